Context: an optimization exercise on an open-source flow, tuned for small area and a short achievable clock period. The choices shown serve that exercise and are no tape-out recipe.
The RTL was checked by simulation tests, not by an equivalence proof against the original design.
Runs are listed by start time; runs that overlapped did not see each other's results, and the first one shown may already differ from the original design.
The series may have gaps, and a smaller design here may also do less where the tests do not look.

**flow/config.mk**
```make
export PLATFORM = sky130hd
export DESIGN_NAME = SM3_top
export DESIGN_NICKNAME = SM3_top
export VERILOG_FILES = /design/flow/design.v
export SDC_FILE = /design/flow/constraint.sdc
export NUM_CORES = 4
export LEC_CHECK = 0
export CAP_MARGIN = 20
export CORE_MARGIN = 2
export CORE_UTILIZATION = 40
export SLEW_MARGIN = 20
```
**flow/constraint.sdc**
```tcl
create_clock -name core_clock -period 9.5 [get_ports {clk_in}]
set_input_delay 1.9000 -clock core_clock [delete_from_list [all_inputs] [get_ports {clk_in}]]
set_output_delay 1.9000 -clock core_clock [all_outputs]
set_load 0.01 [all_outputs]
```
**flow/design.v**
```verilog
module barrel_shifter
	(
		data_in,
		shift_number_in,
		data_after_shift_out
	);
input	[31 : 0]			data_in;
input	[4 : 0]				shift_number_in;
output	reg	[31 : 0]		data_after_shift_out;
always@(*)
	case(shift_number_in)
		5'b0_0000:	data_after_shift_out	<=	 data_in;
		5'b0_0001:	data_after_shift_out	<=	{data_in[31 - 1  : 0], data_in[31 : 31  - 1  + 1]};
		5'b0_0010:	data_after_shift_out	<=	{data_in[31 - 2  : 0], data_in[31 : 31  - 2  + 1]};
		5'b0_0011:	data_after_shift_out	<=	{data_in[31 - 3  : 0], data_in[31 : 31  - 3  + 1]};
		5'b0_0100:	data_after_shift_out	<=	{data_in[31 - 4  : 0], data_in[31 : 31  - 4  + 1]};
		5'b0_0101:	data_after_shift_out	<=	{data_in[31 - 5  : 0], data_in[31 : 31  - 5  + 1]};
		5'b0_0110:	data_after_shift_out	<=	{data_in[31 - 6  : 0], data_in[31 : 31  - 6  + 1]};
		5'b0_0111:	data_after_shift_out	<=	{data_in[31 - 7  : 0], data_in[31 : 31  - 7  + 1]};
		5'b0_1000:	data_after_shift_out	<=	{data_in[31 - 8  : 0], data_in[31 : 31  - 8  + 1]};
		5'b0_1001:	data_after_shift_out	<=	{data_in[31 - 9  : 0], data_in[31 : 31  - 9  + 1]};
		5'b0_1010:	data_after_shift_out	<=	{data_in[31 - 10 : 0], data_in[31 : 31  - 10 + 1]};
		5'b0_1011:	data_after_shift_out	<=	{data_in[31 - 11 : 0], data_in[31 : 31  - 11 + 1]};
		5'b0_1100:	data_after_shift_out	<=	{data_in[31 - 12 : 0], data_in[31 : 31  - 12 + 1]};
		5'b0_1101:	data_after_shift_out	<=	{data_in[31 - 13 : 0], data_in[31 : 31  - 13 + 1]};
		5'b0_1110:	data_after_shift_out	<=	{data_in[31 - 14 : 0], data_in[31 : 31  - 14 + 1]};
		5'b0_1111:	data_after_shift_out	<=	{data_in[31 - 15 : 0], data_in[31 : 31  - 15 + 1]};
		5'b1_0000:	data_after_shift_out	<=	{data_in[31 - 16 : 0], data_in[31 : 31  - 16 + 1]};
		5'b1_0001:	data_after_shift_out	<=	{data_in[31 - 17 : 0], data_in[31 : 31  - 17 + 1]};
		5'b1_0010:	data_after_shift_out	<=	{data_in[31 - 18 : 0], data_in[31 : 31  - 18 + 1]};
		5'b1_0011:	data_after_shift_out	<=	{data_in[31 - 19 : 0], data_in[31 : 31  - 19 + 1]};
		5'b1_0100:	data_after_shift_out	<=	{data_in[31 - 20 : 0], data_in[31 : 31  - 20 + 1]};
		5'b1_0101:	data_after_shift_out	<=	{data_in[31 - 21 : 0], data_in[31 : 31  - 21 + 1]};
		5'b1_0110:	data_after_shift_out	<=	{data_in[31 - 22 : 0], data_in[31 : 31  - 22 + 1]};
		5'b1_0111:	data_after_shift_out	<=	{data_in[31 - 23 : 0], data_in[31 : 31  - 23 + 1]};
		5'b1_1000:	data_after_shift_out	<=	{data_in[31 - 24 : 0], data_in[31 : 31  - 24 + 1]};
		5'b1_1001:	data_after_shift_out	<=	{data_in[31 - 25 : 0], data_in[31 : 31  - 25 + 1]};
		5'b1_1010:	data_after_shift_out	<=	{data_in[31 - 26 : 0], data_in[31 : 31  - 26 + 1]};
		5'b1_1011:	data_after_shift_out	<=	{data_in[31 - 27 : 0], data_in[31 : 31  - 27 + 1]};
		5'b1_1100:	data_after_shift_out	<=	{data_in[31 - 28 : 0], data_in[31 : 31  - 28 + 1]};
		5'b1_1101:	data_after_shift_out	<=	{data_in[31 - 29 : 0], data_in[31 : 31  - 29 + 1]};
		5'b1_1110:	data_after_shift_out	<=	{data_in[31 - 30 : 0], data_in[31 : 31  - 30 + 1]};
		5'b1_1111:	data_after_shift_out	<=	{data_in[31 - 31 : 0], data_in[31 : 31  - 31 + 1]}; 
	endcase
endmodule	
module msg_padding
#(
	parameter	WIDTH = 32
)
	(
		clk_in,
		reset_n_in,
		SM3_en_in,
		padding_en_in,
		msg_in,
		msg_valid_in,
		is_last_word_in,
		last_word_byte_in,
		is_1st_msg_block_out,
		msg_padded_out,
		padding_1_block_finished_out,
		padding_all_finished_out
	);
input					clk_in,
						reset_n_in,
						SM3_en_in,
						padding_en_in;
input	[WIDTH - 1 : 0]	msg_in;
input					msg_valid_in;
input					is_last_word_in;
input	[1:0]			last_word_byte_in;	 
output	reg	[511:0]		msg_padded_out;
output	reg				padding_1_block_finished_out;
output	reg				padding_all_finished_out;
output					is_1st_msg_block_out;
reg		[511:0]			buffer;			 
reg		[3:0]			count;
reg		[54:0]			block_count;
reg		[8:0]			bit_count;
reg						first_block;
reg						data_done;		 
reg						final_block;	 
reg						extra_pending;	 
reg						extra_80;		 
wire					accept;
wire	[31:0]			word_in;
wire	[9:0]			last_bits;
wire	[63:0]			msg_length;
assign	is_1st_msg_block_out = first_block;
assign	accept		=	padding_en_in && msg_valid_in && !data_done && !padding_1_block_finished_out;
assign	word_in		=	!is_last_word_in			? msg_in :
						last_word_byte_in == 2'b00	? {msg_in[31:24], 8'h80, 16'h0} :
						last_word_byte_in == 2'b01	? {msg_in[31:16], 8'h80, 8'h0} :
						last_word_byte_in == 2'b10	? {msg_in[31:8],  8'h80} :
													  msg_in;
assign	last_bits	=	{1'b0, count, 5'd0} + {6'd0, last_word_byte_in, 3'd0} + 10'd8;
assign	msg_length	=	{block_count, bit_count};
always@(*)
	if(extra_80)
		msg_padded_out	=	{32'h8000_0000, 416'd0, msg_length};
	else if(final_block)
		msg_padded_out	=	{buffer[511:64], msg_length};
	else
		msg_padded_out	=	buffer;
always@(posedge clk_in)
	if(!reset_n_in || !SM3_en_in)
		begin
			buffer							<=	512'd0;
			count							<=	4'd0;
			block_count						<=	55'd0;
			bit_count						<=	9'd0;
			first_block						<=	1'b1;
			data_done						<=	1'b0;
			final_block						<=	1'b0;
			extra_pending					<=	1'b0;
			extra_80						<=	1'b0;
			padding_1_block_finished_out	<=	1'b0;
			padding_all_finished_out		<=	1'b0;
		end
	else if(padding_1_block_finished_out)
		begin
			buffer							<=	512'd0;
			count							<=	4'd0;
			first_block						<=	1'b0;
			final_block						<=	1'b0;
			extra_80						<=	1'b0;
			padding_1_block_finished_out	<=	1'b0;
		end
	else if(accept)
		begin
			buffer[511 - 32 * count -: 32]	<=	word_in;
			count							<=	count + 1'b1;
			if(is_last_word_in)
				begin
					data_done		<=	1'b1;
					bit_count		<=	last_bits[8:0];
					if(last_bits[9])
						block_count	<=	block_count + 1'b1;
					if(last_word_byte_in == 2'b11 && count != 4'd15)
						buffer[511 - 32 * (count + 1'b1) -: 32]	<=	32'h8000_0000;
					if(count < 4'd13 || (count == 4'd13 && last_word_byte_in != 2'b11))
						begin
							final_block					<=	1'b1;
							padding_all_finished_out	<=	1'b1;
						end
					else
						begin
							extra_pending	<=	1'b1;
							extra_80		<=	1'b0;
						end
					padding_1_block_finished_out	<=	1'b1;
				end
			else if(count == 4'd15)
				begin
					block_count						<=	block_count + 1'b1;
					padding_1_block_finished_out	<=	1'b1;
				end
		end
	else if(extra_pending && padding_en_in)
		begin
			buffer							<=	512'd0;
			extra_pending					<=	1'b0;
			extra_80						<=	(bit_count == 9'd0);
			final_block						<=	1'b1;
			padding_1_block_finished_out	<=	1'b1;
			padding_all_finished_out		<=	1'b1;
		end
endmodule
module msg_expansion
	(
		clk_in,
		reset_n_in,
		message_in,
		start_in,
		index_j_in,
		word_p_out,
		word_out,
		msg_exp_finished_out
	);
input				clk_in;
input				reset_n_in;	
input	[511 : 0]	message_in;			
input				start_in;		
input	[5:0]		index_j_in;		
output	reg[31 : 0]	word_p_out;			
output	reg[31 : 0]	word_out;			
output				msg_exp_finished_out;
reg					working_en;
reg					msg_exp_finished_out;
reg		[1:0]		current_state,
					next_state;
reg		[31 : 0]	w0;
reg		[31 : 0]	w1;
reg		[31 : 0]	w2;
reg		[31 : 0]	w3;
reg		[31 : 0]	w4;
reg		[31 : 0]	w5;
reg		[31 : 0]	w6;
reg		[31 : 0]	w7;
reg		[31 : 0]	w8;
reg		[31 : 0]	w9;
reg		[31 : 0]	w10;
reg		[31 : 0]	w11;
reg		[31 : 0]	w12;
reg		[31 : 0]	w13;
reg		[31 : 0]	w14;
reg		[31 : 0]	w15;
wire	[31 : 0]	tmp_shift_15;	
wire	[31 : 0]	tmp_shift_7;	
wire	[31 : 0]	data_for_p1;
wire	[31 : 0]	data_after_p1;
wire	[31 : 0]	word_update;
assign	tmp_shift_15	=	{w13[31-15:0], w13[31:31-15+1]};
assign	tmp_shift_7		=	{w3[31-7:0],   w3[31:31-7+1]};
assign	data_for_p1		=	w0 ^ w7 ^ tmp_shift_15;
assign	data_after_p1	=	data_for_p1 ^ {data_for_p1[31-15:0], data_for_p1[31:31-15+1]} ^ {data_for_p1[31-23:0], data_for_p1[31:31-23+1]};
assign	word_update		=	data_after_p1 ^ tmp_shift_7 ^ w10;
always@(posedge clk_in)
	if(!reset_n_in)
		{w0, w1,  w2, w3, w4, w5, w6, w7, w8, w9, w10, w11, w12, w13, w14, w15}	<=	512'd0;
	else if(start_in)
		{w0, w1,  w2, w3, w4, w5, w6, w7, w8, w9, w10, w11, w12, w13, w14, w15}	<=	message_in;
	else if(working_en)
		{w0, w1,  w2, w3, w4, w5, w6, w7, w8, w9, w10, w11, w12, w13, w14, w15}	<=	{w1,  w2, w3, w4, w5, w6, w7, w8, w9, w10, w11, w12, w13, w14, w15, word_update};
	else
		{w0, w1,  w2, w3, w4, w5, w6, w7, w8, w9, w10, w11, w12, w13, w14, w15}	<=	{w0, w1,  w2, w3, w4, w5, w6, w7, w8, w9, w10, w11, w12, w13, w14, w15};	
always@(posedge clk_in)
	if(!reset_n_in)
		begin
			word_p_out	<=	32'd0;
			word_out	<=	32'd0;
		end
	else if(working_en)
		begin
			word_p_out	<=	w0 ^ w4;
			word_out	<=	w0;
		end
	else
		begin
			word_p_out	<=	word_p_out;
			word_out	<=	word_out;
		end
always@(posedge clk_in)					
	if(!reset_n_in)
		current_state	<=	2'b00;
	else
		current_state	<=	next_state;
always@(*)
	begin	
		next_state	=	2'b00;
		case(current_state)
			2'b00:
					if(start_in)
						next_state = 2'b01;
					else
						next_state = 2'b00;
			2'b01:
					if(index_j_in == 'd63)
						next_state = 2'b00;
					else
						next_state = 2'b01;
			default:
					next_state = 2'b00;
		endcase
	end
always@(posedge clk_in)
	if(!reset_n_in)
		begin
			working_en				<=	1'b0;
			msg_exp_finished_out	<=	1'b0;
		end
	else 
		begin
			if(next_state == 2'b01)
				working_en <= 1'b1;
			else
				working_en	<=	1'b0;	
			if(current_state == 2'b01 && next_state == 2'b00)
				msg_exp_finished_out	<=	'd1;
			else
				msg_exp_finished_out	<=	'd0;
		end
endmodule
module compression_function
	(
		clk_in,
		reset_n_in,
		start_in,
		index_j_in,
		is_1st_msg_block_in,
		word_expanded_p_in,
		word_expanded_in,		
		data_after_cf_out
	);
input					clk_in;
input					reset_n_in;
input					start_in;
input	[5  : 0]		index_j_in;
input	[31 : 0]		word_expanded_p_in;
input	[31 : 0]		word_expanded_in;
input					is_1st_msg_block_in;
output	reg[255: 0]		data_after_cf_out;
reg						msg_cf_finished;
reg		[31 : 0]	reg_a;
reg		[31 : 0]	reg_b;
reg		[31 : 0]	reg_c;
reg		[31 : 0]	reg_d;
reg		[31 : 0]	reg_e;
reg		[31 : 0]	reg_f;
reg		[31 : 0]	reg_g;
reg		[31 : 0]	reg_h;
wire	[31 : 0]	tmp_for_ss1_0;
wire	[31 : 0]	TJ;
wire	[5  : 0]	J_mod;
wire	[31 : 0]	tmp_for_ss1_1;
wire	[31 : 0]	tmp_for_ss1_2;
wire	[31 : 0]	ss1;
wire	[31 : 0]	ss2;
wire	[31 : 0]	tmp_for_tt1_0;
wire	[31 : 0]	tmp_for_tt1_1;
wire	[31 : 0]	tt1;
wire	[31 : 0]	tmp_for_tt2_0;
wire	[31 : 0]	tmp_for_tt2_1;
wire	[31 : 0]	tt2;
wire	[31 : 0]	tt2_after_p0;
wire	[255:0]		data;
reg		[1:0]		current_state,
					next_state;
reg					working_en;	
reg					load_en;		
wire	[31:0]		tmp_a,
					tmp_b,
					tmp_c,
					tmp_d,
					tmp_e,
					tmp_f,
					tmp_g,
					tmp_h;
reg					reg_is_1st_msg_block2;
reg					reg_is_1st_msg_block;
always@(posedge clk_in)					
	if(!reset_n_in)
		reg_is_1st_msg_block2	<= 1'b0;
	else
		reg_is_1st_msg_block2	<=	is_1st_msg_block_in;
always@(posedge clk_in)					
	if(!reset_n_in)
		reg_is_1st_msg_block	<= 1'b0;
	else
		reg_is_1st_msg_block	<=	reg_is_1st_msg_block2;
assign	tmp_for_ss1_0	=	{reg_a[31-12:0], reg_a[31:31-12+1]} + reg_e;
assign	TJ				=	index_j_in < 16 ? 32'h79cc4519  : 32'h7a879d8a;
assign	J_mod			=	index_j_in < 6'd32 ? index_j_in	:  index_j_in - 6'd32;
assign	tmp_for_ss1_2	=	tmp_for_ss1_0 + tmp_for_ss1_1;
assign	ss1				=	{tmp_for_ss1_2[31 - 7 : 0], tmp_for_ss1_2[31 : 31 - 7 + 1]};
assign	ss2				=	ss1 ^ {reg_a[31 - 12 : 0], reg_a[31 : 31 - 12 + 1]};
assign	tmp_for_tt1_0	=	index_j_in < 16 ? reg_a ^ reg_b ^ reg_c : (reg_a & reg_b | reg_a & reg_c | reg_b & reg_c);
assign	tmp_for_tt1_1	=	reg_d + ss2 + word_expanded_p_in;
assign	tt1				=	tmp_for_tt1_0 + tmp_for_tt1_1;
assign	tmp_for_tt2_0	=	index_j_in < 16 ? reg_e ^ reg_f ^ reg_g : (reg_e & reg_f | ~reg_e & reg_g);
assign	tmp_for_tt2_1	=	reg_h + ss1 + word_expanded_in;
assign	tt2				=	tmp_for_tt2_0 + tmp_for_tt2_1;
assign	tt2_after_p0	=	tt2 ^ {tt2[31-9:0], tt2[31:31-9+1]} ^ {tt2[31-17:0], tt2[31:31-17+1]};
assign	is_1st_data_block	=	load_en == 1'b1 && index_j_in == 'd0;
assign	data	=	is_1st_data_block 
					? data_after_cf_out 
					: {reg_a,reg_b,reg_c,reg_d,reg_e,reg_f,reg_g,reg_h};
assign	{tmp_a, tmp_b, tmp_c, tmp_d, tmp_e, tmp_f, tmp_g, tmp_h} = data;
always@(posedge clk_in)
	if(!reset_n_in)
		begin
			reg_a	<=	'd0;
			reg_b	<=	'd0;
			reg_c	<=	'd0;
			reg_d	<=	'd0;
			reg_e	<=	'd0;
			reg_f	<=	'd0;
			reg_g	<=	'd0;
			reg_h	<=	'd0;
		end
	else if(load_en && reg_is_1st_msg_block)
		begin
			reg_a	<=	32'h7380166f;
			reg_b	<=	32'h4914b2b9;
			reg_c	<=	32'h172442d7;
			reg_d	<=	32'hda8a0600;
			reg_e	<=	32'ha96f30bc;
			reg_f	<=	32'h163138aa;
			reg_g	<=	32'he38dee4d;
			reg_h	<=	32'hb0fb0e4e;		
		end
	else if(load_en &&!reg_is_1st_msg_block)
		begin
			reg_a	<=	tmp_a;
			reg_b	<=	tmp_b;
			reg_c	<=	tmp_c;
			reg_d	<=	tmp_d;
			reg_e	<=	tmp_e;
			reg_f	<=	tmp_f;
			reg_g	<=	tmp_g;
			reg_h	<=	tmp_h;
		end	
	else if(working_en)
		begin
			reg_d	<=	reg_c;
			reg_c	<=	{reg_b[31 - 9 : 0], reg_b[31 : 31 - 9 + 1]};
			reg_b 	<=	reg_a;
			reg_a	<=	tt1;
			reg_h	<=	reg_g;
			reg_g	<=	{reg_f[31 - 19 : 0], reg_f[31 : 31 - 19 + 1]};
			reg_f	<=	reg_e;
			reg_e	<=	tt2_after_p0;
		end
	else
		begin
			reg_a	<=	reg_a;
			reg_b	<=	reg_b;
			reg_c	<=	reg_c;
			reg_d	<=	reg_d;
			reg_e	<=	reg_e;
			reg_f	<=	reg_f;
			reg_g	<=	reg_g;
			reg_h	<=	reg_h;
		end			
always@(posedge clk_in)
	if(!reset_n_in)
		data_after_cf_out	<=	'd0;
	else if(is_1st_data_block && reg_is_1st_msg_block)
		data_after_cf_out	<=	{32'h7380166f, 32'h4914b2b9, 32'h172442d7, 32'hda8a0600, 32'ha96f30bc, 32'h163138aa, 32'he38dee4d, 32'hb0fb0e4e};
	else if(msg_cf_finished == 1'b1)
		data_after_cf_out	<=	{reg_a,reg_b,reg_c,reg_d,reg_e,reg_f,reg_g,reg_h} ^ data_after_cf_out;
	else
		data_after_cf_out	<=	data_after_cf_out;
barrel_shifter u_barrel_shifter
	(
		.data_in(TJ),
		.shift_number_in(J_mod[4:0]),
		.data_after_shift_out(tmp_for_ss1_1)
	);
always@(posedge clk_in)					
	if(!reset_n_in)
		current_state	<=	2'b00;
	else
		current_state	<=	next_state;
always@(*)
	begin	
		next_state	=	2'b00;
		case(current_state)
			2'b00:
					if(start_in)
						next_state = 2'b01;
					else
						next_state = 2'b00;
			2'b01:
					next_state = 2'b10;
			2'b10:
					if(index_j_in == 'd63)
						next_state = 2'b00;
					else
						next_state = 2'b10;
			default:
					next_state = 2'b00;
		endcase
	end
always@(posedge clk_in)
	if(!reset_n_in)
		begin
			working_en				<=	1'b0;
			msg_cf_finished	<=	1'b0;
		end
	else 
		begin
			if(current_state == 2'b00 && next_state == 2'b01)
				load_en	<=	1'b1;
			else
				load_en	<=	1'b0;
			if(next_state == 2'b10)
				working_en <= 1'b1;
			else
				working_en	<=	1'b0;	
			if(current_state == 2'b10 && next_state == 2'b00)
				msg_cf_finished	<=	'd1;
			else
				msg_cf_finished	<=	'd0;
		end
endmodule
module SM3_top
	(
		clk_in,
		reset_n_in,
		SM3_en_in,
		msg_in,
		msg_valid_in,
		is_last_word_in,
		last_word_byte_in,
		sm3_result_out,
		sm3_finished_out
	);
localparam	WIDTH = 32;	
input					clk_in,
						reset_n_in,
						SM3_en_in;
input	[WIDTH - 1 : 0]	msg_in;	
input					msg_valid_in;
input					is_last_word_in;	
input	[1:0]			last_word_byte_in;	
output	[255 : 0]		sm3_result_out;		
output					sm3_finished_out;	
reg						padding_en,
						iteration_en;
reg						sm3_finished_out;
reg		[1:0]			current_state,
						next_state;		
reg		[5:0]			index_j;
wire					padding_1_block_finished;
wire	[511:0]			msg_padded;
wire					padding_all_finished;
wire	[31:0]			word_expanded_p;
wire	[31:0]			word_expanded;
wire					msg_exp_finished;
reg						is_last_block;
wire					is_1st_msg_block;
always@(posedge clk_in)
	if(!reset_n_in)
		is_last_block 	<=	1'b0;
	else if(padding_all_finished)	
		is_last_block	<=	1'b1;
	else if(SM3_en_in == 1'b0)
		is_last_block	<=	1'b0;
	else
		is_last_block	<=	is_last_block;
always@(posedge clk_in)					
	if(!reset_n_in)
		current_state	<=	2'b00;
	else
		current_state	<=	next_state;
always@(*)
	begin	
		next_state	=	2'b00;
		case(current_state)
			2'b00:
				if(SM3_en_in == 1'b1 && is_last_block != 1'b1)	
					next_state = 2'b01;
				else
					next_state = 2'b00;
			2'b01:
				if(padding_1_block_finished)
					next_state = 2'b10;
				else
					next_state = 2'b01;
			2'b10:
				if(msg_exp_finished)
					next_state = 2'b00;
				else
					next_state = 2'b10;
			default:
					next_state = 2'b00;
		endcase
	end
always@(posedge clk_in)
	if(!reset_n_in)
		begin
			padding_en			<=	1'b0;
			iteration_en		<=	1'b0;
			sm3_finished_out	<=	1'b0;
		end
	else
		begin
			if(next_state == 2'b01)
				padding_en		<=	1'b1;
			else
				padding_en		<=	1'b0;
			if(current_state == 2'b10)
				iteration_en	<=	1'b1;
			else
				iteration_en	<=	1'b0;
			if(current_state == 2'b10 && next_state == 2'b00 && is_last_block ==  1'b1)
				sm3_finished_out	<=	1'b1;
			else
				sm3_finished_out	<=	1'b0;								
		end
always@(posedge clk_in)
	if(!reset_n_in)
		index_j	<=	'd0;
	else if(iteration_en)
		index_j	<=	index_j	+	1'b1;
	else
		index_j	<=	'd0;
msg_padding #(WIDTH) U_pad
	(
		.clk_in(						clk_in),
		.reset_n_in(					reset_n_in),
		.SM3_en_in(						SM3_en_in),
		.padding_en_in(					padding_en),
		.msg_in(						msg_in),
		.msg_valid_in(					msg_valid_in),
		.is_last_word_in(				is_last_word_in),
		.last_word_byte_in(				last_word_byte_in),
		.is_1st_msg_block_out(			is_1st_msg_block),
		.msg_padded_out(				msg_padded),
		.padding_1_block_finished_out(	padding_1_block_finished),
		.padding_all_finished_out(		padding_all_finished)
	);
msg_expansion U_exp
	(
		.clk_in(						clk_in),
		.reset_n_in(					reset_n_in),
		.start_in(						padding_1_block_finished),
		.index_j_in(					index_j),
		.message_in(					msg_padded),
		.word_p_out(					word_expanded_p),
		.word_out(						word_expanded),
		.msg_exp_finished_out(			msg_exp_finished)
	);	
compression_function U_cf
	(
		.clk_in(						clk_in),
		.reset_n_in(					reset_n_in),
		.start_in(						padding_1_block_finished),
		.index_j_in(					index_j),
		.is_1st_msg_block_in(			is_1st_msg_block),
		.word_expanded_p_in(			word_expanded_p),
		.word_expanded_in(				word_expanded),		
		.data_after_cf_out(				sm3_result_out)
	);	
endmodule		
```
**flow/run.sh**
```bash
#!/bin/bash
# synth_recipe.tcl (not shown) runs the flow's synth.tcl, then flattens the netlist and writes it again
# the make line also repeats each setting of config.mk as NAME=value (left out here)
make -C /OpenROAD-flow-scripts/flow DESIGN_CONFIG=/design/flow/config.mk WORK_HOME=/design/flow/orfs CLKGATE_MAP_FILE= SYNTH_SCRIPT=/design/flow/synth_recipe.tcl finish
```
==> impl_results.md, run 1 <==
- Number of hold-repair buffers added at the cts stage: 0
- Register ranked first by flip-flop count: U_pad.buffer
- Mapped Area: 85100 um2
- HPWL reported at the end of detailed placement: 272000 um
- Count of nets left with antenna violations after detail routing: 0
- Via-to-Cell Ratio: 5.97
- Syn-to-layout area delta: 16.9%
- # IOs: 296
- Nets in the synthesized netlist: 10300
- Root Buffer: clkbuf_16
- Post-layout net count: 10600
- Outcome: complete, no violations
- Count of cells along the worst register-to-register path: 41
- Core region area: 212000 um2
- Type of the worst setup path: reg2reg
- Slowest cell on the critical path: xor2_1
- Portion of the clock cycle consumed by the worst path in the final layout: 0.956
- Biggest regs: U_pad.buffer: 512 flops, U_cf.data_after_cf_out: 256 flops, U_pad.block_count: 55 flops
- Placer's final routability congestion estimate: 0.984
- Count of clock tree sinks: 1693
- DIE WIDTH: 465 um
- Count of routing violations after the opening detailed-route iteration: 9368
- Data arrival time of the critical path: 9750 ps
- Cell taking the most area after synthesis: dfxtp_1
- Sequential-to-total area share from yosys stat: 0.398
- TritonRoute pass-1 iters: 6
- Count of cells along the worst hold path: 2
- Starting density of the core: 0.402
- Biggest area contributors in the synthesized netlist: dfxtp_1, nor2_1, mux2i_1
- Seq cells post-synth: 1693
- Worst skew pair latency: 880 ps
- Logic depth of the worst setup path including buffers: 41
- Final setup fails: 0
- Post-detailed-routing wire length: 390000 um
- Wire length per cell after detailed routing: 29.6 um
- Total of max-cap violations: 0
- Shortest clock period the worst path allows after layout: 9090 ps
- Post-synth top flop: dfxtp_1
- Number of library cell types mapped by synthesis: 104
- Number of flip-flops under the largest register name: 512
- Library cell appearing most often on the critical path: buf_4
- Clk_skew: 67.0 ps
- Number of standard cells after synthesis: 10000
- Std cell rows: 169
- Hold Path Class: reg2reg
- Proportion of netlist area held by the largest area contributor: 0.398
- End-of-flow core utilization: 0.470
- Kind of cell with the highest combined delay on the critical path: compound AO/OA/AOI/OAI gates
- Warning count from the yosys run: 6
- Via count: 78700
- Maximum number of pins on one net before global-route repair: 199
- # port buffers: 295
- Mean instance size in the synthesized netlist: 8.51 um2
- Critical Path Fanout Max: 10
- Critical path buffer and inverter count: 10
- Layout cells sized above 1: 0.0963
- Number of fill cells: 20500
- GRT Total Usage: 0.347
- Number of max-slew violations in the final report: 0
- Inserted Clock Buffers: 187
- Required time of the worst setup path: 10160 ps
- Async set-or-reset flop fraction in the synthesized netlist: 0
- CP max stage delay: 540 ps
- Slew @ Worst Pin: 1180 ps
- Number of H-tree levels: 4
- Aggregate global routing overflow: 0
- First-pass GRT wire length: 550000 um
- Capturing element type of the critical path: flop
- Commonest cells after routing, fill and taps aside: nor2_1, dfxtp_1, nand2_1, a21oi_1, mux2i_1
- Count of flip-flops with a built-in enable after synthesis: 1
- F_max: 110 MHz
- Number of remaining DRC errors: 0
- CP startpoint kind: flop
- Via count of the first global-routing pass: 73200
- Clock slew at the register clock pins of the worst setup and hold paths: 60 ps
- Leading cell type in the layout, fill and taps excluded: nor2_1
- Die Footprint: 217000 um2
- Max clock buf depth: 3
- TritonCTS clock tree: built
- Vertical die dimension: 465 um
- Antenna violations before repair: 12
- Tightest slew margin relative to the limit: 0.204
- Final hold violation count: 0
==> worst reg2reg max path, delay by kind of cell (launching register included) <==
| family | cells | cell delay [ps] |
|---|---|---|
| adder cells (fa/ha/maj) | 6 | 2110 |
| buffers and inverters | 10 | 1460 |
| AO/OA/AOI/OAI | 14 | 2270 |
| flip-flops | 1 | 340 |
| AND/OR/NAND/NOR | 9 | 2070 |
| XOR/XNOR | 2 | 680 |
==> synthesized netlist by cell type (all sizes together), types with 111 or more instances <==
cell type  number
a21oi         761
fa            188
nand2        1128
o22a          151
a311oi        143
nor2         1709
or3           111
a22oi         232
xnor2         335
o211ai        119
inv           268
o21ai         226
xor2          415
buf           161
clkbuf        637
ha            115
dfxtp        1692
mux2i         552
==> repair_timing <==
item | in CTS | in global routing
pin swaps | 0 | 12
endpoints found under the hold margin | 0 | 0
resized for setup | 4 | 49
buffers inserted | 0 | 2
setup endpoints to repair | 25 | 49
==> area by class of cell <==
cell class,count,area [um2],share of cell area
Multi-Input combinational cell,7246,47700,0.479
Sequential cell,1693,33900,0.341
Timing Repair Buffer,811,6950,0.0699
Clock buffer,279,5560,0.0559
Tap cell,2821,3530,0.0355
Inverter,269,1020,0.0102
Clock inverter,62,793,0.00797
Antenna cell,4,10.0,0.000101
==> worst paths after layout <==
check	from	to	slack, ps
worst max register to register	index_j[0]	U_cf.reg_e[15]	410
worst max-delay path	index_j[0]	U_cf.reg_e[15]	410
worst min register to register	U_pad.first_block	U_cf.reg_is_1st_msg_block2	430
worst min-delay path	U_pad.first_block	U_cf.reg_is_1st_msg_block2	430
==> layer usage <==
| layer | global-route usage | part of all wire | vias to the layer above |
|---|---|---|---|
| met4 | 0.201 | 0.067 | 10 |
| li1 | - | - | 34900 |
| met5 | 0 | 0.00015 | - |
| met1 | 0.454 | 0.40 | 38800 |
| met2 | 0.532 | 0.44 | 4077 |
| met3 | 0.0672 | 0.092 | 880 |
==> per-stage QoR <==
stage          hold slack (ps)  instance area (um2)  setup WS (ps)  cells  TNS, ps
2_1_floorplan              410                85100            355  10000        0
3_3_place_gp               424                92900           -124  12800     -769
3_5_place_dp               432                92900           -193  12800     -636
4_1_cts                    441                99300           46.2  13200        0
5_1_grt                    461                99500          -24.5  13200    -44.4
6_report                   435                99500            415  13200        0
==> cell families after synthesis <==
| group | share of synthesized area |
|---|---|
| flops | 0.398 |
| simple gates | 0.161 |
| fa+ha+maj | 0.0611 |
| mux | 0.0660 |
| xor+xnor | 0.0791 |
| compound gates | 0.186 |
| buf+inv | 0.0481 |
Power of run 1 is not shown: the default activity estimate is doubtful for this run.
==> run 2: changes to the inputs <==
==> flow/design.v (replaced) <==
module SM3_top
	(
		clk_in,
		reset_n_in,
		SM3_en_in,
		msg_in,
		msg_valid_in,
		is_last_word_in,
		last_word_byte_in,
		sm3_result_out,
		sm3_finished_out
	);
input				clk_in,
					reset_n_in,
					SM3_en_in;
input	[31:0]		msg_in;
input				msg_valid_in;
input				is_last_word_in;
input	[1:0]		last_word_byte_in;
output	[255:0]		sm3_result_out;
output	reg			sm3_finished_out;
localparam [255:0]	IV = {32'h7380166f, 32'h4914b2b9, 32'h172442d7, 32'hda8a0600,
						  32'ha96f30bc, 32'h163138aa, 32'he38dee4d, 32'hb0fb0e4e};
localparam [31:0]	T0 = 32'h79cc4519;
localparam [31:0]	T1 = 32'h7a879d8a;
function [31:0] rotl;
	input [31:0] x;
	input integer n;
	rotl = (x << n) | (x >> (32 - n));
endfunction
wire		clr = !reset_n_in || !SM3_en_in;
reg	[6:0]	cyc;
reg			started;	 
reg			dmode;		 
reg			fin;		 
reg			pend80;		 
reg			done;		 
reg			upd;		 
reg	[54:0]	blk;		 
reg	[5:0]	lenq;		 
wire		at0		= (cyc == 7'd0);
wire		start	= at0 && !done && (dmode ? (msg_valid_in && started) : 1'b1);
wire		inw		= (cyc < 7'd16);					 
wire		dw		= dmode && inw && (!at0 || start);	 
wire		lastw	= dw && is_last_word_in;
wire		pw		= !dmode && inw && (!at0 || start);	 
wire		ld		= (cyc < 7'd4);
wire		early	= (cyc < 7'd20);					 
always @(posedge clk_in)
	if (clr)
		begin
			cyc					<= 7'd0;
			started				<= 1'b0;
			dmode				<= 1'b1;
			fin					<= 1'b0;
			pend80				<= 1'b0;
			done				<= 1'b0;
			upd					<= 1'b0;
			sm3_finished_out	<= 1'b0;
			blk					<= 55'd0;
			lenq				<= 6'd0;
		end
	else
		begin
			started				<= 1'b1;
			upd					<= (cyc == 7'd67);
			sm3_finished_out	<= (cyc == 7'd67) && fin;
			if (start)
				cyc	<= 7'd1;
			else if (cyc == 7'd68)
				cyc	<= 7'd0;
			else if (!at0)
				cyc	<= cyc + 7'd1;
			if (dw && cyc[3:0] == 4'd15 && (!is_last_word_in || last_word_byte_in == 2'b11))
				blk	<= blk + 55'd1;
			if (lastw)
				begin
					dmode	<= 1'b0;
					lenq	<= {cyc[3:0], 2'b00} + {4'd0, last_word_byte_in} + 6'd1;
					pend80	<= (last_word_byte_in == 2'b11);
					fin		<= (cyc[3:0] < 4'd13) || (cyc[3:0] == 4'd13 && last_word_byte_in != 2'b11);
				end
			else if (pw)
				pend80	<= 1'b0;
			if (cyc == 7'd68)
				begin
					if (fin)
						done	<= 1'b1;
					else if (!dmode)
						fin		<= 1'b1;	 
				end
		end
reg	[31:0]	w0, w1, w2, w3, w4, w5, w6, w7, w8, w9, w10, w11, w12, w13, w14, w15;
wire [31:0]	fmt		= !is_last_word_in				? msg_in :
					  last_word_byte_in == 2'b00	? {msg_in[31:24], 8'h80, 16'h0} :
					  last_word_byte_in == 2'b01	? {msg_in[31:16], 8'h80, 8'h0} :
					  last_word_byte_in == 2'b10	? {msg_in[31:8],  8'h80} :
													  msg_in;
wire [31:0]	padw	= (pend80 ? 32'h8000_0000 : 32'd0) |
					  ((fin && cyc[3:0] == 4'd14) ? blk[54:23] : 32'd0) |
					  ((fin && cyc[3:0] == 4'd15) ? {blk[22:0], lenq, 3'b000} : 32'd0);
wire [31:0]	xp		= w0 ^ w7 ^ rotl(w13, 15);
wire [31:0]	expw	= xp ^ rotl(xp, 15) ^ rotl(xp, 23) ^ rotl(w3, 7) ^ w10;
wire [31:0]	wnew	= !inw ? expw : dmode ? fmt : padw;
always @(posedge clk_in)
	{w0, w1, w2, w3, w4, w5, w6, w7, w8, w9, w10, w11, w12, w13, w14, w15} <=
	{w1, w2, w3, w4, w5, w6, w7, w8, w9, w10, w11, w12, w13, w14, w15, wnew};
reg	[31:0]	ra, rb, rc, rd, re, rf, rg, rh;
reg	[255:0]	V;
reg	[31:0]	T;
wire [31:0]	va = V[255:224], vb = V[223:192], vc = V[191:160], vd = V[159:128];
wire [31:0]	ve = V[127:96],  vf = V[95:64],   vg = V[63:32],   vh = V[31:0];
wire [31:0]	a12		= rotl(ra, 12);
wire [31:0]	s1		= a12 + re + T;
wire [31:0]	ss1		= rotl(s1, 7);
wire [31:0]	ss2		= ss1 ^ a12;
wire [31:0]	ff		= early ? (ra ^ rb ^ rc) : ((ra & rb) | (ra & rc) | (rb & rc));
wire [31:0]	gg		= early ? (re ^ rf ^ rg) : ((re & rf) | (~re & rg));
wire [31:0]	tt1		= ff + rd + ss2 + (w12 ^ wnew);
wire [31:0]	tt2		= gg + rh + ss1 + w12;
wire [31:0]	p0		= tt2 ^ rotl(tt2, 9) ^ rotl(tt2, 17);
wire [31:0]	a_ld	= cyc[1:0] == 2'd0 ? rotl(vd, 23) :
					  cyc[1:0] == 2'd1 ? rotl(vc, 23) :
					  cyc[1:0] == 2'd2 ? vb : va;
wire [31:0]	e_ld	= cyc[1:0] == 2'd0 ? rotl(vh, 13) :
					  cyc[1:0] == 2'd1 ? rotl(vg, 13) :
					  cyc[1:0] == 2'd2 ? vf : ve;
always @(posedge clk_in)
	begin
		ra	<= ld ? a_ld : tt1;
		rb	<= ra;
		rc	<= rotl(rb, 9);
		rd	<= rc;
		re	<= ld ? e_ld : p0;
		rf	<= re;
		rg	<= rotl(rf, 19);
		rh	<= rg;
		T	<= ld ? T0 : (cyc == 7'd19) ? rotl(T1, 16) : rotl(T, 1);
	end
wire [255:0] vnext = V ^ ({ra, rb, rc, rd, re, rf, rg, rh} & {256{upd}});
always @(posedge clk_in)
	V	<= clr ? IV : vnext;
assign	sm3_result_out	= vnext;
endmodule
==> run 2 against run 1 <==
Compared with the run above:
- still clean on timing, DRC and antenna
- routed wire length fell by 61%
- register-to-register slack improved by 610 ps
- synthesized cell count fell by 56%
- sequential share of layout area rose by 7.1 points
- worst hold slack got worse by 150 ps
- setup slack improved by 610 ps
- core utilization rose by 1.0 points
- die area fell by 45%
- via count fell by 60%
- highest routed layer is now met4
==> impl_results.md, run 2 <==
- Outcome: complete, no violations
- Max clock buf depth: 3
- Seq cells post-synth: 1131
- Root Buffer: clkbuf_16
- Slew @ Worst Pin: 1310 ps
- Clk_skew: 54.2 ps
- Number of standard cells after synthesis: 4420
- Most common cell in the synthesized netlist: dfxtp_1
- Shortest clock period the worst path allows after layout: 8480 ps
- Combined area of the multi-input logic cells: 22500 um2
- Layout cells sized above 1: 0.0550
- Aggregate global routing overflow: 0
- Nets in the synthesized netlist: 4748
- Cell taking the most area after synthesis: dfxtp_1
- Inserted Clock Buffers: 114
- Mapped Area: 46300 um2
- Setup repair after global routing missed its margin: false
- Antenna violations before repair: 3
- Wire length per cell after detailed routing: 24.1 um
- Syn-to-layout area delta: 18.7%
- Gates resized, CTS repair: 0
- Number of H-tree levels: 3
- Worst reg2reg startpoint: ra[21]
- Count of nets left with antenna violations after detail routing: 0
- Post-synth top flop: dfxtp_1
- Clock slew at the register clock pins of the worst setup and hold paths: 60 ps
- HP Start: w9[21]
- Via-to-Cell Ratio: 5.05
- DIE WIDTH: 344 um
- Warning count from the yosys run: 1
- Mean instance size in the synthesized netlist: 10.5 um2
- Type of the worst setup path: reg2reg
- Number of max-slew violations in the final report: 0
- Proportion of netlist area held by the largest area contributor: 0.489
- Number of fill cells: 10600
- Die Footprint: 119000 um2
- Count of flip-flops with a built-in enable after synthesis: 0
- Final sum of negative setup slack: 0 ps
- Library cell appearing most often on the critical path: fa_1
- Via count of the first global-routing pass: 30900
- Async set-or-reset flop fraction in the synthesized netlist: 0
- CP startpoint kind: flop
- First-pass GRT wire length: 214000 um
- Count of cells along the worst register-to-register path: 29
- F_max: 118 MHz
- Number of remaining DRC errors: 0
- Commonest cells after routing, fill and taps aside: dfxtp_1, xnor2_1, nand2_1, clkdlybuf4s50_1, nor2_1
- Core region area: 115000 um2
- Register ranked first by flip-flop count: V
- Capturing element type of the critical path: flop
- Required time of the worst setup path: 10080 ps
- Register-to-register path setup slack: 1020 ps
- Data arrival time of the critical path: 9060 ps
- Count of clock tree sinks: 1131
- Count of routing violations after the opening detailed-route iteration: 2563
- Most instantiated cells after synthesis: dfxtp_1, xnor2_1, nand2_1
- Critical register-to-register path endpoint: ra[31]
- TritonRoute pass-1 iters: 5
- Leading cell type in the layout, fill and taps excluded: dfxtp_1
- Tightest slew margin relative to the limit: 0.128
- # IOs: 296
- Post-layout net count: 5036
- TritonCTS clock tree: built
- Number of hold-repair buffers added at the cts stage: 0
- Post-detailed-routing wire length: 152000 um
- Register area: 22600 um2
- Number of library cell types mapped by synthesis: 73
- Final hold violation count: 0
- Antenna Diode Count: 0
- Slowest cell on the critical path: o311ai_0
- Vertical die dimension: 344 um
- Worst skew pair latency: 730 ps
- Biggest regs: V: 256 flops, blk: 55 flops
- Std cell rows: 124
- Count of cells along the worst hold path: 0
- Placer's final routability congestion estimate: 0.949
- Sequential-to-total area share from yosys stat: 0.489
- # port buffers: 295
- Critical Path Fanout Max: 5
- Portion of the clock cycle consumed by the worst path in the final layout: 0.892
- Maximum number of pins on one net before global-route repair: 182
- Hold path endpoint: w8[21]
- Number of flip-flops under the largest register name: 256
- Post-CTS repair timing setup buffer count: 0
- Starting density of the core: 0.404
- CP max stage delay: 590 ps
- Via count: 31900
- GRT Total Usage: 0.252
- Total of max-cap violations: 0
- Final setup fails: 0
- HPWL reported at the end of detailed placement: 118000 um
- Hold Path Class: reg2reg
- Biggest area contributors in the synthesized netlist: dfxtp_1, xnor2_1, fa_1
[run 2: per-stage QoR]
| stage | utilization | hold slack [ps] | instances | cell area (um2) | worst slack, ps |
|---|---|---|---|---|---|
| 2_1_floorplan | - | 310 | 4420 | 46300 | 2430 |
| 3_3_place_gp | 0.444 | 310 | 6103 | 50900 | 1360 |
| 3_5_place_dp | 0.444 | 312 | 6103 | 50900 | 1130 |
| 4_1_cts | 0.480 | 274 | 6311 | 55000 | 1100 |
| 5_1_grt | 0.480 | 277 | 6312 | 55000 | 549 |
| 6_report | 0.480 | 283 | 6312 | 55000 | 1020 |
[run 2: logic make-up (layout without fill, tap and decap cells)]
logic type | Yosys count | in the layout | synth area share
muxes | 130 | 130 | 0.0284
DFF | 1131 | 1131 | 0.489
xor gates and xnor gates | 751 | 751 | 0.143
AOI/OAI and AO/OA | 611 | 611 | 0.0807
and+or+nand+nor | 1174 | 1174 | 0.124
adders and majority gates | 289 | 289 | 0.108
buffers and inverters | 334 | 714 | 0.0274
[run 2: worst max-delay path, delay by kind of cell (launching register included)]
family                     cells  cell delay [ps]
buffers and inverters          3              170
AOI/OAI and AO/OA             15             4020
DFF                            1              480
adders and majority gates      6             2540
xor gates and xnor gates       4             1010
and+or+nand+nor                1              100
[run 2: area by class of cell]
class | instances | share of cell area
Tap cell | 1512 | 0.0344
Inverter | 176 | 0.0121
Timing Repair Buffer | 330 | 0.0589
Sequential cell | 1131 | 0.412
Multi-Input combinational cell | 2955 | 0.409
Clock buffer | 162 | 0.0597
Clock inverter | 46 | 0.0146
[run 2: how the worst max path moves through the flow]
stage,start,end
2_1_floorplan,re[1],ra[23]
3_3_place_gp,ra[21],ra[31]
3_5_place_dp,ra[21],ra[31]
4_1_cts,ra[21],ra[31]
5_1_grt,ra[21],ra[31]
6_report,ra[21],ra[31]
[run 2: routing by layer]
| layer | global-route usage | vias to the layer above | routed length, um |
|---|---|---|---|
| met1 | 0.337 | 15500 | 66500 |
| met2 | 0.397 | 1046 | 68700 |
| met3 | 0.0438 | 260 | 9140 |
| met4 | 0.117 | 0 | 7640 |
| li1 | - | 15000 | - |
| met5 | 0 | - | 0 |
Power of run 2 is not shown: the default activity estimate is doubtful for this run.
==> run 3: changes to the inputs <==
--- a/flow/design.v
+++ b/flow/design.v
@@ -29,6 +29,32 @@
 	rotl = (x << n) | (x >> (32 - n));
 endfunction
+function [31:0] add32;
+	input [31:0] a;
+	input [31:0] b;
+	reg [31:0] g, p, pg, pp;
+	integer i, d;
+	begin
+		g = a & b;
+		p = a ^ b;
+		pg = g;
+		pp = p;
+		for (d = 1; d < 32; d = d * 2)
+			for (i = 31; i >= d; i = i - 1)
+				begin
+					pg[i] = pg[i] | (pp[i] & pg[i - d]);
+					pp[i] = pp[i] & pp[i - d];
+				end
+		add32 = p ^ {pg[30:0], 1'b0};
+	end
+endfunction
+function [31:0] maj;
+	input [31:0] a;
+	input [31:0] b;
+	input [31:0] c;
+	maj = (a & b) | (a & c) | (b & c);
+endfunction
 wire		clr = !reset_n_in || !SM3_en_in;
 reg	[6:0]	cyc;
+reg			slow;		 
 reg			started;	 
 reg			dmode;		 
@@ -36,4 +62,7 @@
 reg			pend80;		 
 reg			done;		 
+reg			inw;		 
+reg			ld;			 
+reg			early;		 
 reg			upd;		 
 reg	[54:0]	blk;		 
@@ -41,14 +70,16 @@
 wire		at0		= (cyc == 7'd0);
 wire		start	= at0 && !done && (dmode ? (msg_valid_in && started) : 1'b1);
-wire		inw		= (cyc < 7'd16);					 
 wire		dw		= dmode && inw && (!at0 || start);	 
 wire		lastw	= dw && is_last_word_in;
 wire		pw		= !dmode && inw && (!at0 || start);	 
-wire		ld		= (cyc < 7'd4);
-wire		early	= (cyc < 7'd20);					 
+wire [6:0]	cyc_end	= slow ? 7'd69 : 7'd68;
+wire		at_end	= (cyc == cyc_end);
+wire		slow_n	= start ? (dmode && !is_last_word_in) : slow;
+wire [6:0]	cyc_n	= start ? 7'd1 : (at_end || at0) ? 7'd0 : cyc + 7'd1;
 always @(posedge clk_in)
 	if (clr)
 		begin
 			cyc					<= 7'd0;
+			slow				<= 1'b0;
 			started				<= 1'b0;
 			dmode				<= 1'b1;
@@ -56,4 +87,7 @@
 			pend80				<= 1'b0;
 			done				<= 1'b0;
+			inw					<= 1'b1;
+			ld					<= 1'b1;
+			early				<= 1'b1;
 			upd					<= 1'b0;
 			sm3_finished_out	<= 1'b0;
@@ -63,13 +97,12 @@
 	else
 		begin
+			cyc					<= cyc_n;
+			slow				<= slow_n;
 			started				<= 1'b1;
-			upd					<= (cyc == 7'd67);
-			sm3_finished_out	<= (cyc == 7'd67) && fin;
-			if (start)
-				cyc	<= 7'd1;
-			else if (cyc == 7'd68)
-				cyc	<= 7'd0;
-			else if (!at0)
-				cyc	<= cyc + 7'd1;
+			inw					<= (cyc_n < 7'd16);
+			ld					<= (cyc_n < {6'd2, slow_n});
+			early				<= (cyc_n < {6'd10, slow_n});
+			upd					<= (cyc_n == {6'd34, slow_n});
+			sm3_finished_out	<= (cyc_n == {6'd34, slow_n}) && fin;
 			if (dw && cyc[3:0] == 4'd15 && (!is_last_word_in || last_word_byte_in == 2'b11))
 				blk	<= blk + 55'd1;
@@ -83,5 +116,5 @@
 			else if (pw)
 				pend80	<= 1'b0;
-			if (cyc == 7'd68)
+			if (at_end)
 				begin
 					if (fin)
@@ -102,8 +135,11 @@
 wire [31:0]	xp		= w0 ^ w7 ^ rotl(w13, 15);
 wire [31:0]	expw	= xp ^ rotl(xp, 15) ^ rotl(xp, 23) ^ rotl(w3, 7) ^ w10;
-wire [31:0]	wnew	= !inw ? expw : dmode ? fmt : padw;
+wire [31:0]	genw	= inw ? padw : expw;
+wire [31:0]	wnew	= (inw && dmode) ? fmt : genw;
 always @(posedge clk_in)
 	{w0, w1, w2, w3, w4, w5, w6, w7, w8, w9, w10, w11, w12, w13, w14, w15} <=
 	{w1, w2, w3, w4, w5, w6, w7, w8, w9, w10, w11, w12, w13, w14, w15, wnew};
+wire [31:0]	wj		= slow ? w11 : w12;
+wire [31:0]	wj4		= slow ? w15 : genw;
 reg	[31:0]	ra, rb, rc, rd, re, rf, rg, rh;
 reg	[255:0]	V;
@@ -112,18 +148,30 @@
 wire [31:0]	ve = V[127:96],  vf = V[95:64],   vg = V[63:32],   vh = V[31:0];
 wire [31:0]	a12		= rotl(ra, 12);
-wire [31:0]	s1		= a12 + re + T;
+wire [31:0]	s1		= add32(a12 ^ re ^ T, {maj(a12, re, T), 1'b0} );
 wire [31:0]	ss1		= rotl(s1, 7);
-wire [31:0]	ss2		= ss1 ^ a12;
-wire [31:0]	ff		= early ? (ra ^ rb ^ rc) : ((ra & rb) | (ra & rc) | (rb & rc));
+wire [31:0]	ff		= early ? (ra ^ rb ^ rc) : maj(ra, rb, rc);
 wire [31:0]	gg		= early ? (re ^ rf ^ rg) : ((re & rf) | (~re & rg));
-wire [31:0]	tt1		= ff + rd + ss2 + (w12 ^ wnew);
-wire [31:0]	tt2		= gg + rh + ss1 + w12;
+wire [31:0]	wp		= wj ^ wj4;
+wire [31:0]	p1s		= ff ^ rd ^ wp;
+wire [31:0]	p1c		= {maj(ff, rd, wp), 1'b0};
+wire [31:0]	q1s		= p1s ^ p1c ^ a12;
+wire [31:0]	q1c0	= maj(p1s, p1c, a12);			 
+wire [31:0]	q1c1	= maj(p1s, p1c, ~a12);			 
+wire [31:0]	c1s		= q1s ^ ss1;
+wire [31:0]	c1c		= (ss1 & q1c1) | (~ss1 & q1c0);
+wire [31:0]	tt1		= add32(c1s, {c1c[30:0], 1'b0});
+wire [31:0]	p2s		= gg ^ rh ^ wj;
+wire [31:0]	p2c		= {maj(gg, rh, wj), 1'b0};
+wire [31:0]	c2s		= p2s ^ p2c ^ ss1;
+wire [31:0]	c2c		= maj(p2s, p2c, ss1);
+wire [31:0]	tt2		= add32(c2s, {c2c[30:0], 1'b0});
 wire [31:0]	p0		= tt2 ^ rotl(tt2, 9) ^ rotl(tt2, 17);
-wire [31:0]	a_ld	= cyc[1:0] == 2'd0 ? rotl(vd, 23) :
-					  cyc[1:0] == 2'd1 ? rotl(vc, 23) :
-					  cyc[1:0] == 2'd2 ? vb : va;
-wire [31:0]	e_ld	= cyc[1:0] == 2'd0 ? rotl(vh, 13) :
-					  cyc[1:0] == 2'd1 ? rotl(vg, 13) :
-					  cyc[1:0] == 2'd2 ? vf : ve;
+wire [1:0]	lstep	= at0 ? 2'd0 : cyc[1:0] - {1'b0, slow};
+wire [31:0]	a_ld	= lstep == 2'd0 ? rotl(vd, 23) :
+					  lstep == 2'd1 ? rotl(vc, 23) :
+					  lstep == 2'd2 ? vb : va;
+wire [31:0]	e_ld	= lstep == 2'd0 ? rotl(vh, 13) :
+					  lstep == 2'd1 ? rotl(vg, 13) :
+					  lstep == 2'd2 ? vf : ve;
 always @(posedge clk_in)
 	begin
@@ -136,5 +184,5 @@
 		rg	<= rotl(rf, 19);
 		rh	<= rg;
-		T	<= ld ? T0 : (cyc == 7'd19) ? rotl(T1, 16) : rotl(T, 1);
+		T	<= ld ? T0 : (cyc == (slow ? 7'd20 : 7'd19)) ? rotl(T1, 16) : rotl(T, 1);
 	end
 wire [255:0] vnext = V ^ ({ra, rb, rc, rd, re, rf, rg, rh} & {256{upd}});
==> run 3 against run 2 <==
Compared with the run above:
- still clean
- core utilization decreased by 0.27 points
- highest routed layer unchanged
- routed wire length is 9.4% higher
- setup slack gained 370 ps
- critical path type unchanged
- maximum frequency rose by 4.6%
==> impl_results.md, run 3 <==
- Outcome: complete, no violations
- Post-layout net count: 5337
- Nets in the synthesized netlist: 5049
- Met3 global-route usage: 0.0351
- Starting density of the core: 0.405
- Wire length per cell after detailed routing: 24.9 um
- Warning count from the yosys run: 1
- Async set-or-reset flop fraction in the synthesized netlist: 0
- Cell taking the most area after synthesis: dfxtp_1
- Count of routing violations after the opening detailed-route iteration: 2516
- Register ranked first by flip-flop count: V
- HPWL reported at the end of detailed placement: 131000 um
- Portion of the clock cycle consumed by the worst path in the final layout: 0.853
- Clk_skew: 73.4 ps
- Tightest slew margin relative to the limit: 0.137
- F_max: 123 MHz
- Via count: 34100
- Mapped Area: 48700 um2
- Proportion of netlist area held by the largest area contributor: 0.467
- DIE WIDTH: 353 um
- Leading cell type in the layout, fill and taps excluded: dfxtp_1
- Placer's final routability congestion estimate: 0.974
- Number of library cell types mapped by synthesis: 81
- CP startpoint kind: flop
- Final hold violation count: 0
- Biggest area contributors in the synthesized netlist: dfxtp_1, xnor2_1, fa_1
- # IOs: 296
- Number of flip-flops under the largest register name: 256
- Setup repair after global routing missed its margin: false
- Seq cells post-synth: 1135
- Die Footprint: 124000 um2
- Type of the worst setup path: reg2reg
- Sequential-to-total area share from yosys stat: 0.467
- Shortest clock period the worst path allows after layout: 8110 ps
- Number of H-tree levels: 3
- Hold Path Class: reg2reg
- Critical Path Fanout Max: 5
- Vertical die dimension: 353 um
- Via count of the first global-routing pass: 33700
- Required time of the worst setup path: 10180 ps
- Count of clock tree sinks: 1135
- Number of remaining DRC errors: 0
- Core region area: 120000 um2
- Met1 track demand over resource: 0.355
- Std cell rows: 127
- Maximum number of pins on one net before global-route repair: 176
- # port buffers: 295
- Number of max-slew violations in the final report: 0
- Final setup fails: 0
- Post-CTS repair timing setup buffer count: 0
- TritonCTS clock tree: built
- Syn-to-layout area delta: 18.0%
- Final sum of negative setup slack: 0 ps
- Mean instance size in the synthesized netlist: 10.4 um2
- Most instantiated cells after synthesis: dfxtp_1, xnor2_1, nand2_1
- GRT Total Usage: 0.262
- Routing layer with the top usage in global route: met2
- Slew @ Worst Pin: 1260 ps
- Biggest regs: V: 256 flops, blk: 55 flops
- Post-synth top flop: dfxtp_1
- Post-detailed-routing wire length: 166000 um
- Antenna violations before repair: 2
- Gates resized, CTS repair: 0
- First-pass GRT wire length: 237000 um
- Number of hold-repair buffers added at the cts stage: 0
- Commonest cells after routing, fill and taps aside: dfxtp_1, xnor2_1, nand2_1, clkdlybuf4s50_1, a21oi_1
- Layout cells sized above 1: 0.0688
- Count of nets left with antenna violations after detail routing: 0
- TritonRoute pass-1 iters: 8
- Data arrival time of the critical path: 8780 ps
- Most common cell in the synthesized netlist: dfxtp_1
- Aggregate global routing overflow: 0
- Max clock buf depth: 3
- Capturing element type of the critical path: flop
- Count of flip-flops with a built-in enable after synthesis: 0
- Root Buffer: clkbuf_16
- Worst skew pair latency: 760 ps
- Via-to-Cell Ratio: 5.10
- Inserted Clock Buffers: 116
- Met2 GRT Util: 0.431
- Clock slew at the register clock pins of the worst setup and hold paths: 60 ps
- Number of standard cells after synthesis: 4687
- Total of max-cap violations: 0
## run 3: cell count changes in the layout (fill, tap and decap cells not counted), moves of 20 or more
cell,before,now
a211oi_1,49,27
a221oi_1,37,4
a22o_1,0,21
a22oi_1,0,30
fa_1,188,217
inv_1,175,204
mux2_2,11,68
mux2i_1,119,142
nand2_1,424,466
nand3_1,40,60
o21ai_0,138,163
o22ai_1,0,24
xnor2_1,549,508
## run 3: logic make-up (layout without fill, tap and decap cells)
| logic type | count (synthesis) | in the layout | share of synthesized area |
|---|---|---|---|
| buf+inv | 373 | 759 | 0.0294 |
| flops | 1135 | 1135 | 0.467 |
| simple gates | 1239 | 1239 | 0.123 |
| fa+ha+maj | 324 | 324 | 0.117 |
| other cells | 0 | 6 | 0 |
| xor+xnor | 724 | 724 | 0.133 |
| mux | 215 | 215 | 0.0461 |
| compound gates | 677 | 677 | 0.0849 |
## run 3: path summary, 6_finish.rpt
| kind | to | slack [ps] | depth (start not counted) | from |
|---|---|---|---|---|
| setup / recovery | re[7] | 1390 | 24 | ra[21] |
| hold / removal | w4[20] | 290 | 0 | w5[20] |
| setup reg to reg | re[7] | 1390 | 24 | ra[21] |
| hold reg to reg | w4[20] | 290 | 0 | w5[20] |
## run 3: critical path: stages (launching register included)
cell      delay (ps)
dfxtp_1          440
inv_1            190
fa_1             520
inv_1             50
ha_1             220
fa_1             480
a21oi_1          240
nor2_1           100
o211a_1          260
o41a_1           490
a211o_1          390
a211oi_4         340
nor2_2           130
o311ai_4         410
fa_1             460
ha_1             370
nand3_1           90
o22ai_1          360
o221ai_1         280
o211a_1          320
nor3_1           560
o221ai_1         250
xnor2_1          430
xnor3_1          490
o21ai_1          120
## run 3: layout make-up
cell class                 count  area [um2]
clock inverter                43         534
sequential                  1135       22700
multi-input combinational   3179       24600
clock buffer                 173        3470
tap                         1612        2020
inverter                     205         774
fill                       11200       62900
timing repair buffer         338        3290
antenna                        6        15.0
## run 3: metrics by stage
step / area (um2) / hold slack [ps] / std cells / setup slack, ps / utilization
2_1_floorplan: 48700 / 310 / 4687 / 2930 / -
3_3_place_gp: 53400 / 310 / 6468 / 1720 / 0.444
3_5_place_dp: 53400 / 312 / 6468 / 1710 / 0.444
4_1_cts: 57400 / 294 / 6684 / 1640 / 0.477
5_1_grt: 57400 / 308 / 6685 / 1130 / 0.477
6_report: 57400 / 292 / 6691 / 1390 / 0.477
## run 3: routing by layer
| metal | part of all wire | vias to the layer above |
|---|---|---|
| met1 | 0.45 | 17000 |
| li1 | - | 16000 |
| met5 | 0 | - |
| met3 | 0.048 | 188 |
| met2 | 0.47 | 941 |
| met4 | 0.034 | 0 |
Power of run 3 is not shown: the default activity estimate is doubtful for this run.
==> run 4: changes to the inputs <==
--- a/flow/config.mk
+++ b/flow/config.mk
@@ -8,4 +8,5 @@
 export CAP_MARGIN = 20
 export CORE_MARGIN = 2
-export CORE_UTILIZATION = 40
+export CORE_UTILIZATION = 60
+export CTS_BUF_LIST = sky130_fd_sc_hd__clkbuf_8
 export SLEW_MARGIN = 20
==> run 4 against run 3 <==
Compared with the run above:
- first-iteration DRC count is 28% higher
- sequential cell count stayed put
- core utilization is 22 points higher
- final cell count is 6.8% lower
- setup slack better by 230 ps
==> impl_results.md, run 4 <==
- Outcome: complete, no violations
- F_max: 127 MHz
- HPWL reported at the end of detailed placement: 122000 um
- End-of-flow core utilization: 0.702
- Clock slew at the register clock pins of the worst setup and hold paths: 60 ps
- Via count of the first global-routing pass: 34100
- # port buffers: 295
- Seq cells post-synth: 1135
- DIE WIDTH: 289 um
- Required time of the worst setup path: 10190 ps
- Number of remaining DRC errors: 0
- Hold Path Class: reg2reg
- Multiplexer share of the synthesized area: 0.0461
- Met1 track demand over resource: 0.494
- Most common cell in the synthesized netlist: dfxtp_1
- Adder-Cell Fraction of Synth Area: 0.117
- Biggest area contributors in the synthesized netlist: dfxtp_1, xnor2_1, fa_1
- Clk_skew: 70.5 ps
- Number of flip-flops under the largest register name: 256
- Data arrival time of the critical path: 8570 ps
- Synthesized-area fraction occupied by ao, oa, aoi and oai cells: 0.0849
- Post-layout net count: 5392
- Register ranked first by flip-flop count: V
- Routing layer with the top usage in global route: met2
- Cell Count Post-Placement: 5910
- Tightest slew margin relative to the limit: 0.176
- Sequential-to-total area share from yosys stat: 0.467
- CP startpoint kind: flop
- Portion of the clock cycle consumed by the worst path in the final layout: 0.830
- Count of routing violations after the opening detailed-route iteration: 3222
- GRT Total Usage: 0.375
- Warning count from the yosys run: 1
- Starting density of the core: 0.605
- Post-detailed-routing wire length: 157000 um
- CP max stage delay: 660 ps
- Worst skew pair latency: 860 ps
- Total of max-cap violations: 0
- Count of clock tree sinks: 1135
- Via count: 35200
- # IOs: 296
- Non-filler cells in the finished layout: 6235
- Number of library cell types mapped by synthesis: 81
- Layout cells sized above 1: 0.0783
- Most instantiated cells after synthesis: dfxtp_1, xnor2_1, nand2_1
- Post-synthesis xor/xnor area fraction: 0.133
- Slew @ Worst Pin: 1200 ps
- Capturing element type of the critical path: flop
- Core region area: 80400 um2
- Cell taking the most area after synthesis: dfxtp_1
- Antenna violations before repair: 5
- Nets in the synthesized netlist: 5049
- Die Footprint: 83400 um2
- TritonRoute pass-1 iters: 5
- Leading cell type in the layout, fill and taps excluded: dfxtp_1
- Simple-Gate Fraction of Synth Area: 0.123
- Type of the worst setup path: reg2reg
- Root Buffer: clkbuf_8
- Final hold violation count: 0
- Gates resized, CTS repair: 0
- Post-synth top flop: dfxtp_1
- Combinational family with the most area after synthesis: XOR/XNOR gates
- Count of flip-flops with a built-in enable after synthesis: 0
- Biggest regs: V: 256 flops, blk: 55 flops
- Critical Path Fanout Max: 5
- Proportion of netlist area held by the largest area contributor: 0.467
- TritonCTS clock tree: built
- Mean instance size in the synthesized netlist: 10.4 um2
- Kind of cell with the highest combined delay on the critical path: compound AO/OA/AOI/OAI gates
- Number of H-tree levels: 4
- Wire length per cell after detailed routing: 25.3 um
- Count of nets left with antenna violations after detail routing: 0
- Vertical die dimension: 289 um
- Slowest cell on the critical path: a211oi_1
- Std cell rows: 104
- Commonest cells after routing, fill and taps aside: dfxtp_1, xnor2_1, nand2_1, clkdlybuf4s50_1, inv_1
- Critical path buffer and inverter count: 4
- Async set-or-reset flop fraction in the synthesized netlist: 0
- Aggregate global routing overflow: 0
- Mapped Area: 48700 um2
- Number of hold-repair buffers added at the cts stage: 0
- Inserted Clock Buffers: 177
- Met3 global-route usage: 0.0726
- Post-CTS repair timing setup buffer count: 0
- Met2 GRT Util: 0.584
- Shortest clock period the worst path allows after layout: 7880 ps
- Final sum of negative setup slack: 0 ps
- First-pass GRT wire length: 224000 um
- Via-to-Cell Ratio: 5.64
- Setup repair after global routing missed its margin: false
- Number of max-slew violations in the final report: 0
- Final setup fails: 0
- Maximum number of pins on one net before global-route repair: 187
- Number of standard cells after synthesis: 4687
- Syn-to-layout area delta: 15.9%
- Max clock buf depth: 3
- Placer's final routability congestion estimate: 1.04
-- run 4: cell counts after synthesis --
No cell type changed its count.
-- run 4: path summary, 6_finish.rpt --
| kind | start | to | slack, ps | cells past startpoint |
|---|---|---|---|---|
| setup / recovery | ra[21] | re[0] | 1620 | 26 |
| hold / removal | w14[6] | w13[6] | 280 | 0 |
| setup reg to reg | ra[21] | re[0] | 1620 | 26 |
| hold reg to reg | w14[6] | w13[6] | 280 | 0 |
-- run 4: cell families (layout without fill, tap and decap cells) --
| family | Yosys count | in the layout |
|---|---|---|
| other cells | 0 | 3 |
| mux | 215 | 215 |
| fa+ha+maj | 324 | 324 |
| xor+xnor | 724 | 724 |
| buf+inv | 373 | 858 |
| flops | 1135 | 1135 |
| simple gates | 1239 | 1239 |
| compound gates | 677 | 677 |
-- run 4: per-layer routing --
layer | share of wire | vias to the layer above | wire (um)
met5 | 0 | - | 0
met4 | 0.058 | 0 | 9150
met3 | 0.078 | 331 | 12300
met2 | 0.45 | 1504 | 71300
met1 | 0.41 | 17200 | 64700
li1 | - | 16100 | -
-- run 4: cell type report --
cell class              count  area (um2)
clock inverters           105         795
fillers                  6256       24000
inverters                 205         774
multi-input cells        3179       24600
repair buffers            332        3260
well taps                1060        1330
diodes                      3        7.51
flip-flops and latches   1135       22700
clock buffers             216        2970
-- run 4: metrics by stage --
stage | cell area (um2) | hold WS (ps) | setup WS (ps)
after floorplan | 48700 | 310 | 2930
after global placement | 52600 | 309 | 1930
after detailed placement | 52600 | 312 | 1730
after CTS | 56400 | 284 | 1750
after global routing | 56400 | 295 | 1310
final | 56400 | 278 | 1620
Power of run 4 is not shown: the default activity estimate is doubtful for this run.
==> run 5: changes to the inputs <==
--- a/flow/config.mk
+++ b/flow/config.mk
@@ -10,3 +10,4 @@
 export CORE_UTILIZATION = 60
 export CTS_BUF_LIST = sky130_fd_sc_hd__clkbuf_8
+export SETUP_SLACK_MARGIN = 2.5
 export SLEW_MARGIN = 20
==> run 5 against run 4 <==
Compared with the run above:
- sequential cell count stayed put
- highest routed layer unchanged
- critical endpoint is now re[25]
- clock skew fell by 2.9 ps
- global-route usage up 0.072 points
- sequential share of layout area decreased by 0.23 points
- largest cell class unchanged
- critical path type unchanged
- worst hold slack better by 6.9 ps
==> impl_results.md, run 5 <==
- Mean instance size in the synthesized netlist: 10.4 um2
- Core region area: 80400 um2
- Number of standard cells after synthesis: 4687
- Via count: 35200
- F_max: 145 MHz
- Cell area after layout: 56800 um2
- Std cell rows: 104
- Register ranked first by flip-flop count: V
- Via count of the first global-routing pass: 34200
- Most instantiated cells after synthesis: dfxtp_1, xnor2_1, nand2_1
- Antenna violations before repair: 5
- Library cell appearing most often on the critical path: fa_1
- Async set-or-reset flop fraction in the synthesized netlist: 0
- Sequential-to-total area share from yosys stat: 0.467
- Aggregate global routing overflow: 0
- Count of nets left with antenna violations after detail routing: 0
- CP Cell Sequence: fa_1 > ha_1 > a21oi_1 > o21ai_1 > o21a_1 > o41a_1 > a211o_1 > a211oi_4 > nor2_4 > xnor2_2 > inv_1 > fa_1 > inv_1 > fa_1 > nor2b_1 > o31a_1 > o21bai_4 > a2111oi_4 > buf_4 > o21ai_0 > nand2_1 > xnor2_2 > xor3_1 > mux2i_1
- Portion of the clock cycle consumed by the worst path in the final layout: 0.726
- Post-layout net count: 5405
- CP max stage delay: 660 ps
- Hold Path Class: reg2reg
- Number of hold-repair buffers added at the cts stage: 0
- # IOs: 296
- Count of clock tree sinks: 1135
- Outcome: complete, no violations
- Final hold violation count: 0
- Root Buffer: clkbuf_8
- Total of max-cap violations: 0
- Syn-to-layout area delta: 16.7%
- Warning count from the yosys run: 1
- Number of fill cells: 6235
- Maximum number of pins on one net before global-route repair: 187
- Required time of the worst setup path: 10290 ps
- Biggest regs: V: 256 flops, blk: 55 flops
- Number of H-tree levels: 4
- Final setup fails: 0
- Mapped Area: 48700 um2
- Worst skew pair latency: 870 ps
- Critical Path Fanout Max: 8
- Placer's final routability congestion estimate: 1.04
- Nets in the synthesized netlist: 5049
- Number of remaining DRC errors: 0
- Proportion of netlist area held by the largest area contributor: 0.467
- CP startpoint kind: flop
- First-pass GRT wire length: 225000 um
- Leading cell type in the layout, fill and taps excluded: dfxtp_1
- Data arrival time of the critical path: 7690 ps
- Commonest cells after routing, fill and taps aside: dfxtp_1, xnor2_1, nand2_1, clkdlybuf4s50_1, inv_1
- TritonCTS clock tree: built
- Seq cells post-synth: 1135
- Post-detailed-routing wire length: 158000 um
- HPWL reported at the end of detailed placement: 122000 um
- Max clock buf depth: 3
- Biggest area contributors in the synthesized netlist: dfxtp_1, xnor2_1, fa_1
- Final sum of negative setup slack: 0 ps
- Layout cells sized above 1: 0.0885
- Slowest cell on the critical path: dfxtp_1
- Wire length per cell after detailed routing: 25.3 um
- Capturing element type of the critical path: flop
- Clk_skew: 67.6 ps
- Die Footprint: 83400 um2
- Clock slew at the register clock pins of the worst setup and hold paths: 70 ps
- TritonRoute pass-1 iters: 6
- # port buffers: 295
- Post-synth top flop: dfxtp_1
- Cell taking the most area after synthesis: dfxtp_1
- Starting density of the core: 0.605
- Shortest clock period the worst path allows after layout: 6900 ps
- GRT Total Usage: 0.375
- Number of max-slew violations in the final report: 0
- Number of library cell types mapped by synthesis: 81
- Cell area reported after detailed placement: 52600 um2
- Vertical die dimension: 289 um
- Count of routing violations after the opening detailed-route iteration: 3177
- Type of the worst setup path: reg2reg
- End-of-flow core utilization: 0.706
- Tightest slew margin relative to the limit: 0.164
- Slew @ Worst Pin: 1220 ps
- DIE WIDTH: 289 um
- Setup repair after global routing missed its margin: true
- Number of flip-flops under the largest register name: 256
- Count of flip-flops with a built-in enable after synthesis: 0
- Inserted Clock Buffers: 177
- Most common cell in the synthesized netlist: dfxtp_1
- Via-to-Cell Ratio: 5.63
## run 5: per-stage QoR
stage	hold WS, ps	std cells	worst slack, ps
after floorplan	310	4687	2930
after global placement	309	5909	1930
after detailed placement	312	5910	1730
after CTS	284	6240	2510
after global routing	295	6246	2350
final	285	6247	2600
## run 5: critical path: cells and delay by family, from the launching register on
kind            cells  cell delay [ps]
xor+xnor            3              850
fa+ha+maj           4             1810
compound gates     10             2590
simple gates        3              430
flops               1              660
buf+inv             3              350
mux                 1              130
## run 5: area by class of cell
type | instances | area, um2 | area share
clock inverters | 105 | 795 | 0.0140
clock buffers | 216 | 2970 | 0.0524
flip-flops and latches | 1135 | 22800 | 0.401
repair buffers | 345 | 3350 | 0.0591
well taps | 1060 | 1330 | 0.0234
diodes | 2 | 5.00 | 0.0000881
multi-input cells | 3179 | 24800 | 0.437
inverters | 205 | 774 | 0.0136
## run 5: cells by family (layout without fill, tap and decap cells)
| kind of cell | count (synthesis) | after routing | share of synthesized area |
|---|---|---|---|
| and+or+nand+nor | 1239 | 1239 | 0.123 |
| AOI/OAI and AO/OA | 677 | 677 | 0.0849 |
| adders and majority gates | 324 | 324 | 0.117 |
| xor gates and xnor gates | 724 | 724 | 0.133 |
| DFF | 1135 | 1135 | 0.467 |
| other | 0 | 2 | 0 |
| buffers and inverters | 373 | 871 | 0.0294 |
| muxes | 215 | 215 | 0.0461 |
## run 5: timing repair
action                     4_1_cts  5_1_grt
setup buffers                    9        4
setup endpoints to repair       34       40
pin swaps                       10        7
resized for setup               18       33
hold endpoints to repair         0        0
gates cloned                     0        0
## run 5: worst paths after layout
| kind | startpoint | endpoint | slack, ps | depth (start not counted) |
|---|---|---|---|---|
| hold reg to reg | w14[6] | w13[6] | 290 | 0 |
| hold / removal | w14[6] | w13[6] | 290 | 0 |
| setup / recovery | re[11] | re[25] | 2600 | 24 |
| setup reg to reg | re[11] | re[25] | 2600 | 24 |
## run 5: routing by layer
layer | track usage | wire, um
met5 | 0 | 0
met4 | 0.206 | 9570
met3 | 0.0731 | 12200
met2 | 0.583 | 71400
met1 | 0.495 | 64900
Power of run 5 is not shown: the default activity estimate is doubtful for this run.
==> run 6: changes to the inputs <==
--- a/flow/config.mk
+++ b/flow/config.mk
@@ -10,4 +10,4 @@
 export CORE_UTILIZATION = 60
 export CTS_BUF_LIST = sky130_fd_sc_hd__clkbuf_8
-export SETUP_SLACK_MARGIN = 2.5
+export SETUP_SLACK_MARGIN = 3.5
 export SLEW_MARGIN = 20
==> run 6 against run 5 <==
Compared with the run above:
- synthesized cell count unchanged
- synthesized area unchanged
- setup slack improved by 390 ps
- global-route usage increased by 1.3 points
- maximum frequency increased by 6.0%
- sequential share of layout area decreased by 1.1 points
- register-to-register slack improved by 390 ps
- worst hold slack improved by 21 ps
- first-iteration DRC count increased by 2.0%
- non-clock buffer count increased by 52
- critical endpoint is now re[7]
- largest cell class unchanged
==> impl_results.md, run 6 <==
- TritonRoute pass-1 iters: 6
- Most common cell in the synthesized netlist: dfxtp_1
- Count of routing violations after the opening detailed-route iteration: 3242
- Core region area: 80400 um2
- Leading cell type in the layout, fill and taps excluded: dfxtp_1
- Data arrival time of the critical path: 7330 ps
- F_max: 154 MHz
- Via count: 35700
- Number of H-tree levels: 4
- Final sum of negative setup slack: 0 ps
- # port buffers: 295
- Register ranked first by flip-flop count: V
- Setup repair after global routing missed its margin: true
- Nets in the synthesized netlist: 5049
- Count of nets left with antenna violations after detail routing: 0
- Hold Path Class: reg2reg
- Proportion of netlist area held by the largest area contributor: 0.467
- CP max stage delay: 570 ps
- Via-to-Cell Ratio: 5.68
- Post-synth top flop: dfxtp_1
- Antenna violations before repair: 1
- Post-detailed-routing wire length: 164000 um
- Clock slew at the register clock pins of the worst setup and hold paths: 70 ps
- Register-to-register path setup slack: 2990 ps
- Number of hold-repair buffers added at the cts stage: 0
- Capturing element type of the critical path: flop
- Number of flip-flops under the largest register name: 256
- Clk_skew: 62.5 ps
- Final hold violation count: 0
- Max clock buf depth: 3
- Syn-to-layout area delta: 20.0%
- Cell taking the most area after synthesis: dfxtp_1
- Count of clock tree sinks: 1135
- Via count of the first global-routing pass: 35200
- Async set-or-reset flop fraction in the synthesized netlist: 0
- Maximum number of pins on one net before global-route repair: 191
- Std cell rows: 104
- Aggregate global routing overflow: 0
- # IOs: 296
- TritonCTS clock tree: built
- Post-layout net count: 5457
- Die Footprint: 83400 um2
- Biggest area contributors in the synthesized netlist: dfxtp_1, xnor2_1, fa_1
- Slew @ Worst Pin: 1290 ps
- Wire length per cell after detailed routing: 26.0 um
- Starting density of the core: 0.605
- Number of standard cells after synthesis: 4687
- Commonest cells after routing, fill and taps aside: dfxtp_1, nand2_1, xnor2_1, clkdlybuf4s50_1, inv_1
- HPWL reported at the end of detailed placement: 126000 um
- Number of max-slew violations in the final report: 0
- Portion of the clock cycle consumed by the worst path in the final layout: 0.685
- First-pass GRT wire length: 232000 um
- Most instantiated cells after synthesis: dfxtp_1, xnor2_1, nand2_1
- CP Cell Sequence: fa_1 > ha_1 > a211oi_1 > o211ai_1 > o211ai_1 > a21oi_1 > o21ai_0 > a21oi_1 > nor2b_2 > inv_1 > fa_1 > inv_1 > ha_1 > a21o_1 > a21o_1 > a21o_1 > a21oi_1 > nand3b_1 > o221ai_2 > xnor2_2 > xnor3_2 > o21ai_2
- Vertical die dimension: 289 um
- Layout cells sized above 1: 0.131
- GRT Total Usage: 0.389
- Count of flip-flops with a built-in enable after synthesis: 0
- Outcome: complete, no violations
- Sequential-to-total area share from yosys stat: 0.467
- Seq cells post-synth: 1135
- Root Buffer: clkbuf_8
- Warning count from the yosys run: 1
- Mean instance size in the synthesized netlist: 10.4 um2
- Tightest slew margin relative to the limit: 0.117
- Worst skew pair latency: 900 ps
- Count of cells along the worst hold path: 0
- Number of library cell types mapped by synthesis: 81
- Critical Path Fanout Max: 6
- Total of max-cap violations: 0
- Slowest cell on the critical path: fa_1
- Final setup fails: 0
- CP startpoint kind: flop
- Placer's final routability congestion estimate: 1.02
- Count of cells along the worst register-to-register path: 22
- Number of remaining DRC errors: 0
- Mapped Area: 48700 um2
- Required time of the worst setup path: 10320 ps
- DIE WIDTH: 289 um
- Biggest regs: V: 256 flops, blk: 55 flops
- Inserted Clock Buffers: 177
- Shortest clock period the worst path allows after layout: 6510 ps
- Type of the worst setup path: reg2reg
==> run 6: cell types whose count changed in the layout (fill, tap and decap cells not counted), moves of 19 or more <==
cell     previous run  this run
o21ai_0           162       134
o21ai_1             4        25
xnor2_2            16        51
a21oi_1           250       231
buf_4              47        89
dfxtp_1          1122      1100
xor2_1            201       181
xnor2_1           494       451
==> run 6: timing repair <==
item                                    4_1_cts  5_1_grt
pin swaps                                    86       27
resized for setup                           196       86
endpoints found under the setup margin       53       53
buffers inserted                             55       13
==> run 6: layer usage <==
layer,part of all wire,track usage,routed length (um),up-vias
met5,0,0,0,-
met4,0.070,0.242,11400,0
met3,0.083,0.0813,13600,391
met2,0.45,0.600,73500,1589
met1,0.40,0.500,65100,17500
li1,-,-,-,16200
==> run 6: critical path, delay by kind of cell (launching register included) <==
family,cells,cell delay (ps)
AO/OA/AOI/OAI,12,2690
XOR/XNOR,2,650
adder cells (fa/ha/maj),4,1840
buffers and inverters,2,200
flip-flops,1,510
AND/OR/NAND/NOR,2,550
==> run 6: logic make-up (layout without fill, tap and decap cells) <==
family | Yosys count | after routing | synth area share
AOI/OAI and AO/OA | 677 | 677 | 0.0849
muxes | 215 | 215 | 0.0461
adders and majority gates | 324 | 324 | 0.117
other | 0 | 3 | 0
and+or+nand+nor | 1239 | 1239 | 0.123
xor gates and xnor gates | 724 | 724 | 0.133
DFF | 1135 | 1135 | 0.467
buffers and inverters | 373 | 911 | 0.0294
==> run 6: layout make-up <==
| type | count | area, um2 |
|---|---|---|
| Timing Repair Buffer | 397 | 3780 |
| Antenna cell | 3 | 7.51 |
| Tap cell | 1060 | 1330 |
| Inverter | 205 | 777 |
| Sequential cell | 1135 | 22800 |
| Clock buffer | 221 | 3040 |
| Multi-Input combinational cell | 3179 | 26000 |
| Fill cell | 5843 | 22000 |
| Clock inverter | 88 | 723 |
==> run 6: final timing paths <==
path / from / to
worst min-delay path: w8[13] / w7[13]
worst max-delay path: ra[22] / re[7]
worst max register to register: ra[22] / re[7]
worst min register to register: w8[13] / w7[13]
==> run 6: metrics by stage <==
stage / utilization / cell area [um2] / std cells / hold slack (ps) / worst slack (ps)
2_1_floorplan: - / 48800 / 4687 / 310 / 3490
3_3_place_gp: 0.655 / 52700 / 5907 / 309 / 2150
3_5_place_dp: 0.655 / 52700 / 5907 / 312 / 2230
4_1_cts: 0.720 / 57900 / 6271 / 284 / 3080
5_1_grt: 0.726 / 58400 / 6286 / 307 / 2860
6_report: 0.726 / 58400 / 6288 / 306 / 2990
Power of run 6 is not shown: the default activity estimate is doubtful for this run.
==> run 7: changes to the inputs <==
--- a/flow/config.mk
+++ b/flow/config.mk
@@ -10,4 +10,4 @@
 export CORE_UTILIZATION = 60
 export CTS_BUF_LIST = sky130_fd_sc_hd__clkbuf_8
-export SETUP_SLACK_MARGIN = 3.5
+export SETUP_SLACK_MARGIN = 5
 export SLEW_MARGIN = 20
==> run 7 against run 6 <==
Compared with the run above:
- still clean on timing, DRC and antenna
- sequential share of layout area is 1.1 points lower
- setup slack better by 27 ps
- sequential cell count stayed put
- count of clock-buffer cells in the layout down 12
- register-to-register slack gained 30 ps
- synthesized area unchanged
- clock skew about the same
- critical path type unchanged
- highest routed layer is now met5
==> impl_results.md, run 7 <==
- Number of standard cells after synthesis: 4687
- Tightest slew margin relative to the limit: 0.112
- Hold Path Class: reg2reg
- Wire length per cell after detailed routing: 26.5 um
- GRT Total Usage: 0.398
- Final sum of negative setup slack: 0 ps
- Clk_skew: 62.0 ps
- Data arrival time of the critical path: 7210 ps
- Inserted Clock Buffers: 177
- Vertical die dimension: 289 um
- # IOs: 296
- Final setup fails: 0
- Count of clock tree sinks: 1135
- CP startpoint kind: flop
- Via-to-Cell Ratio: 5.73
- Capturing element type of the critical path: flop
- Max clock buf depth: 3
- Syn-to-layout area delta: 23.6%
- Aggregate global routing overflow: 0
- Post-synth top flop: dfxtp_1
- DIE WIDTH: 289 um
- Clock slew at the register clock pins of the worst setup and hold paths: 60 ps
- Type of the worst setup path: reg2reg
- Nets in the synthesized netlist: 5049
- Post-detailed-routing wire length: 168000 um
- Biggest area contributors in the synthesized netlist: dfxtp_1, xnor2_1, fa_1
- Number of library cell types mapped by synthesis: 81
- Most common cell in the synthesized netlist: dfxtp_1
- Required time of the worst setup path: 10230 ps
- Total of max-cap violations: 0
- Proportion of netlist area held by the largest area contributor: 0.467
- Worst skew pair latency: 870 ps
- Post-layout net count: 5476
- Starting density of the core: 0.605
- # port buffers: 295
- Layout cells sized above 1: 0.168
- Critical Path Fanout Max: 6
- TritonRoute pass-1 iters: 6
- Maximum number of pins on one net before global-route repair: 192
- Register area: 22800 um2
- Slew @ Worst Pin: 1290 ps
- End-of-flow core utilization: 0.748
- Placer's final routability congestion estimate: 1.01
- Count of routing violations after the opening detailed-route iteration: 3566
- Commonest cells after routing, fill and taps aside: dfxtp_1, nand2_1, xnor2_1, inv_1, nor2_1
- Setup repair after global routing missed its margin: true
- HPWL reported at the end of detailed placement: 124000 um
- Via count: 36200
- Root Buffer: clkbuf_8
- Die Footprint: 83400 um2
- Worst-case hold slack: 308 ps
- First-pass GRT wire length: 236000 um
- Core region area: 80400 um2
- Async set-or-reset flop fraction in the synthesized netlist: 0
- Cell taking the most area after synthesis: dfxtp_1
- Final hold violation count: 0
- Register ranked first by flip-flop count: V
- Number of max-slew violations in the final report: 0
- Number of fill cells: 5631
- Leading cell type in the layout, fill and taps excluded: dfxtp_1
- Via count of the first global-routing pass: 35200
- TritonCTS clock tree: built
- Count of nets left with antenna violations after detail routing: 0
- Sequential-to-total area share from yosys stat: 0.467
- Count of flip-flops with a built-in enable after synthesis: 0
- Combined area of the multi-input logic cells: 27500 um2
- F_max: 154 MHz
- Warning count from the yosys run: 1
- Number of remaining DRC errors: 0
- Shortest clock period the worst path allows after layout: 6480 ps
- Mean instance size in the synthesized netlist: 10.4 um2
- Number of flip-flops under the largest register name: 256
- Number of H-tree levels: 4
- Std cell rows: 104
- Portion of the clock cycle consumed by the worst path in the final layout: 0.682
- Mapped Area: 48700 um2
- Most instantiated cells after synthesis: dfxtp_1, xnor2_1, nand2_1
- Outcome: complete, no violations
- Seq cells post-synth: 1135
- Antenna violations before repair: 6
- Biggest regs: V: 256 flops, blk: 55 flops
-- run 7: cell counts after synthesis --
Identical to the previous run, type by type.
-- run 7: cell families (layout without fill, tap and decap cells) --
family / count (synthesis) / after routing / share of synthesized area
AND/OR/NAND/NOR: 1239 / 1239 / 0.123
flip-flops: 1135 / 1135 / 0.467
XOR/XNOR: 724 / 724 / 0.133
AO/OA/AOI/OAI: 677 / 677 / 0.0849
buffers and inverters: 373 / 944 / 0.0294
adder cells (fa/ha/maj): 324 / 324 / 0.117
multiplexers: 215 / 215 / 0.0461
other: 0 / 4 / 0
-- run 7: worst max-delay path: stages, from the launching register on --
cell and delay, ps:
dfxtp_2 490, fa_1 540, fa_2 440, a21oi_2 190, nor2_2 70, o211a_1 250
o41a_1 330, a211o_1 330, a211oi_4 350, nor2_4 80, xnor2_2 200, inv_1 70
fa_1 520, inv_2 50, fa_2 380, nor2b_4 130, o31a_1 230, o21bai_4 120
a2111oi_4 440, buf_4 180, nor2_1 60, xnor2_2 300, xor2_2 140, xnor2_2 350
o21ai_1 100
-- run 7: layout make-up --
| class | count | share of cell area |
|---|---|---|
| multi-input cells | 3179 | 0.457 |
| flip-flops and latches | 1135 | 0.379 |
| repair buffers | 416 | 0.0680 |
| clock buffers | 209 | 0.0478 |
| well taps | 1060 | 0.0221 |
| clock inverters | 114 | 0.0130 |
| inverters | 205 | 0.0129 |
| diodes | 4 | 0.000166 |
-- run 7: worst paths after layout --
kind	from	end	slack [ps]	depth (start not counted)
worst max-delay path	ra[22]	re[6]	3020	24
worst min-delay path	w4[29]	w3[29]	310	0
worst max register to register	ra[22]	re[6]	3020	24
worst min register to register	w4[29]	w3[29]	310	0
-- run 7: per-layer routing --
| metal | track usage | vias to the layer above | wire (um) |
|---|---|---|---|
| li1 | - | 16300 | - |
| met4 | 0.253 | 2 | 11700 |
| met1 | 0.522 | 17900 | 67400 |
| met3 | 0.0836 | 427 | 13900 |
| met2 | 0.602 | 1613 | 74600 |
| met5 | 0 | - | 13 |
-- run 7: what timing repair did --
| item | 4_1_cts | 5_1_grt |
|---|---|---|
| pin swaps | 98 | 71 |
| cloned | 7 | 0 |
| hold buffers | 0 | 0 |
| resized for setup | 495 | 197 |
| setup endpoints to repair | 313 | 169 |
| setup buffers | 55 | 23 |
-- run 7: stage by stage --
| stage | cells | area, um2 | worst slack [ps] |
|---|---|---|---|
| final | 6322 | 60100 | 3020 |
| after global placement | 5908 | 52900 | 2450 |
| after CTS | 6293 | 59000 | 3140 |
| after floorplan | 4687 | 48900 | 3490 |
| after global routing | 6319 | 60100 | 2850 |
| after detailed placement | 5908 | 52900 | 2370 |
Power of run 7 is not shown: the default activity estimate is doubtful for this run.
==> run 8: changes to the inputs <==
--- a/flow/design.v
+++ b/flow/design.v
@@ -153,17 +153,8 @@
 wire [31:0]	gg		= early ? (re ^ rf ^ rg) : ((re & rf) | (~re & rg));
 wire [31:0]	wp		= wj ^ wj4;
-wire [31:0]	p1s		= ff ^ rd ^ wp;
-wire [31:0]	p1c		= {maj(ff, rd, wp), 1'b0};
-wire [31:0]	q1s		= p1s ^ p1c ^ a12;
-wire [31:0]	q1c0	= maj(p1s, p1c, a12);			 
-wire [31:0]	q1c1	= maj(p1s, p1c, ~a12);			 
-wire [31:0]	c1s		= q1s ^ ss1;
-wire [31:0]	c1c		= (ss1 & q1c1) | (~ss1 & q1c0);
-wire [31:0]	tt1		= add32(c1s, {c1c[30:0], 1'b0});
-wire [31:0]	p2s		= gg ^ rh ^ wj;
-wire [31:0]	p2c		= {maj(gg, rh, wj), 1'b0};
-wire [31:0]	c2s		= p2s ^ p2c ^ ss1;
-wire [31:0]	c2c		= maj(p2s, p2c, ss1);
-wire [31:0]	tt2		= add32(c2s, {c2c[30:0], 1'b0});
+wire [31:0]	x1		= ff + rd + wp;
+wire [31:0]	x2		= gg + rh + wj;
+wire [31:0]	tt1		= add32(x1, ss1 ^ a12);
+wire [31:0]	tt2		= add32(x2, ss1);
 wire [31:0]	p0		= tt2 ^ rotl(tt2, 9) ^ rotl(tt2, 17);
 wire [1:0]	lstep	= at0 ? 2'd0 : cyc[1:0] - {1'b0, slow};
--- a/flow/config.mk
+++ b/flow/config.mk
@@ -10,4 +10,4 @@
 export CORE_UTILIZATION = 60
 export CTS_BUF_LIST = sky130_fd_sc_hd__clkbuf_8
-export SETUP_SLACK_MARGIN = 5
+export SETUP_SLACK_MARGIN = 3.5
 export SLEW_MARGIN = 20
==> run 8 against run 7 <==
Compared with the run above:
- still clean on timing, DRC and antenna
- synthesized cell count grew 5.4%
- global-route usage grew 0.37 points
- critical path depth grew 1
- sequential share of layout area shrank 1.3 points
- final cell count grew 5.9%
- design area grew 3.9%
- synthesized area grew 1.1%
- non-clock buffer count grew 123
- clock skew grew 2.9 ps
- setup slack gained 23 ps
- largest cell class unchanged
==> impl_results.md, run 8 <==
- Maximum number of pins on one net before global-route repair: 154
- Final sum of negative setup slack: 0 ps
- Number of hold-repair buffers added at the cts stage: 0
- Count of nets left with antenna violations after detail routing: 0
- Die Footprint: 84300 um2
- # port buffers: 295
- Root Buffer: clkbuf_8
- Final setup fails: 0
- Seq cells post-synth: 1135
- Type of the worst setup path: reg2reg
- Placer's final routability congestion estimate: 1.02
- Total of max-cap violations: 0
- Data arrival time of the critical path: 7180 ps
- Combinational family with the most area after synthesis: XOR/XNOR gates
- Warning count from the yosys run: 1
- Starting density of the core: 0.603
- Via-to-Cell Ratio: 5.87
- Critical path buffer and inverter count: 4
- Via count of the first global-routing pass: 37600
- Count of clock tree sinks: 1135
- # IOs: 296
- Simple-Gate Fraction of Synth Area: 0.127
- Number of library cell types mapped by synthesis: 88
- TritonCTS clock tree: built
- Layout cells sized above 1: 0.196
- Most instantiated cells after synthesis: dfxtp_1, xnor2_1, nand2_1
- Antenna violations before repair: 4
- Proportion of netlist area held by the largest area contributor: 0.462
- Biggest area contributors in the synthesized netlist: dfxtp_1, xnor2_1, fa_1
- Post-layout net count: 5816
- Max clock buf depth: 3
- Slowest cell on the critical path: mux2i_4
- Mean instance size in the synthesized netlist: 9.96 um2
- Most common cell in the synthesized netlist: dfxtp_1
- Leading cell type in the layout, fill and taps excluded: dfxtp_1
- Wire length per cell after detailed routing: 27.0 um
- Std cell rows: 105
- Number of fill cells: 5467
- Setup ws final: 3040 ps
- Vertical die dimension: 290 um
- Post-detailed-routing wire length: 181000 um
- Aggregate global routing overflow: 0
- Required time of the worst setup path: 10220 ps
- Kind of cell with the highest combined delay on the critical path: compound AO/OA/AOI/OAI gates
- DIE WIDTH: 290 um
- Register ranked first by flip-flop count: V
- Number of max-slew violations in the final report: 0
- Number of flip-flops under the largest register name: 256
- Final hold violation count: 0
- Async set-or-reset flop fraction in the synthesized netlist: 0
- Post-synthesis xor/xnor area fraction: 0.143
- Adder-Cell Fraction of Synth Area: 0.0946
- Worst skew pair latency: 910 ps
- Clock slew at the register clock pins of the worst setup and hold paths: 80 ps
- Tightest slew margin relative to the limit: 0.184
- Count of flip-flops with a built-in enable after synthesis: 0
- F_max: 155 MHz
- Number of standard cells after synthesis: 4940
- TritonRoute pass-1 iters: 6
- Shortest clock period the worst path allows after layout: 6460 ps
- HPWL reported at the end of detailed placement: 125000 um
- Slew @ Worst Pin: 1220 ps
- Post-placement setup slack: 1950 ps
- Core region area: 81600 um2
- Syn-to-layout area delta: 27.0%
- Number of remaining DRC errors: 0
- Number of H-tree levels: 4
- Cell taking the most area after synthesis: dfxtp_1
- GRT Total Usage: 0.402
- Multiplexer share of the synthesized area: 0.0363
- Via count: 39300
- Count of routing violations after the opening detailed-route iteration: 4013
- Portion of the clock cycle consumed by the worst path in the final layout: 0.680
- Critical Path Fanout Max: 6
- End-of-flow core utilization: 0.766
- Nets in the synthesized netlist: 5273
- Commonest cells after routing, fill and taps aside: dfxtp_1, nand2_1, xnor2_1, clkdlybuf4s50_1, inv_1
- Inserted Clock Buffers: 176
- Capturing element type of the critical path: flop
- CP startpoint kind: flop
- First-pass GRT wire length: 248000 um
- Synthesized-area fraction occupied by ao, oa, aoi and oai cells: 0.105
- Hold Path Class: reg2reg
- Sequential-to-total area share from yosys stat: 0.462
- Setup repair after global routing missed its margin: true
- Clk_skew: 64.9 ps
- Post-synth top flop: dfxtp_1
- Mapped Area: 49200 um2
- Biggest regs: V: 256 flops, blk: 55 flops
- Outcome: complete, no violations
- CP max stage delay: 520 ps
run 8: changes by cell type in the layout (fill, tap and decap cells not counted), moves of 36 or more:
cell / before / now
buf_4: 90 / 212
clkdlybuf4s50_1: 101 / 295
dlygate4sd2_1: 158 / 0
dlymetal6s2s_1: 36 / 0
fa_1: 214 / 122
mux2_2: 69 / 17
o21ai_0: 116 / 158
xnor2_1: 299 / 453
xnor2_2: 193 / 98
run 8: per-stage QoR:
stage                     cells  cell area (um2)  hold WS, ps
after global routing       6690            62500          299
after detailed placement   6162            53200          312
after global placement     6162            53200          310
after floorplan            4940            49300          310
final                      6692            62500          297
after CTS                  6593            59900          293
run 8: cells by family after synthesis:
family / count (synthesis)
and+or+nand+nor: 1305
DFF: 1135
adders and majority gates: 294
muxes: 176
xor gates and xnor gates: 792
buffers and inverters: 411
AOI/OAI and AO/OA: 827
run 8: worst paths after layout:
check	cells past startpoint	slack [ps]	start	end
hold / removal	0	300	w14[9]	w13[9]
setup / recovery	25	3040	slow	re[8]
hold reg to reg	0	300	w14[9]	w13[9]
setup reg to reg	25	3040	slow	re[8]
run 8: layout make-up:
type	instances	area [um2]	area share
inverters	235	890	0.0142
flip-flops and latches	1135	22900	0.366
clock inverters	103	976	0.0156
diodes	3	7.51	0.000120
clock buffers	211	2900	0.0465
well taps	1070	1340	0.0214
multi-input cells	3396	28400	0.455
repair buffers	539	5100	0.0816
run 8: timing repair:
item,4_1_cts,5_1_grt
cloned,6,0
gates resized for setup,373,339
hold endpoints to repair,0,0
setup endpoints to repair,55,53
buffers inserted,111,96
pin swaps,134,184
run 8: routing by layer:
layer	routed length (um)	track usage	part of all wire	vias to the layer above
met5	0	0	0	-
met4	11900	0.216	0.066	0
met3	16700	0.0849	0.092	580
met2	81900	0.636	0.45	2052
met1	70300	0.516	0.39	19200
li1	-	-	-	17400
Power of run 8 is not shown: the default activity estimate is doubtful for this run.
==> run 9: changes to the inputs <==
--- a/flow/design.v
+++ b/flow/design.v
@@ -153,8 +153,17 @@
 wire [31:0]	gg		= early ? (re ^ rf ^ rg) : ((re & rf) | (~re & rg));
 wire [31:0]	wp		= wj ^ wj4;
-wire [31:0]	x1		= ff + rd + wp;
-wire [31:0]	x2		= gg + rh + wj;
-wire [31:0]	tt1		= add32(x1, ss1 ^ a12);
-wire [31:0]	tt2		= add32(x2, ss1);
+wire [31:0]	p1s		= ff ^ rd ^ wp;
+wire [31:0]	p1c		= {maj(ff, rd, wp), 1'b0};
+wire [31:0]	q1s		= p1s ^ p1c ^ a12;
+wire [31:0]	q1c0	= maj(p1s, p1c, a12);			 
+wire [31:0]	q1c1	= maj(p1s, p1c, ~a12);			 
+wire [31:0]	c1s		= q1s ^ ss1;
+wire [31:0]	c1c		= (ss1 & q1c1) | (~ss1 & q1c0);
+wire [31:0]	tt1		= add32(c1s, {c1c[30:0], 1'b0});
+wire [31:0]	p2s		= gg ^ rh ^ wj;
+wire [31:0]	p2c		= {maj(gg, rh, wj), 1'b0};
+wire [31:0]	c2s		= p2s ^ p2c ^ ss1;
+wire [31:0]	c2c		= maj(p2s, p2c, ss1);
+wire [31:0]	tt2		= add32(c2s, {c2c[30:0], 1'b0});
 wire [31:0]	p0		= tt2 ^ rotl(tt2, 9) ^ rotl(tt2, 17);
 wire [1:0]	lstep	= at0 ? 2'd0 : cyc[1:0] - {1'b0, slow};
==> flow/flow/run.sh (new file) <==
#!/bin/bash
# Layout flow: the standard ORFS flow (standard.sh, standard synthesis
# unchanged), with two placement/CTS choices changed:
#  - the input and output port buffers are sky130_fd_sc_hd__buf_1 (the
#    smallest buffer) instead of the cell buffer_ports picks by default;
#  - clock tree synthesis adds no dummy loads; its buffers are clkbuf_8.
# The output of the whole run goes to flow_run.log in the work folder; the
# ORFS tools keep their own logs under orfs/logs/.
set -euo pipefail
export BUFFER_PORTS_ARGS="-buffer_cell sky130_fd_sc_hd__buf_1"
export CTS_ARGS="-sink_clustering_enable -repair_clock_nets -dont_use_dummy_load -buf_list sky130_fd_sc_hd__clkbuf_8"
bash standard.sh > flow_run.log 2>&1
==> flow/standard.sh (new file) <==
#!/bin/bash
# synth_recipe.tcl (not shown) runs the flow's synth.tcl, then flattens the netlist and writes it again
# the make line also repeats each setting of config.mk as NAME=value (left out here)
make -C /OpenROAD-flow-scripts/flow DESIGN_CONFIG=/design/flow/config.mk WORK_HOME=/design/flow/orfs CLKGATE_MAP_FILE= SYNTH_SCRIPT=/design/flow/synth_recipe.tcl "${@:-finish}"
removed: flow/run.sh
==> run 9 against run 8 <==
Compared with the run above:
- still clean
- final cell count down 7.8%
- setup slack better by 84 ps
- non-clock buffer count down 130
- die area down 1.1%
- synthesized area down 1.1%
- count of clock-buffer cells in the layout down 33
- maximum frequency up 1.3%
- routed wire length down 11%
- sequential share of layout area up 4.6 points
- critical endpoint is now re[1]
- largest cell class unchanged
==> impl_results.md, run 9 <==
- Outcome: complete, no violations
- Number of max-slew violations in the final report: 0
- Portion of the clock cycle consumed by the worst path in the final layout: 0.671
- Warning count from the yosys run: 1
- Count of cells along the worst register-to-register path: 21
- Wire length per cell after detailed routing: 26.2 um
- Tightest slew margin relative to the limit: 0.189
- First-pass GRT wire length: 226000 um
- Via count of the first global-routing pass: 33800
- Total of max-cap violations: 0
- CP startpoint kind: flop
- Number of library cell types mapped by synthesis: 81
- Commonest cells after routing, fill and taps aside: dfxtp_1, nand2_1, xnor2_1, buf_1, nor2_1
- Most common cell in the synthesized netlist: dfxtp_1
- Placer's final routability congestion estimate: 1.03
- Aggregate global routing overflow: 0
- Worst skew pair latency: 870 ps
- Count of cells along the worst hold path: 0
- Antenna violations before repair: 5
- TritonRoute pass-1 iters: 6
- Die Footprint: 83400 um2
- Async set-or-reset flop fraction in the synthesized netlist: 0
- Cell taking the most area after synthesis: dfxtp_1
- Final hold violation count: 0
- Type of the worst setup path: reg2reg
- Hold Path Class: reg2reg
- Capturing element type of the critical path: flop
- Nets in the synthesized netlist: 5049
- Final sum of negative setup slack: 0 ps
- Layout cells sized above 1: 0.119
- Post-detailed-routing wire length: 162000 um
- Critical Path Fanout Max: 6
- Register ranked first by flip-flop count: V
- Inserted Clock Buffers: 178
- Clock slew at the register clock pins of the worst setup and hold paths: 60 ps
- Final setup fails: 0
- DIE WIDTH: 289 um
- Std cell rows: 104
- Shortest clock period the worst path allows after layout: 6370 ps
- Most instantiated cells after synthesis: dfxtp_1, xnor2_1, nand2_1
- Post-layout net count: 5470
- Core region area: 80400 um2
- Root Buffer: clkbuf_8
- Count of routing violations after the opening detailed-route iteration: 3082
- GRT Total Usage: 0.381
- Mapped Area: 48700 um2
- Vertical die dimension: 289 um
- # IOs: 296
- Seq cells post-synth: 1135
- # port buffers: 295
- Number of remaining DRC errors: 0
- Starting density of the core: 0.605
- Via-to-Cell Ratio: 5.73
- Syn-to-layout area delta: 13.8%
- HPWL reported at the end of detailed placement: 126000 um
- Count of clock tree sinks: 1135
- Slew @ Worst Pin: 1180 ps
- Data arrival time of the critical path: 7070 ps
- Via count: 35300
- Mean instance size in the synthesized netlist: 10.4 um2
- Clk_skew: 109 ps
- Number of H-tree levels: 4
- Biggest area contributors in the synthesized netlist: dfxtp_1, xnor2_1, fa_1
- Number of flip-flops under the largest register name: 256
- Setup repair after global routing missed its margin: true
- Sequential-to-total area share from yosys stat: 0.467
- Post-synth top flop: dfxtp_1
- Proportion of netlist area held by the largest area contributor: 0.467
- Max clock buf depth: 3
- Count of nets left with antenna violations after detail routing: 0
- End-of-flow core utilization: 0.688
- Number of standard cells after synthesis: 4687
- Leading cell type in the layout, fill and taps excluded: dfxtp_1
- F_max: 157 MHz
- Count of flip-flops with a built-in enable after synthesis: 0
- Biggest regs: V: 256 flops, blk: 55 flops
- Maximum number of pins on one net before global-route repair: 130
- TritonCTS clock tree: built
- Required time of the worst setup path: 10190 ps
## run 9: changes by cell type after synthesis, sizes merged, moves of 29 or more
cell / previous run / this run
a31oi: 45 / 11
mux2: 21 / 70
inv: 234 / 204
o21ai: 208 / 167
xnor2: 565 / 510
ha: 164 / 106
nor2: 278 / 245
a21o: 75 / 46
fa: 130 / 217
## run 9: metal layers
| metal | routed length, um | global-route usage | vias up |
|---|---|---|---|
| li1 | - | - | 16100 |
| met1 | 66900 | 0.504 | 17400 |
| met2 | 71300 | 0.576 | 1441 |
| met3 | 12600 | 0.0779 | 374 |
| met4 | 10800 | 0.236 | 2 |
| met5 | 13 | 0 | - |
## run 9: worst paths after layout
check | startpoint | slack (ps) | end
setup reg to reg | re[9] | 3130 | re[1]
setup / recovery | re[9] | 3130 | re[1]
hold reg to reg | w1[0] | 270 | w0[0]
hold / removal | w1[0] | 270 | w0[0]
## run 9: cell families after synthesis
logic type	after synthesis	share of synthesized area
multiplexers	215	0.0461
AND/OR/NAND/NOR	1239	0.123
adder cells (fa/ha/maj)	324	0.117
flip-flops	1135	0.467
XOR/XNOR	724	0.133
AO/OA/AOI/OAI	677	0.0849
buffers and inverters	373	0.0294
## run 9: final cells by class
type	instances	area (um2)
well taps	1060	1330
clock buffers	178	2450
diodes	2	5.00
flip-flops and latches	1135	22800
fillers	6290	25100
repair buffers	409	2020
multi-input cells	3179	26000
inverters	205	777
## run 9: repair_timing
| action | CTS | global route |
|---|---|---|
| pin swaps | 58 | 62 |
| hold buffers | 0 | 0 |
| setup buffers | 40 | 31 |
| resized for setup | 126 | 158 |
| endpoints found under the setup margin | 53 | 51 |
## run 9: stage by stage
step	hold WS, ps	std cells	setup slack, ps	instance area [um2]
final	268	6168	3130	55400
after global routing	252	6167	3040	55400
after CTS	248	6134	3040	54300
after detailed placement	312	5916	2490	50900
after global placement	310	5916	2530	50900
after floorplan	310	4687	3490	48800
## run 9: worst max-delay path, stage by stage, from the launching register on
cell and delay (ps):
dfxtp_4 420, fa_1 440, ha_1 370, a21oi_1 200, o21ai_1 140, o21a_1 250
o41a_1 460, a211o_1 340, a211oi_4 360, nor2_4 100, o311ai_4 280, fa_2 510
ha_4 310, a21oi_1 110, o22ai_4 190, o221ai_2 150, o211a_1 290, or2_4 260
o21bai_4 130, xor2_2 230, xor3_2 520, mux2i_1 170
Power of run 9 is not shown: the default activity estimate is doubtful for this run.
==> run 10: changes to the inputs <==
==> flow/run.sh (new file) <==
#!/bin/bash
# synth_recipe.tcl (not shown) runs the flow's synth.tcl, then flattens the netlist and writes it again
# the make line also repeats each setting of config.mk as NAME=value (left out here)
make -C /OpenROAD-flow-scripts/flow DESIGN_CONFIG=/design/flow/config.mk WORK_HOME=/design/flow/orfs CLKGATE_MAP_FILE= SYNTH_SCRIPT=/design/flow/synth_recipe.tcl finish
--- a/flow/config.mk
+++ b/flow/config.mk
@@ -6,4 +6,5 @@
 export NUM_CORES = 4
 export LEC_CHECK = 0
+export ABC_AREA = 1
 export CAP_MARGIN = 20
 export CORE_MARGIN = 2
removed: flow/flow/run.sh
removed: flow/standard.sh
==> run 10 against run 9 <==
Compared with the run above:
- synthesized cell count grew 23%
- via count grew 20%
- core utilization grew 1.9 points
- first-iteration DRC count grew 50%
- design area grew 6.8%
- global-route usage grew 4.6 points
==> impl_results.md, run 10 <==
- Outcome: complete, no violations
- Total of max-cap violations: 0
- Root Buffer: clkbuf_8
- Most common cell in the synthesized netlist: nand2_1
- Count of cells along the worst hold path: 0
- Post-synth top flop: dfxtp_1
- Die Footprint: 86700 um2
- Via-to-Cell Ratio: 5.80
- F_max: 169 MHz
- Number of remaining DRC errors: 0
- Final setup fails: 0
- CP startpoint kind: flop
- Cell area reported after detailed placement: 54600 um2
- Worst-case hold slack: 316 ps
- Setup repair after global routing missed its margin: true
- Mapped Area: 50600 um2
- Type of the worst setup path: reg2reg
- Biggest area contributors in the synthesized netlist: dfxtp_1, nand2_1, fa_1
- Shortest clock period the worst path allows after layout: 5930 ps
- Register ranked first by flip-flop count: V
- Number of max-slew violations in the final report: 0
- Most instantiated cells after synthesis: nand2_1, dfxtp_1, inv_1
- GRT Total Usage: 0.428
- Mean instance size in the synthesized netlist: 8.78 um2
- Hold Path Class: reg2reg
- Clock slew at the register clock pins of the worst setup and hold paths: 70 ps
- TritonRoute pass-1 iters: 9
- Clk_skew: 44.5 ps
- Antenna violations before repair: 10
- Slew @ Worst Pin: 1260 ps
- Count of cells along the worst register-to-register path: 20
- Data arrival time of the critical path: 6690 ps
- DIE WIDTH: 295 um
- Count of clock tree sinks: 1135
- Commonest cells after routing, fill and taps aside: nand2_1, dfxtp_1, inv_1, a21oi_1, o21ai_0
- Proportion of netlist area held by the largest area contributor: 0.449
- Std cell rows: 106
- Count of flip-flops with a built-in enable after synthesis: 0
- Maximum number of pins on one net before global-route repair: 190
- Register-to-register path setup slack: 3570 ps
- Critical Path Fanout Max: 29
- Biggest regs: V: 256 flops, blk: 55 flops
- Count of routing violations after the opening detailed-route iteration: 4618
- Portion of the clock cycle consumed by the worst path in the final layout: 0.625
- Aggregate global routing overflow: 0
- # IOs: 296
- Final hold violation count: 0
- Capturing element type of the critical path: flop
- Post-layout net count: 6479
- Worst skew pair latency: 920 ps
- Post-detailed-routing wire length: 188000 um
- Via count of the first global-routing pass: 40900
- Core region area: 83600 um2
- Count of nets left with antenna violations after detail routing: 0
- Cell taking the most area after synthesis: dfxtp_1
- Wire length per cell after detailed routing: 25.6 um
- Number of flip-flops under the largest register name: 256
- Nets in the synthesized netlist: 6130
- Layout cells sized above 1: 0.124
- Tightest slew margin relative to the limit: 0.135
- Inserted Clock Buffers: 175
- Number of library cell types mapped by synthesis: 63
- Via count: 42500
- Final sum of negative setup slack: 0 ps
- Vertical die dimension: 295 um
- Leading cell type in the layout, fill and taps excluded: nand2_1
- Warning count from the yosys run: 1
- Sequential-to-total area share from yosys stat: 0.449
- First-pass GRT wire length: 268000 um
- Max clock buf depth: 3
- Hold path endpoint: w1[21]
- Cell area after layout: 59100 um2
- Async set-or-reset flop fraction in the synthesized netlist: 0
- Critical register-to-register path endpoint: ra[24]
- Worst reg2reg startpoint: slow
- Starting density of the core: 0.606
- Number of H-tree levels: 4
- HP Start: w2[21]
- Placer's final routability congestion estimate: 1.07
- # port buffers: 295
- TritonCTS clock tree: built
- HPWL reported at the end of detailed placement: 144000 um
- Syn-to-layout area delta: 16.8%
- Seq cells post-synth: 1135
- Required time of the worst setup path: 10260 ps
- Number of hold-repair buffers added at the cts stage: 0
- Number of standard cells after synthesis: 5768
run 10: cell types whose count changed after synthesis, sizes merged, moves of 182 or more:
cell	change
a21oi	+197
o21ai	+182
nand2	+772
or2	+207
xnor2	-351
inv	+403
nand3	+195
run 10: metrics by stage:
| step | worst slack, ps | util | instances |
|---|---|---|---|
| 2_1_floorplan | 4490 | - | 5768 |
| 3_3_place_gp | 3240 | 0.654 | 7007 |
| 3_5_place_dp | 3150 | 0.654 | 7008 |
| 4_1_cts | 3520 | 0.701 | 7321 |
| 5_1_grt | 3400 | 0.708 | 7335 |
| 6_report | 3570 | 0.708 | 7337 |
run 10: per-layer routing:
metal	part of all wire	global-route usage
met5	0.00018	0
met3	0.11	0.105
met4	0.065	0.258
met2	0.42	0.623
met1	0.40	0.575
run 10: cell families after synthesis:
family / Yosys count / synth area share
and+or+nand+nor: 2010 / 0.173
buffers and inverters: 783 / 0.0591
adders and majority gates: 323 / 0.112
muxes: 83 / 0.0177
AOI/OAI and AO/OA: 947 / 0.103
DFF: 1135 / 0.449
xor gates and xnor gates: 487 / 0.0861
run 10: area by class of cell:
type                            count  area (um2)
Fill cell                        6267       24400
Timing Repair Buffer              348        3410
Clock buffer                      218        3000
Inverter                          607        2290
Clock inverter                     94         748
Sequential cell                  1135       22800
Tap cell                         1080        1350
Antenna cell                        5        12.5
Multi-Input combinational cell   3850       25500
run 10: worst max-delay path by stage:
| stage | startpoint | end | slack [ps] | depth (start not counted) |
|---|---|---|---|---|
| 4_1_cts | ra[5] | re[11] | 3520 | 27 |
| 3_5_place_dp | ra[21] | re[7] | 3150 | 30 |
| 5_1_grt | w7[17] | ra[23] | 3400 | 29 |
| 6_report | slow | ra[24] | 3570 | 20 |
| 2_1_floorplan | ra[21] | re[11] | 4490 | 28 |
| 3_3_place_gp | ra[21] | re[7] | 3240 | 30 |
run 10: repair_timing:
item | in CTS | in global routing
setup endpoints to repair | 37 | 49
setup buffers | 1 | 11
pin swaps | 0 | 4
gates resized for setup | 27 | 115
run 10: critical path: stages (launching register included):
cell and delay (ps):
dfxtp_2 410, buf_4 490, mux2i_1 1080, xnor2_1 450
fa_1 680, fa_1 440, xor2_1 180, ha_1 340
a21oi_1 140, nand2_1 120, nand2_1 90, nand2_1 90
a21boi_1 230, o21ai_2 160, a21oi_1 290, nor2_1 80
nand2_1 70, nand2_1 80, xor2_1 150, nand2_1 90
nand2_1 100
Power of run 10 is not shown: the default activity estimate is doubtful for this run.
==> run 11: changes to the inputs <==
--- a/flow/design.v
+++ b/flow/design.v
@@ -75,5 +75,6 @@
 wire [6:0]	cyc_end	= slow ? 7'd69 : 7'd68;
 wire		at_end	= (cyc == cyc_end);
-wire		slow_n	= start ? (dmode && !is_last_word_in) : slow;
+wire		fstart	= start && (!dmode || is_last_word_in);	 
+wire		slow_n	= start ? !fstart : slow;
 wire [6:0]	cyc_n	= start ? 7'd1 : (at_end || at0) ? 7'd0 : cyc + 7'd1;
 always @(posedge clk_in)
@@ -100,5 +101,5 @@
 			slow				<= slow_n;
 			started				<= 1'b1;
-			inw					<= (cyc_n < 7'd16);
+			inw					<= (cyc_n < (slow_n ? 7'd16 : 7'd15));
 			ld					<= (cyc_n < {6'd2, slow_n});
 			early				<= (cyc_n < {6'd10, slow_n});
@@ -111,5 +112,5 @@
 					dmode	<= 1'b0;
 					lenq	<= {cyc[3:0], 2'b00} + {4'd0, last_word_byte_in} + 6'd1;
-					pend80	<= (last_word_byte_in == 2'b11);
+					pend80	<= (last_word_byte_in == 2'b11) && !at0;
 					fin		<= (cyc[3:0] < 4'd13) || (cyc[3:0] == 4'd13 && last_word_byte_in != 2'b11);
 				end
@@ -130,16 +131,19 @@
 					  last_word_byte_in == 2'b10	? {msg_in[31:8],  8'h80} :
 													  msg_in;
-wire [31:0]	padw	= (pend80 ? 32'h8000_0000 : 32'd0) |
-					  ((fin && cyc[3:0] == 4'd14) ? blk[54:23] : 32'd0) |
-					  ((fin && cyc[3:0] == 4'd15) ? {blk[22:0], lenq, 3'b000} : 32'd0);
+wire [31:0]	p80		= pend80 ? 32'h8000_0000 : 32'd0;
+wire [31:0]	padw	= p80 |
+					  ((fin && cyc[3:0] == (slow ? 4'd14 : 4'd13)) ? blk[54:23] : 32'd0) |
+					  ((fin && cyc[3:0] == (slow ? 4'd15 : 4'd14)) ? {blk[22:0], lenq, 3'b000} : 32'd0);
 wire [31:0]	xp		= w0 ^ w7 ^ rotl(w13, 15);
 wire [31:0]	expw	= xp ^ rotl(xp, 15) ^ rotl(xp, 23) ^ rotl(w3, 7) ^ w10;
-wire [31:0]	genw	= inw ? padw : expw;
-wire [31:0]	wnew	= (inw && dmode) ? fmt : genw;
+wire [31:0]	wnew	= fstart ? (dmode ? {last_word_byte_in == 2'b11, 31'd0} : 32'd0) :
+					  (inw && dmode) ? fmt :
+					  inw ? padw : expw;
+wire [31:0]	w14new	= fstart ? (dmode ? fmt : p80) : w15;
 always @(posedge clk_in)
 	{w0, w1, w2, w3, w4, w5, w6, w7, w8, w9, w10, w11, w12, w13, w14, w15} <=
-	{w1, w2, w3, w4, w5, w6, w7, w8, w9, w10, w11, w12, w13, w14, w15, wnew};
-wire [31:0]	wj		= slow ? w11 : w12;
-wire [31:0]	wj4		= slow ? w15 : genw;
+	{w1, w2, w3, w4, w5, w6, w7, w8, w9, w10, w11, w12, w13, w14, w14new, wnew};
+wire [31:0]	wj		= w11;
+wire [31:0]	wj4		= w15;
 reg	[31:0]	ra, rb, rc, rd, re, rf, rg, rh;
 reg	[255:0]	V;
==> flow/flow/run.sh (new file) <==
#!/bin/bash
# Layout flow: the standard ORFS flow (standard.sh), with these changes:
#  - synthesis maps the adders with ABC like the rest of the logic
#    (ADDER_MAP_FILE empty: no full/half adder cell extraction); the
#    registers are those of the standard synthesis;
#  - the input and output port buffers are sky130_fd_sc_hd__buf_1 (the
#    smallest buffer) instead of the cell buffer_ports picks by default;
#  - clock tree synthesis adds no dummy loads; its buffers are clkbuf_8.
# The output of the whole run goes to flow_run.log in the work folder; the
# ORFS tools keep their own logs under orfs/logs/.
set -euo pipefail
export ADDER_MAP_FILE=
export BUFFER_PORTS_ARGS="-buffer_cell sky130_fd_sc_hd__buf_1"
export CTS_ARGS="-sink_clustering_enable -repair_clock_nets -dont_use_dummy_load -buf_list sky130_fd_sc_hd__clkbuf_8"
bash standard.sh > flow_run.log 2>&1
==> flow/standard.sh (new file) <==
#!/bin/bash
# synth_recipe.tcl (not shown) runs the flow's synth.tcl, then flattens the netlist and writes it again
# the make line also repeats each setting of config.mk as NAME=value (left out here)
make -C /OpenROAD-flow-scripts/flow DESIGN_CONFIG=/design/flow/config.mk WORK_HOME=/design/flow/orfs CLKGATE_MAP_FILE= SYNTH_SCRIPT=/design/flow/synth_recipe.tcl "${@:-finish}"
--- a/flow/config.mk
+++ b/flow/config.mk
@@ -6,5 +6,4 @@
 export NUM_CORES = 4
 export LEC_CHECK = 0
-export ABC_AREA = 1
 export CAP_MARGIN = 20
 export CORE_MARGIN = 2
removed: flow/run.sh
==> run 11 against run 10 <==
Compared with the run above:
- synthesized cell count decreased by 6.0%
- synthesized area about the same
- setup slack lost 630 ps
- sequential cell count unchanged
- global-route usage down 5.8 points
- critical endpoint is now re[6]
- worst hold slack lost 38 ps
- via count decreased by 6.0%
- maximum frequency down 9.6%
==> impl_results.md, run 11 <==
- Total of max-cap violations: 0
- Clock slew at the register clock pins of the worst setup and hold paths: 60 ps
- Final hold violation count: 0
- Critical path startpoint: re[10]
- Tightest slew margin relative to the limit: 0.268
- Antenna violations before repair: 6
- F_max: 152 MHz
- Nets in the synthesized netlist: 5463
- Slowest cell on the critical path: a221o_1
- HP Start: w4[1]
- CP max stage delay: 460 ps
- # port buffers: 295
- Count of routing violations after the opening detailed-route iteration: 3469
- Via-to-Cell Ratio: 5.71
- Outcome: complete, no violations
- TritonCTS clock tree: built
- Leading cell type in the layout, fill and taps excluded: dfxtp_1
- Final setup fails: 0
- Data arrival time of the critical path: 7250 ps
- Clk_skew: 97.8 ps
- Core region area: 83700 um2
- Library cell appearing most often on the critical path: maj3_2
- # IOs: 296
- Cell taking the most area after synthesis: dfxtp_1
- Mapped Area: 50700 um2
- Number of flip-flops under the largest register name: 256
- Count of flip-flops with a built-in enable after synthesis: 0
- Via count of the first global-routing pass: 37000
- Die Footprint: 86800 um2
- Setup repair after global routing missed its margin: true
- Register ranked first by flip-flop count: V
- Maximum number of pins on one net before global-route repair: 188
- Capturing element type of the critical path: flop
- Placer's final routability congestion estimate: 0.980
- Critical Path Fanout Max: 8
- Root Buffer: clkbuf_8
- TritonRoute pass-1 iters: 6
- Biggest regs: V: 256 flops, blk: 55 flops
- Seq cells post-synth: 1135
- Starting density of the core: 0.606
- Final sum of negative setup slack: 0 ps
- Number of standard cells after synthesis: 5424
- Aggregate global routing overflow: 0
- End-of-flow core utilization: 0.699
- Worst skew pair latency: 890 ps
- Critical path buffer and inverter count: 2
- Number of remaining DRC errors: 0
- Number of library cell types mapped by synthesis: 98
- Mean instance size in the synthesized netlist: 9.34 um2
- Post-layout net count: 5908
- Via count: 40000
- Worst reg2reg startpoint: re[10]
- DIE WIDTH: 295 um
- Syn-to-layout area delta: 15.4%
- GRT Total Usage: 0.369
- Number of fill cells: 6637
- Hold Path Class: reg2reg
- Sequential-to-total area share from yosys stat: 0.448
- Most instantiated cells after synthesis: dfxtp_1, xnor2_1, nand2_1
- First-pass GRT wire length: 235000 um
- Proportion of netlist area held by the largest area contributor: 0.448
- Wire length per cell after detailed routing: 23.3 um
- Std cell rows: 106
- Kind of cell with the highest combined delay on the critical path: compound AO/OA/AOI/OAI gates
- Async set-or-reset flop fraction in the synthesized netlist: 0
- Slew @ Worst Pin: 1090 ps
- Required time of the worst setup path: 10190 ps
- Number of H-tree levels: 4
- HPWL reported at the end of detailed placement: 124000 um
- Post-synth top flop: dfxtp_1
- Type of the worst setup path: reg2reg
- Warning count from the yosys run: 1
- Shortest clock period the worst path allows after layout: 6560 ps
- Number of max-slew violations in the final report: 0
- Most common cell in the synthesized netlist: dfxtp_1
- Portion of the clock cycle consumed by the worst path in the final layout: 0.691
- Layout cells sized above 1: 0.131
- Count of nets left with antenna violations after detail routing: 0
- Biggest area contributors in the synthesized netlist: dfxtp_1, xnor2_1, nand2_1
- CP startpoint kind: flop
- Max clock buf depth: 3
- Count of clock tree sinks: 1135
- Post-detailed-routing wire length: 163000 um
- Vertical die dimension: 295 um
- Commonest cells after routing, fill and taps aside: dfxtp_1, xnor2_1, nand2_1, nor2_1, buf_1
- Inserted Clock Buffers: 176
## run 11: changes by cell type in the layout (fill, tap and decap cells not counted), moves of 201 or more
| cell | previous run | this run |
|---|---|---|
| fa_1 | 217 | 0 |
| a21oi_1 | 435 | 212 |
| nand2_1 | 1217 | 671 |
| nor2_1 | 168 | 369 |
| xnor2_1 | 140 | 761 |
| inv_1 | 637 | 92 |
| clkdlybuf4s50_1 | 295 | 0 |
| buf_1 | 0 | 291 |
## run 11: metal layers
layer	part of all wire	track usage
met3	0.090	0.0799
met5	0	0
met1	0.42	0.492
met2	0.44	0.573
met4	0.049	0.169
## run 11: worst paths after layout
path	endpoint	slack, ps	cells after the start
max	re[6]	2940	25
min	w3[1]	280	0
min reg2reg	w3[1]	280	0
max reg2reg	re[6]	2940	25
## run 11: layout make-up
cell class / instances / area [um2] / area share
antenna: 1 / 2.50 / 0.0000428
clock buffer: 176 / 2420 / 0.0414
inverter: 96 / 368 / 0.00629
multi-input combinational: 3959 / 28500 / 0.488
sequential: 1135 / 22900 / 0.391
tap: 1134 / 1420 / 0.0243
timing repair buffer: 501 / 2870 / 0.0491
## run 11: cells by family after synthesis
group,share of synthesized area
muxes,0.0167
buffers and inverters,0.0268
xor gates and xnor gates,0.212
AOI/OAI and AO/OA,0.113
DFF,0.448
adders and majority gates,0.0312
and+or+nand+nor,0.152
## run 11: through the flow
stage                     setup WS, ps  area, um2  instances  hold WS [ps]
after floorplan                   2920      50900       5424           310
after global placement            1880      52800       6658           310
after detailed placement          1850      52800       6658           312
after CTS                         3080      57400       6940           275
after global routing              2690      58500       7002           278
final                             2940      58500       7002           277
## run 11: what timing repair did
action	4_1_cts	5_1_grt
hold buffers	0	0
setup endpoints to repair	62	60
pin swaps	114	99
setup buffers	106	61
gates resized for setup	311	126
Power of run 11 is not shown: the default activity estimate is doubtful for this run.
==> run 12: changes to the inputs <==
==> flow/flow/run.sh (replaced) <==
#!/bin/bash
# Layout flow: the standard ORFS flow (standard.sh, standard synthesis
# unchanged), with two placement/CTS choices changed:
#  - the input and output port buffers are sky130_fd_sc_hd__buf_1 (the
#    smallest buffer) instead of the cell buffer_ports picks by default;
#  - clock tree synthesis adds no dummy loads; its buffers are clkbuf_8.
# The output of the whole run goes to flow_run.log in the work folder; the
# ORFS tools keep their own logs under orfs/logs/.
set -euo pipefail
export BUFFER_PORTS_ARGS="-buffer_cell sky130_fd_sc_hd__buf_1"
export CTS_ARGS="-sink_clustering_enable -repair_clock_nets -dont_use_dummy_load -buf_list sky130_fd_sc_hd__clkbuf_8"
bash standard.sh > flow_run.log 2>&1
--- a/flow/config.mk
+++ b/flow/config.mk
@@ -6,8 +6,9 @@
 export NUM_CORES = 4
 export LEC_CHECK = 0
+export ABC_AREA = 1
 export CAP_MARGIN = 20
 export CORE_MARGIN = 2
 export CORE_UTILIZATION = 60
 export CTS_BUF_LIST = sky130_fd_sc_hd__clkbuf_8
-export SETUP_SLACK_MARGIN = 3.5
+export SETUP_SLACK_MARGIN = 4
 export SLEW_MARGIN = 20
==> run 12 against run 11 <==
Compared with the run above:
- design area down 1.8%
- non-clock buffer count shrank 159
- core utilization shrank 3.5 points
- largest cell class unchanged
==> impl_results.md, run 12 <==
- Required time of the worst setup path: 10230 ps
- Nets in the synthesized netlist: 6566
- Combinational family with the most area after synthesis: simple AND/OR/NAND/NOR gates
- Via count: 43800
- Final hold violation count: 0
- Worst reg2reg startpoint: ra[21]
- Total of max-cap violations: 0
- Number of library cell types mapped by synthesis: 67
- Cell area reported after detailed placement: 54200 um2
- Outcome: complete, no violations
- Starting density of the core: 0.603
- Number of hold-repair buffers added at the cts stage: 0
- Critical register-to-register path endpoint: ra[18]
- Syn-to-layout area delta: 10.2%
- Cell Count Post-Placement: 7500
- Vertical die dimension: 299 um
- Die Footprint: 89200 um2
- Std cell rows: 108
- Maximum number of pins on one net before global-route repair: 194
- Proportion of netlist area held by the largest area contributor: 0.436
- Register area: 22900 um2
- Data arrival time of the critical path: 6100 ps
- Non-filler cells in the finished layout: 7697
- Commonest cells after routing, fill and taps aside: nand2_1, dfxtp_1, inv_1, a21oi_1, xor2_1
- Number of standard cells after synthesis: 6200
- # IOs: 296
- Core region area: 86500 um2
- Sequential-to-total area share from yosys stat: 0.436
- Via-to-Cell Ratio: 5.70
- Capturing element type of the critical path: flop
- Root Buffer: clkbuf_8
- Simple-Gate Fraction of Synth Area: 0.199
- Async set-or-reset flop fraction in the synthesized netlist: 0
- Shortest clock period the worst path allows after layout: 5370 ps
- Via count of the first global-routing pass: 42000
- Clock slew at the register clock pins of the worst setup and hold paths: 60 ps
- Seq cells post-synth: 1135
- Count of nets left with antenna violations after detail routing: 0
- Register ranked first by flip-flop count: V
- Slew @ Worst Pin: 1130 ps
- Warning count from the yosys run: 1
- First-pass GRT wire length: 268000 um
- End-of-flow core utilization: 0.664
- CP startpoint kind: flop
- Synthesized-area fraction occupied by ao, oa, aoi and oai cells: 0.0956
- Number of fill cells: 7376
- Layout cells sized above 1: 0.102
- Post-synthesis xor/xnor area fraction: 0.0814
- Number of max-slew violations in the final report: 0
- Setup repair after global routing missed its margin: true
- Count of flip-flops with a built-in enable after synthesis: 0
- Most instantiated cells after synthesis: nand2_1, dfxtp_1, inv_1
- Routed wire length on met2: 82300 um
- Hold Path Class: reg2reg
- Biggest regs: V: 256 flops, blk: 55 flops
- Cell area after layout: 57400 um2
- Number of H-tree levels: 4
- Capturing element of the worst setup path: ra[18]
- Count of clock tree sinks: 1135
- TritonRoute pass-1 iters: 8
- Count of routing violations after the opening detailed-route iteration: 4403
- Most common cell in the synthesized netlist: nand2_1
- F_max: 186 MHz
- Aggregate global routing overflow: 0
- Adder-Cell Fraction of Synth Area: 0.110
- Count of cells along the worst hold path: 0
- Post-synth top flop: dfxtp_1
- HPWL reported at the end of detailed placement: 146000 um
- Antenna violations before repair: 4
- Wire length per cell after detailed routing: 24.2 um
- Biggest area contributors in the synthesized netlist: dfxtp_1, nand2_1, fa_1
- Placer's final routability congestion estimate: 1.05
- Post-detailed-routing wire length: 186000 um
- # port buffers: 295
- Final sum of negative setup slack: 0 ps
- Post-layout net count: 6905
- TritonCTS clock tree: built
- Worst skew pair latency: 890 ps
- DIE WIDTH: 299 um
- Tightest slew margin relative to the limit: 0.240
- Clk_skew: 132 ps
- Top layer reached by signal wires: met4
- Number of remaining DRC errors: 0
- Inserted Clock Buffers: 175
- Critical Path Fanout Max: 5
- Mean instance size in the synthesized netlist: 8.41 um2
- Type of the worst setup path: reg2reg
- Detail Route met3 WL: 16300 um
- Final setup fails: 0
- Combined area of the multi-input logic cells: 26500 um2
- Count of cells along the worst register-to-register path: 25
- Number of flip-flops under the largest register name: 256
- Leading cell type in the layout, fill and taps excluded: nand2_1
- Mapped Area: 52100 um2
- Register-to-register path setup slack: 4130 ps
- Multiplexer share of the synthesized area: 0.00970
- Portion of the clock cycle consumed by the worst path in the final layout: 0.565
- GRT Total Usage: 0.411
- Critical path startpoint: ra[21]
- Max clock buf depth: 3
- Total routed wire length on the met1 layer: 73800 um
- Cell taking the most area after synthesis: dfxtp_1
-- run 12: cell types whose count changed after synthesis, moves of 183 or more --
cell     before   now
inv_1        93   729
xnor2_1     803   144
nand3_1      85   322
and2_1      186     3
fa_1          0   217
nand2_1     677  1464
-- run 12: worst min path at each step --
stage	start	to	slack, ps
3_3_place_gp	w12[10]	w11[10]	310
5_1_grt	w5[24]	w4[24]	230
4_1_cts	w5[24]	w4[24]	220
3_5_place_dp	w1[10]	w0[10]	310
2_1_floorplan	w1[0]	w0[0]	310
6_report	w5[24]	w4[24]	230
-- run 12: layout make-up --
class	instances	share of cell area
Multi-Input combinational cell	4146	0.461
Sequential cell	1135	0.398
Inverter	739	0.0483
Clock buffer	175	0.0419
Timing Repair Buffer	342	0.0259
Tap cell	1155	0.0252
Antenna cell	5	0.000218
-- run 12: cell families (layout without fill, tap and decap cells) --
kind of cell / after synthesis / count (layout)
XOR/XNOR: 481 / 481
AO/OA/AOI/OAI: 901 / 901
AND/OR/NAND/NOR: 2392 / 2392
buffers and inverters: 919 / 1256
flip-flops: 1135 / 1135
adder cells (fa/ha/maj): 327 / 327
other: 0 / 5
multiplexers: 45 / 45
-- run 12: repair_timing --
item,in CTS,in global routing
endpoints found under the setup margin,43,43
gates cloned,0,0
setup buffers,6,11
pin swaps,6,11
gates resized for setup,71,121
-- run 12: through the flow --
stage               setup slack (ps)  hold WS (ps)
CTS                             3940           223
global route                    3920           230
global placement                3310           310
detailed placement              3330           312
floorplan                       4710           310
finish                          4130           230
-- run 12: worst max-delay path: stages, from the launching register on --
cell and delay, ps:
dfxtp_4 380, inv_1 90, fa_1 500, inv_1 50, ha_1 210, fa_2 370, nand2_1 80, nand2_1 70
nand3_1 120, nand2_4 100, nand2_4 100, nand3_4 120, nand3_1 110, nand4_1 190, or2_1 320, nand3_1 80
nand2_1 140, ha_1 440, nand2_1 140, nor2_1 100, nand2_1 60, o21ai_0 590, a21o_1 240, o21ai_0 80
a21oi_1 470, nor2_1 80
-- run 12: per-layer routing --
layer	up-vias	global-route usage
li1	20200	-
met1	21000	0.529
met2	2122	0.637
met3	519	0.0815
met4	0	0.260
met5	-	0
Power of run 12 is not shown: the default activity estimate is doubtful for this run.
==> run 13: changes to the inputs <==
--- a/flow/config.mk
+++ b/flow/config.mk
@@ -11,4 +11,4 @@
 export CORE_UTILIZATION = 60
 export CTS_BUF_LIST = sky130_fd_sc_hd__clkbuf_8
-export SETUP_SLACK_MARGIN = 4
+export SETUP_SLACK_MARGIN = 4.5
 export SLEW_MARGIN = 20
==> run 13 against run 12 <==
Compared with the run above:
- still clean
- synthesized area is the same
- setup slack better by 360 ps
- design area up 3.7%
- maximum frequency up 7.2%
- critical path type unchanged
- critical endpoint is now re[0]
==> impl_results.md, run 13 <==
- Async set-or-reset flop fraction in the synthesized netlist: 0
- Commonest cells after routing, fill and taps aside: nand2_1, dfxtp_1, inv_1, a21oi_1, xor2_1
- Wire length per cell after detailed routing: 24.5 um
- Biggest regs: V: 256 flops, blk: 55 flops
- Post-synth top flop: dfxtp_1
- Number of standard cells after synthesis: 6200
- Placer's final routability congestion estimate: 1.05
- F_max: 200 MHz
- Seq cells post-synth: 1135
- GRT Total Usage: 0.415
- Via count of the first global-routing pass: 42500
- Worst skew pair latency: 890 ps
- Most instantiated cells after synthesis: nand2_1, dfxtp_1, inv_1
- Core region area: 86500 um2
- Register-to-register path setup slack: 4490 ps
- Mapped Area: 52100 um2
- Type of the worst setup path: reg2reg
- Number of flip-flops under the largest register name: 256
- Std cell rows: 108
- Final sum of negative setup slack: 0 ps
- CP max stage delay: 560 ps
- Total of max-cap violations: 0
- Aggregate global routing overflow: 0
- Slowest cell on the critical path: fa_2
- Count of cells along the worst register-to-register path: 26
- Starting density of the core: 0.603
- Nets in the synthesized netlist: 6566
- Number of remaining DRC errors: 0
- Hold path endpoint: w4[24]
- Worst reg2reg startpoint: T[16]
- Via-to-Cell Ratio: 5.75
- Count of clock tree sinks: 1135
- Inserted Clock Buffers: 175
- Outcome: complete, no violations
- Critical Path Fanout Max: 5
- Number of hold-repair buffers added at the cts stage: 0
- Count of flip-flops with a built-in enable after synthesis: 0
- Die Footprint: 89200 um2
- Library cell appearing most often on the critical path: nand2_4
- Adder-Cell Fraction of Synth Area: 0.110
- Portion of the clock cycle consumed by the worst path in the final layout: 0.527
- Via count: 44800
- Vertical die dimension: 299 um
- Clock slew at the register clock pins of the worst setup and hold paths: 60 ps
- Number of H-tree levels: 4
- DIE WIDTH: 299 um
- Setup repair after global routing missed its margin: true
- # port buffers: 295
- Shortest clock period the worst path allows after layout: 5010 ps
- Required time of the worst setup path: 10220 ps
- Layout cells sized above 1: 0.147
- Tightest slew margin relative to the limit: 0.277
- Hold Path Class: reg2reg
- CP startpoint kind: flop
- Count of nets left with antenna violations after detail routing: 0
- Number of max-slew violations in the final report: 0
- Syn-to-layout area delta: 14.3%
- Antenna violations before repair: 5
- Slew @ Worst Pin: 1070 ps
- Warning count from the yosys run: 1
- HPWL reported at the end of detailed placement: 146000 um
- Leading cell type in the layout, fill and taps excluded: nand2_1
- Simple-Gate Fraction of Synth Area: 0.199
- Maximum number of pins on one net before global-route repair: 194
- Critical path buffer and inverter count: 0
- Mean instance size in the synthesized netlist: 8.41 um2
- Critical register-to-register path endpoint: re[0]
- Combinational family with the most area after synthesis: simple AND/OR/NAND/NOR gates
- TritonCTS clock tree: built
- Max clock buf depth: 3
- Final hold violation count: 0
- Post-detailed-routing wire length: 190000 um
- Post-layout net count: 6995
- Cell taking the most area after synthesis: dfxtp_1
- Data arrival time of the critical path: 5730 ps
- Synthesized-area fraction occupied by ao, oa, aoi and oai cells: 0.0956
- Multiplexer share of the synthesized area: 0.00970
- Post-synthesis xor/xnor area fraction: 0.0814
- # IOs: 296
- Root Buffer: clkbuf_8
- Kind of cell with the highest combined delay on the critical path: simple AND/OR/NAND/NOR gates
- Most common cell in the synthesized netlist: nand2_1
- First-pass GRT wire length: 270000 um
- Count of routing violations after the opening detailed-route iteration: 4866
- Sequential-to-total area share from yosys stat: 0.436
- TritonRoute pass-1 iters: 8
- Biggest area contributors in the synthesized netlist: dfxtp_1, nand2_1, fa_1
- Register ranked first by flip-flop count: V
- Capturing element type of the critical path: flop
- HP Start: w5[24]
- Clk_skew: 128 ps
- Final setup fails: 0
- Count of cells along the worst hold path: 0
- Number of library cell types mapped by synthesis: 67
- Proportion of netlist area held by the largest area contributor: 0.436
[run 13: worst max-delay path by stage]
stage	endpoint	slack, ps	start	cells past startpoint
floorplan	re[9]	4710	ra[21]	30
global placement	re[0]	3310	ra[5]	27
detailed placement	re[0]	3330	ra[5]	27
CTS	sm3_result_out[100]	4270	upd	4
global route	re[7]	4340	ra[23]	26
finish	re[0]	4490	T[16]	26
[run 13: what timing repair did]
action                     in CTS  in global routing
gates resized for setup       220                306
cloned                          0                  1
pin swaps                      35                107
setup buffers                  36                 70
setup endpoints to repair     137                160
[run 13: through the flow]
step / util / instances / area (um2) / setup WS (ps) / hold WS (ps)
2_1_floorplan: - / 6200 / 52100 / 4710 / 310
3_3_place_gp: 0.626 / 7500 / 54200 / 3310 / 310
3_5_place_dp: 0.626 / 7500 / 54200 / 3330 / 312
4_1_cts: 0.667 / 7711 / 57700 / 4270 / 223
5_1_grt: 0.689 / 7784 / 59600 / 4340 / 230
6_report: 0.689 / 7784 / 59600 / 4490 / 230
[run 13: per-layer routing]
metal,share of wire,vias to the layer above,global-route usage
met3,0.096,594,0.0859
met5,0.000084,-,0
li1,-,20400,-
met2,0.44,2397,0.639
met1,0.39,21400,0.531
met4,0.076,2,0.270
[run 13: logic make-up after synthesis]
group	Yosys count
and+or+nand+nor	2392
DFF	1135
buffers and inverters	919
AOI/OAI and AO/OA	901
xor gates and xnor gates	481
adders and majority gates	327
muxes	45
[run 13: area by class of cell]
type / instances / area [um2]
well taps: 1155 / 1450
inverters: 739 / 2780
multi-input cells: 4146 / 27800
repair buffers: 432 / 2280
flip-flops and latches: 1135 / 22900
clock buffers: 175 / 2410
diodes: 2 / 5.00
fillers: 7153 / 26900
Power of run 13 is not shown: the default activity estimate is doubtful for this run.
==> run 14: changes to the inputs <==
--- a/flow/config.mk
+++ b/flow/config.mk
@@ -11,4 +11,4 @@
 export CORE_UTILIZATION = 60
 export CTS_BUF_LIST = sky130_fd_sc_hd__clkbuf_8
-export SETUP_SLACK_MARGIN = 4.5
+export SETUP_SLACK_MARGIN = 5
 export SLEW_MARGIN = 20
==> run 14 against run 13 <==
Compared with the run above:
- maximum frequency about the same
- worst hold slack better by 6.6 ps
- register-to-register slack about the same
- count of clock-buffer cells in the layout up 4
- design area up 3.3%
- synthesized cell count unchanged
- still clean on timing, DRC and antenna
- critical endpoint is now ra[25]
- routed wire length up 0.75%
- core utilization up 2.3 points
- critical path depth up 2
- clock skew up 29 ps
- first-iteration DRC count down 1.5%
==> impl_results.md, run 14 <==
- Hold Path Class: reg2reg
- Vertical die dimension: 299 um
- Most instantiated cells after synthesis: nand2_1, dfxtp_1, inv_1
- Root Buffer: clkbuf_8
- End-of-flow core utilization: 0.712
- Number of hold-repair buffers added at the cts stage: 0
- Type of the worst setup path: reg2reg
- HPWL reported at the end of detailed placement: 145000 um
- Proportion of netlist area held by the largest area contributor: 0.436
- Number of max-slew violations in the final report: 0
- Count of clock tree sinks: 1135
- Number of H-tree levels: 4
- Most common cell in the synthesized netlist: nand2_1
- Wire length per cell after detailed routing: 24.4 um
- Critical Path Fanout Max: 7
- Die Footprint: 89200 um2
- # port buffers: 295
- Library cell appearing most often on the critical path: nand2_2
- Biggest regs: V: 256 flops, blk: 55 flops
- Placer's final routability congestion estimate: 1.06
- Number of standard cells after synthesis: 6200
- Critical path startpoint: re[10]
- Post-layout net count: 7065
- Clk_skew: 157 ps
- Final sum of negative setup slack: 0 ps
- TritonRoute pass-1 iters: 9
- GRT Total Usage: 0.419
- DIE WIDTH: 299 um
- Mapped Area: 52100 um2
- Aggregate global routing overflow: 0
- Worst reg2reg startpoint: re[10]
- Seq cells post-synth: 1135
- Clock slew at the register clock pins of the worst setup and hold paths: 60 ps
- F_max: 199 MHz
- Shortest clock period the worst path allows after layout: 5010 ps
- Maximum number of pins on one net before global-route repair: 112
- Core region area: 86500 um2
- Number of flip-flops under the largest register name: 256
- TritonCTS clock tree: built
- # IOs: 296
- Post-detailed-routing wire length: 192000 um
- Layout cells sized above 1: 0.180
- Slowest cell on the critical path: fa_2
- Via count of the first global-routing pass: 42700
- Count of flip-flops with a built-in enable after synthesis: 0
- Post-synth top flop: dfxtp_1
- HP Start: w1[2]
- Number of remaining DRC errors: 0
- Data arrival time of the critical path: 5730 ps
- Tightest slew margin relative to the limit: 0.300
- Starting density of the core: 0.603
- Std cell rows: 108
- Inserted Clock Buffers: 179
- Portion of the clock cycle consumed by the worst path in the final layout: 0.528
- CP max stage delay: 590 ps
- Via count: 45100
- First-pass GRT wire length: 273000 um
- Warning count from the yosys run: 1
- Number of library cell types mapped by synthesis: 67
- Worst skew pair latency: 910 ps
- Final setup fails: 0
- Count of routing violations after the opening detailed-route iteration: 4795
- Async set-or-reset flop fraction in the synthesized netlist: 0
- Capturing element type of the critical path: flop
- Commonest cells after routing, fill and taps aside: nand2_1, dfxtp_1, inv_1, a21oi_1, xor2_1
- Slew @ Worst Pin: 1050 ps
- Syn-to-layout area delta: 18.1%
- Antenna violations before repair: 5
- Sequential-to-total area share from yosys stat: 0.436
- Count of nets left with antenna violations after detail routing: 0
- CP startpoint kind: flop
- Nets in the synthesized netlist: 6566
- Total of max-cap violations: 0
- Mean instance size in the synthesized netlist: 8.41 um2
- Setup repair after global routing missed its margin: true
- Via-to-Cell Ratio: 5.74
- Outcome: complete, no violations
- Biggest area contributors in the synthesized netlist: dfxtp_1, nand2_1, fa_1
- Max clock buf depth: 3
- Register ranked first by flip-flop count: V
- Cell taking the most area after synthesis: dfxtp_1
- Required time of the worst setup path: 10210 ps
- Leading cell type in the layout, fill and taps excluded: nand2_1
- Final hold violation count: 0
run 14: changes by cell type in the layout (fill, tap and decap cells not counted), moves of 10 or more:
cell,change
nand2_1,-69
nand2_2,+43
buf_4,+38
nand3_1,-26
nand2_4,+25
buf_6,+20
ha_4,+20
nand3_2,+19
a21oi_1,-14
a21oi_4,+12
inv_1,-12
o21ai_0,-12
ha_1,-10
ha_2,-10
run 14: cells by family (layout without fill, tap and decap cells):
kind of cell,after synthesis,count (layout),share of synthesized area
flops,1135,1135,0.436
xor+xnor,481,481,0.0814
fa+ha+maj,327,327,0.110
other cells,0,7,0
mux,45,45,0.00970
simple gates,2392,2392,0.199
compound gates,901,901,0.0956
buf+inv,919,1416,0.0685
run 14: stage by stage:
stage / worst slack (ps) / hold slack, ps / std cells / cell area, um2
finish: 4490 / 237 / 7859 / 61600
CTS: 4660 / 232 / 7765 / 59700
detailed placement: 3330 / 312 / 7500 / 54200
global placement: 3250 / 310 / 7500 / 54200
global route: 4360 / 240 / 7857 / 61600
floorplan: 5020 / 310 / 6200 / 52200
run 14: what timing repair did:
item / in CTS / in global routing
setup buffers: 82 / 85
cloned: 4 / 1
pin swaps: 91 / 146
setup endpoints to repair: 276 / 63
resized for setup: 516 / 289
run 14: area by class of cell:
type	count	area (um2)
Antenna cell	7	17.5
Clock buffer	179	2460
Fill cell	6907	24900
Inverter	739	2800
Multi-Input combinational cell	4146	28900
Sequential cell	1135	22900
Tap cell	1155	1450
Timing Repair Buffer	498	3040
run 14: metal layers:
metal / global-route usage / routed length (um) / share of wire
met1: 0.536 / 73300 / 0.38
met2: 0.636 / 83100 / 0.43
met3: 0.0920 / 19600 / 0.10
met4: 0.284 / 15800 / 0.082
met5: 0 / 0 / 0
run 14: worst paths after layout:
| path | endpoint | depth (start not counted) | slack, ps |
|---|---|---|---|
| hold / removal | w0[2] | 0 | 240 |
| setup reg to reg | ra[25] | 28 | 4490 |
| setup / recovery | ra[25] | 28 | 4490 |
| hold reg to reg | w0[2] | 0 | 240 |
run 14: worst max-delay path: cells and delay by family (launching register included):
kind | cells | cell delay [ps]
multiplexers | 1 | 220
flip-flops | 1 | 390
AO/OA/AOI/OAI | 6 | 1230
AND/OR/NAND/NOR | 12 | 1140
buffers and inverters | 5 | 550
adder cells (fa/ha/maj) | 4 | 1340
Power of run 14 is not shown: the default activity estimate is doubtful for this run.
==> run 15: changes to the inputs <==
--- a/flow/config.mk
+++ b/flow/config.mk
@@ -9,6 +9,6 @@
 export CAP_MARGIN = 20
 export CORE_MARGIN = 2
-export CORE_UTILIZATION = 60
+export CORE_UTILIZATION = 70
 export CTS_BUF_LIST = sky130_fd_sc_hd__clkbuf_8
-export SETUP_SLACK_MARGIN = 5
+export SETUP_SLACK_MARGIN = 4.5
 export SLEW_MARGIN = 20
==> run 15 against run 14 <==
Compared with the run above:
- core utilization increased by 8.4 points
- sequential cell count is the same
- clock skew increased by 9.9 ps
- die area fell by 14%
- design area down 4.2%
- synthesized cell count unchanged
- sequential share of layout area is 1.6 points higher
- final cell count shrank 3.7%
- global-route usage up 10 points
- still clean on timing, DRC and antenna
- routed wire length up 6.6%
==> impl_results.md, run 15 <==
- Async set-or-reset flop fraction in the synthesized netlist: 0
- Vertical die dimension: 277 um
- Setup ws final: 4300 ps
- Required time of the worst setup path: 10190 ps
- Register ranked first by flip-flop count: V
- Via count of the first global-routing pass: 46700
- Placer's final routability congestion estimate: 1.06
- Warning count from the yosys run: 1
- Count of flip-flops with a built-in enable after synthesis: 0
- Final hold violation count: 0
- Biggest area contributors in the synthesized netlist: dfxtp_1, nand2_1, fa_1
- Inserted Clock Buffers: 172
- Hold Path Class: reg2reg
- Number of hold-repair buffers added at the cts stage: 0
- Mapped Area: 52100 um2
- DIE WIDTH: 277 um
- Number of flip-flops under the largest register name: 256
- Cell taking the most area after synthesis: dfxtp_1
- Via count: 48200
- Max clock buf depth: 3
- Capturing element type of the critical path: flop
- Worst skew pair latency: 910 ps
- Slew @ Worst Pin: 1200 ps
- Std cell rows: 100
- Most instantiated cells after synthesis: nand2_1, dfxtp_1, inv_1
- Antenna violations before repair: 9
- Starting density of the core: 0.704
- End-of-flow core utilization: 0.796
- Final setup fails: 0
- Setup repair after global routing missed its margin: true
- Proportion of netlist area held by the largest area contributor: 0.436
- Die Footprint: 76700 um2
- Tightest slew margin relative to the limit: 0.189
- # IOs: 296
- HP Start: w14[19]
- Post-layout net count: 6959
- Nets in the synthesized netlist: 6566
- Critical Path Fanout Max: 34
- TritonRoute pass-1 iters: 9
- Post-placement setup slack: 3350 ps
- Maximum number of pins on one net before global-route repair: 108
- Outcome: complete, no violations
- Number of max-slew violations in the final report: 0
- Shortest clock period the worst path allows after layout: 5200 ps
- Layout cells sized above 1: 0.142
- Number of H-tree levels: 4
- Type of the worst setup path: reg2reg
- Wire length per cell after detailed routing: 27.0 um
- Mean instance size in the synthesized netlist: 8.41 um2
- Count of cells along the worst register-to-register path: 18
- Number of remaining DRC errors: 0
- Core region area: 74100 um2
- Hold path endpoint: w13[19]
- Root Buffer: clkbuf_8
- Post-detailed-routing wire length: 204000 um
- Non-filler cells in the finished layout: 7565
- Most common cell in the synthesized netlist: nand2_1
- Aggregate global routing overflow: 0
- Final sum of negative setup slack: 0 ps
- Syn-to-layout area delta: 13.1%
- Number of library cell types mapped by synthesis: 67
- Count of cells along the worst hold path: 0
- Clock slew at the register clock pins of the worst setup and hold paths: 60 ps
- Worst reg2reg startpoint: early
- Register-to-register path setup slack: 4300 ps
- F_max: 192 MHz
- Critical register-to-register path endpoint: re[31]
- Count of nets left with antenna violations after detail routing: 0
- Clk_skew: 167 ps
- Cell Count Post-Placement: 7312
- Sequential-to-total area share from yosys stat: 0.436
- GRT Total Usage: 0.520
- Portion of the clock cycle consumed by the worst path in the final layout: 0.548
- Via-to-Cell Ratio: 6.38
- TritonCTS clock tree: built
- # port buffers: 295
- Biggest regs: V: 256 flops, blk: 55 flops
- Commonest cells after routing, fill and taps aside: nand2_1, dfxtp_1, inv_1, a21oi_1, xor2_1
- Count of routing violations after the opening detailed-route iteration: 7652
- Data arrival time of the critical path: 5890 ps
- HPWL reported at the end of detailed placement: 147000 um
- First-pass GRT wire length: 293000 um
- Total of max-cap violations: 0
- Count of clock tree sinks: 1135
- Seq cells post-synth: 1135
- Leading cell type in the layout, fill and taps excluded: nand2_1
- Number of standard cells after synthesis: 6200
- CP startpoint kind: flop
- Post-synth top flop: dfxtp_1
run 15: how the worst max path moves through the flow:
| stage | start | end | slack (ps) |
|---|---|---|---|
| after detailed placement | ra[6] | re[0] | 3350 |
| after global placement | ra[6] | re[0] | 3340 |
| after floorplan | ra[21] | re[9] | 4710 |
| after global routing | ra[17] | re[2] | 4270 |
| final | early | re[31] | 4300 |
| after CTS | ra[5] | re[10] | 4420 |
run 15: worst max-delay path, cell delays in order (launching register included):
cell	delay, ps
dfxtp_4	730
o21ai_0	320
xor2_1	830
fa_1	570
fa_1	500
inv_1	50
ha_2	460
nand2_1	200
o21ai_0	300
a21oi_2	60
buf_4	170
nand3_4	100
nand2_1	170
nand2_2	150
nand2_1	110
nand2_2	120
nand3_1	70
nand3_1	80
nand2_1	70
run 15: routing by layer:
layer	global-route usage	wire length, um	vias up
met5	0.000625	39	-
met4	0.450	22600	6
met3	0.169	27800	1348
met2	0.764	85100	4058
met1	0.616	69000	22500
li1	-	-	20300
run 15: area by class of cell:
| type | count | area (um2) |
|---|---|---|
| Tap cell | 969 | 1210 |
| Fill cell | 4592 | 15100 |
| Timing Repair Buffer | 399 | 2000 |
| Sequential cell | 1135 | 22900 |
| Antenna cell | 5 | 12.5 |
| Clock buffer | 172 | 2370 |
| Multi-Input combinational cell | 4146 | 27700 |
| Inverter | 739 | 2800 |
run 15: cells by family after synthesis:
logic type	share of synthesized area
AOI/OAI and AO/OA	0.0956
buffers and inverters	0.0685
adders and majority gates	0.110
xor gates and xnor gates	0.0814
DFF	0.436
and+or+nand+nor	0.199
muxes	0.00970
run 15: what timing repair did:
action | 4_1_cts | 5_1_grt
pin swaps | 37 | 77
setup endpoints to repair | 110 | 54
gates cloned | 1 | 0
gates resized for setup | 253 | 263
setup buffers | 29 | 45
run 15: metrics by stage:
| step | area (um2) | hold WS (ps) |
|---|---|---|
| finish | 59000 | 257 |
| CTS | 57500 | 252 |
| global route | 58900 | 260 |
| detailed placement | 53900 | 312 |
| floorplan | 52100 | 310 |
| global placement | 53900 | 310 |
Power of run 15 is not shown: the default activity estimate is doubtful for this run.
==> run 16: changes to the inputs <==
--- a/flow/design.v
+++ b/flow/design.v
@@ -63,7 +63,8 @@
 reg			done;		 
 reg			inw;		 
-reg			ld;			 
-reg			early;		 
-reg			upd;		 
+reg			lda, lde;	 
+reg			earlya, earlye;	 
+reg			upd0, upd1;	 
+reg			updn0, updn1;	 
 reg	[54:0]	blk;		 
 reg	[5:0]	lenq;		 
@@ -89,7 +90,12 @@
 			done				<= 1'b0;
 			inw					<= 1'b1;
-			ld					<= 1'b1;
-			early				<= 1'b1;
-			upd					<= 1'b0;
+			lda					<= 1'b1;
+			lde					<= 1'b1;
+			earlya				<= 1'b1;
+			earlye				<= 1'b1;
+			upd0				<= 1'b0;
+			upd1				<= 1'b0;
+			updn0				<= 1'b1;
+			updn1				<= 1'b1;
 			sm3_finished_out	<= 1'b0;
 			blk					<= 55'd0;
@@ -102,7 +108,12 @@
 			started				<= 1'b1;
 			inw					<= (cyc_n < (slow_n ? 7'd16 : 7'd15));
-			ld					<= (cyc_n < {6'd2, slow_n});
-			early				<= (cyc_n < {6'd10, slow_n});
-			upd					<= (cyc_n == {6'd34, slow_n});
+			lda					<= (cyc_n < {6'd2, slow_n});
+			lde					<= (cyc_n <= 7'd3 + slow_n);
+			earlya				<= (cyc_n < {6'd10, slow_n});
+			earlye				<= (cyc_n <= 7'd19 + slow_n);
+			upd0				<= (cyc_n == {6'd34, slow_n});
+			updn0				<= (cyc_n != {6'd34, slow_n});
+			upd1				<= (cyc == (slow ? 7'd68 : 7'd67));
+			updn1				<= (cyc != (slow ? 7'd68 : 7'd67));
 			sm3_finished_out	<= (cyc_n == {6'd34, slow_n}) && fin;
 			if (dw && cyc[3:0] == 4'd15 && (!is_last_word_in || last_word_byte_in == 2'b11))
@@ -154,6 +165,6 @@
 wire [31:0]	s1		= add32(a12 ^ re ^ T, {maj(a12, re, T), 1'b0} );
 wire [31:0]	ss1		= rotl(s1, 7);
-wire [31:0]	ff		= early ? (ra ^ rb ^ rc) : maj(ra, rb, rc);
-wire [31:0]	gg		= early ? (re ^ rf ^ rg) : ((re & rf) | (~re & rg));
+wire [31:0]	ff		= earlya ? (ra ^ rb ^ rc) : maj(ra, rb, rc);
+wire [31:0]	gg		= earlye ? (re ^ rf ^ rg) : ((re & rf) | (~re & rg));
 wire [31:0]	wp		= wj ^ wj4;
 wire [31:0]	p1s		= ff ^ rd ^ wp;
@@ -180,15 +191,16 @@
 always @(posedge clk_in)
 	begin
-		ra	<= ld ? a_ld : tt1;
+		ra	<= lda ? a_ld : tt1;
 		rb	<= ra;
 		rc	<= rotl(rb, 9);
 		rd	<= rc;
-		re	<= ld ? e_ld : p0;
+		re	<= lde ? e_ld : p0;
 		rf	<= re;
 		rg	<= rotl(rf, 19);
 		rh	<= rg;
-		T	<= ld ? T0 : (cyc == (slow ? 7'd20 : 7'd19)) ? rotl(T1, 16) : rotl(T, 1);
+		T	<= lda ? T0 : (cyc == (slow ? 7'd20 : 7'd19)) ? rotl(T1, 16) : rotl(T, 1);
 	end
-wire [255:0] vnext = V ^ ({ra, rb, rc, rd, re, rf, rg, rh} & {256{upd}});
+wire [255:0] vnext = V ^ {ra & {32{upd0}}, rb & {32{upd0}}, rc & ~{32{updn0}}, rd & ~{32{updn0}},
+						  re & {32{upd1}}, rf & {32{upd1}}, rg & ~{32{updn1}}, rh & ~{32{updn1}}};
 always @(posedge clk_in)
 	V	<= clr ? IV : vnext;
--- a/flow/config.mk
+++ b/flow/config.mk
@@ -9,5 +9,5 @@
 export CAP_MARGIN = 20
 export CORE_MARGIN = 2
-export CORE_UTILIZATION = 70
+export CORE_UTILIZATION = 60
 export CTS_BUF_LIST = sky130_fd_sc_hd__clkbuf_8
 export SETUP_SLACK_MARGIN = 4.5
==> run 16 against run 15 <==
Compared with the run above:
- worst hold slack better by 3.6 ps
- count of clock-buffer cells in the layout grew 3
- clock skew shrank 80 ps
- final cell count is 2.5% higher
- setup slack better by 120 ps
- critical path depth increased by 11
- via count down 7.2%
- critical path type unchanged
- first-iteration DRC count down 28%
- routed wire length fell by 3.5%
- still clean
- synthesized cell count down 0.34%
==> impl_results.md, run 16 <==
- Starting density of the core: 0.603
- Count of cells along the worst register-to-register path: 29
- Placer's final routability congestion estimate: 1.07
- Final hold violation count: 0
- Cell Count Post-Placement: 7504
- Worst reg2reg startpoint: ra[21]
- Library cell appearing most often on the critical path: nand2_4
- Die Footprint: 89200 um2
- # port buffers: 295
- Number of remaining DRC errors: 0
- Register ranked first by flip-flop count: V
- Adder-Cell Fraction of Synth Area: 0.110
- Via count of the first global-routing pass: 41700
- CP max stage delay: 590 ps
- Leading cell type in the layout, fill and taps excluded: nand2_1
- Mapped Area: 52100 um2
- Nets in the synthesized netlist: 6545
- Required time of the worst setup path: 10210 ps
- Critical Path Fanout Max: 5
- Count of routing violations after the opening detailed-route iteration: 5521
- Post-layout net count: 6963
- Sequential-to-total area share from yosys stat: 0.438
- Number of flip-flops under the largest register name: 256
- GRT Total Usage: 0.431
- Biggest area contributors in the synthesized netlist: dfxtp_1, nand2_1, fa_1
- Count of flip-flops with a built-in enable after synthesis: 0
- F_max: 197 MHz
- Final setup fails: 0
- Async set-or-reset flop fraction in the synthesized netlist: 0
- Most common cell in the synthesized netlist: nand2_1
- Antenna violations before repair: 8
- Core region area: 86500 um2
- Number of standard cells after synthesis: 6179
- Post-detailed-routing wire length: 197000 um
- Std cell rows: 108
- End-of-flow core utilization: 0.689
- Commonest cells after routing, fill and taps aside: nand2_1, dfxtp_1, inv_1, a21oi_1, nand3_1
- Capturing element type of the critical path: flop
- Vertical die dimension: 299 um
- Mean instance size in the synthesized netlist: 8.44 um2
- Clock slew at the register clock pins of the worst setup and hold paths: 60 ps
- Cell taking the most area after synthesis: dfxtp_1
- Proportion of netlist area held by the largest area contributor: 0.438
- # IOs: 296
- Syn-to-layout area delta: 14.2%
- Slew @ Worst Pin: 1150 ps
- Type of the worst setup path: reg2reg
- Combinational family with the most area after synthesis: simple AND/OR/NAND/NOR gates
- Hold Path Class: reg2reg
- Multiplexer share of the synthesized area: 0.0103
- Final sum of negative setup slack: 0 ps
- Count of nets left with antenna violations after detail routing: 0
- HP Start: w8[15]
- DIE WIDTH: 299 um
- Shortest clock period the worst path allows after layout: 5080 ps
- Seq cells post-synth: 1140
- Worst skew pair latency: 890 ps
- Via count: 44800
- Simple-Gate Fraction of Synth Area: 0.194
- Critical path startpoint: ra[21]
- Non-filler cells in the finished layout: 7753
- Layout cells sized above 1: 0.141
- First-pass GRT wire length: 278000 um
- Number of hold-repair buffers added at the cts stage: 0
- Portion of the clock cycle consumed by the worst path in the final layout: 0.534
- Warning count from the yosys run: 1
- Root Buffer: clkbuf_8
- HPWL reported at the end of detailed placement: 154000 um
- Number of library cell types mapped by synthesis: 63
- Clk_skew: 87.0 ps
- Setup repair after global routing missed its margin: true
- Most instantiated cells after synthesis: nand2_1, dfxtp_1, inv_1
- Tightest slew margin relative to the limit: 0.227
- Total of max-cap violations: 0
- Count of cells along the worst hold path: 0
- Post-synth top flop: dfxtp_1
- Number of max-slew violations in the final report: 0
- Inserted Clock Buffers: 175
- TritonRoute pass-1 iters: 8
- Maximum number of pins on one net before global-route repair: 99
- Max clock buf depth: 3
- Slowest cell on the critical path: fa_2
- Worst-case hold slack: 260 ps
- Count of clock tree sinks: 1140
- Synthesized-area fraction occupied by ao, oa, aoi and oai cells: 0.0997
- Post-synthesis xor/xnor area fraction: 0.0788
- CP startpoint kind: flop
- Data arrival time of the critical path: 5780 ps
- TritonCTS clock tree: built
- Wire length per cell after detailed routing: 25.5 um
- Number of H-tree levels: 4
- Aggregate global routing overflow: 0
- Outcome: complete, no violations
- Via-to-Cell Ratio: 5.78
- Biggest regs: V: 256 flops, blk: 55 flops
run 16: logic make-up after synthesis:
| logic type | after synthesis |
|---|---|
| multiplexers | 48 |
| AND/OR/NAND/NOR | 2316 |
| flip-flops | 1140 |
| AO/OA/AOI/OAI | 941 |
| XOR/XNOR | 468 |
| buffers and inverters | 939 |
| adder cells (fa/ha/maj) | 327 |
run 16: path summary, 6_finish.rpt:
kind              endpoint  slack [ps]
setup reg to reg    re[13]        4420
hold / removal      w7[15]         260
setup / recovery    re[13]        4420
hold reg to reg     w7[15]         260
run 16: repair_timing:
action	in CTS	in global routing
setup endpoints to repair	72	61
resized for setup	260	253
setup buffers	20	51
pin swaps	27	75
run 16: per-layer routing:
metal | vias to the layer above | GRT usage | routed length (um) | share of wire
met5 | - | 0.0175 | 266 | 0.0013
met4 | 10 | 0.235 | 12700 | 0.064
met3 | 532 | 0.135 | 23900 | 0.12
met2 | 2383 | 0.623 | 82100 | 0.42
met1 | 21400 | 0.575 | 78500 | 0.40
li1 | 20400 | - | - | -
run 16: through the flow:
stage	setup WS, ps	instance area (um2)
after CTS	4440	58000
after global placement	2970	54300
after global routing	4270	59500
final	4420	59500
after detailed placement	3050	54400
after floorplan	4670	52100
run 16: critical path: cells and delay by family, from the launching register on:
family          cells  cell delay [ps]
buf+inv             4              430
xor+xnor            2              440
fa+ha+maj           5             1870
flops               1              370
compound gates      3              390
simple gates       15             1420
run 16: final cells by class:
type / instances / area (um2)
fillers: 6992 / 26900
diodes: 3 / 7.51
clock buffers: 175 / 2410
well taps: 1155 / 1450
flip-flops and latches: 1140 / 22900
repair buffers: 413 / 2170
inverters: 767 / 2890
multi-input cells: 4100 / 27700
Power of run 16 is not shown: the default activity estimate is doubtful for this run.
==> run 17: changes to the inputs <==
--- a/flow/design.v
+++ b/flow/design.v
@@ -46,4 +46,21 @@
 				end
 		add32 = p ^ {pg[30:0], 1'b0};
+	end
+endfunction
+function [31:0] carries32;
+	input [31:0] g;
+	input [31:0] p;
+	reg [31:0] pg, pp;
+	integer i, d;
+	begin
+		pg = g;
+		pp = p;
+		for (d = 1; d < 32; d = d * 2)
+			for (i = 31; i >= d; i = i - 1)
+				begin
+					pg[i] = pg[i] | (pp[i] & pg[i - d]);
+					pp[i] = pp[i] & pp[i - d];
+				end
+		carries32 = {pg[30:0], 1'b0};
 	end
 endfunction
@@ -163,21 +180,33 @@
 wire [31:0]	ve = V[127:96],  vf = V[95:64],   vg = V[63:32],   vh = V[31:0];
 wire [31:0]	a12		= rotl(ra, 12);
-wire [31:0]	s1		= add32(a12 ^ re ^ T, {maj(a12, re, T), 1'b0} );
-wire [31:0]	ss1		= rotl(s1, 7);
 wire [31:0]	ff		= earlya ? (ra ^ rb ^ rc) : maj(ra, rb, rc);
 wire [31:0]	gg		= earlye ? (re ^ rf ^ rg) : ((re & rf) | (~re & rg));
 wire [31:0]	wp		= wj ^ wj4;
+wire [31:0]	sv		= a12 ^ re ^ T;
+wire [31:0]	so		= a12 | re;
+wire [31:0]	sa		= a12 & re;
+wire [31:0]	sp		= {T[30:0], 1'b0} & {so[30:0], 1'b0} | ~{T[30:0], 1'b0} & {sa[30:0], 1'b0};
+wire [31:0]	s1p		= sv ^ sp;									 
+wire [31:0]	s1g		= {T[30:0], 1'b0} & (sv & {so[30:0], 1'b0}) |
+					  ~{T[30:0], 1'b0} & (sv & {sa[30:0], 1'b0});	 
+wire [31:0]	s1c		= carries32(s1g, s1p);						 
+wire [31:0]	pr		= rotl(s1p, 7);
+wire [31:0]	cr		= rotl(s1c, 7);
+wire [31:0]	pa		= pr ^ a12;
 wire [31:0]	p1s		= ff ^ rd ^ wp;
 wire [31:0]	p1c		= {maj(ff, rd, wp), 1'b0};
-wire [31:0]	q1s		= p1s ^ p1c ^ a12;
-wire [31:0]	q1c0	= maj(p1s, p1c, a12);			 
-wire [31:0]	q1c1	= maj(p1s, p1c, ~a12);			 
-wire [31:0]	c1s		= q1s ^ ss1;
-wire [31:0]	c1c		= (ss1 & q1c1) | (~ss1 & q1c0);
+wire [31:0]	k1		= p1s ^ p1c ^ pa;
+wire [31:0]	q10		= maj(p1s, p1c, pa);				 
+wire [31:0]	q11		= maj(p1s, p1c, ~pa);				 
+wire [31:0]	c1s		= k1 ^ cr;
+wire [31:0]	c1c		= (cr & q11) | (~cr & q10);
 wire [31:0]	tt1		= add32(c1s, {c1c[30:0], 1'b0});
 wire [31:0]	p2s		= gg ^ rh ^ wj;
 wire [31:0]	p2c		= {maj(gg, rh, wj), 1'b0};
-wire [31:0]	c2s		= p2s ^ p2c ^ ss1;
-wire [31:0]	c2c		= maj(p2s, p2c, ss1);
+wire [31:0]	k2		= p2s ^ p2c ^ pr;
+wire [31:0]	q20		= maj(p2s, p2c, pr);
+wire [31:0]	q21		= maj(p2s, p2c, ~pr);
+wire [31:0]	c2s		= k2 ^ cr;
+wire [31:0]	c2c		= (cr & q21) | (~cr & q20);
 wire [31:0]	tt2		= add32(c2s, {c2c[30:0], 1'b0});
 wire [31:0]	p0		= tt2 ^ rotl(tt2, 9) ^ rotl(tt2, 17);
==> run 17 against run 16 <==
Compared with the run above:
- global-route usage is 1.4 points lower
- critical path depth is 13 lower
- first-iteration DRC count is 9.7% lower
- core utilization hardly changed
- routed wire length is 1.1% lower
- synthesized area is 2.7% higher
- synthesized cell count is 0.74% higher
- sequential share of layout area is 0.73 points lower
==> impl_results.md, run 17 <==
- Outcome: complete, no violations
- Mean instance size in the synthesized netlist: 8.60 um2
- Shortest clock period the worst path allows after layout: 5030 ps
- Adder-Cell Fraction of Synth Area: 0.113
- Data arrival time of the critical path: 5740 ps
- TritonRoute pass-1 iters: 6
- Max clock buf depth: 3
- Count of clock tree sinks: 1140
- Combined area of the multi-input logic cells: 28700 um2
- # IOs: 296
- Met3 global-route usage: 0.103
- First-pass GRT wire length: 275000 um
- Setup ws final: 4470 ps
- Nets in the synthesized netlist: 6619
- Count of flip-flops with a built-in enable after synthesis: 0
- Critical path startpoint: w11[6]
- Clock slew at the register clock pins of the worst setup and hold paths: 60 ps
- Number of H-tree levels: 4
- Mapped Area: 53500 um2
- Critical Path Fanout Max: 5
- Number of hold-repair buffers added at the cts stage: 0
- Number of flip-flops under the largest register name: 256
- Number of library cell types mapped by synthesis: 75
- Number of standard cells after synthesis: 6225
- Slew @ Worst Pin: 1250 ps
- Final sum of negative setup slack: 0 ps
- Post-synth top flop: dfxtp_1
- Seq cells post-synth: 1140
- Antenna violations before repair: 7
- Warning count from the yosys run: 1
- Die Footprint: 91600 um2
- Biggest regs: V: 256 flops, blk: 55 flops
- Post-layout net count: 7073
- DIE WIDTH: 303 um
- CP startpoint kind: flop
- Leading cell type in the layout, fill and taps excluded: nand2_1
- Std cell rows: 109
- Via-to-Cell Ratio: 5.77
- Synthesized-area fraction occupied by ao, oa, aoi and oai cells: 0.114
- Portion of the clock cycle consumed by the worst path in the final layout: 0.530
- Layout cells sized above 1: 0.155
- Post-synthesis xor/xnor area fraction: 0.0895
- Placer's final routability congestion estimate: 1.06
- Final setup fails: 0
- HPWL reported at the end of detailed placement: 153000 um
- Post-detailed-routing wire length: 195000 um
- Hold Path Class: reg2reg
- Sequential-to-total area share from yosys stat: 0.427
- Total of max-cap violations: 0
- Vertical die dimension: 303 um
- Worst reg2reg startpoint: w11[6]
- Register ranked first by flip-flop count: V
- Post-placement setup slack: 3160 ps
- Tightest slew margin relative to the limit: 0.161
- Starting density of the core: 0.605
- Final hold violation count: 0
- Met2 GRT Util: 0.617
- Wire length per cell after detailed routing: 24.9 um
- Number of fill cells: 7254
- Root Buffer: clkbuf_8
- Via count: 45200
- Capturing element type of the critical path: flop
- Inserted Clock Buffers: 178
- Cell area after layout: 60900 um2
- Combinational family with the most area after synthesis: simple AND/OR/NAND/NOR gates
- Setup repair after global routing missed its margin: true
- Clk_skew: 176 ps
- Number of max-slew violations in the final report: 0
- Routing layer with the top usage in global route: met2
- Count of routing violations after the opening detailed-route iteration: 4984
- Type of the worst setup path: reg2reg
- Most common cell in the synthesized netlist: nand2_1
- TritonCTS clock tree: built
- Multiplexer share of the synthesized area: 0.0148
- Via count of the first global-routing pass: 42400
- Async set-or-reset flop fraction in the synthesized netlist: 0
- Met1 track demand over resource: 0.540
- Worst skew pair latency: 940 ps
- Cell area reported after detailed placement: 55800 um2
- Number of remaining DRC errors: 0
- Simple-Gate Fraction of Synth Area: 0.176
- GRT Total Usage: 0.417
- Core region area: 88400 um2
- Aggregate global routing overflow: 0
- Syn-to-layout area delta: 13.8%
- HP Start: w14[13]
- Commonest cells after routing, fill and taps aside: nand2_1, dfxtp_1, inv_1, a21oi_1, xor2_1
- Register area: 23000 um2
- Proportion of netlist area held by the largest area contributor: 0.427
- Maximum number of pins on one net before global-route repair: 181
- Required time of the worst setup path: 10210 ps
- Most instantiated cells after synthesis: nand2_1, dfxtp_1, inv_1
- F_max: 199 MHz
- # port buffers: 295
- Count of nets left with antenna violations after detail routing: 0
- Cell taking the most area after synthesis: dfxtp_1
- Biggest area contributors in the synthesized netlist: dfxtp_1, nand2_1, fa_1
==> run 17: cell types whose count changed in the layout (fill, tap and decap cells not counted), sizes merged, moves of 29 or more <==
| cell | before | now |
|---|---|---|
| o21ai | 322 | 392 |
| nand3 | 351 | 213 |
| buf | 412 | 441 |
| nand2 | 1395 | 1313 |
| mux2i | 3 | 40 |
| ha | 110 | 143 |
| xor2 | 326 | 397 |
==> run 17: final cells by class <==
| class | count | area share |
|---|---|---|
| antenna | 5 | 0.000205 |
| clock buffer | 178 | 0.0402 |
| inverter | 779 | 0.0484 |
| multi-input combinational | 4139 | 0.471 |
| sequential | 1140 | 0.378 |
| tap | 1165 | 0.0239 |
| timing repair buffer | 441 | 0.0384 |
==> run 17: repair_timing <==
item                       in CTS  in global routing
resized for setup             219                251
buffers inserted               40                 71
pin swaps                      30                 78
setup endpoints to repair      97                 50
==> run 17: per-layer routing <==
metal  vias to the layer above  wire length [um]
met5                         -                39
met2                      2380             82900
met1                     21600             76300
li1                      20600                 -
met4                         4             15000
met3                       577             20900
==> run 17: through the flow <==
| stage | util | hold WS, ps | instances |
|---|---|---|---|
| 3_3_place_gp | 0.631 | 310 | 7553 |
| 4_1_cts | 0.671 | 231 | 7771 |
| 5_1_grt | 0.689 | 250 | 7844 |
| 2_1_floorplan | - | 310 | 6225 |
| 6_report | 0.689 | 229 | 7847 |
| 3_5_place_dp | 0.631 | 312 | 7553 |
==> run 17: cell families after synthesis <==
logic type               count (synthesis)
buffers and inverters                  946
AND/OR/NAND/NOR                       2098
multiplexers                            75
XOR/XNOR                               547
AO/OA/AOI/OAI                         1064
adder cells (fa/ha/maj)                355
flip-flops                            1140
==> run 17: worst paths after layout <==
| kind | cells past startpoint | slack (ps) | to |
|---|---|---|---|
| hold / removal | 0 | 230 | w13[13] |
| setup reg to reg | 16 | 4470 | ra[24] |
| hold reg to reg | 0 | 230 | w13[13] |
| setup / recovery | 16 | 4470 | ra[24] |
==> run 17: critical path, stage by stage (launching register included) <==
cell and delay [ps]:
dfxtp_1 530, xor2_1 870, fa_1 590, inv_1 120, fa_1 430, xor2_1 180
ha_1 430, nand2_1 120, o21ai_0 180, nand2_1 60, nand2_1 120, a31oi_4 60
o21ai_1 300, nand2_1 140, o21ai_2 200, xor2_2 370, o22ai_1 100
Power of run 17 is not shown: the default activity estimate is doubtful for this run.
==> run 18: changes to the inputs <==
--- a/flow/design.v
+++ b/flow/design.v
@@ -48,21 +48,4 @@
 	end
 endfunction
-function [31:0] carries32;
-	input [31:0] g;
-	input [31:0] p;
-	reg [31:0] pg, pp;
-	integer i, d;
-	begin
-		pg = g;
-		pp = p;
-		for (d = 1; d < 32; d = d * 2)
-			for (i = 31; i >= d; i = i - 1)
-				begin
-					pg[i] = pg[i] | (pp[i] & pg[i - d]);
-					pp[i] = pp[i] & pp[i - d];
-				end
-		carries32 = {pg[30:0], 1'b0};
-	end
-endfunction
 function [31:0] maj;
 	input [31:0] a;
@@ -85,4 +68,5 @@
 reg			updn0, updn1;	 
 reg	[54:0]	blk;		 
+reg			blkinc;		 
 reg	[5:0]	lenq;		 
 wire		at0		= (cyc == 7'd0);
@@ -117,4 +101,5 @@
 			sm3_finished_out	<= 1'b0;
 			blk					<= 55'd0;
+			blkinc				<= 1'b0;
 			lenq				<= 6'd0;
 		end
@@ -134,5 +119,6 @@
 			updn1				<= (cyc != (slow ? 7'd68 : 7'd67));
 			sm3_finished_out	<= (cyc_n == {6'd34, slow_n}) && fin;
-			if (dw && cyc[3:0] == 4'd15 && (!is_last_word_in || last_word_byte_in == 2'b11))
+			blkinc	<= dw && cyc[3:0] == 4'd15 && (!is_last_word_in || last_word_byte_in == 2'b11);
+			if (blkinc)
 				blk	<= blk + 55'd1;
 			if (lastw)
@@ -180,33 +166,21 @@
 wire [31:0]	ve = V[127:96],  vf = V[95:64],   vg = V[63:32],   vh = V[31:0];
 wire [31:0]	a12		= rotl(ra, 12);
+wire [31:0]	s1		= add32(a12 ^ re ^ T, {maj(a12, re, T), 1'b0} );
+wire [31:0]	ss1		= rotl(s1, 7);
 wire [31:0]	ff		= earlya ? (ra ^ rb ^ rc) : maj(ra, rb, rc);
 wire [31:0]	gg		= earlye ? (re ^ rf ^ rg) : ((re & rf) | (~re & rg));
 wire [31:0]	wp		= wj ^ wj4;
-wire [31:0]	sv		= a12 ^ re ^ T;
-wire [31:0]	so		= a12 | re;
-wire [31:0]	sa		= a12 & re;
-wire [31:0]	sp		= {T[30:0], 1'b0} & {so[30:0], 1'b0} | ~{T[30:0], 1'b0} & {sa[30:0], 1'b0};
-wire [31:0]	s1p		= sv ^ sp;									 
-wire [31:0]	s1g		= {T[30:0], 1'b0} & (sv & {so[30:0], 1'b0}) |
-					  ~{T[30:0], 1'b0} & (sv & {sa[30:0], 1'b0});	 
-wire [31:0]	s1c		= carries32(s1g, s1p);						 
-wire [31:0]	pr		= rotl(s1p, 7);
-wire [31:0]	cr		= rotl(s1c, 7);
-wire [31:0]	pa		= pr ^ a12;
 wire [31:0]	p1s		= ff ^ rd ^ wp;
 wire [31:0]	p1c		= {maj(ff, rd, wp), 1'b0};
-wire [31:0]	k1		= p1s ^ p1c ^ pa;
-wire [31:0]	q10		= maj(p1s, p1c, pa);				 
-wire [31:0]	q11		= maj(p1s, p1c, ~pa);				 
-wire [31:0]	c1s		= k1 ^ cr;
-wire [31:0]	c1c		= (cr & q11) | (~cr & q10);
+wire [31:0]	q1s		= p1s ^ p1c ^ a12;
+wire [31:0]	q1c0	= maj(p1s, p1c, a12);			 
+wire [31:0]	q1c1	= maj(p1s, p1c, ~a12);			 
+wire [31:0]	c1s		= q1s ^ ss1;
+wire [31:0]	c1c		= (ss1 & q1c1) | (~ss1 & q1c0);
 wire [31:0]	tt1		= add32(c1s, {c1c[30:0], 1'b0});
 wire [31:0]	p2s		= gg ^ rh ^ wj;
 wire [31:0]	p2c		= {maj(gg, rh, wj), 1'b0};
-wire [31:0]	k2		= p2s ^ p2c ^ pr;
-wire [31:0]	q20		= maj(p2s, p2c, pr);
-wire [31:0]	q21		= maj(p2s, p2c, ~pr);
-wire [31:0]	c2s		= k2 ^ cr;
-wire [31:0]	c2c		= (cr & q21) | (~cr & q20);
+wire [31:0]	c2s		= p2s ^ p2c ^ ss1;
+wire [31:0]	c2c		= maj(p2s, p2c, ss1);
 wire [31:0]	tt2		= add32(c2s, {c2c[30:0], 1'b0});
 wire [31:0]	p0		= tt2 ^ rotl(tt2, 9) ^ rotl(tt2, 17);
==> flow/flow/run.sh (replaced) <==
#!/bin/bash
# Layout flow: the standard ORFS flow (standard.sh, standard synthesis
# unchanged), with two placement/CTS choices changed:
#  - the input and output port buffers are sky130_fd_sc_hd__buf_1 (the
#    smallest buffer) instead of the cell buffer_ports picks by default;
#  - clock tree synthesis adds no dummy loads; its buffers are clkbuf_4 and clkbuf_8.
# The output of the whole run goes to flow_run.log in the work folder; the
# ORFS tools keep their own logs under orfs/logs/.
set -euo pipefail
export BUFFER_PORTS_ARGS="-buffer_cell sky130_fd_sc_hd__buf_1"
export CTS_ARGS="-sink_clustering_enable -repair_clock_nets -dont_use_dummy_load -buf_list {sky130_fd_sc_hd__clkbuf_4 sky130_fd_sc_hd__clkbuf_8}"
bash standard.sh > flow_run.log 2>&1
--- a/flow/config.mk
+++ b/flow/config.mk
@@ -7,8 +7,8 @@
 export LEC_CHECK = 0
 export ABC_AREA = 1
-export CAP_MARGIN = 20
+export CAP_MARGIN = 10
 export CORE_MARGIN = 2
 export CORE_UTILIZATION = 60
-export CTS_BUF_LIST = sky130_fd_sc_hd__clkbuf_8
+export CTS_BUF_LIST = sky130_fd_sc_hd__clkbuf_4 sky130_fd_sc_hd__clkbuf_8
 export SETUP_SLACK_MARGIN = 4.5
-export SLEW_MARGIN = 20
+export SLEW_MARGIN = 10
==> run 18 against run 17 <==
Compared with the run above:
- core utilization down 0.052 points
- non-clock buffer count is 46 lower
- sequential cell count rose by 1
- final cell count shrank 2.2%
- design area fell by 3.4%
- clock skew shrank 16 ps
- critical path depth up 16
- synthesized cell count decreased by 1.6%
==> impl_results.md, run 18 <==
- Biggest area contributors in the synthesized netlist: dfxtp_1, nand2_1, fa_1
- Biggest regs: V: 256 flops, blk: 55 flops
- Outcome: complete, no violations
- Number of library cell types mapped by synthesis: 62
- Worst reg2reg startpoint: ra[21]
- Seq cells post-synth: 1141
- Cell taking the most area after synthesis: dfxtp_1
- Data arrival time of the critical path: 5750 ps
- Count of clock tree sinks: 1141
- Number of H-tree levels: 4
- Required time of the worst setup path: 10170 ps
- Antenna violations before repair: 7
- Slowest cell on the critical path: fa_2
- Total of max-cap violations: 0
- Clock slew at the register clock pins of the worst setup and hold paths: 60 ps
- Warning count from the yosys run: 1
- Type of the worst setup path: reg2reg
- Count of nets left with antenna violations after detail routing: 0
- Aggregate global routing overflow: 0
- Count of flip-flops with a built-in enable after synthesis: 0
- Post-synth top flop: dfxtp_1
- Final hold violation count: 0
- Core region area: 85400 um2
- Proportion of netlist area held by the largest area contributor: 0.441
- Tightest slew margin relative to the limit: 0.254
- Count of cells along the worst hold path: 0
- Register ranked first by flip-flop count: V
- Critical path startpoint: ra[21]
- # IOs: 296
- Library cell appearing most often on the critical path: nand2_4
- Layout cells sized above 1: 0.140
- Sequential-to-total area share from yosys stat: 0.441
- Shortest clock period the worst path allows after layout: 5070 ps
- Max clock buf depth: 3
- Via-to-Cell Ratio: 5.75
- Maximum number of pins on one net before global-route repair: 214
- Commonest cells after routing, fill and taps aside: nand2_1, dfxtp_1, inv_1, a21oi_1, o21ai_0
- CP max stage delay: 570 ps
- Vertical die dimension: 298 um
- # port buffers: 295
- Number of remaining DRC errors: 0
- Syn-to-layout area delta: 13.6%
- Most instantiated cells after synthesis: nand2_1, dfxtp_1, inv_1
- CP startpoint kind: flop
- TritonRoute pass-1 iters: 7
- Setup repair after global routing missed its margin: true
- Leading cell type in the layout, fill and taps excluded: nand2_1
- Mapped Area: 51800 um2
- Inserted Clock Buffers: 178
- Hold Path Class: reg2reg
- Number of fill cells: 7110
- Die Footprint: 88700 um2
- TritonCTS clock tree: built
- HP Start: w11[9]
- Post-layout net count: 6897
- First-pass GRT wire length: 265000 um
- Worst skew pair latency: 910 ps
- Final sum of negative setup slack: 0 ps
- Async set-or-reset flop fraction in the synthesized netlist: 0
- Final setup fails: 0
- Count of routing violations after the opening detailed-route iteration: 5038
- Mean instance size in the synthesized netlist: 8.46 um2
- Most common cell in the synthesized netlist: nand2_1
- Number of max-slew violations in the final report: 0
- DIE WIDTH: 298 um
- Via count of the first global-routing pass: 41600
- F_max: 197 MHz
- Hold path endpoint: w10[9]
- Root Buffer: clkbuf_8
- Slew @ Worst Pin: 1120 ps
- Wire length per cell after detailed routing: 24.1 um
- Nets in the synthesized netlist: 6491
- Number of hold-repair buffers added at the cts stage: 0
- Post-detailed-routing wire length: 185000 um
- Critical Path Fanout Max: 5
- Register-to-register path setup slack: 4430 ps
- Std cell rows: 107
- Number of standard cells after synthesis: 6125
- Clk_skew: 160 ps
- GRT Total Usage: 0.407
- Portion of the clock cycle consumed by the worst path in the final layout: 0.534
- Capturing element type of the critical path: flop
- Starting density of the core: 0.606
- HPWL reported at the end of detailed placement: 143000 um
- Via count: 44200
- Count of cells along the worst register-to-register path: 32
- Placer's final routability congestion estimate: 1.07
- Number of flip-flops under the largest register name: 256
- Critical register-to-register path endpoint: re[28]
==> run 18: changes by cell type after synthesis, sizes merged, moves of 27 or more <==
cell	previous run	this run
xor2	397	314
buf	24	63
mux2i	40	2
nor2	230	262
clkbuf	143	106
nand3	213	340
or2	202	175
ha	143	110
o21ai	392	352
==> run 18: cell families after synthesis <==
kind of cell	Yosys count	synth area share
AOI/OAI and AO/OA	963	0.102
and+or+nand+nor	2247	0.189
buffers and inverters	948	0.0705
xor gates and xnor gates	452	0.0767
muxes	47	0.0102
DFF	1141	0.441
adders and majority gates	327	0.110
==> run 18: area by class of cell <==
type / count / area [um2] / area share
Antenna cell: 5 / 12.5 / 0.000213
Multi-Input combinational cell: 4036 / 27000 / 0.460
Timing Repair Buffer: 395 / 1930 / 0.0328
Tap cell: 1144 / 1430 / 0.0243
Clock buffer: 178 / 2450 / 0.0417
Sequential cell: 1141 / 23000 / 0.391
Inverter: 779 / 2930 / 0.0498
==> run 18: repair_timing <==
item	in CTS	in global routing
buffers inserted	19	50
pin swaps	26	83
resized for setup	200	293
cloned	0	0
setup endpoints to repair	55	52
==> run 18: per-stage QoR <==
step | cells | utilization | area, um2 | setup slack (ps) | hold WS, ps
floorplan | 6125 | - | 51800 | 4670 | 310
global placement | 7426 | 0.631 | 53900 | 3710 | 310
detailed placement | 7426 | 0.631 | 53900 | 3630 | 312
CTS | 7623 | 0.669 | 57100 | 4490 | 280
global route | 7675 | 0.688 | 58800 | 4270 | 284
finish | 7678 | 0.689 | 58800 | 4430 | 291
==> run 18: routing by layer <==
layer / global-route usage / wire [um] / vias to the layer above
li1: - / - / 20200
met3: 0.0933 / 19100 / 536
met2: 0.610 / 79000 / 2307
met4: 0.246 / 13100 / 0
met1: 0.538 / 73500 / 21100
met5: 0 / 0 / -
==> run 18: worst max-delay path: cells and delay by family, from the launching register on <==
kind                     cells  cell delay, ps
AND/OR/NAND/NOR             23            2180
adder cells (fa/ha/maj)      5            1860
flip-flops                   1             400
AO/OA/AOI/OAI                2             350
buffers and inverters        2             110
==> run 18: how the worst max path moves through the flow <==
| stage | end | slack [ps] |
|---|---|---|
| finish | re[28] | 4430 |
| global route | re[8] | 4270 |
| CTS | re[31] | 4490 |
| detailed placement | re[28] | 3630 |
| global placement | re[7] | 3710 |
| floorplan | re[16] | 4670 |
Power of run 18 is not shown: the default activity estimate is doubtful for this run.
==> run 19: changes to the inputs <==
==> flow/flow/run.sh (replaced) <==
#!/bin/bash
# Layout flow: the standard ORFS flow (standard.sh), with these changes:
#  - synthesis maps the adders with ABC like the rest of the logic
#    (ADDER_MAP_FILE empty: no full/half adder cell extraction); the
#    registers are those of the standard synthesis;
#  - the input and output port buffers are sky130_fd_sc_hd__buf_1 (the
#    smallest buffer) instead of the cell buffer_ports picks by default;
#  - clock tree synthesis adds no dummy loads; its buffers are clkbuf_8.
# The output of the whole run goes to flow_run.log in the work folder; the
# ORFS tools keep their own logs under orfs/logs/.
set -euo pipefail
export ADDER_MAP_FILE=
export BUFFER_PORTS_ARGS="-buffer_cell sky130_fd_sc_hd__buf_1"
export CTS_ARGS="-sink_clustering_enable -repair_clock_nets -dont_use_dummy_load -buf_list sky130_fd_sc_hd__clkbuf_8"
bash standard.sh > flow_run.log 2>&1
==> flow/config.mk (replaced) <==
export PLATFORM = sky130hd
export DESIGN_NAME = SM3_top
export DESIGN_NICKNAME = SM3_top
export VERILOG_FILES = /design/flow/design.v
export SDC_FILE = /design/flow/constraint.sdc
export NUM_CORES = 4
export LEC_CHECK = 0
export ABC_AREA = 1
export CAP_MARGIN = 20
export CORE_MARGIN = 2
export CORE_UTILIZATION = 60
export CTS_BUF_LIST = sky130_fd_sc_hd__clkbuf_8
export SETUP_SLACK_MARGIN = 5
export SLEW_MARGIN = 20
==> run 19 against run 18 <==
Compared with the run above:
- routed wire length is 22% higher
- setup slack improved by 620 ps
- sequential cell count is the same
- largest cell class unchanged
- sequential share of layout area down 1.1 points
- via count increased by 23%
==> impl_results.md, run 19 <==
- Biggest regs: V: 256 flops, blk: 55 flops
- Most instantiated cells after synthesis: nand2_1, dfxtp_1, inv_1
- Nets in the synthesized netlist: 7713
- Detail Route met3 WL: 30000 um
- Worst skew pair latency: 890 ps
- Number of flip-flops under the largest register name: 256
- Count of routing violations after the opening detailed-route iteration: 7873
- Mean instance size in the synthesized netlist: 7.13 um2
- Number of standard cells after synthesis: 7674
- Total of max-cap violations: 0
- Tightest slew margin relative to the limit: 0.217
- Vertical die dimension: 306 um
- Count of clock tree sinks: 1141
- Type of the worst setup path: reg2out
- Syn-to-layout area delta: 10.6%
- Slew @ Worst Pin: 1160 ps
- Async set-or-reset flop fraction in the synthesized netlist: 0
- First-pass GRT wire length: 318000 um
- Mapped Area: 54800 um2
- Wire length per cell after detailed routing: 24.4 um
- Cell taking the most area after synthesis: dfxtp_1
- Clk_skew: 122 ps
- TritonRoute pass-1 iters: 9
- Seq cells post-synth: 1141
- CP startpoint kind: flop
- Count of flip-flops with a built-in enable after synthesis: 0
- Portion of the clock cycle consumed by the worst path in the final layout: 0.469
- # IOs: 296
- Post-detailed-routing wire length: 225000 um
- Data arrival time of the critical path: 2560 ps
- Warning count from the yosys run: 1
- Final setup fails: 0
- Number of library cell types mapped by synthesis: 66
- Leading cell type in the layout, fill and taps excluded: nand2_1
- Required time of the worst setup path: 7600 ps
- Most common cell in the synthesized netlist: nand2_1
- Via count: 54500
- Number of fill cells: 7689
- Critical Path Fanout Max: 30
- Hold Path Class: reg2reg
- Aggregate global routing overflow: 0
- Commonest cells after routing, fill and taps aside: nand2_1, dfxtp_1, inv_1, nand3_1, nor2_1
- Final hold violation count: 0
- Maximum number of pins on one net before global-route repair: 102
- Routed wire length on met2: 91700 um
- Post-synth top flop: dfxtp_1
- GRT Total Usage: 0.463
- DIE WIDTH: 306 um
- Post-layout net count: 8075
- Die Footprint: 93700 um2
- Shortest clock period the worst path allows after layout: 4460 ps
- # port buffers: 295
- TritonCTS clock tree: built
- Capturing element type of the critical path: output port
- Setup repair after global routing missed its margin: true
- Via count of the first global-routing pass: 50200
- F_max: 224 MHz
- Biggest area contributors in the synthesized netlist: dfxtp_1, nand2_1, xor2_1
- Starting density of the core: 0.606
- HPWL reported at the end of detailed placement: 174000 um
- Placer's final routability congestion estimate: 1.15
- Std cell rows: 110
- Count of nets left with antenna violations after detail routing: 0
- Root Buffer: clkbuf_8
- Total routed wire length on the met1 layer: 85200 um
- Clock slew at the register clock pins of the worst setup and hold paths: 70 ps
- Core region area: 90300 um2
- Max clock buf depth: 3
- Worst-case hold slack: 279 ps
- Register ranked first by flip-flop count: V
- Final sum of negative setup slack: 0 ps
- Antenna violations before repair: 10
- Top layer reached by signal wires: met5
- Layout cells sized above 1: 0.112
- Sequential-to-total area share from yosys stat: 0.417
- Number of remaining DRC errors: 0
- Number of max-slew violations in the final report: 0
- Outcome: complete, no violations
- Via-to-Cell Ratio: 5.91
- Number of H-tree levels: 4
- Proportion of netlist area held by the largest area contributor: 0.417
- Inserted Clock Buffers: 177
-- run 19: cell types whose count changed after synthesis, sizes merged, moves of 65 or more --
cell	change
nand2	+1160
nor2	+185
fa	-217
xnor2	+65
inv	+104
ha	-110
nand3	+232
-- run 19: final cells by class --
class                      instances  area, um2  area share
multi-input combinational       5467      28500       0.471
sequential                      1141      23000       0.380
inverter                         891       3380      0.0558
clock buffer                     177       2440      0.0402
timing repair buffer             357       1730      0.0285
tap                             1176       1470      0.0243
timing repair inverter             1       5.00   0.0000827
antenna                            2       5.00   0.0000827
-- run 19: worst max-delay path, cell delays in order (launching register included) --
cell     delay (ps)
dfxtp_1         340
buf_8           260
inv_2           240
nand2_1         140
xor2_1          510
buf_1           230
-- run 19: repair_timing --
action	4_1_cts	5_1_grt
pin swaps	2	12
hold buffers	0	0
cloned	1	2
setup buffers	3	22
gates resized for setup	91	197
endpoints found under the hold margin	0	0
endpoints found under the setup margin	234	79
-- run 19: worst paths after layout --
kind              slack, ps   start  cells after the start             endpoint
setup / recovery       5040   updn0                      5  sm3_result_out[167]
hold / removal          280   w6[1]                      0                w5[1]
setup reg to reg       5060  earlya                     20               ra[18]
hold reg to reg         280   w6[1]                      0                w5[1]
-- run 19: through the flow --
step / setup slack (ps) / cells / util / instance area (um2)
finish: 5040 / 9212 / 0.671 / 60500
global route: 4960 / 9211 / 0.671 / 60500
CTS: 5000 / 9186 / 0.661 / 59700
detailed placement: 4180 / 9005 / 0.631 / 56900
global placement: 4330 / 9005 / 0.631 / 56900
floorplan: 5500 / 7674 / - / 54800
-- run 19: layer usage --
metal / track usage / vias up
met5: 0 / -
met4: 0.322 / 10
met3: 0.131 / 833
met2: 0.674 / 3595
met1: 0.592 / 25100
li1: - / 24900
-- run 19: cells by family (layout without fill, tap and decap cells) --
logic type | count (synthesis) | after routing | synth area share
xor+xnor | 590 | 590 | 0.0986
flops | 1141 | 1141 | 0.417
other cells | 0 | 2 | 0
fa+ha+maj | 10 | 10 | 0.00183
simple gates | 3883 | 3883 | 0.306
buf+inv | 1066 | 1426 | 0.0744
compound gates | 984 | 984 | 0.102
Power of run 19 is not shown: the default activity estimate is doubtful for this run.
==> run 20: changes to the inputs <==
--- a/flow/design.v
+++ b/flow/design.v
@@ -65,4 +65,5 @@
 reg			lda, lde;	 
 reg			earlya, earlye;	 
+reg			tsw;		 
 reg			upd0, upd1;	 
 reg			updn0, updn1;	 
@@ -95,4 +96,5 @@
 			earlya				<= 1'b1;
 			earlye				<= 1'b1;
+			tsw					<= 1'b0;
 			upd0				<= 1'b0;
 			upd1				<= 1'b0;
@@ -114,8 +116,9 @@
 			earlya				<= (cyc_n < {6'd10, slow_n});
 			earlye				<= (cyc_n <= 7'd19 + slow_n);
-			upd0				<= (cyc_n == {6'd34, slow_n});
-			updn0				<= (cyc_n != {6'd34, slow_n});
-			upd1				<= (cyc == (slow ? 7'd68 : 7'd67));
-			updn1				<= (cyc != (slow ? 7'd68 : 7'd67));
+			tsw					<= (cyc_n == (slow_n ? 7'd20 : 7'd19));
+			upd0				<= (cyc_n == (slow_n ? 7'd68 : 7'd67));
+			updn0				<= (cyc_n != (slow_n ? 7'd68 : 7'd67));
+			upd1				<= (cyc == (slow ? 7'd67 : 7'd66));
+			updn1				<= (cyc != (slow ? 7'd67 : 7'd66));
 			sm3_finished_out	<= (cyc_n == {6'd34, slow_n}) && fin;
 			blkinc	<= dw && cyc[3:0] == 4'd15 && (!is_last_word_in || last_word_byte_in == 2'b11);
@@ -192,20 +195,22 @@
 					  lstep == 2'd1 ? rotl(vg, 13) :
 					  lstep == 2'd2 ? vf : ve;
+wire [31:0]	ra_d	= lda ? a_ld : tt1;
+wire [31:0]	re_d	= lde ? e_ld : p0;
 always @(posedge clk_in)
 	begin
-		ra	<= lda ? a_ld : tt1;
+		ra	<= ra_d;
 		rb	<= ra;
 		rc	<= rotl(rb, 9);
 		rd	<= rc;
-		re	<= lde ? e_ld : p0;
+		re	<= re_d;
 		rf	<= re;
 		rg	<= rotl(rf, 19);
 		rh	<= rg;
-		T	<= lda ? T0 : (cyc == (slow ? 7'd20 : 7'd19)) ? rotl(T1, 16) : rotl(T, 1);
+		T	<= lda ? T0 : tsw ? rotl(T1, 16) : rotl(T, 1);
 	end
-wire [255:0] vnext = V ^ {ra & {32{upd0}}, rb & {32{upd0}}, rc & ~{32{updn0}}, rd & ~{32{updn0}},
-						  re & {32{upd1}}, rf & {32{upd1}}, rg & ~{32{updn1}}, rh & ~{32{updn1}}};
+wire [255:0] vnext = V ^ {ra_d & {32{upd0}}, ra & {32{upd0}}, rotl(rb, 9) & ~{32{updn0}}, rc & ~{32{updn0}},
+						  re_d & {32{upd1}}, re & {32{upd1}}, rotl(rf, 19) & ~{32{updn1}}, rg & ~{32{updn1}}};
 always @(posedge clk_in)
 	V	<= clr ? IV : vnext;
-assign	sm3_result_out	= vnext;
+assign	sm3_result_out	= V;
 endmodule
==> run 20 against run 19 <==
Compared with the run above:
- highest routed layer unchanged
- critical endpoint is now V[120]
- setup slack worse by 250 ps
- count of clock-buffer cells in the layout up 2
- maximum frequency down 5.3%
==> impl_results.md, run 20 <==
- Via count of the first global-routing pass: 51300
- Hold Path Class: reg2reg
- Seq cells post-synth: 1142
- Cell area after layout: 64000 um2
- Total of max-cap violations: 0
- Number of flip-flops under the largest register name: 256
- Antenna violations before repair: 9
- # port buffers: 295
- Cell area reported after detailed placement: 56600 um2
- Number of max-slew violations in the final report: 0
- # IOs: 296
- Count of flip-flops with a built-in enable after synthesis: 0
- TritonCTS clock tree: built
- Number of library cell types mapped by synthesis: 70
- Sequential-to-total area share from yosys stat: 0.419
- Clk_skew: 96.4 ps
- Post-layout net count: 8123
- DIE WIDTH: 306 um
- Tightest slew margin relative to the limit: 0.124
- Std cell rows: 110
- HPWL reported at the end of detailed placement: 180000 um
- Post-synthesis xor/xnor area fraction: 0.0805
- Root Buffer: clkbuf_8
- Post-detailed-routing wire length: 241000 um
- HP Start: w8[13]
- Worst reg2reg startpoint: earlye
- Biggest area contributors in the synthesized netlist: dfxtp_1, nand2_1, nand3_1
- Placer's final routability congestion estimate: 1.08
- Number of standard cells after synthesis: 7601
- Maximum number of pins on one net before global-route repair: 184
- Library cell appearing most often on the critical path: nand2_1
- Async set-or-reset flop fraction in the synthesized netlist: 0
- Via-to-Cell Ratio: 6.18
- Leading cell type in the layout, fill and taps excluded: nand2_1
- Starting density of the core: 0.606
- TritonRoute pass-1 iters: 12
- CP max stage delay: 420 ps
- Nets in the synthesized netlist: 7640
- Mapped Area: 54600 um2
- Syn-to-layout area delta: 17.2%
- Final setup fails: 0
- Wire length per cell after detailed routing: 26.0 um
- Kind of cell with the highest combined delay on the critical path: simple AND/OR/NAND/NOR gates
- Via count: 57200
- Biggest regs: V: 256 flops, blk: 55 flops
- Worst skew pair latency: 910 ps
- Core region area: 90000 um2
- Number of hold-repair buffers added at the cts stage: 0
- Data arrival time of the critical path: 5400 ps
- Mean instance size in the synthesized netlist: 7.18 um2
- Max clock buf depth: 3
- Final hold violation count: 0
- Proportion of netlist area held by the largest area contributor: 0.419
- Clock slew at the register clock pins of the worst setup and hold paths: 70 ps
- Synthesized-area fraction occupied by ao, oa, aoi and oai cells: 0.118
- F_max: 212 MHz
- Combinational family with the most area after synthesis: simple AND/OR/NAND/NOR gates
- Count of clock tree sinks: 1142
- Shortest clock period the worst path allows after layout: 4710 ps
- Post-synth top flop: dfxtp_1
- Count of nets left with antenna violations after detail routing: 0
- Multiplexer share of the synthesized area: 0
- CP startpoint kind: flop
- Register ranked first by flip-flop count: V
- Vertical die dimension: 306 um
- Warning count from the yosys run: 1
- Final sum of negative setup slack: 0 ps
- Die Footprint: 93300 um2
- Most common cell in the synthesized netlist: nand2_1
- Count of routing violations after the opening detailed-route iteration: 7941
- Critical Path Fanout Max: 13
- Cell taking the most area after synthesis: dfxtp_1
- Portion of the clock cycle consumed by the worst path in the final layout: 0.496
- Commonest cells after routing, fill and taps aside: nand2_1, dfxtp_1, inv_1, nand3_1, o21ai_0
- Adder-Cell Fraction of Synth Area: 0.000734
- Type of the worst setup path: reg2reg
- Setup repair after global routing missed its margin: true
- Critical path buffer and inverter count: 4
- Simple-Gate Fraction of Synth Area: 0.302
- Aggregate global routing overflow: 0
- GRT Total Usage: 0.483
- Outcome: complete, no violations
- Most instantiated cells after synthesis: nand2_1, dfxtp_1, inv_1
- Number of H-tree levels: 4
- Critical path startpoint: earlye
- Slowest cell on the critical path: dfxtp_4
- Inserted Clock Buffers: 179
- Number of remaining DRC errors: 0
- First-pass GRT wire length: 331000 um
- Required time of the worst setup path: 10200 ps
- Layout cells sized above 1: 0.175
- Slew @ Worst Pin: 1300 ps
- Capturing element type of the critical path: flop
run 20: cell count changes after synthesis, moves of 24 or more:
cell	delta
buf_2	+25
inv_2	+24
nand2_1	-289
nand2_2	+27
nand3_1	+133
o21ai_0	+142
or2_2	-143
xnor2_1	-60
xor2_1	-54
run 20: path summary, 6_finish.rpt:
path / endpoint / slack [ps] / cells past startpoint
worst max register to register: V[120] / 4790 / 29
worst max-delay path: V[120] / 4790 / 29
worst min-delay path: w7[13] / 270 / 0
worst min register to register: w7[13] / 270 / 0
run 20: worst reg2reg max path: cells and delay by family, from the launching register on:
family,cells,cell delay (ps)
flops,1,420
xor+xnor,3,850
compound gates,2,310
buf+inv,4,500
simple gates,20,2460
run 20: cells by family (layout without fill, tap and decap cells):
logic type      after synthesis  in the layout
flops                      1142           1142
fa+ha+maj                     4              4
buf+inv                    1116           1597
simple gates               3714           3714
compound gates             1148           1148
other cells                   0              7
xor+xnor                    477            477
run 20: cell type report:
cell class,count,area [um2]
antenna,7,17.5
clock buffer,179,2460
timing repair buffer,494,2880
tap,1176,1470
fill,7244,26100
inverter,924,3590
sequential,1142,23100
multi-input combinational,5343,30500
run 20: layer usage:
layer | vias up | GRT usage | part of all wire
met5 | - | 0 | 0.00011
met4 | 4 | 0.407 | 0.11
met3 | 1207 | 0.127 | 0.13
met2 | 4240 | 0.715 | 0.42
met1 | 26600 | 0.586 | 0.35
li1 | 25200 | - | -
run 20: what timing repair did:
| item | CTS | global route |
|---|---|---|
| endpoints found under the setup margin | 121 | 122 |
| setup buffers | 22 | 141 |
| cloned | 0 | 2 |
| pin swaps | 9 | 199 |
| gates resized for setup | 230 | 690 |
run 20: per-stage QoR:
stage	util	std cells	setup WS (ps)	hold slack, ps
floorplan	-	7601	6230	310
global placement	0.629	8914	4140	309
detailed placement	0.629	8914	4100	312
CTS	0.666	9115	5000	264
global route	0.710	9260	4760	267
finish	0.711	9265	4790	273
Power of run 20 is not shown: the default activity estimate is doubtful for this run.
==> run 21: changes to the inputs <==
--- a/flow/design.v
+++ b/flow/design.v
@@ -65,5 +65,4 @@
 reg			lda, lde;	 
 reg			earlya, earlye;	 
-reg			tsw;		 
 reg			upd0, upd1;	 
 reg			updn0, updn1;	 
@@ -96,5 +95,4 @@
 			earlya				<= 1'b1;
 			earlye				<= 1'b1;
-			tsw					<= 1'b0;
 			upd0				<= 1'b0;
 			upd1				<= 1'b0;
@@ -116,9 +114,8 @@
 			earlya				<= (cyc_n < {6'd10, slow_n});
 			earlye				<= (cyc_n <= 7'd19 + slow_n);
-			tsw					<= (cyc_n == (slow_n ? 7'd20 : 7'd19));
-			upd0				<= (cyc_n == (slow_n ? 7'd68 : 7'd67));
-			updn0				<= (cyc_n != (slow_n ? 7'd68 : 7'd67));
-			upd1				<= (cyc == (slow ? 7'd67 : 7'd66));
-			updn1				<= (cyc != (slow ? 7'd67 : 7'd66));
+			upd0				<= (cyc_n == {6'd34, slow_n});
+			updn0				<= (cyc_n != {6'd34, slow_n});
+			upd1				<= (cyc == (slow ? 7'd68 : 7'd67));
+			updn1				<= (cyc != (slow ? 7'd68 : 7'd67));
 			sm3_finished_out	<= (cyc_n == {6'd34, slow_n}) && fin;
 			blkinc	<= dw && cyc[3:0] == 4'd15 && (!is_last_word_in || last_word_byte_in == 2'b11);
@@ -195,22 +192,20 @@
 					  lstep == 2'd1 ? rotl(vg, 13) :
 					  lstep == 2'd2 ? vf : ve;
-wire [31:0]	ra_d	= lda ? a_ld : tt1;
-wire [31:0]	re_d	= lde ? e_ld : p0;
 always @(posedge clk_in)
 	begin
-		ra	<= ra_d;
+		ra	<= lda ? a_ld : tt1;
 		rb	<= ra;
 		rc	<= rotl(rb, 9);
 		rd	<= rc;
-		re	<= re_d;
+		re	<= lde ? e_ld : p0;
 		rf	<= re;
 		rg	<= rotl(rf, 19);
 		rh	<= rg;
-		T	<= lda ? T0 : tsw ? rotl(T1, 16) : rotl(T, 1);
+		T	<= lda ? T0 : (cyc == (slow ? 7'd20 : 7'd19)) ? rotl(T1, 16) : rotl(T, 1);
 	end
-wire [255:0] vnext = V ^ {ra_d & {32{upd0}}, ra & {32{upd0}}, rotl(rb, 9) & ~{32{updn0}}, rc & ~{32{updn0}},
-						  re_d & {32{upd1}}, re & {32{upd1}}, rotl(rf, 19) & ~{32{updn1}}, rg & ~{32{updn1}}};
+wire [255:0] vnext = V ^ {ra & {32{upd0}}, rb & {32{upd0}}, rc & ~{32{updn0}}, rd & ~{32{updn0}},
+						  re & {32{upd1}}, rf & {32{upd1}}, rg & ~{32{updn1}}, rh & ~{32{updn1}}};
 always @(posedge clk_in)
 	V	<= clr ? IV : vnext;
-assign	sm3_result_out	= V;
+assign	sm3_result_out	= vnext;
 endmodule
--- a/flow/flow/run.sh
+++ b/flow/flow/run.sh
@@ -11,4 +11,5 @@
 set -euo pipefail
 export ADDER_MAP_FILE=
+export SETUP_SLACK_MARGIN=5.75
 export BUFFER_PORTS_ARGS="-buffer_cell sky130_fd_sc_hd__buf_1"
 export CTS_ARGS="-sink_clustering_enable -repair_clock_nets -dont_use_dummy_load -buf_list sky130_fd_sc_hd__clkbuf_8"
--- a/flow/config.mk
+++ b/flow/config.mk
@@ -11,4 +11,3 @@
 export CORE_UTILIZATION = 60
 export CTS_BUF_LIST = sky130_fd_sc_hd__clkbuf_8
-export SETUP_SLACK_MARGIN = 5
 export SLEW_MARGIN = 20
==> run 21 against run 20 <==
Compared with the run above:
- the run now fails in 5_1_grt
- synthesized cell count up 0.96%
- synthesized area up 0.36%
==> impl_results.md, run 21 <==
- Outcome: aborted with a tool error
- Failed at: 5_1_grt
- First error: [ERROR GRT-0116] Global routing finished with congestion. Check the congestion regions in the DRC Viewer.
- # IOs: 296
- Inserted Clock Buffers: 173
- Placer's final routability congestion estimate: 1.11
- Sequential-to-total area share from yosys stat: 0.417
- Most instantiated cells after synthesis: nand2_1, dfxtp_1, inv_1
- Seq cells post-synth: 1141
- Nets in the synthesized netlist: 7713
- Biggest area contributors in the synthesized netlist: dfxtp_1, nand2_1, xor2_1
- First-pass GRT wire length: 599000 um
- Std cell rows: 110
- HPWL reported at the end of detailed placement: 178000 um
- Number of H-tree levels: 4
- Starting density of the core: 0.606
- Mapped Area: 54800 um2
- Async set-or-reset flop fraction in the synthesized netlist: 0
- # port buffers: 295
- Number of standard cells after synthesis: 7674
- Most common cell in the synthesized netlist: nand2_1
- Cell taking the most area after synthesis: dfxtp_1
- Proportion of netlist area held by the largest area contributor: 0.417
- GRT Total Usage: 0.874
- Number of library cell types mapped by synthesis: 66
- Aggregate global routing overflow: 2349
- Count of clock tree sinks: 1141
- Count of flip-flops with a built-in enable after synthesis: 0
- Vertical die dimension: 306 um
- DIE WIDTH: 306 um
- Max clock buf depth: 3
- Root Buffer: clkbuf_8
- Maximum number of pins on one net before global-route repair: 210
- Mean instance size in the synthesized netlist: 7.13 um2
- Post-synth top flop: dfxtp_1
- Number of hold-repair buffers added at the cts stage: 0
- Warning count from the yosys run: 1
- Via count of the first global-routing pass: 76600
run 21: changes by cell type after synthesis, sizes merged, moves of 16 or more:
cell | previous run | this run
a21oi | 404 | 385
and2 | 19 | 3
buf | 72 | 46
inv | 910 | 882
nand2 | 2234 | 2487
nand3 | 726 | 572
nand4 | 72 | 56
nor2 | 466 | 447
o21ai | 545 | 399
o221ai | 21 | 40
or2 | 55 | 190
xnor2 | 144 | 203
xor2 | 324 | 376
run 21: logic make-up after synthesis:
family | synth area share
AO/OA/AOI/OAI | 0.102
XOR/XNOR | 0.0986
adder cells (fa/ha/maj) | 0.00183
buffers and inverters | 0.0744
flip-flops | 0.417
AND/OR/NAND/NOR | 0.306
run 21: stage by stage:
| stage | std cells | utilization | hold WS [ps] | setup WS, ps | instance area [um2] |
|---|---|---|---|---|---|
| floorplan | 7674 | - | 310 | 5820 | 54800 |
| global placement | 9001 | 0.630 | 310 | 4290 | 56900 |
| detailed placement | 9001 | 0.630 | 312 | 4190 | 56900 |
| CTS | 9656 | 0.793 | 278 | 5360 | 71600 |
run 21: worst max path at each step:
stage / from / end / slack (ps) / cells after the start
2_1_floorplan: msg_valid_in / T[14] / 5820 / 17
3_3_place_gp: msg_valid_in / T[19] / 4290 / 20
3_5_place_dp: msg_valid_in / T[19] / 4190 / 20
4_1_cts: upd0 / sm3_result_out[241] / 5360 / 7
run 21: repair_timing:
action                     in CTS
gates resized for setup      1930
setup endpoints to repair     348
cloned                         45
buffers inserted              437
pin swaps                     369
run 21: metal layers:
metal	global-route usage	GRT overflow
met5	0.553	17
met4	0.869	562
met3	0.759	227
met2	1.01	1231
met1	0.863	312
==> run 22: changes to the inputs <==
--- a/flow/design.v
+++ b/flow/design.v
@@ -65,6 +65,6 @@
 reg			lda, lde;	 
 reg			earlya, earlye;	 
-reg			upd0, upd1;	 
-reg			updn0, updn1;	 
+reg	[3:0]	upd;		 
+reg	[3:0]	updn;		 
 reg	[54:0]	blk;		 
 reg			blkinc;		 
@@ -95,8 +95,6 @@
 			earlya				<= 1'b1;
 			earlye				<= 1'b1;
-			upd0				<= 1'b0;
-			upd1				<= 1'b0;
-			updn0				<= 1'b1;
-			updn1				<= 1'b1;
+			upd					<= 4'b0000;
+			updn				<= 4'b1111;
 			sm3_finished_out	<= 1'b0;
 			blk					<= 55'd0;
@@ -114,8 +112,12 @@
 			earlya				<= (cyc_n < {6'd10, slow_n});
 			earlye				<= (cyc_n <= 7'd19 + slow_n);
-			upd0				<= (cyc_n == {6'd34, slow_n});
-			updn0				<= (cyc_n != {6'd34, slow_n});
-			upd1				<= (cyc == (slow ? 7'd68 : 7'd67));
-			updn1				<= (cyc != (slow ? 7'd68 : 7'd67));
+			upd[0]				<= (cyc_n == {6'd34, slow_n});
+			updn[0]				<= (cyc_n != {6'd34, slow_n});
+			upd[1]				<= (cyc == (slow ? 7'd68 : 7'd67));
+			updn[1]				<= (cyc != (slow ? 7'd68 : 7'd67));
+			upd[2]				<= ({cyc_n, slow_n} == 8'b1000_1000) || ({cyc_n, slow_n} == 8'b1000_1011);
+			updn[2]				<= ({cyc_n, slow_n} != 8'b1000_1000) && ({cyc_n, slow_n} != 8'b1000_1011);
+			upd[3]				<= ({cyc, slow} == 8'b1000_0110) || ({cyc, slow} == 8'b1000_1001);
+			updn[3]				<= ({cyc, slow} != 8'b1000_0110) && ({cyc, slow} != 8'b1000_1001);
 			sm3_finished_out	<= (cyc_n == {6'd34, slow_n}) && fin;
 			blkinc	<= dw && cyc[3:0] == 4'd15 && (!is_last_word_in || last_word_byte_in == 2'b11);
@@ -204,6 +206,6 @@
 		T	<= lda ? T0 : (cyc == (slow ? 7'd20 : 7'd19)) ? rotl(T1, 16) : rotl(T, 1);
 	end
-wire [255:0] vnext = V ^ {ra & {32{upd0}}, rb & {32{upd0}}, rc & ~{32{updn0}}, rd & ~{32{updn0}},
-						  re & {32{upd1}}, rf & {32{upd1}}, rg & ~{32{updn1}}, rh & ~{32{updn1}}};
+wire [255:0] vnext = V ^ {ra & {32{upd[0]}}, rb & ~{32{updn[0]}}, rc & {32{upd[1]}}, rd & ~{32{updn[1]}},
+						  re & {32{upd[2]}}, rf & ~{32{updn[2]}}, rg & {32{upd[3]}}, rh & ~{32{updn[3]}}};
 always @(posedge clk_in)
 	V	<= clr ? IV : vnext;
--- a/flow/flow/run.sh
+++ b/flow/flow/run.sh
@@ -11,5 +11,5 @@
 set -euo pipefail
 export ADDER_MAP_FILE=
-export SETUP_SLACK_MARGIN=5.75
+export SETUP_SLACK_MARGIN=5.3
 export BUFFER_PORTS_ARGS="-buffer_cell sky130_fd_sc_hd__buf_1"
 export CTS_ARGS="-sink_clustering_enable -repair_clock_nets -dont_use_dummy_load -buf_list sky130_fd_sc_hd__clkbuf_8"
==> run 22 against run 21 <==
Compared with the run above:
- now clean on timing, DRC and antenna
- synthesized area is 0.39% higher
- synthesized cell count is 0.38% higher
==> impl_results.md, run 22 <==
- Outcome: complete, no violations
- Commonest cells after routing, fill and taps aside: nand2_1, dfxtp_1, inv_1, nand3_1, a21oi_1
- Proportion of netlist area held by the largest area contributor: 0.417
- Required time of the worst setup path: 7600 ps
- Via-to-Cell Ratio: 5.96
- Leading cell type in the layout, fill and taps excluded: nand2_1
- Total of max-cap violations: 0
- Number of library cell types mapped by synthesis: 69
- # IOs: 296
- Antenna violations before repair: 19
- Count of flip-flops with a built-in enable after synthesis: 0
- Tightest slew margin relative to the limit: 0.254
- Cell Count Post-Placement: 9043
- Wire length per cell after detailed routing: 24.9 um
- Async set-or-reset flop fraction in the synthesized netlist: 0
- Placer's final routability congestion estimate: 1.16
- # port buffers: 295
- Number of standard cells after synthesis: 7703
- Number of flip-flops under the largest register name: 256
- Number of H-tree levels: 4
- Critical Path Fanout Max: 17
- Hold Path Class: reg2reg
- Shortest clock period the worst path allows after layout: 4330 ps
- Final hold violation count: 0
- Final setup fails: 0
- Count of clock tree sinks: 1145
- Die Footprint: 94000 um2
- Worst skew pair latency: 890 ps
- Seq cells post-synth: 1145
- HPWL reported at the end of detailed placement: 177000 um
- Layout cells sized above 1: 0.156
- Type of the worst setup path: reg2out
- Via count: 55700
- Non-filler cells in the finished layout: 9345
- Vertical die dimension: 307 um
- Maximum number of pins on one net before global-route repair: 101
- Std cell rows: 111
- Number of max-slew violations in the final report: 0
- First-pass GRT wire length: 324000 um
- Final sum of negative setup slack: 0 ps
- Nets in the synthesized netlist: 7742
- Number of hold-repair buffers added at the cts stage: 0
- Biggest area contributors in the synthesized netlist: dfxtp_1, nand2_1, xor2_1
- Mean instance size in the synthesized netlist: 7.14 um2
- Post-synth top flop: dfxtp_1
- Warning count from the yosys run: 1
- Starting density of the core: 0.602
- Most instantiated cells after synthesis: nand2_1, dfxtp_1, inv_1
- Portion of the clock cycle consumed by the worst path in the final layout: 0.456
- Post-layout net count: 8191
- Data arrival time of the critical path: 2430 ps
- Post-detailed-routing wire length: 233000 um
- Via count of the first global-routing pass: 50200
- Syn-to-layout area delta: 15.5%
- Mapped Area: 55000 um2
- GRT Total Usage: 0.472
- Sequential-to-total area share from yosys stat: 0.417
- TritonRoute pass-1 iters: 10
- Clock slew at the register clock pins of the worst setup and hold paths: 60 ps
- Setup repair after global routing missed its margin: true
- Capturing element type of the critical path: output port
- Cell area after layout: 63500 um2
- Clk_skew: 111 ps
- Inserted Clock Buffers: 175
- F_max: 231 MHz
- Cell area reported after detailed placement: 57100 um2
- Count of nets left with antenna violations after detail routing: 0
- Root Buffer: clkbuf_8
- Cell taking the most area after synthesis: dfxtp_1
- TritonCTS clock tree: built
- DIE WIDTH: 307 um
- Register ranked first by flip-flop count: V
- Aggregate global routing overflow: 0
- Biggest regs: V: 256 flops, blk: 55 flops
- Most common cell in the synthesized netlist: nand2_1
- Slew @ Worst Pin: 1110 ps
- Core region area: 91200 um2
- Count of routing violations after the opening detailed-route iteration: 8034
- Max clock buf depth: 3
- Number of remaining DRC errors: 0
- CP startpoint kind: flop
==> run 22: what timing repair did <==
item	in CTS	in global routing
cloned	2	6
setup endpoints to repair	229	67
gates resized for setup	258	506
pin swaps	7	99
setup buffers	14	96
==> run 22: layout make-up <==
class,count,area (um2)
timing repair buffer,445,2600
tap,1186,1480
fill,7466,27700
inverter,870,3390
sequential,1145,23200
clock buffer,175,2410
antenna,9,22.5
multi-input combinational,5515,30400
==> run 22: stage by stage <==
step,worst slack [ps],util,hold slack (ps)
6_report,5170,0.696,275
5_1_grt,5180,0.696,264
4_1_cts,5250,0.664,266
3_5_place_dp,4340,0.626,312
3_3_place_gp,4430,0.626,310
2_1_floorplan,5460,-,310
==> run 22: cells by family after synthesis <==
group,synth area share
simple gates,0.309
flops,0.417
buf+inv,0.0732
compound gates,0.100
xor+xnor,0.0984
fa+ha+maj,0.00255
==> run 22: routing by layer <==
layer | part of all wire | GRT usage | up-vias
li1 | - | - | 25100
met1 | 0.37 | 0.619 | 25700
met2 | 0.40 | 0.668 | 3899
met3 | 0.14 | 0.143 | 879
met4 | 0.080 | 0.315 | 12
met5 | 0.00040 | 0 | -
==> run 22: final timing paths <==
kind	cells past startpoint	startpoint	slack (ps)	to
setup reg to reg	23	earlye	5280	re[9]
setup / recovery	5	updn[3]	5170	sm3_result_out[21]
hold reg to reg	0	w2[20]	280	w1[20]
hold / removal	0	w2[20]	280	w1[20]
==> run 22: worst max-delay path: stages (launching register included) <==
cell and delay (ps):
dfxtp_4 510, clkinvlp_4 250, buf_12 220, nand2_1 120, xor2_2 280, buf_1 200
Power of run 22 is not shown: the default activity estimate is doubtful for this run.

==> afterwards: timing with drivers on the ports <==
In the flow no input, the clock included, has a driving cell. The finished layouts below were timed again as built, in two steps. Step 1 (the two cells are an assumption about what drives the block):
set clk [get_ports {clk_in}]
set_driving_cell -lib_cell sky130_fd_sc_hd__clkbuf_16 $clk
set_driving_cell -lib_cell sky130_fd_sc_hd__buf_2 [delete_from_list [all_inputs] $clk]
Step 2 moves the port delays by t, midway between the first and last clock arrival at a register: inputs arrive t later, outputs are due t later. That takes back most of the time a late clock gives input paths. Slacks: no drivers / after step 1 / after step 2; pairs: no drivers / after step 1.
run | t (ns) | setup slack, ns | worst hold slack (ns)
run 1 | 0.940 | 0.415 / 0.415 / 0.415 | 0.435 / 0.435 / 0.435
run 2 | 0.785 | 1.023 / 1.023 / 1.023 | 0.283 / 0.283 / 0.283
run 3 | 0.806 | 1.392 / 1.392 / 1.392 | 0.292 / 0.292 / 0.292
run 4 | 0.893 | 1.618 / 1.618 / 1.618 | 0.278 / 0.278 / 0.278
run 5 | 0.898 | 2.603 / 2.603 / 2.603 | 0.285 / 0.285 / 0.285
run 6 | 0.935 | 2.992 / 2.992 / 2.992 | 0.306 / 0.306 / 0.306
run 7 | 0.914 | 3.019 / 3.019 / 3.019 | 0.308 / 0.308 / 0.308
run 8 | 0.948 | 3.042 / 3.042 / 3.042 | 0.297 / 0.297 / 0.297
run 9 | 0.884 | 3.126 / 3.126 / 3.126 | 0.268 / 0.268 / 0.268
run 10 | 0.972 | 3.567 / 3.562 / 3.567 | 0.315 / 0.315 / 0.315
run 11 | 0.909 | 2.940 / 2.940 / 2.918 | 0.277 / 0.277 / 0.277
run 12 | 0.897 | 4.130 / 4.130 / 4.130 | 0.230 / 0.230 / 0.230
run 13 | 0.900 | 4.491 / 4.491 / 4.491 | 0.230 / 0.230 / 0.230
run 14 | 0.912 | 4.487 / 4.487 / 4.487 | 0.237 / 0.237 / 0.237
run 15 | 0.897 | 4.298 / 4.298 / 4.298 | 0.257 / 0.257 / 0.257
run 16 | 0.919 | 4.423 / 4.423 / 4.171 | 0.260 / 0.260 / 0.260
run 17 | 0.929 | 4.467 / 4.467 / 4.184 | 0.229 / 0.229 / 0.229
run 18 | 0.895 | 4.427 / 4.427 / 3.914 | 0.291 / 0.291 / 0.291
run 19 | 0.905 | 5.043 / 4.965 / 4.398 | 0.279 / 0.279 / 0.279
run 20 | 0.940 | 4.793 / 4.793 / 4.271 | 0.273 / 0.273 / 0.273
run 22 | 0.913 | 5.166 / 5.088 / 4.780 | 0.275 / 0.275 / 0.275
After both steps every run listed still meets setup and hold. The setup slack of run 19, which loses most, moves by -0.078 ns with the drivers and by -0.645 ns with both steps.
